Source: an optimization exercise on an open RTL-to-GDS flow (aim: small area). Production flows keep margins and buffers that such runs may drop. Where RTL was checked, it was by simulation tests only, not by an equivalence proof against the original. The runs stand in the order in which they began. Some may have run side by side, so a run need not build on the results above it, and the first need not be the original design. Some runs may be left out. An edit can pass the tests and still lose a function that they never use. For runs 2 to 4, 7, 8 and 18, only the layout was checked, not whether the RTL still works. No driver is modelled on the clock port, so clocking that relies on it looks cheaper here than on a real chip.

[design/flow/design.v]
module counter
#(parameter xLen = 64)
(input  clk,
 input  start,
 input  reset,
 input  [xLen-1 : 0] init_val,
 input  init,
 input  return_current_count,
 output [xLen-1 : 0] current_count,
 output [xLen-1 : 0] debug_out,
 output count_valid,
 output count_valid_fsm
 );
reg [xLen-1 : 0] counter_reg;
reg [xLen-1 : 0] current_count_reg;
reg [xLen-1 : 0] init_val_reg;
reg return_current_count_reg;
reg init_reg;
reg start_reg;
reg count_valid_reg;
reg count_valid_fsm_reg;
reg[1:0] count_valid_timer;
reg[1:0] state, next_state;
parameter idle  = 2'b00;
parameter init_state  = 2'b01;
parameter count = 2'b10;
parameter current_count_state  = 2'b11;
reg cv_state, cv_next_state;
parameter c_not_valid = 1'b0;
parameter c_valid = 1'b1;
assign debug_out = counter_reg;
assign count_valid = count_valid_reg;
assign count_valid_fsm = count_valid_fsm_reg;
always @(posedge clk , posedge reset) begin
    if(reset) begin
        state <= idle;
        cv_state <= c_not_valid; 
    end
    else begin
        state <= next_state;
        cv_state <= cv_next_state;
    end
end
always @(*) begin
    next_state = state;
    case(state)
        idle                : if(start_reg) next_state = count;
                              else if(init_reg) next_state = init_state;
        count               : if(return_current_count_reg) next_state = current_count_state;
        current_count_state : next_state = count;
        init_state          : next_state = idle;
        default             : next_state = idle; 
    endcase
end
always @(*) begin
    cv_next_state = cv_state;
    case (cv_state)
        c_not_valid             : if (next_state == current_count_state) cv_next_state = c_valid; 
        c_valid                 : if (count_valid_timer == 3 )cv_next_state = c_not_valid;
        default                 : cv_next_state = c_not_valid;
    endcase 
end
always @(posedge clk) begin
    if(reset) begin
        counter_reg <= 0;
        current_count_reg <= 0;
        return_current_count_reg <= 0 ;
        init_reg <= 0;
        start_reg <=0;
        count_valid_fsm_reg <=0;
    end
    else if(state == idle) begin        
        if(init) begin 
            init_reg <= init;
            init_val_reg <= init_val;
        end
        else start_reg <= start;
    end
    else if (state == init_state) begin
        init_reg <= 0;
        counter_reg <= init_val_reg;
        current_count_reg <= init_val_reg;   
    end
    else if (state == current_count_state) begin
        current_count_reg <= counter_reg; 
        return_current_count_reg <=0;
        count_valid_fsm_reg <=1;
    end
    else if (state == count) begin
        start_reg <= 0;
        return_current_count_reg <= return_current_count;
        count_valid_fsm_reg <= 0;
        counter_reg <= counter_reg + 1;
    end
end
always @(posedge clk) begin
    if(reset) begin
        count_valid_reg <= 0;
        count_valid_timer <=0;
    end
    else if(cv_state == c_valid) begin
        count_valid_reg <= 1;
        count_valid_timer <= count_valid_timer + 1;
    end
    else if(cv_state == c_not_valid)begin
        count_valid_timer <= 0;
        count_valid_reg <= 0;
    end 
end
assign current_count = current_count_reg;
endmodule
[design/flow/run.sh]
#!/bin/bash
# synth_recipe.tcl (not shown) runs the flow's synth.tcl, then flattens the netlist and writes it again
# the make line also repeats each setting of config.mk as NAME=value (left out here)
make -C /OpenROAD-flow-scripts/flow DESIGN_CONFIG=/design/flow/config.mk WORK_HOME=/design/flow/orfs CLKGATE_MAP_FILE= SYNTH_SCRIPT=/design/flow/synth_recipe.tcl finish
[design/flow/config.mk]
export PLATFORM = sky130hd
export DESIGN_NAME = counter
export DESIGN_NICKNAME = counter
export VERILOG_FILES = /design/flow/design.v
export SDC_FILE = /design/flow/constraint.sdc
export NUM_CORES = 4
export LEC_CHECK = 0
export CAP_MARGIN = 20
export CORE_MARGIN = 2
export CORE_UTILIZATION = 40
export SLEW_MARGIN = 20
[design/flow/constraint.sdc]
create_clock -name core_clock -period 4.0 [get_ports {clk}]
set_input_delay 0.8000 -clock core_clock [delete_from_list [all_inputs] [get_ports {clk}]]
set_output_delay 0.8000 -clock core_clock [all_outputs]
set_load 0.01 [all_outputs]
==> out/metrics.yaml, run 1 <==
run_status: "timing/DRC/antenna clean"
cp_max_fanout: 8
regToRegStartpoint: "counter_reg[0]$_SDFFE_PP0P_"
dieHeight_um: 156.7
tns_ns: 0
cts_buffers: 23
area_growth_pct: 31.21
antenna_cells_inserted: 0
ys_seq_area_frac: 0.5037
nFillCells: 2105
regToRegSetupSlack_ns: 1.0
postCtsSetupRepairBufs: 0
worst_skew_late_latency_ns: 0.51
routed_wirelength_mm: 29.08
reg2reg_to: "counter_reg[54]$_SDFFE_PP0P_"
crit_path_cell_trace: "ha_1 -> and3_1 -> nand3_1 -> nor4_1 -> nand4b_1 -> or3_1 -> a31oi_1"
slew_headroom: 0.3082
number_of_cells_on_the_critical_path: 7
first_global_vias: 7760
cts.sinks: 202
htree_num_levels: 1
post_cts_resized: 0
ios: 199
finalWorstPathRequiredPeriod_ns: 3.001
cpLargestDelayFamily: "simple AND/OR/NAND/NOR gates"
finalMaxSlewViolations: 0
root_buffer: "sky130_fd_sc_hd__clkbuf_16"
critical_path.startpoint_type: "flip-flop"
floorplan.initialDensity: 0.4096
worstSetupEndpoint: "counter_reg[54]$_SDFFE_PP0P_"
worst_path_cell_with_the_longest_stage_delay: "sky130_fd_sc_hd__nor4_1"
drtPass1Iterations: 5
hold_violations: 0
fraction_of_layout_cells_with_a_size_suffix_above_1: 0.04839
drtIter0Drc: 753
finalClockSkew_ns: 0.008859
synth_area_per_cell_um2: 9.201
crit_path_max_incr_delay_ns: 0.88
ant_nets: 0
post_synth_num_cell_types: 56
worst_pin_slew_ns: 1.038
die_area_um2: 24560
syn-instance-count: 1014
drv_cap: 0
syn_area_um2: 9330
timing.critical_path.arrival_ns: 3.42
timing.hold.worst_path_depth: 1
synth_async_sr_flop_share: 0.01485
gr-usage-all-layers: 0.2320
r2r_cells: 7
synthesis.nets: 1089
clock.fmax_ghz: 0.3333
hold_class: "flip-flop to flip-flop"
drt_drc_violations_left: 0
tritoncts: "built"
worst-endpoint-required_ns: 4.42
vias: 8394
gp_routability_congestion: 0.8766
final-setup-viol-count: 0
path_clk_slew_ns: 0.06
global_route_wire_length_before_repair_mm: 45.41
port-buffer-count: 198
number_of_antenna_violations_at_the_first_check_in_global_routing: 0
yosysWarningCount: 1
finalCritPeriodShare: 0.7501
nNetsFinal: 1237
die_width_um: 156.7
route.detailed.wl_per_inst_um: 19.50
register_bit_total_from_synthesis: 202
fp-row-count: 55
number_of_enable_type_register_cells_in_the_synthesized_netlist: 64
cts_hold_bufs: 0
worstSetupEndpointType: "flip-flop"
largest_net_degree_at_the_start_of_global_routing: 135
crit_start: "counter_reg[0]$_SDFFE_PP0P_"
cp_num_buf_inv: 0
most-common-layout-cells: "197 x sky130_fd_sc_hd__clkdlybuf4s50_1, 135 x sky130_fd_sc_hd__dfxtp_1, 118 x sky130_fd_sc_hd__nor2_1"
rsz0062_at_grt: "false"
route.detailed.vias_per_inst: 5.630
cts_buffer_depth: 3
grt_overflow_total: 0
hpwl_mm: 19.62
worstSetupPathType: "flip-flop to flip-flop"
final_common_cell: "sky130_fd_sc_hd__clkdlybuf4s50_1"
postSynth.topFlopCell: "sky130_fd_sc_hd__dfxtp_1"
floorplan.core_area_um2: 22780
[synth_stat cells (all sizes together) (2+ instances only)]
| library cell | count | area (um^2) |
|---|---|---|
| a211oi | 61 | 457.9 |
| a21oi | 74 | 370.4 |
| a221oi | 2 | 17.52 |
| a22o | 2 | 17.52 |
| a22oi | 10 | 75.07 |
| a311oi | 18 | 157.7 |
| a31oi | 9 | 56.30 |
| a32o | 4 | 40.04 |
| a32oi | 4 | 35.03 |
| and2 | 5 | 31.28 |
| and3 | 32 | 200.2 |
| and4 | 5 | 43.79 |
| buf | 12 | 52.55 |
| clkbuf | 74 | 279.0 |
| dfrtp | 3 | 75.07 |
| dfxtp | 135 | 2703 |
| edfxtp | 64 | 1922 |
| ha | 6 | 75.07 |
| inv | 11 | 41.29 |
| mux2i | 53 | 530.5 |
| nand2 | 85 | 319.1 |
| nand2b | 5 | 38.78 |
| nand3 | 35 | 175.2 |
| nand4 | 26 | 162.7 |
| nor2 | 120 | 450.4 |
| nor2b | 19 | 118.9 |
| nor3 | 13 | 65.06 |
| nor3b | 4 | 30.03 |
| nor4 | 18 | 140.1 |
| o21ai | 51 | 255.2 |
| o22ai | 14 | 87.58 |
| o31a | 3 | 26.28 |
| o31ai | 8 | 60.06 |
| o41ai | 3 | 26.28 |
| or2 | 2 | 15.02 |
| or3 | 8 | 50.05 |
| or4 | 6 | 48.80 |
[per-stage QoR]
step | utilization | cell area (um^2) | setup slack (ns) | std cells | hold WS [ns]
2_1_floorplan | - | 9333 | 0.4848 | 1014 | 0.3984
3_3_place_gp | 0.5049 | 11500 | 1.064 | 1450 | 0.4112
3_5_place_dp | 0.5049 | 11500 | 1.011 | 1450 | 0.4303
4_1_cts | 0.5374 | 12240 | 1.005 | 1491 | 0.4421
5_1_grt | 0.5374 | 12240 | 0.7552 | 1491 | 0.4497
6_report | 0.5374 | 12240 | 0.9995 | 1491 | 0.4467
[cell families after synthesis]
| family | count (synthesis) | synth area share |
|---|---|---|
| adders and majority gates | 6 | 0.008046 |
| DFF | 202 | 0.5037 |
| muxes | 53 | 0.05686 |
| buffers and inverters | 98 | 0.04036 |
| and+or+nand+nor | 385 | 0.2044 |
| AOI/OAI and AO/OA | 270 | 0.1867 |
[per-layer routing]
metal | up-vias | track usage | share of wire
li1 | 4078 | - | -
met1 | 3980 | 0.3500 | 0.48
met2 | 287 | 0.3444 | 0.43
met3 | 49 | 0.03711 | 0.059
met4 | 0 | 0.05854 | 0.025
met5 | - | 0 | 0
[how the worst min path moves through the flow]
| stage | startpoint | to | slack [ns] |
|---|---|---|---|
| floorplan | count_valid_timer[0]$_SDFF_PP0_ | count_valid_timer[0]$_SDFF_PP0_ | 0.40 |
| global placement | count_valid_timer[0]$_SDFF_PP0_ | count_valid_timer[0]$_SDFF_PP0_ | 0.41 |
| detailed placement | count_valid_timer[0]$_SDFF_PP0_ | count_valid_timer[0]$_SDFF_PP0_ | 0.43 |
| CTS | count_valid_timer[0]$_SDFF_PP0_ | count_valid_timer[0]$_SDFF_PP0_ | 0.44 |
| global route | count_valid_timer[0]$_SDFF_PP0_ | count_valid_timer[0]$_SDFF_PP0_ | 0.45 |
| finish | count_valid_timer[0]$_SDFF_PP0_ | count_valid_timer[0]$_SDFF_PP0_ | 0.45 |
[layout make-up]
class                   count  area, um^2  area share
flip-flops and latches    202        4700      0.3839
multi-input cells         714        4290      0.3505
repair buffers            209        2074      0.1695
clock buffers              36       715.7     0.05846
well taps                 313       391.6     0.03199
inverters                  12       45.04    0.003679
clock inverters             5       25.02    0.002044
Power of run 1 is not shown: the default activity estimate is doubtful for this run.
==> run 2: changes to the inputs <==
==> design/flow/design.v (replaced) <==
module counter
#(parameter xLen = 64)
(input  clk,
 input  start,
 input  reset,
 input  [xLen-1 : 0] init_val,
 input  init,
 input  return_current_count,
 output [xLen-1 : 0] current_count,
 output [xLen-1 : 0] debug_out,
 output count_valid,
 output count_valid_fsm
 );
reg [xLen-1 : 0] cnt;
reg [xLen-1 : 0] hold;
reg return_current_count_reg;
reg init_reg;
reg start_reg;
reg count_valid_reg;
reg count_valid_fsm_reg;
reg [1:0] count_valid_timer;
reg [1:0] state, next_state;
localparam idle                = 2'b00;
localparam init_state          = 2'b01;
localparam count               = 2'b10;
localparam current_count_state = 2'b11;
reg cv_state, cv_next_state;
assign debug_out = cnt;
assign current_count = state[1] ? hold : cnt;
assign count_valid = count_valid_reg;
assign count_valid_fsm = count_valid_fsm_reg;
always @(posedge clk, posedge reset) begin
    if (reset) begin
        state <= idle;
        cv_state <= 1'b0;
    end else begin
        state <= next_state;
        cv_state <= cv_next_state;
    end
end
always @(*) begin
    next_state = state;
    case (state)
        idle                : if (start_reg) next_state = count;
                              else if (init_reg) next_state = init_state;
        count               : if (return_current_count_reg) next_state = current_count_state;
        current_count_state : next_state = count;
        init_state          : next_state = idle;
    endcase
end
always @(*) begin
    cv_next_state = cv_state;
    if (!cv_state) begin
        if (next_state == current_count_state) cv_next_state = 1'b1;
    end else begin
        if (count_valid_timer == 2'd3) cv_next_state = 1'b0;
    end
end
always @(posedge clk) begin
    if (reset) begin
        return_current_count_reg <= 0;
        init_reg <= 0;
        start_reg <= 0;
        count_valid_fsm_reg <= 0;
    end else begin
        case (state)
            idle: if (init) init_reg <= 1'b1; else start_reg <= start;
            init_state: init_reg <= 1'b0;
            current_count_state: begin
                return_current_count_reg <= 1'b0;
                count_valid_fsm_reg <= 1'b1;
            end
            count: begin
                start_reg <= 1'b0;
                return_current_count_reg <= return_current_count;
                count_valid_fsm_reg <= 1'b0;
            end
        endcase
    end
end
always @(posedge clk) begin
    if (reset)
        cnt <= 0;
    else if (state == init_state)
        cnt <= hold;
    else if (state == count)
        cnt <= cnt + 1'b1;
end
always @(posedge clk) begin
    if (state == current_count_state || (state == idle && start_reg))
        hold <= cnt;
    else if (state == idle && init)
        hold <= init_val;
end
always @(posedge clk) begin
    if (reset) begin
        count_valid_reg <= 0;
        count_valid_timer <= 0;
    end else if (cv_state) begin
        count_valid_reg <= 1;
        count_valid_timer <= count_valid_timer + 1'b1;
    end else begin
        count_valid_timer <= 0;
        count_valid_reg <= 0;
    end
end
endmodule
==> run 2 against run 1 <==
- die area down 9.6%
- synthesized cell count down 13%
- hold slack worse by 0.017 ns
- clock skew up 0.0011 ns
- global-route usage up 0.44 points
- core utilization about the same
- first-iteration DRC count down 18%
- critical path type is now flip-flop to output pin
- critical path depth down 4
- routed wire length down 9.9%
- setup slack worse by 0.33 ns
- via count down 8.6%
- flip-flop and latch count down 64
==> out/metrics.yaml, run 2 <==
fp-row-count: 53
tns_ns: 0
htree_num_levels: 4
finalWorstPathRequiredPeriod_ns: 3.329
nNetsFinal: 1105
die_width_um: 149.0
synthesis.nets: 955
crit_path_max_incr_delay_ns: 0.78
syn-instance-count: 879
postCtsSetupRepairBufs: 0
drv_cap: 0
route.detailed.wl_per_inst_um: 19.90
register_bit_total_from_synthesis: 138
finalCritPeriodShare: 0.8323
ys_seq_area_frac: 0.4065
port-buffer-count: 198
run_status: "timing/DRC/antenna clean"
path_clk_slew_ns: 0.06
global_route_wire_length_before_repair_mm: 41.26
regToRegStartpoint: "cnt[1]$_SDFFE_PP0P_"
worstSetupEndpointType: "output pin"
number_of_antenna_violations_at_the_first_check_in_global_routing: 0
ant_nets: 0
area_growth_pct: 32.99
layout.core_utilization: 0.5371
timing.critical_path.arrival_ns: 2.53
floorplan.initialDensity: 0.4039
worstSetupPathType: "flip-flop to output pin"
worst_skew_late_latency_ns: 0.43
root_buffer: "sky130_fd_sc_hd__clkbuf_16"
netlist_top_cells_count: "119 x sky130_fd_sc_hd__mux2_2, 71 x sky130_fd_sc_hd__dfxtp_1, 71 x sky130_fd_sc_hd__nand2_1"
crit_start: "state[1]$_DFF_PP0_"
most-common-layout-cells: "197 x sky130_fd_sc_hd__clkdlybuf4s50_1, 119 x sky130_fd_sc_hd__mux2_2, 71 x sky130_fd_sc_hd__dfxtp_1"
synthDominantAreaCellType: "sky130_fd_sc_hd__edfxtp_1"
vias: 7670
synth_area_per_cell_um2: 9.567
floorplan.core_area_um2: 20820
worst-endpoint-required_ns: 3.20
cpLargestDelayFamily: "buffers and inverters"
dieHeight_um: 149.0
postSynth.topFlopCell: "sky130_fd_sc_hd__dfxtp_1"
yosysWarningCount: 1
post_synth_num_cell_types: 62
drtPass1Iterations: 5
critical_path.startpoint_type: "flip-flop"
ios: 199
route.detailed.vias_per_inst: 5.824
worst_path_cell_with_the_longest_stage_delay: "sky130_fd_sc_hd__dfrtp_2"
cts_buffer_depth: 2
finalMaxSlewViolations: 0
antenna_cells_inserted: 0
synth_async_sr_flop_share: 0.02174
proportion_of_netlist_area_held_by_the_largest_area_contributor: 0.2285
first_global_vias: 7315
largest_net_degree_at_the_start_of_global_routing: 73
fraction_of_layout_cells_with_a_size_suffix_above_1: 0.1833
final-setup-viol-count: 0
gr-usage-all-layers: 0.2364
worst_pin_slew_ns: 0.8982
slew_headroom: 0.4012
cts_buffers: 17
finalClockSkew_ns: 0.009932
drtIter0Drc: 621
cts.sinks: 138
tritoncts: "built"
clock.fmax_ghz: 0.3004
drt_drc_violations_left: 0
rsz0062_at_grt: "false"
post_route_design_area_um2: 11180
post_cts_resized: 0
cp_max_fanout: 29
cp_num_buf_inv: 2
hold_class: "flip-flop to flip-flop"
hpwl_mm: 17.81
cts_hold_bufs: 0
final_common_cell: "sky130_fd_sc_hd__clkdlybuf4s50_1"
syn_area_um2: 8409
die_area_um2: 22200
cell_area_after_placement_um2: 10550
min-delay-start: "count_valid_timer[0]$_SDFF_PP0_"
hold_violations: 0
yosys.cell_count.top_type: "sky130_fd_sc_hd__mux2_2"
netlist_top_cells_area: "sky130_fd_sc_hd__edfxtp_1 23%, sky130_fd_sc_hd__dfxtp_1 17%, sky130_fd_sc_hd__mux2_2 16%, sky130_fd_sc_hd__nand2_1 3.2%, sky130_fd_sc_hd__o21ai_0 3.1%"
number_of_enable_type_register_cells_in_the_synthesized_netlist: 64
nFillCells: 1907
gp_routability_congestion: 0.8598
routed_wirelength_mm: 26.20
crit_path_cell_trace: "buf_4 -> mux2_2 -> clkdlybuf4s50_1"
grt_overflow_total: 0
[run 2: cell types whose count changed after synthesis, sizes merged, moves of 32 or more]
cell	change
a21oi	-32
mux2i	-43
dfxtp	-64
mux2	+119
nor2	-72
a211oi	-49
[run 2: kinds of logic (layout without fill, tap and decap cells)]
family,count (synthesis),after routing,synth area share
AND/OR/NAND/NOR,286,286,0.1931
AO/OA/AOI/OAI,221,221,0.1727
flip-flops,138,138,0.4065
multiplexers,129,129,0.1713
buffers and inverters,98,261,0.04598
adder cells (fa/ha/maj),7,7,0.01041
[run 2: metal layers]
layer	global-route usage	part of all wire	up-vias
met5	0	0	-
met4	0.08286	0.021	0
met3	0.04557	0.063	40
met2	0.3747	0.46	285
met1	0.3233	0.45	3663
li1	-	-	3682
[run 2: per-stage QoR]
step,cells,hold slack (ns),setup WS (ns)
2_1_floorplan,879,0.3984,0.4476
3_3_place_gp,1285,0.4085,1.152
3_5_place_dp,1285,0.4260,1.110
4_1_cts,1317,0.4366,0.6381
5_1_grt,1317,0.4602,0.5477
6_report,1317,0.4298,0.6710
[run 2: area by class of cell]
cell class	instances	area, um^2	area share
Multi-Input combinational cell	643	4633	0.4143
Sequential cell	138	3420	0.3058
Timing Repair Buffer	215	2105	0.1882
Clock buffer	24	524.3	0.04688
Tap cell	275	344.1	0.03077
Clock inverter	8	105.1	0.009398
Inverter	14	52.55	0.004699
[run 2: final timing paths]
| path | endpoint | slack, ns | cells after the start |
|---|---|---|---|
| max in group asynchronous | state[1]$_DFF_PP0_ | 3.14 | 2 |
| setup reg to reg | cnt[54]$_SDFFE_PP0P_ | 1.13 | 6 |
| hold reg to reg | count_valid_timer[0]$_SDFF_PP0_ | 0.43 | 1 |
| setup / recovery | current_count[47] | 0.67 | 3 |
| min in group asynchronous | state[0]$_DFF_PP0_ | 0.54 | 2 |
| hold / removal | count_valid_timer[0]$_SDFF_PP0_ | 0.43 | 1 |
Power of run 2 is not shown: the default activity estimate is doubtful for this run.
==> run 3: changes to the inputs <==
--- a/design/flow/design.v
+++ b/design/flow/design.v
@@ -13,5 +13,5 @@
  );
 reg [xLen-1 : 0] cnt;
-reg [xLen-1 : 0] hold;
+reg [xLen-1 : 0] held;
 reg return_current_count_reg;
 reg init_reg;
@@ -26,6 +26,7 @@
 localparam current_count_state = 2'b11;
 reg cv_state, cv_next_state;
-assign debug_out = cnt;
-assign current_count = state[1] ? hold : cnt;
+wire capture = (state == idle) && init && !start_reg;
+assign debug_out = state[1] ? cnt : held;
+assign current_count = held;
 assign count_valid = count_valid_reg;
 assign count_valid_fsm = count_valid_fsm_reg;
@@ -79,17 +80,15 @@
     end
 end
-always @(posedge clk) begin
+always @(posedge clk, posedge reset) begin
     if (reset)
         cnt <= 0;
-    else if (state == init_state)
-        cnt <= hold;
-    else if (state == count)
-        cnt <= cnt + 1'b1;
+    else if (capture)
+        cnt <= init_val;
+    else
+        cnt <= cnt + (state == count);
 end
 always @(posedge clk) begin
-    if (state == current_count_state || (state == idle && start_reg))
-        hold <= cnt;
-    else if (state == idle && init)
-        hold <= init_val;
+    if (state[0] || reset)
+        held <= cnt;
 end
 always @(posedge clk) begin
==> run 3 against run 2 <==
- die area decreased by 17%
- critical endpoint is now debug_out[60]
- setup slack got worse by 0.078 ns
- flip-flop and latch count stayed put
- final cell count fell by 19%
- critical path depth unchanged
==> out/metrics.yaml, run 3 <==
run_status: "timing/DRC/antenna clean"
gp_routability_congestion: 0.7679
most-common-layout-cells: "198 x sky130_fd_sc_hd__clkdlybuf4s50_1, 79 x sky130_fd_sc_hd__nand2_1, 66 x sky130_fd_sc_hd__dfrtp_1"
worst_skew_late_latency_ns: 0.42
first_global_vias: 5733
slew_headroom: 0.3778
htree_num_levels: 4
post_synth_num_cell_types: 49
floorplan.core_area_um2: 17180
global_route_wire_length_before_repair_mm: 30.71
finalWorstPathRequiredPeriod_ns: 3.407
clock.fmax_ghz: 0.2935
critical_path.startpoint_type: "flip-flop"
fin_ws_ns: 0.5925
dieHeight_um: 135.9
routed_wirelength_mm: 19.45
layout.core_utilization: 0.5698
postSynth.topFlopCell: "sky130_fd_sc_hd__dfrtp_1"
worstSetupPathType: "flip-flop to output pin"
worstSetupEndpointType: "output pin"
cp_max_fanout: 39
root_buffer: "sky130_fd_sc_hd__clkbuf_16"
grt_overflow_total: 0
netlist_top_cells_count: "80 x sky130_fd_sc_hd__nand2_1, 67 x sky130_fd_sc_hd__dfrtp_1, 65 x sky130_fd_sc_hd__mux2_2"
synth_area_per_cell_um2: 11.02
hold_violations: 0
tns_ns: 0
final-seq-area_um2: 3742
largest_net_degree_at_the_start_of_global_routing: 68
vias: 5761
number_of_enable_type_register_cells_in_the_synthesized_netlist: 64
worst-endpoint-required_ns: 3.20
preCtsSetupSlack_ns: 0.7487
syn-instance-count: 632
rsz0062_at_grt: "false"
synthDominantAreaCellType: "sky130_fd_sc_hd__edfxtp_1"
proportion_of_netlist_area_held_by_the_largest_area_contributor: 0.2760
drtIter0Drc: 413
number_of_antenna_violations_at_the_first_check_in_global_routing: 2
synth-xor-area-share: 0.05031
cts_hold_bufs: 0
share_of_synthesized_area_spent_on_multiplexers: 0.1209
crit_path_cell_trace: "buf_4 -> mux2_2 -> clkdlybuf4s50_1"
nFillCells: 1515
post_cts_resized: 0
floorplan.initialDensity: 0.4054
fraction_of_layout_cells_with_a_size_suffix_above_1: 0.1364
ys_seq_area_frac: 0.5369
synthesis.nets: 703
antenna_cells_inserted: 0
yosys.area_share.adder: 0.003594
ios: 199
die_area_um2: 18480
whs_ns: 0.4336
yosys.cell_count.top_type: "sky130_fd_sc_hd__nand2_1"
cts_buffer_depth: 2
worst_path_cell_with_the_longest_stage_delay: "sky130_fd_sc_hd__dfrtp_4"
synth-simple-area-share: 0.1960
gr-usage-all-layers: 0.2142
cts.sinks: 138
final_common_cell: "sky130_fd_sc_hd__clkdlybuf4s50_1"
route.detailed.wl_per_inst_um: 18.33
die_width_um: 135.9
drt_drc_violations_left: 0
timing.critical_path.arrival_ns: 2.61
crit_path_max_incr_delay_ns: 0.74
hpwl_mm: 13.66
drv_cap: 0
synth_top_family_by_area: "simple AND/OR/NAND/NOR gates"
fp-row-count: 48
netlist_top_cells_area: "sky130_fd_sc_hd__edfxtp_1 28%, sky130_fd_sc_hd__dfrtp_1 24%, sky130_fd_sc_hd__mux2_2 11%, sky130_fd_sc_hd__nand2_1 4.3%, sky130_fd_sc_hd__xnor2_1 3.6%"
cts_buffers: 17
synth_async_sr_flop_share: 0.4855
postCtsSetupRepairBufs: 0
drtPass1Iterations: 5
syn_area_um2: 6963
port-buffer-count: 198
register_bit_total_from_synthesis: 138
worst_pin_slew_ns: 0.9334
path_clk_slew_ns: 0.06
ant_nets: 0
finalMaxSlewViolations: 0
area_growth_pct: 40.56
route.detailed.vias_per_inst: 5.430
tritoncts: "built"
yosysWarningCount: 1
finalClockSkew_ns: 0.01074
final-setup-viol-count: 0
finalCritPeriodShare: 0.8519
multi_input_comb_area_um2: 3078
synth_compound_area_frac: 0.06918
hold_class: "flip-flop to flip-flop"
nNetsFinal: 894
[run 3: worst paths after layout]
kind | startpoint | to | depth (start not counted) | slack [ns]
min in group asynchronous | reset | cv_state$_DFF_PP0_ | 3 | 1.26
hold reg to reg | count_valid_timer[0]$_SDFF_PP0_ | count_valid_timer[0]$_SDFF_PP0_ | 1 | 0.43
hold / removal | count_valid_timer[0]$_SDFF_PP0_ | count_valid_timer[0]$_SDFF_PP0_ | 1 | 0.43
setup / recovery | state[1]$_DFF_PP0_ | debug_out[60] | 3 | 0.59
max in group asynchronous | reset | state[1]$_DFF_PP0_ | 3 | 2.04
setup reg to reg | state[1]$_DFF_PP0_ | cnt[49]$_DFF_PP0_ | 5 | 0.81
[run 3: logic make-up after synthesis]
kind of cell,count (synthesis)
fa+ha+maj,2
xor+xnor,40
simple gates,253
mux,76
compound gates,83
buf+inv,40
flops,138
[run 3: layout make-up]
type                    instances  area share
clock inverters                10     0.01432
clock buffers                  22     0.04948
well taps                     225     0.02877
multi-input cells             454      0.3145
inverters                       8    0.003452
flip-flops and latches        138      0.3824
repair buffers                204      0.2071
[run 3: worst max-delay path: cells and delay by family, from the launching register on]
kind                   cells  cell delay (ns)
flip-flops                 1             0.74
buffers and inverters      2             1.03
multiplexers               1             0.41
[run 3: routing by layer]
layer | vias to the layer above | GRT usage | wire length (um)
li1 | 2734 | - | -
met1 | 2805 | 0.2824 | 8539
met2 | 193 | 0.3502 | 9391
met3 | 25 | 0.05220 | 1214
met4 | 4 | 0.06597 | 279
met5 | - | 0 | 22
[run 3: through the flow]
stage / cells / area, um^2
finish: 1061 / 9787
global route: 1061 / 9787
CTS: 1061 / 9787
detailed placement: 1029 / 9163
global placement: 1029 / 9163
floorplan: 632 / 6967
Power of run 3 is not shown: the default activity estimate is doubtful for this run.
==> run 4: changes to the inputs <==
==> design/flow/flow/run.sh (new file) <==
#!/bin/bash
# Standard ORFS layout with the smallest buffer on the ports and no dummy
# clock loads from CTS.
cp standard.sh standard.sh.txt
export BUFFER_PORTS_ARGS="-buffer_cell sky130_fd_sc_hd__buf_1"
export CTS_ARGS="-sink_clustering_enable -repair_clock_nets -dont_use_dummy_load"
bash standard.sh > standard.log 2>&1
==> design/flow/standard.sh (new file) <==
#!/bin/bash
# synth_recipe.tcl (not shown) runs the flow's synth.tcl, then flattens the netlist and writes it again
# the make line also repeats each setting of config.mk as NAME=value (left out here)
make -C /OpenROAD-flow-scripts/flow DESIGN_CONFIG=/design/flow/config.mk WORK_HOME=/design/flow/orfs CLKGATE_MAP_FILE= SYNTH_SCRIPT=/design/flow/synth_recipe.tcl "${@:-finish}"
removed: design/flow/run.sh
==> run 4 against run 3 <==
- still clean
- clock-buffer cell count down 5
- die area unchanged
- synthesized cell count unchanged
- first-iteration DRC count down 30%
- sequential share of layout area increased by 6.6 points
- core utilization down 8.4 points
- setup slack gained 0.50 ns
- non-clock buffer count is the same
- critical path type unchanged
- largest cell class unchanged
==> out/metrics.yaml, run 4 <==
run_status: "timing/DRC/antenna clean"
port-buffer-count: 198
route.detailed.wl_per_inst_um: 17.21
hpwl_mm: 12.60
nNetsFinal: 894
fp-row-count: 48
drv_cap: 0
critical_path.startpoint_type: "flip-flop"
number_of_enable_type_register_cells_in_the_synthesized_netlist: 64
gp_routability_congestion: 0.7559
multi_input_comb_area_um2: 3078
ios: 199
drt_drc_violations_left: 0
post_synth_num_cell_types: 49
drtIter0Drc: 290
root_buffer: "sky130_fd_sc_hd__clkbuf_16"
clock.fmax_ghz: 0.3436
syn_area_um2: 6963
number_of_antenna_violations_at_the_first_check_in_global_routing: 0
floorplan.core_area_um2: 17180
antenna_cells_inserted: 0
finalWorstPathRequiredPeriod_ns: 2.911
layout.core_utilization: 0.4861
synthesis.nets: 703
worstSetupEndpointType: "output pin"
floorplan.initialDensity: 0.4054
cts_buffer_depth: 2
r2r_cells: 5
postCtsSetupRepairBufs: 0
synth_async_sr_flop_share: 0.4855
final-seq-area_um2: 3742
slew_headroom: 0.3863
finalClockSkew_ns: 0.02355
die_width_um: 135.9
worst-endpoint-required_ns: 3.20
worst_pin_slew_ns: 0.9205
timing.critical_path.arrival_ns: 2.11
tns_ns: 0
vias: 5595
rsz0062_at_grt: "false"
synthDominantAreaCellType: "sky130_fd_sc_hd__edfxtp_1"
area_growth_pct: 19.91
final_common_cell: "sky130_fd_sc_hd__buf_1"
yosysWarningCount: 1
yosys.cell_count.top_type: "sky130_fd_sc_hd__nand2_1"
netlist_top_cells_area: "sky130_fd_sc_hd__edfxtp_1 28%, sky130_fd_sc_hd__dfrtp_1 24%, sky130_fd_sc_hd__mux2_2 11%, sky130_fd_sc_hd__nand2_1 4.3%, sky130_fd_sc_hd__xnor2_1 3.6%"
route.detailed.vias_per_inst: 5.349
netlist_top_cells_count: "80 x sky130_fd_sc_hd__nand2_1, 67 x sky130_fd_sc_hd__dfrtp_1, 65 x sky130_fd_sc_hd__mux2_2"
worstSetupPathType: "flip-flop to output pin"
timing.hold.worst_path_depth: 1
nFillCells: 1668
ant_nets: 0
cts_buffers: 17
crit_path_cell_trace: "buf_4 -> mux2_2 -> buf_1"
drtPass1Iterations: 4
cp_max_fanout: 71
most-common-layout-cells: "198 x sky130_fd_sc_hd__buf_1, 79 x sky130_fd_sc_hd__nand2_1, 66 x sky130_fd_sc_hd__dfrtp_1"
cts_hold_bufs: 0
global_route_wire_length_before_repair_mm: 28.57
dieHeight_um: 135.9
tritoncts: "built"
proportion_of_netlist_area_held_by_the_largest_area_contributor: 0.2760
synth_area_per_cell_um2: 11.02
post_route_design_area_um2: 8349
first_global_vias: 5433
crit_path_max_incr_delay_ns: 0.71
path_clk_slew_ns: 0.05
worst_skew_late_latency_ns: 0.42
cts.sinks: 138
htree_num_levels: 4
largest_net_degree_at_the_start_of_global_routing: 80
ys_seq_area_frac: 0.5369
cell_area_after_placement_um2: 7924
fraction_of_layout_cells_with_a_size_suffix_above_1: 0.1218
register_bit_total_from_synthesis: 138
grt_overflow_total: 0
syn-instance-count: 632
die_area_um2: 18480
post_cts_resized: 0
gr-usage-all-layers: 0.1992
worst_path_cell_with_the_longest_stage_delay: "sky130_fd_sc_hd__buf_4"
final-setup-viol-count: 0
hold_violations: 0
finalCritPeriodShare: 0.7277
routed_wirelength_mm: 18.00
finalMaxSlewViolations: 0
hold_class: "flip-flop to flip-flop"
postSynth.topFlopCell: "sky130_fd_sc_hd__dfrtp_1"
run 4: cell counts after synthesis:
Identical to the previous run, type by type.
run 4: routing by layer:
layer	global-route usage	share of wire	vias to the layer above
met1	0.2666	0.47	2698
met5	0	0	-
met3	0.04512	0.054	19
met4	0.06366	0.013	0
met2	0.3221	0.47	151
li1	-	-	2727
run 4: per-stage QoR:
step	setup slack [ns]	hold WS [ns]	std cells
final	1.089	0.4229	1046
after global routing	0.9623	0.4607	1046
after CTS	1.055	0.4274	1046
after detailed placement	1.095	0.4187	1029
after global placement	1.135	0.4146	1029
after floorplan	0.07866	0.3984	632
run 4: logic make-up (layout without fill, tap and decap cells):
kind of cell               after synthesis  in the layout  share of synthesized area
and+or+nand+nor                        253            253                     0.1960
DFF                                    138            138                     0.5369
AOI/OAI and AO/OA                       83             83                    0.06918
muxes                                   76             76                     0.1209
xor gates and xnor gates                40             40                    0.05031
buffers and inverters                   40            229                    0.02300
adders and majority gates                2              2                   0.003593
run 4: layout make-up:
type / count / area share
inverter: 8 / 0.004046
sequential: 138 / 0.4482
clock buffer: 17 / 0.05095
tap: 225 / 0.03372
multi-input combinational: 454 / 0.3686
timing repair buffer: 204 / 0.09441
run 4: path summary, 6_finish.rpt:
check                                                startpoint                              end  slack [ns]
max in group asynchronous                                 reset               state[1]$_DFF_PP0_        2.47
worst min register to register  count_valid_timer[0]$_SDFF_PP0_  count_valid_timer[0]$_SDFF_PP0_        0.42
worst max-delay path                         state[1]$_DFF_PP0_                    debug_out[23]        1.09
worst min-delay path            count_valid_timer[0]$_SDFF_PP0_  count_valid_timer[0]$_SDFF_PP0_        0.42
min in group asynchronous                                 reset                 cnt[0]$_DFF_PP0_        0.86
worst max register to register                 cnt[3]$_DFF_PP0_                cnt[51]$_DFF_PP0_        1.14
run 4: critical path: cells and delay by family (launching register included):
family	cells	cell delay (ns)
flops	1	0.40
buf+inv	2	0.84
mux	1	0.43
Power of run 4 is not shown: the default activity estimate is doubtful for this run.
==> run 5: changes to the inputs <==
--- a/design/flow/design.v
+++ b/design/flow/design.v
@@ -26,4 +26,87 @@
 localparam current_count_state = 2'b11;
 reg cv_state, cv_next_state;
+wire [xLen-1:0] carry;
+wire cin = (state == count);
+wire gc0 = cin;
+wire ga0 = &cnt[7:0];
+wire gc1 = gc0 & ga0;
+assign carry[0] = gc0;
+assign carry[1] = carry[0] & cnt[0];
+assign carry[2] = carry[1] & cnt[1];
+assign carry[3] = carry[2] & cnt[2];
+assign carry[4] = carry[3] & cnt[3];
+assign carry[5] = carry[4] & cnt[4];
+assign carry[6] = carry[5] & cnt[5];
+assign carry[7] = carry[6] & cnt[6];
+wire ga1 = &cnt[15:8];
+wire gc2 = gc1 & ga1;
+assign carry[8] = gc1;
+assign carry[9] = carry[8] & cnt[8];
+assign carry[10] = carry[9] & cnt[9];
+assign carry[11] = carry[10] & cnt[10];
+assign carry[12] = carry[11] & cnt[11];
+assign carry[13] = carry[12] & cnt[12];
+assign carry[14] = carry[13] & cnt[13];
+assign carry[15] = carry[14] & cnt[14];
+wire ga2 = &cnt[23:16];
+wire gc3 = gc2 & ga2;
+assign carry[16] = gc2;
+assign carry[17] = carry[16] & cnt[16];
+assign carry[18] = carry[17] & cnt[17];
+assign carry[19] = carry[18] & cnt[18];
+assign carry[20] = carry[19] & cnt[19];
+assign carry[21] = carry[20] & cnt[20];
+assign carry[22] = carry[21] & cnt[21];
+assign carry[23] = carry[22] & cnt[22];
+wire ga3 = &cnt[31:24];
+wire gc4 = gc3 & ga3;
+assign carry[24] = gc3;
+assign carry[25] = carry[24] & cnt[24];
+assign carry[26] = carry[25] & cnt[25];
+assign carry[27] = carry[26] & cnt[26];
+assign carry[28] = carry[27] & cnt[27];
+assign carry[29] = carry[28] & cnt[28];
+assign carry[30] = carry[29] & cnt[29];
+assign carry[31] = carry[30] & cnt[30];
+wire ga4 = &cnt[39:32];
+wire gc5 = gc4 & ga4;
+assign carry[32] = gc4;
+assign carry[33] = carry[32] & cnt[32];
+assign carry[34] = carry[33] & cnt[33];
+assign carry[35] = carry[34] & cnt[34];
+assign carry[36] = carry[35] & cnt[35];
+assign carry[37] = carry[36] & cnt[36];
+assign carry[38] = carry[37] & cnt[37];
+assign carry[39] = carry[38] & cnt[38];
+wire ga5 = &cnt[47:40];
+wire gc6 = gc5 & ga5;
+assign carry[40] = gc5;
+assign carry[41] = carry[40] & cnt[40];
+assign carry[42] = carry[41] & cnt[41];
+assign carry[43] = carry[42] & cnt[42];
+assign carry[44] = carry[43] & cnt[43];
+assign carry[45] = carry[44] & cnt[44];
+assign carry[46] = carry[45] & cnt[45];
+assign carry[47] = carry[46] & cnt[46];
+wire ga6 = &cnt[55:48];
+wire gc7 = gc6 & ga6;
+assign carry[48] = gc6;
+assign carry[49] = carry[48] & cnt[48];
+assign carry[50] = carry[49] & cnt[49];
+assign carry[51] = carry[50] & cnt[50];
+assign carry[52] = carry[51] & cnt[51];
+assign carry[53] = carry[52] & cnt[52];
+assign carry[54] = carry[53] & cnt[53];
+assign carry[55] = carry[54] & cnt[54];
+wire ga7 = &cnt[63:56];
+wire gc8 = gc7 & ga7;
+assign carry[56] = gc7;
+assign carry[57] = carry[56] & cnt[56];
+assign carry[58] = carry[57] & cnt[57];
+assign carry[59] = carry[58] & cnt[58];
+assign carry[60] = carry[59] & cnt[59];
+assign carry[61] = carry[60] & cnt[60];
+assign carry[62] = carry[61] & cnt[61];
+assign carry[63] = carry[62] & cnt[62];
 wire capture = (state == idle) && init && !start_reg;
 assign debug_out = state[1] ? cnt : held;
@@ -86,5 +169,5 @@
         cnt <= init_val;
     else
-        cnt <= cnt + (state == count);
+        cnt <= cnt ^ carry;
 end
 always @(posedge clk) begin
==> design/flow/flow/run.sh (replaced) <==
#!/bin/bash
# Standard ORFS layout with the smallest buffer on the ports and a small
# clock tree (clkbuf_4 only, no dummy loads).
export BUFFER_PORTS_ARGS="-buffer_cell sky130_fd_sc_hd__buf_1"
export CTS_ARGS="-sink_clustering_enable -repair_clock_nets -dont_use_dummy_load -buf_list sky130_fd_sc_hd__clkbuf_4 -sink_clustering_size 30 -sink_clustering_max_diameter 60"
bash standard.sh > standard.log 2>&1
==> run 5 against run 4 <==
- routed wire length fell by 20%
- die area down 8.5%
- global-route usage is 2.7 points lower
- non-clock buffer count is 2 lower
- synthesized cell count decreased by 36%
- via count fell by 27%
- largest cell class unchanged
- highest routed layer unchanged
==> out/metrics.yaml, run 5 <==
post_route_design_area_um2: 7457
register_bit_total_from_synthesis: 138
syn-instance-count: 407
worst-endpoint-required_ns: 4.41
nFillCells: 1486
fin_ws_ns: 0.7843
syn_area_um2: 6355
synthesis.nets: 533
htree_num_levels: 4
critical_path.startpoint_type: "flip-flop"
rsz0062_at_grt: "false"
worst_pin_slew_ns: 0.9915
worst_path_cell_with_the_longest_stage_delay: "sky130_fd_sc_hd__or4_1"
ios: 199
nNetsFinal: 737
route.detailed.vias_per_inst: 4.938
port-buffer-count: 198
hold_violations: 0
tritoncts: "built"
post_cts_resized: 0
gp_routability_congestion: 0.7785
worstSetupPathType: "flip-flop to flip-flop"
yosys.cell_count.top_type: "sky130_fd_sc_hd__mux2_2"
cts_buffers: 17
gr-usage-all-layers: 0.1725
ant_nets: 0
timing.hold.worst_path_depth: 1
root_buffer: "sky130_fd_sc_hd__clkbuf_4"
cp_max_fanout: 8
hpwl_mm: 10.17
die_width_um: 130.0
netlist_top_cells_count: "120 x sky130_fd_sc_hd__mux2_2, 67 x sky130_fd_sc_hd__dfrtp_1, 64 x sky130_fd_sc_hd__edfxtp_1"
final_common_cell: "sky130_fd_sc_hd__buf_1"
layout.core_utilization: 0.4746
final-setup-viol-count: 0
finalMaxSlewViolations: 0
global_route_wire_length_before_repair_mm: 21.85
timing.critical_path.arrival_ns: 3.63
routed_wirelength_mm: 14.34
postSynth.topFlopCell: "sky130_fd_sc_hd__dfrtp_1"
largest_net_degree_at_the_start_of_global_routing: 75
crit_path_max_incr_delay_ns: 0.74
run_status: "timing/DRC/antenna clean"
die_area_um2: 16910
first_global_vias: 4199
synth_area_per_cell_um2: 15.61
postCtsSetupRepairBufs: 0
ys_seq_area_frac: 0.5883
path_clk_slew_ns: 0.09
preCtsSetupSlack_ns: 0.7309
cts_buffer_depth: 2
drt_drc_violations_left: 0
slew_headroom: 0.3390
number_of_antenna_violations_at_the_first_check_in_global_routing: 1
crit_path_cell_trace: "or4_1 -> nor4_1 -> ha_1 -> ha_1 -> ha_1 -> ha_1 -> ha_1 -> ha_1 -> ha_1 -> mux2_2"
proportion_of_netlist_area_held_by_the_largest_area_contributor: 0.3024
yosysWarningCount: 1
finalCritPeriodShare: 0.8039
post_synth_num_cell_types: 29
synthDominantAreaCellType: "sky130_fd_sc_hd__edfxtp_1"
cpLargestDelayFamily: "adder cells"
finalClockSkew_ns: 0.03212
hold_class: "flip-flop to flip-flop"
grt_overflow_total: 0
finalWorstPathRequiredPeriod_ns: 3.216
timing.critical_path.mode_cell: "sky130_fd_sc_hd__ha_1"
netlist_top_cells_area: "sky130_fd_sc_hd__edfxtp_1 30%, sky130_fd_sc_hd__dfrtp_1 26%, sky130_fd_sc_hd__mux2_2 21%, sky130_fd_sc_hd__ha_1 11%, sky130_fd_sc_hd__dfxtp_1 2.2%"
cell_area_after_placement_um2: 7325
floorplan.initialDensity: 0.4044
drtPass1Iterations: 4
synth_async_sr_flop_share: 0.4855
r2r_cells: 10
cp_num_buf_inv: 0
floorplan.core_area_um2: 15710
dieHeight_um: 130.0
worstSetupEndpointType: "flip-flop"
clock.fmax_ghz: 0.3110
number_of_enable_type_register_cells_in_the_synthesized_netlist: 64
drv_cap: 0
tns_ns: 0
most-common-layout-cells: "198 x sky130_fd_sc_hd__buf_1, 120 x sky130_fd_sc_hd__mux2_2, 66 x sky130_fd_sc_hd__dfrtp_1"
cts.sinks: 138
worst_skew_late_latency_ns: 0.54
number_of_cells_on_the_critical_path: 10
fraction_of_layout_cells_with_a_size_suffix_above_1: 0.2430
vias: 4084
area_growth_pct: 17.35
route.detailed.wl_per_inst_um: 17.34
drtIter0Drc: 143
fp-row-count: 46
cts_hold_bufs: 0
[run 5: changes by cell type after synthesis, moves of 21 or more]
cell and change:
sky130_fd_sc_hd__clkbuf_1 -21, sky130_fd_sc_hd__ha_1 +55, sky130_fd_sc_hd__mux2_2 +55, sky130_fd_sc_hd__nand2_1 -71, sky130_fd_sc_hd__nor2_1 -24, sky130_fd_sc_hd__o21ai_0 -38, sky130_fd_sc_hd__xnor2_1 -21
[run 5: area by class of cell]
cell class,count,area [um^2],share of cell area
Multi-Input combinational cell,248,2520,0.3379
Timing Repair Buffer,202,773.2,0.1037
Antenna cell,2,5.005,0.0006711
Clock buffer,17,127.6,0.01711
Sequential cell,138,3742,0.5018
Tap cell,216,270.3,0.03624
Inverter,4,18.77,0.002517
[run 5: per-layer routing]
metal | GRT usage | routed length [um] | vias up | part of all wire
met5 | 0 | 0 | - | 0
met4 | 0.07337 | 290 | 0 | 0.020
met3 | 0.06109 | 928 | 16 | 0.065
met2 | 0.2775 | 6947 | 122 | 0.48
met1 | 0.2114 | 6177 | 2000 | 0.43
li1 | - | - | 1946 | -
[run 5: cells by family after synthesis]
group / after synthesis / share of synthesized area
muxes: 122 / 0.2158
adders and majority gates: 57 / 0.1122
xor gates and xnor gates: 8 / 0.01103
AOI/OAI and AO/OA: 14 / 0.01319
buffers and inverters: 21 / 0.01733
DFF: 138 / 0.5883
and+or+nand+nor: 47 / 0.04213
[run 5: worst reg2reg max path: cells and delay by family (launching register included)]
kind / cells / cell delay (ns)
AND/OR/NAND/NOR: 2 / 1.15
flip-flops: 1 / 0.47
adder cells (fa/ha/maj): 7 / 1.22
multiplexers: 1 / 0.25
[run 5: final timing paths]
| check | startpoint | endpoint | slack (ns) |
|---|---|---|---|
| max | state[0]$_DFF_PP0_ | cnt[54]$_DFF_PP0_ | 0.78 |
| min | count_valid_timer[0]$_SDFF_PP0_ | count_valid_timer[0]$_SDFF_PP0_ | 0.43 |
| max reg2reg | state[0]$_DFF_PP0_ | cnt[54]$_DFF_PP0_ | 0.78 |
| min reg2reg | count_valid_timer[0]$_SDFF_PP0_ | count_valid_timer[0]$_SDFF_PP0_ | 0.43 |
| max in group asynchronous | reset | state[1]$_DFF_PP0_ | 2.62 |
| min in group asynchronous | reset | cnt[1]$_DFF_PP0_ | 0.72 |
[run 5: metrics by stage]
| stage | std cells | hold slack, ns |
|---|---|---|
| after CTS | 825 | 0.4268 |
| after floorplan | 407 | 0.3984 |
| final | 827 | 0.4321 |
| after detailed placement | 808 | 0.4199 |
| after global placement | 808 | 0.4101 |
| after global routing | 827 | 0.4257 |
Power of run 5 is not shown: the default activity estimate is doubtful for this run.
==> run 6: changes to the inputs <==
--- a/design/flow/config.mk
+++ b/design/flow/config.mk
@@ -8,4 +8,4 @@
 export CAP_MARGIN = 20
 export CORE_MARGIN = 2
-export CORE_UTILIZATION = 40
+export CORE_UTILIZATION = 70
 export SLEW_MARGIN = 20
==> run 6 against run 5 <==
- still clean on timing, DRC and antenna
- clock skew grew 0.0085 ns
- final area is 1.7% lower
- sequential share of layout area increased by 0.84 points
- clock-buffer cell count is the same
- hold slack improved by 0.025 ns
- critical path type unchanged
- critical endpoint is now cnt[62]$_DFF_PP0_
==> out/metrics.yaml, run 6 <==
route.detailed.vias_per_inst: 5.791
finalWorstPathRequiredPeriod_ns: 3.313
regToRegStartpoint: "state[0]$_DFF_PP0_"
synth_area_per_cell_um2: 15.61
synth_async_sr_flop_share: 0.4855
worst_skew_late_latency_ns: 0.51
timing.critical_path.mode_cell: "sky130_fd_sc_hd__ha_1"
floorplan.core_area_um2: 8763
hold_violations: 0
worstHoldEndpoint: "count_valid_timer[0]$_SDFF_PP0_"
route.met3.wl_um: 837
netlist_top_cells_count: "120 x sky130_fd_sc_hd__mux2_2, 67 x sky130_fd_sc_hd__dfrtp_1, 64 x sky130_fd_sc_hd__edfxtp_1"
post_cts_resized: 0
cts_buffer_depth: 2
proportion_of_netlist_area_held_by_the_largest_area_contributor: 0.3024
final_common_cell: "sky130_fd_sc_hd__buf_1"
netlist_top_cells_area: "sky130_fd_sc_hd__edfxtp_1 30%, sky130_fd_sc_hd__dfrtp_1 26%, sky130_fd_sc_hd__mux2_2 21%, sky130_fd_sc_hd__ha_1 11%, sky130_fd_sc_hd__dfxtp_1 2.2%"
floorplan.initialDensity: 0.7252
fp-row-count: 34
top_layer_used: "met4"
cts_buffers: 17
cts_hold_bufs: 0
cp_max_fanout: 8
route.detailed.wl_per_inst_um: 18.29
rsz0062_at_grt: "false"
run_status: "timing/DRC/antenna clean"
whs_ns: 0.4567
min-delay-start: "count_valid_timer[0]$_SDFF_PP0_"
preCtsSetupSlack_ns: 0.7122
die_area_um2: 9857
critical_path.startpoint_type: "flip-flop"
first_global_vias: 4082
ant_nets: 0
worst_path_cell_with_the_longest_stage_delay: "sky130_fd_sc_hd__or4_1"
drt_drc_violations_left: 0
routed_wirelength_mm: 13.13
route.met2.wl_mm: 6.424
ios: 199
met1Wirelength_mm: 5.692
timing.hold.worst_path_depth: 1
number_of_enable_type_register_cells_in_the_synthesized_netlist: 64
hpwl_mm: 9.503
htree_num_levels: 4
synthesis.nets: 533
gp_routability_congestion: 0.8017
timing.critical_path.arrival_ns: 3.69
nNetsFinal: 738
area_growth_pct: 15.34
largest_net_degree_at_the_start_of_global_routing: 75
finalMaxSlewViolations: 0
fraction_of_layout_cells_with_a_size_suffix_above_1: 0.2443
vias: 4158
worstSetupEndpointType: "flip-flop"
antenna_cells_inserted: 0
die_width_um: 99.28
drtIter0Drc: 138
worstSetupPathType: "flip-flop to flip-flop"
worst-endpoint-required_ns: 4.38
dieHeight_um: 99.28
postSynth.topFlopCell: "sky130_fd_sc_hd__dfrtp_1"
postCtsSetupRepairBufs: 0
ys_seq_area_frac: 0.5883
finalClockSkew_ns: 0.04061
cts.sinks: 138
synthDominantAreaCellType: "sky130_fd_sc_hd__edfxtp_1"
crit_path_max_incr_delay_ns: 0.72
worst_pin_slew_ns: 0.9561
nFillCells: 516
clock.fmax_ghz: 0.3019
number_of_antenna_violations_at_the_first_check_in_global_routing: 0
syn-instance-count: 407
fin_ws_ns: 0.6873
tritoncts: "built"
root_buffer: "sky130_fd_sc_hd__clkbuf_4"
yosys.cell_count.top_type: "sky130_fd_sc_hd__mux2_2"
r2r_cells: 10
crit_path_cell_trace: "or4_1 -> nor4_1 -> ha_1 -> ha_1 -> ha_1 -> ha_1 -> ha_1 -> ha_1 -> ha_1 -> mux2_2"
path_clk_slew_ns: 0.09
most-common-layout-cells: "198 x sky130_fd_sc_hd__buf_1, 120 x sky130_fd_sc_hd__mux2_2, 66 x sky130_fd_sc_hd__dfrtp_1"
regToRegSetupSlack_ns: 0.69
port-buffer-count: 198
yosysWarningCount: 1
syn_area_um2: 6355
drtPass1Iterations: 4
global_route_wire_length_before_repair_mm: 20.66
reg2reg_to: "cnt[62]$_DFF_PP0_"
final-setup-viol-count: 0
hold_class: "flip-flop to flip-flop"
drv_cap: 0
grt_overflow_total: 0
finalCritPeriodShare: 0.8282
register_bit_total_from_synthesis: 138
slew_headroom: 0.3626
post_synth_num_cell_types: 29
gr-usage-all-layers: 0.2715
tns_ns: 0
-- run 6: changes by cell type in the layout (fill, tap and decap cells not counted) --
| cell | before | now |
|---|---|---|
| sky130_fd_sc_hd__diode_2 | 2 | 0 |
| sky130_fd_sc_hd__buf_12 | 0 | 1 |
| sky130_fd_sc_hd__dfrtp_2 | 0 | 1 |
| sky130_fd_sc_hd__dfrtp_4 | 1 | 0 |
| sky130_fd_sc_hd__nand2_2 | 0 | 1 |
| sky130_fd_sc_hd__nand2_4 | 1 | 0 |
-- run 6: cells by family (layout without fill, tap and decap cells) --
kind of cell	after synthesis	in the layout	share of synthesized area
mux	122	122	0.2158
flops	138	138	0.5883
simple gates	47	47	0.04213
buf+inv	21	224	0.01733
xor+xnor	8	8	0.01103
fa+ha+maj	57	57	0.1122
compound gates	14	14	0.01319
-- run 6: routing by layer --
metal / GRT usage / vias up
met2: 0.4330 / 171
li1: - / 1935
met4: 0.07692 / 0
met3: 0.06887 / 17
met5: 0 / -
met1: 0.3771 / 2035
-- run 6: how the worst max path moves through the flow --
| stage | startpoint | end | slack (ns) |
|---|---|---|---|
| after global routing | state[0]$_DFF_PP0_ | cnt[62]$_DFF_PP0_ | 0.50 |
| after global placement | state[0]$_DFF_PP0_ | cnt[62]$_DFF_PP0_ | 0.79 |
| after detailed placement | state[0]$_DFF_PP0_ | cnt[62]$_DFF_PP0_ | 0.71 |
| after CTS | state[0]$_DFF_PP0_ | cnt[62]$_DFF_PP0_ | 0.68 |
| after floorplan | reset | held[0]$_DFFE_PP_ | 0.07 |
| final | state[0]$_DFF_PP0_ | cnt[62]$_DFF_PP0_ | 0.69 |
-- run 6: area by class of cell --
type                            count  area [um^2]  area share
Timing Repair Buffer              203        793.3      0.1082
Tap cell                          108        135.1     0.01844
Inverter                            4        18.77    0.002561
Clock buffer                       17        127.6     0.01741
Sequential cell                   138         3740      0.5102
Multi-Input combinational cell    248         2515      0.3431
-- run 6: worst max-delay path: cells and delay by family, from the launching register on --
family                   cells  cell delay [ns]
AND/OR/NAND/NOR              2             1.27
multiplexers                 1             0.27
adder cells (fa/ha/maj)      7             1.19
flip-flops                   1             0.47
-- run 6: metrics by stage --
| step | std cells | utilization | area [um^2] |
|---|---|---|---|
| 6_report | 718 | 0.8364 | 7330 |
| 5_1_grt | 718 | 0.8364 | 7330 |
| 4_1_cts | 718 | 0.8364 | 7330 |
| 3_5_place_dp | 701 | 0.8218 | 7202 |
| 3_3_place_gp | 701 | 0.8218 | 7202 |
| 2_1_floorplan | 407 | - | 6359 |
Power of run 6 is not shown: the default activity estimate is doubtful for this run.
==> run 7: changes to the inputs <==
--- a/design/flow/design.v
+++ b/design/flow/design.v
@@ -163,15 +163,10 @@
     end
 end
-always @(posedge clk, posedge reset) begin
-    if (reset)
-        cnt <= 0;
-    else if (capture)
-        cnt <= init_val;
-    else
-        cnt <= cnt ^ carry;
-end
+wire [xLen-1:0] cnt_next = reset ? {xLen{1'b0}} : capture ? init_val : cnt ^ carry;
+always @(posedge clk)
+    cnt <= cnt_next;
 always @(posedge clk) begin
     if (state[0] || reset)
-        held <= cnt;
+        held <= cnt_next;
 end
 always @(posedge clk) begin
--- a/design/flow/config.mk
+++ b/design/flow/config.mk
@@ -8,4 +8,4 @@
 export CAP_MARGIN = 20
 export CORE_MARGIN = 2
-export CORE_UTILIZATION = 70
+export CORE_UTILIZATION = 40
 export SLEW_MARGIN = 20
==> run 7 against run 6 <==
- still clean on timing, DRC and antenna
- critical path depth increased by 1
- flip-flop and latch count unchanged
- core utilization decreased by 36 points
- global-route usage decreased by 8.7 points
- via count increased by 13%
- final area decreased by 0.48%
- maximum frequency increased by 1.2%
- final cell count increased by 30%
- critical path type unchanged
==> out/metrics.yaml, run 7 <==
tns_ns: 0
worstHoldEndpoint: "count_valid_timer[0]$_SDFF_PP0_"
fraction_of_layout_cells_with_a_size_suffix_above_1: 0.1454
fin_ws_ns: 0.7271
rsz0062_at_grt: "false"
number_of_antenna_violations_at_the_first_check_in_global_routing: 0
floorplan.core_area_um2: 15260
cts.sinks: 138
die_area_um2: 16640
hold_class: "flip-flop to flip-flop"
finalMaxSlewViolations: 0
yosys.cell_count.top_type: "sky130_fd_sc_hd__nand2_1"
port-buffer-count: 198
slew_headroom: 0.3409
drv_cap: 0
route.detailed.wl_per_inst_um: 16.39
postCtsSetupRepairBufs: 0
multi_input_comb_area_um2: 2671
global_route_wire_length_before_repair_mm: 23.60
fp-row-count: 45
finalClockSkew_ns: 0.03190
tritoncts: "built"
critical_path.startpoint_type: "flip-flop"
dieHeight_um: 129.0
final-seq-area_um2: 3422
vias: 4693
timing.hold.worst_path_depth: 1
preCtsSetupSlack_ns: 0.7223
min-delay-start: "count_valid_timer[0]$_SDFF_PP0_"
cts_hold_bufs: 0
die_width_um: 129.0
worstSetupPathType: "flip-flop to flip-flop"
ios: 199
drt_drc_violations_left: 0
final_common_cell: "sky130_fd_sc_hd__buf_1"
reg2reg_to: "held[63]$_DFFE_PP_"
path_clk_slew_ns: 0.09
drtIter0Drc: 224
synthesis.nets: 659
cts_buffers: 17
finalWorstPathRequiredPeriod_ns: 3.273
area_growth_pct: 16.69
clock.fmax_ghz: 0.3055
ant_nets: 0
synth_area_per_cell_um2: 11.73
antenna_cells_inserted: 0
regToRegStartpoint: "state[0]$_DFF_PP0_"
r2r_cells: 11
number_of_enable_type_register_cells_in_the_synthesized_netlist: 64
synth_async_sr_flop_share: 0.02174
timing.critical_path.arrival_ns: 3.49
regToRegSetupSlack_ns: 0.73
postSynth.topFlopCell: "sky130_fd_sc_hd__dfxtp_1"
cts_buffer_depth: 2
numPlacedInstances: 916
route.detailed.vias_per_inst: 5.030
layout.core_utilization: 0.4781
post_cts_resized: 0
netlist_top_cells_area: "sky130_fd_sc_hd__edfxtp_1 31%, sky130_fd_sc_hd__dfxtp_1 23%, sky130_fd_sc_hd__mux2_2 12%, sky130_fd_sc_hd__ha_1 11%, sky130_fd_sc_hd__nand2_1 6.8%"
grt_overflow_total: 0
drtPass1Iterations: 4
run_status: "timing/DRC/antenna clean"
routed_wirelength_mm: 15.29
root_buffer: "sky130_fd_sc_hd__clkbuf_4"
worst-endpoint-required_ns: 4.22
worst_pin_slew_ns: 0.9886
nFillCells: 1493
ys_seq_area_frac: 0.5468
proportion_of_netlist_area_held_by_the_largest_area_contributor: 0.3074
largest_net_degree_at_the_start_of_global_routing: 75
stdcell_count: 933
hold_violations: 0
yosysWarningCount: 1
worstSetupEndpointType: "flip-flop"
first_global_vias: 4687
syn_area_um2: 6251
post_synth_num_cell_types: 33
final-setup-viol-count: 0
floorplan.initialDensity: 0.4097
hpwl_mm: 10.59
most-common-layout-cells: "197 x sky130_fd_sc_hd__buf_1, 112 x sky130_fd_sc_hd__nand2_1, 71 x sky130_fd_sc_hd__dfxtp_1"
htree_num_levels: 4
worst_skew_late_latency_ns: 0.52
cp_max_fanout: 9
synthDominantAreaCellType: "sky130_fd_sc_hd__edfxtp_1"
finalCritPeriodShare: 0.8182
nNetsFinal: 850
netlist_top_cells_count: "113 x sky130_fd_sc_hd__nand2_1, 71 x sky130_fd_sc_hd__dfxtp_1, 64 x sky130_fd_sc_hd__edfxtp_1, 64 x sky130_fd_sc_hd__mux2_2, 58 x sky130_fd_sc_hd__a21oi_1"
gp_routability_congestion: 0.8043
register_bit_total_from_synthesis: 138
syn-instance-count: 533
gr-usage-all-layers: 0.1845
[run 7: cell count changes in the layout (fill, tap and decap cells not counted), moves of 56 or more]
cell                      previous run  this run
sky130_fd_sc_hd__dfxtp_1             7        71
sky130_fd_sc_hd__mux2_2            120        64
sky130_fd_sc_hd__nand2_1             8       112
sky130_fd_sc_hd__a21oi_1             1        58
sky130_fd_sc_hd__dfrtp_1            66         2
[run 7: routing by layer]
layer  global-route usage  wire length [um]  vias up
li1                     -                 -     2286
met1               0.2286              6825     2215
met2               0.3072              7220      172
met3              0.04955              1003       20
met4              0.07481               244        0
met5                    0                 0        -
[run 7: how the worst max path moves through the flow]
stage / startpoint / endpoint / slack, ns / cells after the start
finish: state[0]$_DFF_PP0_ / held[63]$_DFFE_PP_ / 0.73 / 11
global route: state[0]$_DFF_PP0_ / held[63]$_DFFE_PP_ / 0.45 / 11
CTS: state[0]$_DFF_PP0_ / held[63]$_DFFE_PP_ / 0.69 / 11
detailed placement: state[0]$_DFF_PP0_ / held[63]$_DFFE_PP_ / 0.72 / 11
global placement: state[0]$_DFF_PP0_ / held[63]$_DFFE_PP_ / 0.73 / 11
floorplan: reset / held[0]$_DFFE_PP_ / 0.62 / 4
[run 7: cell type report]
cell class / instances / area share
inverter: 4 / 0.002058
clock buffer: 17 / 0.01750
sequential: 138 / 0.4691
tap: 211 / 0.03619
timing repair buffer: 203 / 0.1089
multi-input combinational: 360 / 0.3662
[run 7: cells by family after synthesis]
group           share of synthesized area
compound gates                    0.06745
xor+xnor                          0.01121
fa+ha+maj                          0.1141
buf+inv                           0.02782
flops                              0.5468
mux                                0.1185
simple gates                       0.1141
[run 7: stage by stage]
step	hold WS [ns]	instance area (um^2)
4_1_cts	0.4322	7295
2_1_floorplan	0.3984	6251
3_5_place_dp	0.4238	7167
5_1_grt	0.4394	7295
6_report	0.4397	7295
3_3_place_gp	0.4094	7167
[run 7: critical path: stages (launching register included)]
cell	delay (ns)
sky130_fd_sc_hd__dfrtp_1	0.48
sky130_fd_sc_hd__or4_1	0.77
sky130_fd_sc_hd__nor4_2	0.39
sky130_fd_sc_hd__ha_1	0.21
sky130_fd_sc_hd__ha_1	0.14
sky130_fd_sc_hd__ha_1	0.16
sky130_fd_sc_hd__ha_1	0.15
sky130_fd_sc_hd__ha_1	0.14
sky130_fd_sc_hd__ha_1	0.15
sky130_fd_sc_hd__ha_1	0.16
sky130_fd_sc_hd__xnor2_1	0.13
sky130_fd_sc_hd__a211oi_2	0.10
Power of run 7 is not shown: the default activity estimate is doubtful for this run.
==> run 8: changes to the inputs <==
==> design/flow/flow/run.sh (replaced) <==
#!/bin/bash
# Standard ORFS layout with the smallest buffer on the ports and a small
# clock tree (clkbuf_8 only, no dummy loads).
export BUFFER_PORTS_ARGS="-buffer_cell sky130_fd_sc_hd__buf_1"
export CTS_ARGS="-sink_clustering_enable -repair_clock_nets -dont_use_dummy_load -buf_list sky130_fd_sc_hd__clkbuf_8 -sink_clustering_size 40 -sink_clustering_max_diameter 100"
bash standard.sh > standard.log 2>&1
==> run 8 against run 7 <==
- still clean
- final area increased by 1.5%
- hold slack worse by 0.0047 ns
- flip-flop and latch count stayed put
- synthesized cell count is the same
- routed wire length increased by 0.73%
- clock-buffer cell count unchanged
- maximum frequency increased by 0.46%
- register-to-register slack barely moved
- highest routed layer unchanged
==> out/metrics.yaml, run 8 <==
run_status: "timing/DRC/antenna clean"
antenna_cells_inserted: 0
cp_max_fanout: 9
hold_class: "flip-flop to flip-flop"
syn-instance-count: 533
floorplan.core_area_um2: 15260
cts_buffers: 17
postSynth.topFlopCell: "sky130_fd_sc_hd__dfxtp_1"
crit_start: "state[0]$_DFF_PP0_"
area_growth_pct: 18.39
cts_hold_bufs: 0
cts_buffer_depth: 2
worstSetupPathType: "flip-flop to flip-flop"
finalMaxSlewViolations: 0
syn_area_um2: 6251
register_bit_total_from_synthesis: 138
most-common-layout-cells: "197 x sky130_fd_sc_hd__buf_1, 112 x sky130_fd_sc_hd__nand2_1, 71 x sky130_fd_sc_hd__dfxtp_1"
final_common_cell: "sky130_fd_sc_hd__buf_1"
synth-simple-area-share: 0.1141
timing.critical_path.arrival_ns: 3.39
clock.fmax_ghz: 0.3069
post_synth_num_cell_types: 33
gr-usage-met3: 0.05078
largest_net_degree_at_the_start_of_global_routing: 75
route.detailed.vias_per_inst: 5.040
regToRegStartpoint: "state[0]$_DFF_PP0_"
dieHeight_um: 129.0
cell_area_after_placement_um2: 7167
nFillCells: 1481
post_route_design_area_um2: 7401
root_buffer: "sky130_fd_sc_hd__clkbuf_8"
netlist_top_cells_count: "113 x sky130_fd_sc_hd__nand2_1, 71 x sky130_fd_sc_hd__dfxtp_1, 64 x sky130_fd_sc_hd__edfxtp_1, 64 x sky130_fd_sc_hd__mux2_2, 58 x sky130_fd_sc_hd__a21oi_1"
synth_top_family_by_area: "multiplexers"
route.detailed.wl_per_inst_um: 16.51
gr-usage-all-layers: 0.1855
die_area_um2: 16640
share_of_synthesized_area_spent_on_multiplexers: 0.1185
tns_ns: 0
ant_nets: 0
synth_area_per_cell_um2: 11.73
slew_headroom: 0.3435
finalWorstPathRequiredPeriod_ns: 3.258
ios: 199
timing.critical_path.mode_cell: "sky130_fd_sc_hd__ha_1"
hpwl_mm: 10.59
yosys.cell_count.top_type: "sky130_fd_sc_hd__nand2_1"
tritoncts: "built"
floorplan.initialDensity: 0.4097
crit_path_cell_trace: "or4_1 -> nor4_2 -> ha_1 -> ha_1 -> ha_1 -> ha_1 -> ha_1 -> ha_1 -> ha_1 -> xnor2_1 -> a211oi_2"
critical_path.startpoint_type: "flip-flop"
yosys.area_share.adder: 0.1141
grt_use_met2: 0.3100
number_of_enable_type_register_cells_in_the_synthesized_netlist: 64
number_of_antenna_violations_at_the_first_check_in_global_routing: 0
synth_compound_area_frac: 0.06745
worst-endpoint-required_ns: 4.13
port-buffer-count: 198
gp_routability_congestion: 0.8043
synth_async_sr_flop_share: 0.02174
drtIter0Drc: 232
worst_pin_slew_ns: 0.9848
min-delay-start: "count_valid_timer[0]$_SDFF_PP0_"
vias: 4702
first_global_vias: 4702
hold_violations: 0
path_clk_slew_ns: 0.06
nNetsFinal: 850
fp-row-count: 45
final-setup-viol-count: 0
die_width_um: 129.0
fraction_of_layout_cells_with_a_size_suffix_above_1: 0.1454
routed_wirelength_mm: 15.40
whs_ns: 0.4350
gr-max-usage-layer: "met2"
rsz0062_at_grt: "false"
grt_overflow_total: 0
drt_drc_violations_left: 0
global_route_wire_length_before_repair_mm: 23.63
netlist_top_cells_area: "sky130_fd_sc_hd__edfxtp_1 31%, sky130_fd_sc_hd__dfxtp_1 23%, sky130_fd_sc_hd__mux2_2 12%, sky130_fd_sc_hd__ha_1 11%, sky130_fd_sc_hd__nand2_1 6.8%"
synthDominantAreaCellType: "sky130_fd_sc_hd__edfxtp_1"
proportion_of_netlist_area_held_by_the_largest_area_contributor: 0.3074
drv_cap: 0
postCtsSetupRepairBufs: 0
synthesis.nets: 659
synth-xor-area-share: 0.01121
crit_path_max_incr_delay_ns: 0.77
drtPass1Iterations: 4
finalCritPeriodShare: 0.8145
ys_seq_area_frac: 0.5468
grt_use_met1: 0.2269
worst_path_cell_with_the_longest_stage_delay: "sky130_fd_sc_hd__or4_1"
htree_num_levels: 4
yosysWarningCount: 1
worst_skew_late_latency_ns: 0.44
cts.sinks: 138
finalClockSkew_ns: 0.02237
worstSetupEndpointType: "flip-flop"
post_cts_resized: 0
-- run 8: cell count changes in the layout (fill, tap and decap cells not counted) --
cell,previous run,this run
sky130_fd_sc_hd__clkbuf_8,0,17
sky130_fd_sc_hd__clkbuf_4,17,0
-- run 8: worst max-delay path: cells and delay by family (launching register included) --
| family | cells | cell delay, ns |
|---|---|---|
| adder cells (fa/ha/maj) | 7 | 1.11 |
| flip-flops | 1 | 0.46 |
| AND/OR/NAND/NOR | 2 | 1.16 |
| XOR/XNOR | 1 | 0.13 |
| AO/OA/AOI/OAI | 1 | 0.10 |
-- run 8: layer usage --
metal | share of wire | vias to the layer above | routed length (um)
li1 | - | 2284 | -
met1 | 0.45 | 2219 | 6913
met2 | 0.47 | 179 | 7212
met3 | 0.067 | 20 | 1031
met4 | 0.016 | 0 | 247
met5 | 0 | - | 0
-- run 8: kinds of logic after synthesis --
kind of cell | Yosys count
DFF | 138
xor gates and xnor gates | 8
AOI/OAI and AO/OA | 70
muxes | 66
and+or+nand+nor | 159
adders and majority gates | 57
buffers and inverters | 35
-- run 8: final cells by class --
type	count	area (um^2)	area share
sequential	138	3422	0.4624
clock buffer	17	234.0	0.03161
multi-input combinational	360	2671	0.3609
timing repair buffer	203	794.5	0.1074
inverter	4	15.01	0.002029
tap	211	264.0	0.03567
-- run 8: metrics by stage --
stage	cells	util	setup slack (ns)
finish	933	0.4850	0.7421
global route	933	0.4850	0.4540
CTS	933	0.4850	0.6972
detailed placement	916	0.4697	0.7223
global placement	916	0.4697	0.7316
floorplan	533	-	0.6234
-- run 8: path summary, 6_finish.rpt --
| kind | end | slack, ns | cells after the start |
|---|---|---|---|
| worst max-delay path | held[63]$_DFFE_PP_ | 0.74 | 11 |
| worst min-delay path | count_valid_timer[0]$_SDFF_PP0_ | 0.43 | 1 |
| worst max register to register | held[63]$_DFFE_PP_ | 0.74 | 11 |
| worst min register to register | count_valid_timer[0]$_SDFF_PP0_ | 0.43 | 1 |
| max in group asynchronous | state[1]$_DFF_PP0_ | 3.11 | 2 |
| min in group asynchronous | cv_state$_DFF_PP0_ | 0.68 | 2 |
Power of run 8 is not shown: the default activity estimate is doubtful for this run.
==> run 9: changes to the inputs <==
==> design/flow/design.v (replaced) <==
module counter
#(parameter xLen = 64)
(input  clk,
 input  start,
 input  reset,
 input  [xLen-1 : 0] init_val,
 input  init,
 input  return_current_count,
 output [xLen-1 : 0] current_count,
 output [xLen-1 : 0] debug_out,
 output count_valid,
 output count_valid_fsm
 );
reg [xLen-1 : 0] cnt;
reg [xLen-1 : 0] held;
reg return_current_count_reg;
reg init_reg;
reg start_reg;
reg count_valid_fsm_reg;
reg cv_on;
reg [1:0] cv_ph;
reg [1:0] state, next_state;
localparam idle                = 2'b00;
localparam init_state          = 2'b01;
localparam count               = 2'b10;
localparam current_count_state = 2'b11;
wire [xLen-1:0] carry;
wire cin = (state == count);
wire gc0 = cin;
wire ga0 = &cnt[3:0];
wire gc1 = gc0 & ga0;
assign carry[0] = gc0;
assign carry[1] = carry[0] & cnt[0];
assign carry[2] = carry[1] & cnt[1];
assign carry[3] = carry[2] & cnt[2];
wire ga1 = &cnt[11:4];
wire gc2 = gc1 & ga1;
assign carry[4] = gc1;
assign carry[5] = carry[4] & cnt[4];
assign carry[6] = carry[5] & cnt[5];
assign carry[7] = carry[6] & cnt[6];
assign carry[8] = carry[7] & cnt[7];
assign carry[9] = carry[8] & cnt[8];
assign carry[10] = carry[9] & cnt[9];
assign carry[11] = carry[10] & cnt[10];
wire ga2 = &cnt[19:12];
wire gc3 = gc2 & ga2;
assign carry[12] = gc2;
assign carry[13] = carry[12] & cnt[12];
assign carry[14] = carry[13] & cnt[13];
assign carry[15] = carry[14] & cnt[14];
assign carry[16] = carry[15] & cnt[15];
assign carry[17] = carry[16] & cnt[16];
assign carry[18] = carry[17] & cnt[17];
assign carry[19] = carry[18] & cnt[18];
wire ga3 = &cnt[27:20];
wire gc4 = gc3 & ga3;
assign carry[20] = gc3;
assign carry[21] = carry[20] & cnt[20];
assign carry[22] = carry[21] & cnt[21];
assign carry[23] = carry[22] & cnt[22];
assign carry[24] = carry[23] & cnt[23];
assign carry[25] = carry[24] & cnt[24];
assign carry[26] = carry[25] & cnt[25];
assign carry[27] = carry[26] & cnt[26];
wire ga4 = &cnt[35:28];
wire gc5 = gc4 & ga4;
assign carry[28] = gc4;
assign carry[29] = carry[28] & cnt[28];
assign carry[30] = carry[29] & cnt[29];
assign carry[31] = carry[30] & cnt[30];
assign carry[32] = carry[31] & cnt[31];
assign carry[33] = carry[32] & cnt[32];
assign carry[34] = carry[33] & cnt[33];
assign carry[35] = carry[34] & cnt[34];
wire ga5 = &cnt[43:36];
wire gc6 = gc5 & ga5;
assign carry[36] = gc5;
assign carry[37] = carry[36] & cnt[36];
assign carry[38] = carry[37] & cnt[37];
assign carry[39] = carry[38] & cnt[38];
assign carry[40] = carry[39] & cnt[39];
assign carry[41] = carry[40] & cnt[40];
assign carry[42] = carry[41] & cnt[41];
assign carry[43] = carry[42] & cnt[42];
wire ga6 = &cnt[51:44];
wire gc7 = gc6 & ga6;
assign carry[44] = gc6;
assign carry[45] = carry[44] & cnt[44];
assign carry[46] = carry[45] & cnt[45];
assign carry[47] = carry[46] & cnt[46];
assign carry[48] = carry[47] & cnt[47];
assign carry[49] = carry[48] & cnt[48];
assign carry[50] = carry[49] & cnt[49];
assign carry[51] = carry[50] & cnt[50];
wire ga7 = &cnt[63:52];
wire gc8 = gc7 & ga7;
assign carry[52] = gc7;
assign carry[53] = carry[52] & cnt[52];
assign carry[54] = carry[53] & cnt[53];
assign carry[55] = carry[54] & cnt[54];
assign carry[56] = carry[55] & cnt[55];
assign carry[57] = carry[56] & cnt[56];
assign carry[58] = carry[57] & cnt[57];
assign carry[59] = carry[58] & cnt[58];
assign carry[60] = carry[59] & cnt[59];
assign carry[61] = carry[60] & cnt[60];
assign carry[62] = carry[61] & cnt[61];
assign carry[63] = carry[62] & cnt[62];
wire capture = (state == idle) && init && !start_reg;
assign debug_out = state[1] ? cnt : held;
assign current_count = held;
assign count_valid = cv_on;
assign count_valid_fsm = count_valid_fsm_reg;
always @(*) begin
    next_state = state;
    case (state)
        idle                : if (start_reg) next_state = count;
                              else if (init_reg) next_state = init_state;
        count               : if (return_current_count_reg) next_state = current_count_state;
        current_count_state : next_state = count;
        init_state          : next_state = idle;
    endcase
end
wire cv_start = (state == count) && return_current_count_reg;
wire cv_free = cv_on ? (cv_ph == 2'b11) : (cv_ph == 2'b00);
always @(posedge clk, posedge reset) begin
    if (reset) state <= idle;
    else state <= next_state;
end
always @(posedge clk) begin
    if (reset) begin
        init_reg <= 1'b0;
        start_reg <= 1'b0;
        count_valid_fsm_reg <= 1'b0;
        cv_on <= 1'b0;
        cv_ph <= 2'b00;
    end else begin
        if (state == idle) begin
            if (init) init_reg <= 1'b1; else start_reg <= start;
        end
        if (state == init_state) init_reg <= 1'b0;
        count_valid_fsm_reg <= (state == current_count_state);
        if (cv_free) begin
            cv_on <= 1'b0;
            cv_ph <= {1'b0, cv_start};
        end else begin
            cv_on <= 1'b1;
            cv_ph <= cv_on ? cv_ph + 1'b1 : 2'b00;
        end
    end
end
always @(posedge clk)
    return_current_count_reg <= (state == count) && return_current_count;
wire [xLen-1:0] cnt_next = reset ? {xLen{1'b0}} : capture ? init_val : cnt ^ carry;
always @(posedge clk)
    cnt <= cnt_next;
always @(posedge clk) begin
    if (state[0] || reset)
        held <= cnt_next;
end
endmodule
==> design/flow/flow/run.sh (replaced) <==
#!/bin/bash
# Standard ORFS layout with the smallest buffer on the ports and a small
# clock tree (clkbuf_4 only, no dummy loads).
export BUFFER_PORTS_ARGS="-buffer_cell sky130_fd_sc_hd__buf_1"
export CTS_ARGS="-sink_clustering_enable -repair_clock_nets -dont_use_dummy_load -buf_list {sky130_fd_sc_hd__clkbuf_4 sky130_fd_sc_hd__clkbuf_8} -sink_clustering_buffer sky130_fd_sc_hd__clkbuf_8 -sink_clustering_size 35 -sink_clustering_max_diameter 80 -sink_clustering_levels 1"
bash standard.sh > standard.log 2>&1
==> run 9 against run 8 <==
- register-to-register slack got worse by 0.45 ns
- core utilization barely moved
- critical path depth rose by 5
- still clean
==> out/metrics.yaml, run 9 <==
run_status: "timing/DRC/antenna clean"
route.detailed.vias_per_inst: 5.128
ant_nets: 0
final_common_cell: "sky130_fd_sc_hd__buf_1"
proportion_of_netlist_area_held_by_the_largest_area_contributor: 0.3104
preCtsSetupSlack_ns: 0.2067
worst-endpoint-required_ns: 4.24
yosys.area_share.adder: 0.1172
routed_wirelength_mm: 15.32
slew_headroom: 0.3333
rsz0062_at_grt: "false"
synthDominantAreaCellType: "sky130_fd_sc_hd__edfxtp_1"
hold_class: "primary input to async pin"
crit_path_cell_trace: "nand4_1 -> or4_1 -> nor4_2 -> ha_1 -> ha_1 -> ha_1 -> ha_1 -> ha_1 -> ha_1 -> ha_1 -> ha_1 -> ha_1 -> ha_1 -> ha_1 -> xnor2_1 -> a211oi_1"
finalCritPeriodShare: 0.9281
syn_area_um2: 6192
postCtsSetupRepairBufs: 0
largest_net_degree_at_the_start_of_global_routing: 72
most-common-layout-cells: "197 x sky130_fd_sc_hd__buf_1, 112 x sky130_fd_sc_hd__nand2_1, 71 x sky130_fd_sc_hd__dfxtp_1"
ys_seq_area_frac: 0.5480
final-setup-viol-count: 0
fin_ws_ns: 0.2874
die_area_um2: 16490
post_synth_num_cell_types: 31
worst_path_cell_with_the_longest_stage_delay: "sky130_fd_sc_hd__or4_1"
netlist_top_cells_area: "sky130_fd_sc_hd__edfxtp_1 31%, sky130_fd_sc_hd__dfxtp_1 23%, sky130_fd_sc_hd__mux2_2 12%, sky130_fd_sc_hd__ha_1 12%, sky130_fd_sc_hd__nand2_1 6.8%"
synth_top_family_by_area: "multiplexers"
cp_num_buf_inv: 0
clock.fmax_ghz: 0.2694
root_buffer: "sky130_fd_sc_hd__clkbuf_8"
drt_drc_violations_left: 0
worstSetupPathType: "flip-flop to flip-flop"
ios: 199
yosysWarningCount: 1
number_of_antenna_violations_at_the_first_check_in_global_routing: 0
cts_buffers: 17
vias: 4682
postSynth.topFlopCell: "sky130_fd_sc_hd__dfxtp_1"
nFillCells: 1458
synth-xor-area-share: 0.01132
cts.sinks: 137
synth_area_per_cell_um2: 11.60
grt_overflow_total: 0
cts_buffer_depth: 2
hold_violations: 0
synth_async_sr_flop_share: 0.01460
route.detailed.wl_per_inst_um: 16.78
fraction_of_layout_cells_with_a_size_suffix_above_1: 0.1393
post_cts_resized: 0
path_clk_slew_ns: 0.07
finalClockSkew_ns: 0.01892
dieHeight_um: 128.4
critical_path.startpoint_type: "flip-flop"
floorplan.core_area_um2: 15150
timing.critical_path.arrival_ns: 3.96
antenna_cells_inserted: 0
drtPass1Iterations: 4
gr-usage-all-layers: 0.1884
share_of_synthesized_area_spent_on_multiplexers: 0.1198
finalWorstPathRequiredPeriod_ns: 3.713
die_width_um: 128.4
global_route_wire_length_before_repair_mm: 24.09
register_bit_total_from_synthesis: 137
hpwl_mm: 10.63
htree_num_levels: 4
first_global_vias: 4845
tns_ns: 0
gp_routability_congestion: 0.8072
worstSetupEndpointType: "flip-flop"
drv_cap: 0
cpLargestDelayFamily: "adder cells"
cts_hold_bufs: 0
syn-instance-count: 534
worst_skew_late_latency_ns: 0.44
area_growth_pct: 18.73
port-buffer-count: 198
synth-simple-area-share: 0.1146
nNetsFinal: 854
number_of_enable_type_register_cells_in_the_synthesized_netlist: 64
drtIter0Drc: 215
yosys.cell_count.top_type: "sky130_fd_sc_hd__nand2_1"
crit_path_max_incr_delay_ns: 0.64
worst_pin_slew_ns: 1.000
synthesis.nets: 661
timing.critical_path.mode_cell: "sky130_fd_sc_hd__ha_1"
finalMaxSlewViolations: 0
cp_max_fanout: 3
floorplan.initialDensity: 0.4088
tritoncts: "built"
fp-row-count: 45
layout.core_utilization: 0.4854
synth_compound_area_frac: 0.06163
netlist_top_cells_count: "113 x sky130_fd_sc_hd__nand2_1, 71 x sky130_fd_sc_hd__dfxtp_1, 65 x sky130_fd_sc_hd__mux2_2"
[run 9: cell type report]
cell class	count	area (um^2)	area share
timing repair buffer	205	822.0	0.1118
inverter	7	26.28	0.003574
clock buffer	17	234.0	0.03182
multi-input combinational	359	2638	0.3587
tap	188	235.2	0.03199
sequential	137	3397	0.4620
[run 9: worst paths after layout]
kind | from | endpoint | slack (ns) | cells after the start
worst max-delay path | cnt[21]$_DFF_P_ | held[63]$_DFFE_PP_ | 0.29 | 16
worst min-delay path | reset | state[0]$_DFFE_PP0P_ | 0.24 | 2
worst max register to register | cnt[21]$_DFF_P_ | held[63]$_DFFE_PP_ | 0.29 | 16
worst min register to register | return_current_count_reg$_DFF_P_ | cv_ph[0]$_SDFF_PP0_ | 0.50 | 2
max in group asynchronous | reset | state[1]$_DFFE_PP0P_ | 3.61 | 2
min in group core_clock | return_current_count_reg$_DFF_P_ | cv_ph[0]$_SDFF_PP0_ | 0.50 | 2
[run 9: per-stage QoR]
stage          hold slack (ns)  area [um^2]  std cells
3_3_place_gp            0.4793         7118        896
3_5_place_dp            0.4943         7118        896
4_1_cts                 0.1986         7352        913
2_1_floorplan           0.4696         6192        534
5_1_grt                 0.2059         7352        913
6_report                0.2400         7352        913
[run 9: kinds of logic after synthesis]
group,count (synthesis)
AO/OA/AOI/OAI,69
XOR/XNOR,8
adder cells (fa/ha/maj),58
buffers and inverters,38
flip-flops,137
multiplexers,66
AND/OR/NAND/NOR,158
[run 9: worst register-to-register path, stage by stage (launching register included)]
cell                       delay (ns)
sky130_fd_sc_hd__dfxtp_1         0.36
sky130_fd_sc_hd__nand4_1         0.16
sky130_fd_sc_hd__or4_1           0.64
sky130_fd_sc_hd__nor4_2          0.34
sky130_fd_sc_hd__ha_1            0.21
sky130_fd_sc_hd__ha_1            0.14
sky130_fd_sc_hd__ha_1            0.14
sky130_fd_sc_hd__ha_1            0.15
sky130_fd_sc_hd__ha_1            0.14
sky130_fd_sc_hd__ha_1            0.14
sky130_fd_sc_hd__ha_1            0.14
sky130_fd_sc_hd__ha_1            0.15
sky130_fd_sc_hd__ha_1            0.14
sky130_fd_sc_hd__ha_1            0.16
sky130_fd_sc_hd__ha_1            0.16
sky130_fd_sc_hd__xnor2_1         0.07
sky130_fd_sc_hd__a211oi_1        0.29
[run 9: routing by layer]
metal  vias to the layer above  wire (um)  track usage
met2                       156       6942       0.3013
met5                         -          0            0
met4                         0        218      0.06206
li1                       2280          -            -
met3                        17       1108      0.06944
met1                      2229       7054       0.2372
Power of run 9 is not shown: the default activity estimate is doubtful for this run.
==> run 10: changes to the inputs <==
==> design/flow/flow/run.sh (replaced) <==
#!/bin/bash
# Standard ORFS layout with the smallest buffer on the ports and a small
# clock tree (clkbuf_4 only, no dummy loads).
export BUFFER_PORTS_ARGS="-buffer_cell sky130_fd_sc_hd__buf_1"
export CTS_ARGS="-sink_clustering_enable -repair_clock_nets -dont_use_dummy_load -buf_list sky130_fd_sc_hd__clkbuf_4 -sink_clustering_size 30 -sink_clustering_max_diameter 60"
bash standard.sh > standard.log 2>&1
==> run 10 against run 9 <==
- clock-buffer cell count stayed put
- final area down 1.4%
- highest routed layer unchanged
- register-to-register slack got worse by 0.02 ns
- global-route usage is essentially flat
- first-iteration DRC count fell by 11%
- hold slack worse by 0.099 ns
- maximum frequency down 0.47%
- final cell count is the same
- critical path type unchanged
- synthesized cell count unchanged
- clock skew rose by 0.015 ns
- non-clock buffer count did not move
- sequential share of layout area up 0.68 points
==> out/metrics.yaml, run 10 <==
run_status: "timing/DRC/antenna clean"
route.detailed.wl_per_inst_um: 16.77
final_common_cell: "sky130_fd_sc_hd__buf_1"
register_bit_total_from_synthesis: 137
antenna_cells_inserted: 0
ios: 199
synth_area_per_cell_um2: 11.60
worst-endpoint-required_ns: 4.34
postSynth.topFlopCell: "sky130_fd_sc_hd__dfxtp_1"
finalMaxSlewViolations: 0
area_growth_pct: 17.01
cts_hold_bufs: 0
route.detailed.vias_per_inst: 5.140
number_of_antenna_violations_at_the_first_check_in_global_routing: 0
synthDominantAreaCellType: "sky130_fd_sc_hd__edfxtp_1"
postCtsSetupRepairBufs: 0
syn-instance-count: 534
fraction_of_layout_cells_with_a_size_suffix_above_1: 0.1393
number_of_enable_type_register_cells_in_the_synthesized_netlist: 64
rsz0062_at_grt: "false"
worst_pin_slew_ns: 0.9802
synth_async_sr_flop_share: 0.01460
tns_ns: 0
most-common-layout-cells: "197 x sky130_fd_sc_hd__buf_1, 112 x sky130_fd_sc_hd__nand2_1, 71 x sky130_fd_sc_hd__dfxtp_1"
path_clk_slew_ns: 0.11
finalClockSkew_ns: 0.03404
r2r_cells: 16
yosys.cell_count.top_type: "sky130_fd_sc_hd__nand2_1"
post_cts_resized: 0
tritoncts: "built"
die_width_um: 128.4
final-setup-viol-count: 0
vias: 4693
ant_nets: 0
netlist_top_cells_area: "sky130_fd_sc_hd__edfxtp_1 31%, sky130_fd_sc_hd__dfxtp_1 23%, sky130_fd_sc_hd__mux2_2 12%, sky130_fd_sc_hd__ha_1 12%, sky130_fd_sc_hd__nand2_1 6.8%"
synthesis.nets: 661
root_buffer: "sky130_fd_sc_hd__clkbuf_4"
yosysWarningCount: 1
critical_path.startpoint_type: "flip-flop"
cts_buffer_depth: 2
port-buffer-count: 198
worstSetupPathType: "flip-flop to flip-flop"
ys_seq_area_frac: 0.5480
syn_area_um2: 6192
drtIter0Drc: 192
grt_overflow_total: 0
proportion_of_netlist_area_held_by_the_largest_area_contributor: 0.3104
routed_wirelength_mm: 15.32
post_synth_num_cell_types: 31
drv_cap: 0
clock.fmax_ghz: 0.2681
first_global_vias: 4833
worstSetupEndpointType: "flip-flop"
hpwl_mm: 10.63
slew_headroom: 0.3465
htree_num_levels: 4
cp_max_fanout: 3
hold_class: "primary input to async pin"
finalCritPeriodShare: 0.9325
largest_net_degree_at_the_start_of_global_routing: 72
nNetsFinal: 854
drtPass1Iterations: 5
drt_drc_violations_left: 0
worst_skew_late_latency_ns: 0.53
netlist_top_cells_count: "113 x sky130_fd_sc_hd__nand2_1, 71 x sky130_fd_sc_hd__dfxtp_1, 65 x sky130_fd_sc_hd__mux2_2"
fp-row-count: 45
cts.sinks: 137
timing.critical_path.arrival_ns: 4.07
dieHeight_um: 128.4
floorplan.core_area_um2: 15150
gp_routability_congestion: 0.8072
finalWorstPathRequiredPeriod_ns: 3.730
global_route_wire_length_before_repair_mm: 24.10
gr-usage-all-layers: 0.1885
hold_violations: 0
floorplan.initialDensity: 0.4088
cts_buffers: 17
die_area_um2: 16490
[run 10: final timing paths]
| kind | from | endpoint | slack (ns) |
|---|---|---|---|
| min in group core_clock | init_val[18] | cnt[18]$_DFF_P_ | 0.49 |
| setup / recovery | cnt[21]$_DFF_P_ | held[63]$_DFFE_PP_ | 0.27 |
| setup reg to reg | cnt[21]$_DFF_P_ | held[63]$_DFFE_PP_ | 0.27 |
| hold / removal | reset | state[1]$_DFFE_PP0P_ | 0.14 |
| max in group asynchronous | reset | state[1]$_DFFE_PP0P_ | 3.71 |
| hold reg to reg | cv_on$_SDFF_PP0_ | cv_ph[1]$_SDFF_PP0_ | 0.51 |
[run 10: critical path, stage by stage, from the launching register on]
cell,delay (ns)
sky130_fd_sc_hd__dfxtp_1,0.38
sky130_fd_sc_hd__nand4_1,0.16
sky130_fd_sc_hd__or4_1,0.64
sky130_fd_sc_hd__nor4_2,0.34
sky130_fd_sc_hd__ha_1,0.21
sky130_fd_sc_hd__ha_1,0.14
sky130_fd_sc_hd__ha_1,0.14
sky130_fd_sc_hd__ha_1,0.15
sky130_fd_sc_hd__ha_1,0.14
sky130_fd_sc_hd__ha_1,0.14
sky130_fd_sc_hd__ha_1,0.14
sky130_fd_sc_hd__ha_1,0.15
sky130_fd_sc_hd__ha_1,0.14
sky130_fd_sc_hd__ha_1,0.16
sky130_fd_sc_hd__ha_1,0.16
sky130_fd_sc_hd__xnor2_1,0.07
sky130_fd_sc_hd__a211oi_1,0.29
[run 10: cell families (layout without fill, tap and decap cells)]
| logic type | Yosys count | in the layout | share of synthesized area |
|---|---|---|---|
| compound gates | 69 | 69 | 0.06163 |
| xor+xnor | 8 | 8 | 0.01132 |
| fa+ha+maj | 58 | 58 | 0.1172 |
| buf+inv | 38 | 229 | 0.02748 |
| flops | 137 | 137 | 0.5480 |
| mux | 66 | 66 | 0.1198 |
| simple gates | 158 | 158 | 0.1146 |
[run 10: cell type report]
cell class	instances	area [um^2]
Clock buffer	17	127.6
Fill cell	1476	7900
Inverter	7	26.28
Multi-Input combinational cell	359	2638
Sequential cell	137	3397
Tap cell	188	235.2
Timing Repair Buffer	205	822.0
[run 10: metrics by stage]
stage	instance area, um^2	setup slack (ns)	util	std cells	hold WS, ns
after floorplan	6192	0.5529	-	534	0.4696
after global placement	7118	0.3404	0.4700	896	0.4793
after detailed placement	7118	0.2067	0.4700	896	0.4943
after CTS	7246	0.1894	0.4784	913	0.07330
after global routing	7246	0.02935	0.4784	913	0.06943
final	7246	0.2698	0.4784	913	0.1409
[run 10: per-layer routing]
metal / vias to the layer above / share of wire / wire length [um] / track usage
met4: 0 / 0.014 / 212 / 0.06206
met1: 2237 / 0.46 / 7042 / 0.2384
met5: - / 0 / 0 / 0
li1: 2280 / - / - / -
met3: 15 / 0.071 / 1088 / 0.07069
met2: 161 / 0.46 / 6972 / 0.2994
Power of run 10 is not shown: the default activity estimate is doubtful for this run.
==> run 11: changes to the inputs <==
--- a/design/flow/config.mk
+++ b/design/flow/config.mk
@@ -6,6 +6,6 @@
 export NUM_CORES = 4
 export LEC_CHECK = 0
-export CAP_MARGIN = 20
+export CAP_MARGIN = 0
 export CORE_MARGIN = 2
 export CORE_UTILIZATION = 40
-export SLEW_MARGIN = 20
+export SLEW_MARGIN = 0
==> run 11 against run 10 <==
- still clean on timing, DRC and antenna
- flip-flop and latch count stayed put
- critical path depth stayed put
- area after synthesis stayed put
- final area stayed put
==> out/metrics.yaml, run 11 <==
cp_num_buf_inv: 0
synth_compound_area_frac: 0.06163
cts_buffers: 17
finalClockSkew_ns: 0.03404
nNetsFinal: 854
drt_drc_violations_left: 0
synthDominantAreaCellType: "sky130_fd_sc_hd__edfxtp_1"
antenna_cells_inserted: 0
synth_async_sr_flop_share: 0.01460
tns_ns: 0
postSynth.topFlopCell: "sky130_fd_sc_hd__dfxtp_1"
hold_class: "primary input to async pin"
rsz0062_at_grt: "false"
timing.critical_path.arrival_ns: 4.07
ant_nets: 0
area_growth_pct: 17.01
post_synth_num_cell_types: 31
ys_seq_area_frac: 0.5480
run_status: "timing/DRC/antenna clean"
number_of_antenna_violations_at_the_first_check_in_global_routing: 0
finalWorstPathRequiredPeriod_ns: 3.730
floorplan.core_area_um2: 15150
worst-endpoint-required_ns: 4.34
cts_buffer_depth: 2
route.detailed.vias_per_inst: 5.140
hold_violations: 0
worst_path_cell_with_the_longest_stage_delay: "sky130_fd_sc_hd__or4_1"
dieHeight_um: 128.4
route.met2.wl_mm: 6.972
synthesis.nets: 661
synth-xor-area-share: 0.01132
hpwl_mm: 10.63
tritoncts: "built"
global_route_wire_length_before_repair_mm: 24.10
gp_routability_congestion: 0.8072
met1Wirelength_mm: 7.042
postCtsSetupRepairBufs: 0
synth-simple-area-share: 0.1146
path_clk_slew_ns: 0.11
cts_hold_bufs: 0
cpLargestDelayFamily: "adder cells"
ios: 199
synth_top_family_by_area: "multiplexers"
drtPass1Iterations: 5
worst_skew_late_latency_ns: 0.53
number_of_enable_type_register_cells_in_the_synthesized_netlist: 64
routed_wirelength_mm: 15.32
netlist_top_cells_area: "sky130_fd_sc_hd__edfxtp_1 31%, sky130_fd_sc_hd__dfxtp_1 23%, sky130_fd_sc_hd__mux2_2 12%, sky130_fd_sc_hd__ha_1 12%, sky130_fd_sc_hd__nand2_1 6.8%"
vias: 4693
finalCritPeriodShare: 0.9325
fp-row-count: 45
die_area_um2: 16490
share_of_synthesized_area_spent_on_multiplexers: 0.1198
post_cts_resized: 0
syn_area_um2: 6192
netlist_top_cells_count: "113 x sky130_fd_sc_hd__nand2_1, 71 x sky130_fd_sc_hd__dfxtp_1, 65 x sky130_fd_sc_hd__mux2_2"
largest_net_degree_at_the_start_of_global_routing: 72
yosys.area_share.adder: 0.1172
syn-instance-count: 534
finalMaxSlewViolations: 0
cts.sinks: 137
crit_path_cell_trace: "nand4_1 -> or4_1 -> nor4_2 -> ha_1 -> ha_1 -> ha_1 -> ha_1 -> ha_1 -> ha_1 -> ha_1 -> ha_1 -> ha_1 -> ha_1 -> ha_1 -> xnor2_1 -> a211oi_1"
crit_path_max_incr_delay_ns: 0.64
drv_cap: 0
timing.critical_path.mode_cell: "sky130_fd_sc_hd__ha_1"
whs_ns: 0.1409
worst_pin_slew_ns: 0.9802
route.detailed.wl_per_inst_um: 16.77
slew_headroom: 0.3465
gr-usage-all-layers: 0.1885
cp_max_fanout: 3
register_bit_total_from_synthesis: 137
final_common_cell: "sky130_fd_sc_hd__buf_1"
worstSetupPathType: "flip-flop to flip-flop"
route.met3.wl_mm: 1.088
proportion_of_netlist_area_held_by_the_largest_area_contributor: 0.3104
grt_overflow_total: 0
yosysWarningCount: 1
port-buffer-count: 198
floorplan.initialDensity: 0.4088
yosys.cell_count.top_type: "sky130_fd_sc_hd__nand2_1"
worstSetupEndpointType: "flip-flop"
final-setup-viol-count: 0
clock.fmax_ghz: 0.2681
critical_path.startpoint_type: "flip-flop"
most-common-layout-cells: "197 x sky130_fd_sc_hd__buf_1, 112 x sky130_fd_sc_hd__nand2_1, 71 x sky130_fd_sc_hd__dfxtp_1"
first_global_vias: 4833
drtIter0Drc: 192
top_layer_used: "met4"
htree_num_levels: 4
root_buffer: "sky130_fd_sc_hd__clkbuf_4"
synth_area_per_cell_um2: 11.60
die_width_um: 128.4
fraction_of_layout_cells_with_a_size_suffix_above_1: 0.1393
-- run 11: cell counts in the layout (fill, tap and decap cells not counted) --
Identical to the previous run, type by type.
-- run 11: cell families after synthesis --
family | Yosys count
buf+inv | 38
simple gates | 158
fa+ha+maj | 58
xor+xnor | 8
mux | 66
flops | 137
compound gates | 69
-- run 11: worst register-to-register path, stage by stage (launching register included) --
cell and delay (ns):
sky130_fd_sc_hd__dfxtp_1 0.38, sky130_fd_sc_hd__nand4_1 0.16, sky130_fd_sc_hd__or4_1 0.64, sky130_fd_sc_hd__nor4_2 0.34, sky130_fd_sc_hd__ha_1 0.21, sky130_fd_sc_hd__ha_1 0.14, sky130_fd_sc_hd__ha_1 0.14, sky130_fd_sc_hd__ha_1 0.15
sky130_fd_sc_hd__ha_1 0.14, sky130_fd_sc_hd__ha_1 0.14, sky130_fd_sc_hd__ha_1 0.14, sky130_fd_sc_hd__ha_1 0.15, sky130_fd_sc_hd__ha_1 0.14, sky130_fd_sc_hd__ha_1 0.16, sky130_fd_sc_hd__ha_1 0.16, sky130_fd_sc_hd__xnor2_1 0.07
sky130_fd_sc_hd__a211oi_1 0.29
-- run 11: path summary, 6_finish.rpt --
check	from	to	slack, ns	cells past startpoint
setup reg to reg	cnt[21]$_DFF_P_	held[63]$_DFFE_PP_	0.27	16
hold / removal	reset	state[1]$_DFFE_PP0P_	0.14	2
hold reg to reg	cv_on$_SDFF_PP0_	cv_ph[1]$_SDFF_PP0_	0.51	1
min in group core_clock	init_val[18]	cnt[18]$_DFF_P_	0.49	3
max in group asynchronous	reset	state[1]$_DFFE_PP0P_	3.71	2
setup / recovery	cnt[21]$_DFF_P_	held[63]$_DFFE_PP_	0.27	16
-- run 11: area by class of cell --
cell class / instances / area [um^2]
fill: 1476 / 7900
tap: 188 / 235.2
sequential: 137 / 3397
inverter: 7 / 26.28
multi-input combinational: 359 / 2638
timing repair buffer: 205 / 822.0
clock buffer: 17 / 127.6
-- run 11: metal layers --
metal,global-route usage,up-vias
li1,-,2280
met2,0.2994,161
met5,0,-
met1,0.2384,2237
met3,0.07069,15
met4,0.06206,0
-- run 11: stage by stage --
stage	utilization	area, um^2	worst slack (ns)	std cells
2_1_floorplan	-	6192	0.5529	534
3_3_place_gp	0.4700	7118	0.3404	896
3_5_place_dp	0.4700	7118	0.2067	896
4_1_cts	0.4784	7246	0.1894	913
5_1_grt	0.4784	7246	0.02935	913
6_report	0.4784	7246	0.2698	913
Power of run 11 is not shown: the default activity estimate is doubtful for this run.
==> run 12: changes to the inputs <==
--- a/design/flow/design.v
+++ b/design/flow/design.v
@@ -28,5 +28,5 @@
 wire cin = (state == count);
 wire gc0 = cin;
-wire ga0 = &cnt[3:0];
+wire ga0 = &cnt[7:0];
 wire gc1 = gc0 & ga0;
 assign carry[0] = gc0;
@@ -34,71 +34,71 @@
 assign carry[2] = carry[1] & cnt[1];
 assign carry[3] = carry[2] & cnt[2];
-wire ga1 = &cnt[11:4];
-wire gc2 = gc1 & ga1;
-assign carry[4] = gc1;
+assign carry[4] = carry[3] & cnt[3];
 assign carry[5] = carry[4] & cnt[4];
 assign carry[6] = carry[5] & cnt[5];
 assign carry[7] = carry[6] & cnt[6];
-assign carry[8] = carry[7] & cnt[7];
+wire ga1 = &cnt[15:8];
+wire gc2 = gc1 & ga1;
+assign carry[8] = gc1;
 assign carry[9] = carry[8] & cnt[8];
 assign carry[10] = carry[9] & cnt[9];
 assign carry[11] = carry[10] & cnt[10];
-wire ga2 = &cnt[19:12];
-wire gc3 = gc2 & ga2;
-assign carry[12] = gc2;
+assign carry[12] = carry[11] & cnt[11];
 assign carry[13] = carry[12] & cnt[12];
 assign carry[14] = carry[13] & cnt[13];
 assign carry[15] = carry[14] & cnt[14];
-assign carry[16] = carry[15] & cnt[15];
+wire ga2 = &cnt[23:16];
+wire gc3 = gc2 & ga2;
+assign carry[16] = gc2;
 assign carry[17] = carry[16] & cnt[16];
 assign carry[18] = carry[17] & cnt[17];
 assign carry[19] = carry[18] & cnt[18];
-wire ga3 = &cnt[27:20];
-wire gc4 = gc3 & ga3;
-assign carry[20] = gc3;
+assign carry[20] = carry[19] & cnt[19];
 assign carry[21] = carry[20] & cnt[20];
 assign carry[22] = carry[21] & cnt[21];
 assign carry[23] = carry[22] & cnt[22];
-assign carry[24] = carry[23] & cnt[23];
+wire ga3 = &cnt[31:24];
+wire gc4 = gc3 & ga3;
+assign carry[24] = gc3;
 assign carry[25] = carry[24] & cnt[24];
 assign carry[26] = carry[25] & cnt[25];
 assign carry[27] = carry[26] & cnt[26];
-wire ga4 = &cnt[35:28];
-wire gc5 = gc4 & ga4;
-assign carry[28] = gc4;
+assign carry[28] = carry[27] & cnt[27];
 assign carry[29] = carry[28] & cnt[28];
 assign carry[30] = carry[29] & cnt[29];
 assign carry[31] = carry[30] & cnt[30];
-assign carry[32] = carry[31] & cnt[31];
+wire ga4 = &cnt[39:32];
+wire gc5 = gc4 & ga4;
+assign carry[32] = gc4;
 assign carry[33] = carry[32] & cnt[32];
 assign carry[34] = carry[33] & cnt[33];
 assign carry[35] = carry[34] & cnt[34];
-wire ga5 = &cnt[43:36];
-wire gc6 = gc5 & ga5;
-assign carry[36] = gc5;
+assign carry[36] = carry[35] & cnt[35];
 assign carry[37] = carry[36] & cnt[36];
 assign carry[38] = carry[37] & cnt[37];
 assign carry[39] = carry[38] & cnt[38];
-assign carry[40] = carry[39] & cnt[39];
+wire ga5 = &cnt[47:40];
+wire gc6 = gc5 & ga5;
+assign carry[40] = gc5;
 assign carry[41] = carry[40] & cnt[40];
 assign carry[42] = carry[41] & cnt[41];
 assign carry[43] = carry[42] & cnt[42];
-wire ga6 = &cnt[51:44];
-wire gc7 = gc6 & ga6;
-assign carry[44] = gc6;
+assign carry[44] = carry[43] & cnt[43];
 assign carry[45] = carry[44] & cnt[44];
 assign carry[46] = carry[45] & cnt[45];
 assign carry[47] = carry[46] & cnt[46];
-assign carry[48] = carry[47] & cnt[47];
+wire ga6 = &cnt[55:48];
+wire gc7 = gc6 & ga6;
+assign carry[48] = gc6;
 assign carry[49] = carry[48] & cnt[48];
 assign carry[50] = carry[49] & cnt[49];
 assign carry[51] = carry[50] & cnt[50];
-wire ga7 = &cnt[63:52];
-wire gc8 = gc7 & ga7;
-assign carry[52] = gc7;
+assign carry[52] = carry[51] & cnt[51];
 assign carry[53] = carry[52] & cnt[52];
 assign carry[54] = carry[53] & cnt[53];
 assign carry[55] = carry[54] & cnt[54];
-assign carry[56] = carry[55] & cnt[55];
+wire ga7 = &cnt[63:56];
+wire gc8 = gc7 & ga7;
+assign carry[56] = gc7;
 assign carry[57] = carry[56] & cnt[56];
 assign carry[58] = carry[57] & cnt[57];
@@ -109,5 +109,4 @@
 assign carry[63] = carry[62] & cnt[62];
 wire capture = (state == idle) && init && !start_reg;
-assign debug_out = state[1] ? cnt : held;
 assign current_count = held;
 assign count_valid = cv_on;
@@ -153,5 +152,12 @@
 always @(posedge clk)
     return_current_count_reg <= (state == count) && return_current_count;
-wire [xLen-1:0] cnt_next = reset ? {xLen{1'b0}} : capture ? init_val : cnt ^ carry;
+wire take_init = capture && !reset;
+wire take_sum = !capture && !reset;
+wire [xLen-1:0] cnt_next;
+genvar bi;
+generate for (bi = 0; bi < xLen; bi = bi + 1) begin : g_bit
+    and_or u_next (.a(init_val[bi]), .sa(take_init), .b(cnt[bi] ^ carry[bi]), .sb(take_sum), .y(cnt_next[bi]));
+    and_or u_out (.a(cnt[bi]), .sa(state[1]), .b(held[bi]), .sb(!state[1]), .y(debug_out[bi]));
+end endgenerate
 always @(posedge clk)
     cnt <= cnt_next;
@@ -161,2 +167,5 @@
 end
 endmodule
+module and_or(input a, input sa, input b, input sb, output y);
+    assign y = (a & sa) | (b & sb);
+endmodule
--- a/design/flow/config.mk
+++ b/design/flow/config.mk
@@ -6,6 +6,8 @@
 export NUM_CORES = 4
 export LEC_CHECK = 0
-export CAP_MARGIN = 0
+export CAP_MARGIN = 20
 export CORE_MARGIN = 2
 export CORE_UTILIZATION = 40
-export SLEW_MARGIN = 0
+export SLEW_MARGIN = 20
+export SYNTH_HIERARCHICAL = 1
+export SYNTH_MINIMUM_KEEP_SIZE = 0
==> run 12 against run 11 <==
- still clean
- first-iteration DRC count up 57%
- global-route usage up 0.66 points
- clock-buffer cell count unchanged
- clock skew down 0.0050 ns
- maximum frequency up 15%
- sequential share of layout area up 3.0 points
- routed wire length down 4.0%
- via count down 6.6%
- final cell count down 14%
- critical path depth down 5
- register-to-register slack better by 0.50 ns
- critical endpoint unchanged
- highest routed layer unchanged
==> out/metrics.yaml, run 12 <==
postSynth.topFlopCell: "sky130_fd_sc_hd__dfxtp_1"
postCtsSetupRepairBufs: 0
gr-usage-met3: 0.07528
grt_use_met2: 0.3011
final_common_cell: "sky130_fd_sc_hd__buf_1"
hold_class: "primary input to async pin"
floorplan.core_area_um2: 13830
die_width_um: 122.8
cts_hold_bufs: 0
cts_buffer_depth: 2
routed_wirelength_mm: 14.70
clock.fmax_ghz: 0.3092
grt_use_met1: 0.2493
drt_drc_violations_left: 0
crit_path_max_incr_delay_ns: 0.74
ys_seq_area_frac: 0.6011
yosysWarningCount: 7
fin_ws_ns: 0.7662
hold_violations: 0
nNetsFinal: 734
finalMaxSlewViolations: 0
htree_num_levels: 4
crit_path_cell_trace: "or4_1 -> nor4_1 -> ha_1 -> ha_1 -> ha_1 -> ha_1 -> ha_1 -> ha_1 -> ha_1 -> xor2_1 -> a22o_1"
port-buffer-count: 198
route.detailed.wl_per_inst_um: 18.71
syn-instance-count: 388
grt_overflow_total: 0
die_area_um2: 15080
synthesis.nets: 515
root_buffer: "sky130_fd_sc_hd__clkbuf_4"
finalClockSkew_ns: 0.02904
dieHeight_um: 122.8
tritoncts: "built"
synthDominantAreaCellType: "sky130_fd_sc_hd__edfxtp_1"
most-common-layout-cells: "198 x sky130_fd_sc_hd__buf_1, 128 x sky130_fd_sc_hd__a22o_1, 71 x sky130_fd_sc_hd__dfxtp_1"
worstSetupPathType: "flip-flop to flip-flop"
cpLargestDelayFamily: "simple AND/OR/NAND/NOR gates"
syn_area_um2: 5645
finalCritPeriodShare: 0.8084
run_status: "timing/DRC/antenna clean"
first_global_vias: 4353
post_cts_resized: 0
rsz0062_at_grt: "false"
cts_buffers: 17
register_bit_total_from_synthesis: 137
vias: 4381
gr-usage-all-layers: 0.1951
cp_num_buf_inv: 0
yosys.cell_count.top_type: "sky130_fd_sc_hd__a22o_1"
post_synth_num_cell_types: 28
proportion_of_netlist_area_held_by_the_largest_area_contributor: 0.3404
worstSetupEndpointType: "flip-flop"
route.detailed.vias_per_inst: 5.574
fp-row-count: 43
ios: 199
timing.critical_path.arrival_ns: 3.52
synth_area_per_cell_um2: 14.55
worst_skew_late_latency_ns: 0.53
worst-endpoint-required_ns: 4.28
path_clk_slew_ns: 0.09
worst_pin_slew_ns: 0.9544
cts.sinks: 137
synth_async_sr_flop_share: 0.01460
cp_max_fanout: 8
ant_nets: 0
timing.critical_path.mode_cell: "sky130_fd_sc_hd__ha_1"
final-setup-viol-count: 0
worst_path_cell_with_the_longest_stage_delay: "sky130_fd_sc_hd__or4_1"
netlist_top_cells_area: "sky130_fd_sc_hd__edfxtp_1 34%, sky130_fd_sc_hd__dfxtp_1 25%, sky130_fd_sc_hd__a22o_1 20%, sky130_fd_sc_hd__ha_1 13%, sky130_fd_sc_hd__nand4_1 1.6%"
drtIter0Drc: 302
preCtsSetupSlack_ns: 0.7384
gr-max-usage-layer: "met2"
netlist_top_cells_count: "128 x sky130_fd_sc_hd__a22o_1, 71 x sky130_fd_sc_hd__dfxtp_1, 64 x sky130_fd_sc_hd__edfxtp_1"
floorplan.initialDensity: 0.4083
fraction_of_layout_cells_with_a_size_suffix_above_1: 0.04793
finalWorstPathRequiredPeriod_ns: 3.234
largest_net_degree_at_the_start_of_global_routing: 71
drv_cap: 0
global_route_wire_length_before_repair_mm: 22.26
gp_routability_congestion: 0.7888
number_of_enable_type_register_cells_in_the_synthesized_netlist: 64
number_of_antenna_violations_at_the_first_check_in_global_routing: 1
hpwl_mm: 9.663
area_growth_pct: 20.61
drtPass1Iterations: 7
slew_headroom: 0.3631
tns_ns: 0
critical_path.startpoint_type: "flip-flop"
-- run 12: changes by cell type after synthesis, moves of 4 or more --
cell	before	now
sky130_fd_sc_hd__nand2_1	113	1
sky130_fd_sc_hd__clkbuf_1	16	1
sky130_fd_sc_hd__a211oi_1	7	0
sky130_fd_sc_hd__xnor2_1	8	0
sky130_fd_sc_hd__mux2_2	65	0
sky130_fd_sc_hd__a21oi_1	58	1
sky130_fd_sc_hd__xor2_1	0	8
sky130_fd_sc_hd__nor4_1	0	4
sky130_fd_sc_hd__buf_2	13	1
sky130_fd_sc_hd__a22o_1	0	128
sky130_fd_sc_hd__nor2_1	15	6
-- run 12: kinds of logic (layout without fill, tap and decap cells) --
| kind of cell | after synthesis | in the layout | share of synthesized area |
|---|---|---|---|
| flops | 137 | 137 | 0.6011 |
| compound gates | 132 | 132 | 0.2035 |
| fa+ha+maj | 58 | 58 | 0.1285 |
| simple gates | 42 | 42 | 0.04455 |
| buf+inv | 9 | 226 | 0.006203 |
| xor+xnor | 8 | 8 | 0.01241 |
| mux | 2 | 2 | 0.003768 |
| other cells | 0 | 1 | 0 |
-- run 12: final timing paths --
check	start	endpoint	slack, ns	cells after the start
setup / recovery	state[0]$_DFFE_PP0P_	held[63]$_DFFE_PP_	0.77	11
hold reg to reg	init_reg$_SDFFE_PP0P_	init_reg$_SDFFE_PP0P_	0.49	2
min in group core_clock	return_current_count	return_current_count_reg$_DFF_P_	0.48	2
hold / removal	reset	state[1]$_DFFE_PP0P_	0.36	2
setup reg to reg	state[0]$_DFFE_PP0P_	held[63]$_DFFE_PP_	0.77	11
max in group asynchronous	reset	state[1]$_DFFE_PP0P_	3.47	2
-- run 12: per-layer routing --
metal,share of wire,vias up,routed length [um]
li1,-,2053,-
met3,0.085,17,1246
met4,0.013,0,194
met1,0.45,2125,6567
met5,0,-,0
met2,0.46,186,6695
-- run 12: cell type report --
type | count | area (um^2)
multi-input cells | 242 | 2247
well taps | 180 | 225.2
diodes | 1 | 2.502
clock buffers | 17 | 127.6
repair buffers | 202 | 785.8
fillers | 1292 | 7018
flip-flops and latches | 137 | 3395
inverters | 7 | 26.28
-- run 12: per-module statistics from Yosys, one instance, submodules excluded --
module   cells inside  copies in the design  flops+latches
and_or              1                   128              0
counter           260                     1            137
-- run 12: worst reg2reg max path, stage by stage (launching register included) --
cell and delay [ns]:
sky130_fd_sc_hd__dfrtp_1 0.49, sky130_fd_sc_hd__or4_1 0.74, sky130_fd_sc_hd__nor4_1 0.41, sky130_fd_sc_hd__ha_1 0.22, sky130_fd_sc_hd__ha_1 0.14, sky130_fd_sc_hd__ha_1 0.15, sky130_fd_sc_hd__ha_1 0.14, sky130_fd_sc_hd__ha_1 0.14
sky130_fd_sc_hd__ha_1 0.14, sky130_fd_sc_hd__ha_1 0.15, sky130_fd_sc_hd__xor2_1 0.07, sky130_fd_sc_hd__a22o_1 0.21
-- run 12: through the flow --
step / cell area (um^2) / instances / util / hold WS (ns)
after floorplan: 5662 / 388 / - / 0.4420
after global placement: 6679 / 768 / 0.4830 / 0.4572
after detailed placement: 6679 / 768 / 0.4830 / 0.4709
after CTS: 6807 / 785 / 0.4923 / 0.3154
after global routing: 6809 / 786 / 0.4924 / 0.3404
final: 6809 / 786 / 0.4924 / 0.3627
Power of run 12 is not shown: the default activity estimate is doubtful for this run.
==> run 13: changes to the inputs <==
--- a/design/flow/design.v
+++ b/design/flow/design.v
@@ -155,15 +155,17 @@
 wire take_sum = !capture && !reset;
 wire [xLen-1:0] cnt_next;
+wire held_load = state[0] && !reset;
+wire held_keep = !state[0] && !reset;
+wire [xLen-1:0] held_next;
 genvar bi;
 generate for (bi = 0; bi < xLen; bi = bi + 1) begin : g_bit
     and_or u_next (.a(init_val[bi]), .sa(take_init), .b(cnt[bi] ^ carry[bi]), .sb(take_sum), .y(cnt_next[bi]));
+    and_or u_held (.a(cnt[bi]), .sa(held_load), .b(held[bi]), .sb(held_keep), .y(held_next[bi]));
     and_or u_out (.a(cnt[bi]), .sa(state[1]), .b(held[bi]), .sb(!state[1]), .y(debug_out[bi]));
 end endgenerate
 always @(posedge clk)
     cnt <= cnt_next;
-always @(posedge clk) begin
-    if (state[0] || reset)
-        held <= cnt_next;
-end
+always @(posedge clk)
+    held <= held_next;
 endmodule
 module and_or(input a, input sa, input b, input sb, output y);
==> run 13 against run 12 <==
- first-iteration DRC count grew 7.6%
- core utilization about the same
- clock skew rose by 0.012 ns
- register-to-register slack improved by 0.11 ns
- critical path depth increased by 1
- sequential share of layout area fell by 9.2 points
- largest cell class is now multi-input combinational cells
- via count is 12% higher
- final cell count grew 8.7%
- non-clock buffer count increased by 3
==> out/metrics.yaml, run 13 <==
worst_skew_late_latency_ns: 0.54
top_layer_used: "met4"
die_area_um2: 14920
dieHeight_um: 122.1
fin_ws_ns: 0.8721
drt_drc_violations_left: 0
worstSetupPathType: "flip-flop to flip-flop"
global_route_wire_length_before_repair_mm: 24.20
synthesis.nets: 581
hold_violations: 0
synthDominantAreaCellType: "sky130_fd_sc_hd__dfxtp_1"
regToRegSetupSlack_ns: 0.87
vias: 4886
cts_buffer_depth: 2
cts_hold_bufs: 0
most-common-layout-cells: "198 x sky130_fd_sc_hd__buf_1, 192 x sky130_fd_sc_hd__a22o_1, 135 x sky130_fd_sc_hd__dfxtp_1"
register_bit_total_from_synthesis: 137
whs_ns: 0.4235
drtPass1Iterations: 4
nNetsFinal: 802
postSynth.topFlopCell: "sky130_fd_sc_hd__dfxtp_1"
route.detailed.vias_per_inst: 5.721
finalMaxSlewViolations: 0
port-buffer-count: 198
tns_ns: 0
drv_cap: 0
final_common_cell: "sky130_fd_sc_hd__buf_1"
floorplan.core_area_um2: 13770
clock.fmax_ghz: 0.3197
ant_nets: 0
worst_pin_slew_ns: 0.9503
slew_headroom: 0.3650
numPlacedInstances: 836
proportion_of_netlist_area_held_by_the_largest_area_contributor: 0.4841
tritoncts: "built"
route.detailed.wl_per_inst_um: 18.75
root_buffer: "sky130_fd_sc_hd__clkbuf_4"
floorplan.initialDensity: 0.4053
drtIter0Drc: 325
run_status: "timing/DRC/antenna clean"
worstSetupEndpointType: "flip-flop"
route.met3.wl_mm: 1.059
finalWorstPathRequiredPeriod_ns: 3.128
post_synth_num_cell_types: 27
synth_async_sr_flop_share: 0.01460
number_of_antenna_violations_at_the_first_check_in_global_routing: 1
first_global_vias: 4558
yosysWarningCount: 7
met1Wirelength_mm: 7.153
timing.critical_path.arrival_ns: 3.55
cp_max_fanout: 5
hold_class: "primary input to async pin"
cts.sinks: 137
critical_path.startpoint_type: "flip-flop"
finalClockSkew_ns: 0.04128
number_of_enable_type_register_cells_in_the_synthesized_netlist: 0
path_clk_slew_ns: 0.11
syn_area_um2: 5583
synth_area_per_cell_um2: 12.30
netlist_top_cells_count: "192 x sky130_fd_sc_hd__a22o_1, 135 x sky130_fd_sc_hd__dfxtp_1, 58 x sky130_fd_sc_hd__ha_1"
hpwl_mm: 10.62
route.met2.wl_mm: 7.543
postCtsSetupRepairBufs: 0
preCtsSetupSlack_ns: 0.8325
post_cts_resized: 0
cts_buffers: 17
largest_net_degree_at_the_start_of_global_routing: 70
gp_routability_congestion: 0.8147
finalCritPeriodShare: 0.7820
fp-row-count: 43
grt_overflow_total: 0
final-setup-viol-count: 0
worst-endpoint-required_ns: 4.42
stdcell_count: 854
ios: 199
rsz0062_at_grt: "false"
netlist_top_cells_area: "sky130_fd_sc_hd__dfxtp_1 48%, sky130_fd_sc_hd__a22o_1 30%, sky130_fd_sc_hd__ha_1 13%, sky130_fd_sc_hd__nand4_1 1.6%, sky130_fd_sc_hd__xor2_1 1.3%"
die_width_um: 122.1
htree_num_levels: 4
gr-usage-all-layers: 0.2113
area_growth_pct: 21.43
routed_wirelength_mm: 16.01
fraction_of_layout_cells_with_a_size_suffix_above_1: 0.05052
syn-instance-count: 454
ys_seq_area_frac: 0.4931
yosys.cell_count.top_type: "sky130_fd_sc_hd__a22o_1"
==> run 13: layer usage <==
metal  vias up  track usage
li1       2313            -
met1      2381       0.2744
met2       172       0.3293
met3        20      0.05946
met4         0      0.08980
met5         -            0
==> run 13: logic make-up after synthesis <==
| group | share of synthesized area |
|---|---|
| compound gates | 0.3061 |
| xor+xnor | 0.01255 |
| buf+inv | 0.008069 |
| fa+ha+maj | 0.1300 |
| simple gates | 0.04639 |
| flops | 0.4931 |
| mux | 0.003810 |
==> run 13: through the flow <==
stage	util	cell area, um^2
floorplan	-	5599
global placement	0.4827	6649
detailed placement	0.4827	6649
CTS	0.4920	6777
global route	0.4922	6779
finish	0.4922	6779
==> run 13: worst max-delay path, cell delays in order (launching register included) <==
cell                      delay (ns)
sky130_fd_sc_hd__dfxtp_1        0.40
sky130_fd_sc_hd__nand4_1        0.16
sky130_fd_sc_hd__or4_1          0.66
sky130_fd_sc_hd__nor4_1         0.43
sky130_fd_sc_hd__ha_1           0.22
sky130_fd_sc_hd__ha_1           0.15
sky130_fd_sc_hd__ha_1           0.15
sky130_fd_sc_hd__ha_1           0.14
sky130_fd_sc_hd__ha_1           0.14
sky130_fd_sc_hd__ha_1           0.14
sky130_fd_sc_hd__ha_1           0.16
sky130_fd_sc_hd__xor2_1         0.07
sky130_fd_sc_hd__a22o_1         0.20
==> run 13: area by class of cell <==
| type | instances | area (um^2) |
|---|---|---|
| Clock buffer | 17 | 127.6 |
| Timing Repair Buffer | 205 | 820.8 |
| Antenna cell | 1 | 2.502 |
| Tap cell | 180 | 225.2 |
| Multi-Input combinational cell | 307 | 2823 |
| Sequential cell | 137 | 2754 |
| Inverter | 7 | 26.28 |
| Fill cell | 1350 | 6994 |
==> run 13: final timing paths <==
check | startpoint | end | depth (start not counted)
worst max-delay path | cnt[12]$_DFF_P_ | cnt[55]$_DFF_P_ | 12
worst min-delay path | reset | state[0]$_DFFE_PP0P_ | 2
worst max register to register | cnt[12]$_DFF_P_ | cnt[55]$_DFF_P_ | 12
worst min register to register | init_reg$_SDFFE_PP0P_ | init_reg$_SDFFE_PP0P_ | 2
max in group asynchronous | reset | state[1]$_DFFE_PP0P_ | 2
min in group core_clock | return_current_count | return_current_count_reg$_DFF_P_ | 2
==> run 13: modules after synthesis, one instance, submodules excluded <==
| module | copies in the design | cell area [um^2] |
|---|---|---|
| counter | 1 | 3901 |
| and_or | 192 | 8.758 |
Power of run 13 is not shown: the default activity estimate is doubtful for this run.
==> run 14: changes to the inputs <==
--- a/design/flow/config.mk
+++ b/design/flow/config.mk
@@ -8,5 +8,5 @@
 export CAP_MARGIN = 20
 export CORE_MARGIN = 2
-export CORE_UTILIZATION = 40
+export CORE_UTILIZATION = 30
 export SLEW_MARGIN = 20
 export SYNTH_HIERARCHICAL = 1
==> run 14 against run 13 <==
- still clean on timing, DRC and antenna
- setup slack worse by 0.035 ns
- global-route usage is 4.6 points lower
- clock-buffer cell count unchanged
- largest cell class unchanged
==> out/metrics.yaml, run 14 <==
worst_path_cell_with_the_longest_stage_delay: "sky130_fd_sc_hd__or4_1"
drv_cap: 0
floorplan.core_area_um2: 18090
hpwl_mm: 10.96
finalCritPeriodShare: 0.7907
postCtsSetupRepairBufs: 0
worst_skew_late_latency_ns: 0.55
synthesis.nets: 581
rsz0062_at_grt: "false"
crit_path_cell_trace: "nand4_1 -> or4_1 -> nor4_1 -> ha_1 -> ha_1 -> ha_1 -> ha_1 -> ha_1 -> ha_1 -> ha_1 -> a22o_1"
nNetsFinal: 802
yosysWarningCount: 7
numPlacedInstances: 885
tritoncts: "built"
hold_violations: 0
drtIter0Drc: 238
root_buffer: "sky130_fd_sc_hd__clkbuf_4"
syn_area_um2: 5583
number_of_enable_type_register_cells_in_the_synthesized_netlist: 0
synth_async_sr_flop_share: 0.01460
post_synth_num_cell_types: 27
finalMaxSlewViolations: 0
gr-usage-all-layers: 0.1653
drtPass1Iterations: 4
proportion_of_netlist_area_held_by_the_largest_area_contributor: 0.4841
netlist_top_cells_count: "192 x sky130_fd_sc_hd__a22o_1, 135 x sky130_fd_sc_hd__dfxtp_1, 58 x sky130_fd_sc_hd__ha_1"
die_area_um2: 19720
slew_headroom: 0.4135
fin_ws_ns: 0.8374
drt_drc_violations_left: 0
run_status: "timing/DRC/antenna clean"
critical_path.startpoint_type: "flip-flop"
htree_num_levels: 4
vias: 4810
route.detailed.wl_per_inst_um: 18.36
cpLargestDelayFamily: "simple AND/OR/NAND/NOR gates"
nFillCells: 1823
area_growth_pct: 22.75
cts.sinks: 137
gp_routability_congestion: 0.7523
hold_class: "primary input to async pin"
cts_buffer_depth: 2
postSynth.topFlopCell: "sky130_fd_sc_hd__dfxtp_1"
route.detailed.vias_per_inst: 5.327
global_route_wire_length_before_repair_mm: 25.63
worst_pin_slew_ns: 0.8776
worstSetupEndpointType: "flip-flop"
cts_hold_bufs: 0
routed_wirelength_mm: 16.58
fraction_of_layout_cells_with_a_size_suffix_above_1: 0.05052
path_clk_slew_ns: 0.12
post_cts_resized: 0
grt_overflow_total: 0
crit_path_max_incr_delay_ns: 0.65
finalClockSkew_ns: 0.03800
finalWorstPathRequiredPeriod_ns: 3.163
cp_num_buf_inv: 0
ys_seq_area_frac: 0.4931
synth_area_per_cell_um2: 12.30
fp-row-count: 49
worst-endpoint-required_ns: 4.44
floorplan.initialDensity: 0.3087
die_width_um: 140.4
register_bit_total_from_synthesis: 137
cts_buffers: 17
timing.critical_path.arrival_ns: 3.61
number_of_antenna_violations_at_the_first_check_in_global_routing: 2
final_common_cell: "sky130_fd_sc_hd__buf_1"
port-buffer-count: 198
netlist_top_cells_area: "sky130_fd_sc_hd__dfxtp_1 48%, sky130_fd_sc_hd__a22o_1 30%, sky130_fd_sc_hd__ha_1 13%, sky130_fd_sc_hd__nand4_1 1.6%, sky130_fd_sc_hd__xor2_1 1.3%"
clock.fmax_ghz: 0.3162
cp_max_fanout: 5
first_global_vias: 4700
dieHeight_um: 140.4
ios: 199
preCtsSetupSlack_ns: 0.7784
final-setup-viol-count: 0
layout.core_utilization: 0.3789
largest_net_degree_at_the_start_of_global_routing: 71
syn-instance-count: 454
synthDominantAreaCellType: "sky130_fd_sc_hd__dfxtp_1"
tns_ns: 0
stdcell_count: 903
worstSetupPathType: "flip-flop to flip-flop"
most-common-layout-cells: "198 x sky130_fd_sc_hd__buf_1, 192 x sky130_fd_sc_hd__a22o_1, 135 x sky130_fd_sc_hd__dfxtp_1"
ant_nets: 0
yosys.cell_count.top_type: "sky130_fd_sc_hd__a22o_1"
timing.critical_path.mode_cell: "sky130_fd_sc_hd__ha_1"
run 14: cell counts after synthesis:
Identical to the previous run, type by type.
run 14: per-module statistics from Yosys, one instance, submodules excluded:
module,cells inside,copies in the design,flip-flops and latches,area (um^2)
and_or,1,192,0,8.758
counter,262,1,137,3901
run 14: logic make-up after synthesis:
logic type,share of synthesized area
buffers and inverters,0.008069
multiplexers,0.003810
flip-flops,0.4931
AND/OR/NAND/NOR,0.04639
XOR/XNOR,0.01255
adder cells (fa/ha/maj),0.1300
AO/OA/AOI/OAI,0.3061
run 14: worst paths after layout:
| check | start | endpoint | slack, ns | depth (start not counted) |
|---|---|---|---|---|
| setup / recovery | cnt[14]$_DFF_P_ | cnt[62]$_DFF_P_ | 0.84 | 11 |
| hold / removal | reset | state[0]$_DFFE_PP0P_ | 0.42 | 2 |
| setup reg to reg | cnt[14]$_DFF_P_ | cnt[62]$_DFF_P_ | 0.84 | 11 |
| hold reg to reg | init_reg$_SDFFE_PP0P_ | init_reg$_SDFFE_PP0P_ | 0.48 | 2 |
| max in group asynchronous | reset | state[1]$_DFFE_PP0P_ | 3.43 | 2 |
| min in group core_clock | return_current_count | return_current_count_reg$_DFF_P_ | 0.45 | 2 |
run 14: cell type report:
cell class / instances / area [um^2] / share of cell area
Sequential cell: 137 / 2754 / 0.4019
Tap cell: 229 / 286.5 / 0.04181
Timing Repair Buffer: 205 / 833.3 / 0.1216
Inverter: 7 / 26.28 / 0.003834
Antenna cell: 1 / 2.502 / 0.0003652
Multi-Input combinational cell: 307 / 2823 / 0.4119
Clock buffer: 17 / 127.6 / 0.01862
run 14: per-stage QoR:
step / instance area (um^2) / hold WS, ns
final: 6853 / 0.4226
after global placement: 6723 / 0.4673
after detailed placement: 6723 / 0.4713
after floorplan: 5599 / 0.4420
after global routing: 6853 / 0.3737
after CTS: 6850 / 0.3840
run 14: routing by layer:
layer  vias up  share of wire  global-route usage  wire [um]
met4         2          0.014             0.04944        231
met1      2331           0.46              0.2135       7689
met3        19          0.063             0.05846       1038
met2       146           0.46              0.2603       7604
li1       2312              -                   -          -
met5         -        0.00078                   0         13
Power of run 14 is not shown: the default activity estimate is doubtful for this run.
==> run 15: changes to the inputs <==
==> design/flow/flow/run.sh (replaced) <==
#!/bin/bash
# Standard ORFS layout with the smallest buffer on the ports, a small clock
# tree (clkbuf_4, no dummy loads), and the slowest leaf clock buffers
# upsized after CTS.
export BUFFER_PORTS_ARGS="-buffer_cell sky130_fd_sc_hd__buf_1"
export CTS_ARGS="-sink_clustering_enable -repair_clock_nets -dont_use_dummy_load -buf_list sky130_fd_sc_hd__clkbuf_4 -sink_clustering_size 30 -sink_clustering_max_diameter 60"
export POST_CTS_TCL="$PWD/flow/post_cts.tcl"
export CLK_SLEW_SWAP=0.074
bash standard.sh > standard.log 2>&1
==> design/flow/flow/post_cts.tcl (new file) <==
set_propagated_clock [all_clocks]
estimate_parasitics -placement
set swapped 0
foreach inst [get_cells clkbuf_*] {
  if {[get_property $inst ref_name] ne "sky130_fd_sc_hd__clkbuf_4"} { continue }
  set out [get_pins -of_objects $inst -filter "direction==output"]
  set worst 0.0
  foreach pin [get_pins -of_objects [get_nets -of_objects $out] -filter "direction==input"] {
    if {![sta::is_clock_pin $pin] && [string first "CLK" [get_full_name $pin]] < 0} { continue }
    foreach a {max min} { foreach e {rise fall} {
      set s [get_property $pin slew_${a}_$e]
      if {[string is double -strict $s] && $s > $worst} { set worst $s }
    } }
  }
  puts "post_cts: [get_full_name $inst] worst clock-pin slew $worst"
  if {$worst > $::env(CLK_SLEW_SWAP)} {
    replace_cell $inst sky130_fd_sc_hd__clkbuf_8
    incr swapped
  }
}
puts "post_cts: swapped $swapped leaf clock buffers"
if {$swapped} {
  detailed_placement
  check_placement -verbose
}
--- a/design/flow/config.mk
+++ b/design/flow/config.mk
@@ -8,5 +8,5 @@
 export CAP_MARGIN = 20
 export CORE_MARGIN = 2
-export CORE_UTILIZATION = 30
+export CORE_UTILIZATION = 40
 export SLEW_MARGIN = 20
 export SYNTH_HIERARCHICAL = 1
==> run 15 against run 14 <==
- area after synthesis stayed put
- synthesized cell count is the same
- the flow now stops in 4_1_cts
==> out/metrics.yaml, run 15 <==
number_of_enable_type_register_cells_in_the_synthesized_netlist: 0
die_width_um: 122.1
syn-instance-count: 454
fp-row-count: 43
floorplan.initialDensity: 0.4053
error_message: "Error: cts.tcl, 90 invalid command name \"sta::is_clock_pin\""
postSynth.topFlopCell: "sky130_fd_sc_hd__dfxtp_1"
yosysWarningCount: 7
run_status: "did not finish"
share_of_synthesized_area_spent_on_multiplexers: 0.003810
proportion_of_netlist_area_held_by_the_largest_area_contributor: 0.4841
synth_async_sr_flop_share: 0.01460
synth_area_per_cell_um2: 12.30
cts.sinks: 137
syn_area_um2: 5583
numPlacedInstances: 836
netlist_top_cells_area: "sky130_fd_sc_hd__dfxtp_1 48%, sky130_fd_sc_hd__a22o_1 30%, sky130_fd_sc_hd__ha_1 13%, sky130_fd_sc_hd__nand4_1 1.6%, sky130_fd_sc_hd__xor2_1 1.3%"
hpwl_mm: 10.62
synth-xor-area-share: 0.01255
yosys.cell_count.top_type: "sky130_fd_sc_hd__a22o_1"
synth-simple-area-share: 0.04639
ys_seq_area_frac: 0.4931
synthesis.nets: 581
yosys.area_share.adder: 0.1300
netlist_top_cells_count: "192 x sky130_fd_sc_hd__a22o_1, 135 x sky130_fd_sc_hd__dfxtp_1, 58 x sky130_fd_sc_hd__ha_1"
register_bit_total_from_synthesis: 137
post_synth_num_cell_types: 27
synthDominantAreaCellType: "sky130_fd_sc_hd__dfxtp_1"
gp_routability_congestion: 0.8147
dieHeight_um: 122.1
synth_top_family_by_area: "compound AO/OA/AOI/OAI gates"
ios: 199
port-buffer-count: 198
haltStage: "4_1_cts"
synth_compound_area_frac: 0.3061
-- run 15: cell families after synthesis --
logic type,count (synthesis)
compound gates,196
mux,2
fa+ha+maj,58
flops,137
xor+xnor,8
simple gates,43
buf+inv,10
-- run 15: how the worst max path moves through the flow --
stage | startpoint | endpoint | slack (ns) | depth (start not counted)
3_3_place_gp | cnt[12]$_DFF_P_ | cnt[62]$_DFF_P_ | 0.92 | 11
2_1_floorplan | state[1]$_DFFE_PP0P_ | cnt[54]$_DFF_P_ | 0.20 | 12
3_5_place_dp | cnt[12]$_DFF_P_ | cnt[55]$_DFF_P_ | 0.83 | 12
-- run 15: per-stage QoR --
step	worst slack (ns)	hold slack, ns	util	area, um^2
global placement	0.9217	0.4632	0.4827	6649
floorplan	0.1993	0.4420	-	5599
detailed placement	0.8325	0.4594	0.4827	6649
-- run 15: modules after synthesis (local to each module, per instance) --
module | cells inside | copies in the design | area, um^2
counter | 262 | 1 | 3901
and_or | 1 | 192 | 8.758
==> run 16: changes to the inputs <==
--- a/design/flow/flow/run.sh
+++ b/design/flow/flow/run.sh
@@ -6,4 +6,4 @@
 export CTS_ARGS="-sink_clustering_enable -repair_clock_nets -dont_use_dummy_load -buf_list sky130_fd_sc_hd__clkbuf_4 -sink_clustering_size 30 -sink_clustering_max_diameter 60"
 export POST_CTS_TCL="$PWD/flow/post_cts.tcl"
-export CLK_SLEW_SWAP=0.074
+export CLK_SLEW_SWAP=0.108
 bash standard.sh > standard.log 2>&1
--- a/design/flow/flow/post_cts.tcl
+++ b/design/flow/flow/post_cts.tcl
@@ -7,5 +7,5 @@
   set worst 0.0
   foreach pin [get_pins -of_objects [get_nets -of_objects $out] -filter "direction==input"] {
-    if {![sta::is_clock_pin $pin] && [string first "CLK" [get_full_name $pin]] < 0} { continue }
+    if {[get_property $pin lib_pin_name] ne "CLK"} { continue }
     foreach a {max min} { foreach e {rise fall} {
       set s [get_property $pin slew_${a}_$e]
==> run 16 against run 15 <==
- now clean on timing, DRC and antenna
- area after synthesis unchanged
- synthesized cell count unchanged
==> out/metrics.yaml, run 16 <==
regToRegSetupSlack_ns: 0.87
fin_ws_ns: 0.8735
netlist_top_cells_area: "sky130_fd_sc_hd__dfxtp_1 48%, sky130_fd_sc_hd__a22o_1 30%, sky130_fd_sc_hd__ha_1 13%, sky130_fd_sc_hd__nand4_1 1.6%, sky130_fd_sc_hd__xor2_1 1.3%"
finalClockSkew_ns: 0.03587
largest_net_degree_at_the_start_of_global_routing: 70
hold_violations: 0
first_global_vias: 4558
floorplan.initialDensity: 0.4053
crit_path_cell_trace: "nand4_1 -> or4_1 -> nor4_1 -> ha_1 -> ha_1 -> ha_1 -> ha_1 -> ha_1 -> ha_1 -> ha_1 -> a22o_1"
run_status: "timing/DRC/antenna clean"
finalWorstPathRequiredPeriod_ns: 3.126
worst_skew_late_latency_ns: 0.54
route.detailed.wl_per_inst_um: 18.82
most-common-layout-cells: "198 x sky130_fd_sc_hd__buf_1, 192 x sky130_fd_sc_hd__a22o_1, 135 x sky130_fd_sc_hd__dfxtp_1"
register_bit_total_from_synthesis: 137
ys_seq_area_frac: 0.4931
slew_headroom: 0.3613
tns_ns: 0
clock.fmax_ghz: 0.3198
netlist_top_cells_count: "192 x sky130_fd_sc_hd__a22o_1, 135 x sky130_fd_sc_hd__dfxtp_1, 58 x sky130_fd_sc_hd__ha_1"
proportion_of_netlist_area_held_by_the_largest_area_contributor: 0.4841
yosys.cell_count.top_type: "sky130_fd_sc_hd__a22o_1"
die_area_um2: 14920
port-buffer-count: 198
finalCritPeriodShare: 0.7816
syn-instance-count: 454
synthesis.nets: 581
drt_drc_violations_left: 0
syn_area_um2: 5583
worstSetupPathType: "flip-flop to flip-flop"
number_of_enable_type_register_cells_in_the_synthesized_netlist: 0
number_of_antenna_violations_at_the_first_check_in_global_routing: 1
nNetsFinal: 802
routed_wirelength_mm: 16.08
gp_routability_congestion: 0.8147
hpwl_mm: 10.62
drv_cap: 0
crit_path_max_incr_delay_ns: 0.66
yosysWarningCount: 7
rsz0062_at_grt: "false"
timing.critical_path.arrival_ns: 3.54
gr-usage-all-layers: 0.2113
finalMaxSlewViolations: 0
tritoncts: "built"
critical_path.startpoint_type: "flip-flop"
post_synth_num_cell_types: 27
worst-endpoint-required_ns: 4.42
drtIter0Drc: 325
postSynth.topFlopCell: "sky130_fd_sc_hd__dfxtp_1"
worstSetupEndpointType: "flip-flop"
synth_async_sr_flop_share: 0.01460
area_growth_pct: 21.65
path_clk_slew_ns: 0.11
ant_nets: 0
fraction_of_layout_cells_with_a_size_suffix_above_1: 0.05052
nFillCells: 1348
grt_overflow_total: 0
timing.critical_path.mode_cell: "sky130_fd_sc_hd__ha_1"
dieHeight_um: 122.1
global_route_wire_length_before_repair_mm: 24.21
hold_class: "primary input to async pin"
cp_max_fanout: 5
drtPass1Iterations: 6
worst_path_cell_with_the_longest_stage_delay: "sky130_fd_sc_hd__or4_1"
preCtsSetupSlack_ns: 0.8325
synthDominantAreaCellType: "sky130_fd_sc_hd__dfxtp_1"
cts.sinks: 137
floorplan.core_area_um2: 13770
final-setup-viol-count: 0
die_width_um: 122.1
synth_area_per_cell_um2: 12.30
fp-row-count: 43
vias: 4882
ios: 199
route.detailed.vias_per_inst: 5.717
cp_num_buf_inv: 0
final_common_cell: "sky130_fd_sc_hd__buf_1"
cpLargestDelayFamily: "simple AND/OR/NAND/NOR gates"
worst_pin_slew_ns: 0.9558
run 16: area by class of cell:
type | instances | area, um^2 | area share
Antenna cell | 1 | 2.502 | 0.0003685
Clock buffer | 17 | 140.1 | 0.02063
Sequential cell | 137 | 2754 | 0.4055
Tap cell | 180 | 225.2 | 0.03316
Inverter | 7 | 26.28 | 0.003869
Multi-Input combinational cell | 307 | 2823 | 0.4156
Timing Repair Buffer | 205 | 820.8 | 0.1209
run 16: routing by layer:
layer	vias up	track usage	routed length, um
met5	-	0	0
met4	0	0.08980	252
met3	20	0.05946	996
met2	157	0.3300	7572
met1	2394	0.2739	7254
li1	2311	-	-
run 16: cell families after synthesis:
| kind of cell | synth area share |
|---|---|
| AO/OA/AOI/OAI | 0.3061 |
| XOR/XNOR | 0.01255 |
| adder cells (fa/ha/maj) | 0.1300 |
| buffers and inverters | 0.008069 |
| flip-flops | 0.4931 |
| multiplexers | 0.003810 |
| AND/OR/NAND/NOR | 0.04639 |
run 16: worst reg2reg max path, cell delays in order (launching register included):
cell	delay (ns)
sky130_fd_sc_hd__dfxtp_1	0.40
sky130_fd_sc_hd__nand4_1	0.16
sky130_fd_sc_hd__or4_1	0.66
sky130_fd_sc_hd__nor4_1	0.43
sky130_fd_sc_hd__ha_1	0.22
sky130_fd_sc_hd__ha_1	0.15
sky130_fd_sc_hd__ha_1	0.15
sky130_fd_sc_hd__ha_1	0.14
sky130_fd_sc_hd__ha_1	0.14
sky130_fd_sc_hd__ha_1	0.14
sky130_fd_sc_hd__ha_1	0.22
sky130_fd_sc_hd__a22o_1	0.19
run 16: modules after synthesis (local to each module, per instance):
module   flip-flops and latches  times used  cell area, um^2
counter                     137           1             3901
and_or                        0         192            8.758
run 16: final timing paths:
check	startpoint	endpoint	cells after the start
worst max-delay path	cnt[12]$_DFF_P_	cnt[54]$_DFF_P_	11
worst min-delay path	reset	state[0]$_DFFE_PP0P_	2
worst max register to register	cnt[12]$_DFF_P_	cnt[54]$_DFF_P_	11
worst min register to register	cv_on$_SDFF_PP0_	cv_ph[1]$_SDFF_PP0_	1
max in group asynchronous	reset	state[1]$_DFFE_PP0P_	2
min in group core_clock	return_current_count	return_current_count_reg$_DFF_P_	2
run 16: through the flow:
step | instance area [um^2] | util | std cells | hold slack [ns]
after floorplan | 5599 | - | 454 | 0.4420
after global placement | 6649 | 0.4827 | 836 | 0.4632
after detailed placement | 6649 | 0.4827 | 836 | 0.4594
after global routing | 6792 | 0.4931 | 854 | 0.3797
final | 6792 | 0.4931 | 854 | 0.4122
Power of run 16 is not shown: the default activity estimate is doubtful for this run.
==> run 17: changes to the inputs <==
==> design/flow/design.v (replaced) <==
module counter
#(parameter xLen = 64)
(input  clk,
 input  start,
 input  reset,
 input  [xLen-1 : 0] init_val,
 input  init,
 input  return_current_count,
 output [xLen-1 : 0] current_count,
 output [xLen-1 : 0] debug_out,
 output count_valid,
 output count_valid_fsm
 );
reg [xLen-1 : 0] cnt;
reg [xLen-1 : 0] held;
reg return_current_count_reg;
reg init_reg;
reg start_reg;
reg count_valid_fsm_reg;
reg cv_on;
reg [1:0] cv_ph;
reg [1:0] state, next_state;
localparam idle                = 2'b00;
localparam init_state          = 2'b01;
localparam count               = 2'b10;
localparam current_count_state = 2'b11;
localparam GROUP = 8;
wire [xLen-1:0] carry;
wire [xLen/GROUP:0] gc;
assign gc[0] = (state == count);
genvar gi, gj;
generate for (gi = 0; gi < xLen/GROUP; gi = gi + 1) begin : g_grp
    assign gc[gi+1] = gc[gi] & (&cnt[gi*GROUP +: GROUP]);
    assign carry[gi*GROUP] = gc[gi];
    for (gj = 1; gj < GROUP; gj = gj + 1) begin : g_rip
        assign carry[gi*GROUP+gj] = carry[gi*GROUP+gj-1] & cnt[gi*GROUP+gj-1];
    end
end endgenerate
wire capture = (state == idle) && init && !start_reg;
assign current_count = held;
assign count_valid = cv_on;
assign count_valid_fsm = count_valid_fsm_reg;
always @(*) begin
    next_state = state;
    case (state)
        idle                : if (start_reg) next_state = count;
                              else if (init_reg) next_state = init_state;
        count               : if (return_current_count_reg) next_state = current_count_state;
        current_count_state : next_state = count;
        init_state          : next_state = idle;
    endcase
end
wire cv_start = (state == count) && return_current_count_reg;
wire cv_free = cv_on ? (cv_ph == 2'b11) : (cv_ph == 2'b00);
always @(posedge clk, posedge reset) begin
    if (reset) state <= idle;
    else state <= next_state;
end
always @(posedge clk) begin
    if (reset) begin
        init_reg <= 1'b0;
        start_reg <= 1'b0;
        count_valid_fsm_reg <= 1'b0;
        cv_on <= 1'b0;
        cv_ph <= 2'b00;
    end else begin
        if (state == idle) begin
            if (init) init_reg <= 1'b1; else start_reg <= start;
        end
        if (state == init_state) init_reg <= 1'b0;
        count_valid_fsm_reg <= (state == current_count_state);
        if (cv_free) begin
            cv_on <= 1'b0;
            cv_ph <= {1'b0, cv_start};
        end else begin
            cv_on <= 1'b1;
            cv_ph <= cv_on ? cv_ph + 1'b1 : 2'b00;
        end
    end
end
always @(posedge clk)
    return_current_count_reg <= (state == count) && return_current_count;
wire take_init = capture && !reset;
wire take_sum = !capture && !reset;
wire [xLen-1:0] cnt_next;
wire held_load = state[0] && !reset;
wire held_keep = !state[0] && !reset;
wire [xLen-1:0] held_next;
genvar bi;
generate for (bi = 0; bi < xLen; bi = bi + 1) begin : g_bit
    and_or u_next (.a(init_val[bi]), .sa(take_init), .b(cnt[bi] ^ carry[bi]), .sb(take_sum), .y(cnt_next[bi]));
    and_or u_held (.a(cnt[bi]), .sa(held_load), .b(held[bi]), .sb(held_keep), .y(held_next[bi]));
    and_or u_out (.a(cnt[bi]), .sa(state[1]), .b(held[bi]), .sb(!state[1]), .y(debug_out[bi]));
end endgenerate
always @(posedge clk)
    cnt <= cnt_next;
always @(posedge clk)
    held <= held_next;
endmodule
module and_or(input a, input sa, input b, input sb, output y);
    assign y = (a & sa) | (b & sb);
endmodule
==> run 17 against run 16 <==
- still clean on timing, DRC and antenna
- flip-flop and latch count unchanged
- clock-buffer cell count stayed put
- final area unchanged
- non-clock buffer count did not move
- first-iteration DRC count unchanged
- via count is the same
- largest cell class unchanged
==> out/metrics.yaml, run 17 <==
run_status: "timing/DRC/antenna clean"
ant_nets: 0
nNetsFinal: 802
grt_overflow_total: 0
hpwl_mm: 10.62
finalCritPeriodShare: 0.7816
yosys.cell_count.top_type: "sky130_fd_sc_hd__a22o_1"
nFillCells: 1348
r2r_cells: 11
regToRegStartpoint: "cnt[12]$_DFF_P_"
rsz0062_at_grt: "false"
cp_max_fanout: 5
netlist_top_cells_count: "192 x sky130_fd_sc_hd__a22o_1, 135 x sky130_fd_sc_hd__dfxtp_1, 58 x sky130_fd_sc_hd__ha_1"
syn_area_um2: 5583
critical_path.startpoint_type: "flip-flop"
synthesis.nets: 581
largest_net_degree_at_the_start_of_global_routing: 70
routed_wirelength_mm: 16.08
area_growth_pct: 21.65
route.detailed.vias_per_inst: 5.717
drtIter0Drc: 325
syn-instance-count: 454
synthDominantAreaCellType: "sky130_fd_sc_hd__dfxtp_1"
synth_async_sr_flop_share: 0.01460
number_of_enable_type_register_cells_in_the_synthesized_netlist: 0
ys_seq_area_frac: 0.4931
fp-row-count: 43
multi_input_comb_area_um2: 2823
die_area_um2: 14920
worstSetupPathType: "flip-flop to flip-flop"
first_global_vias: 4558
register_bit_total_from_synthesis: 137
finalClockSkew_ns: 0.03587
route.detailed.wl_per_inst_um: 18.82
floorplan.core_area_um2: 13770
cts.sinks: 137
gp_routability_congestion: 0.8147
gr-usage-all-layers: 0.2113
fin_ws_ns: 0.8735
netlist_top_cells_area: "sky130_fd_sc_hd__dfxtp_1 48%, sky130_fd_sc_hd__a22o_1 30%, sky130_fd_sc_hd__ha_1 13%, sky130_fd_sc_hd__nand4_1 1.6%, sky130_fd_sc_hd__xor2_1 1.3%"
worst_skew_late_latency_ns: 0.54
layout.core_utilization: 0.4931
timing.critical_path.arrival_ns: 3.54
fraction_of_layout_cells_with_a_size_suffix_above_1: 0.05052
clock.fmax_ghz: 0.3198
floorplan.initialDensity: 0.4053
top_layer_used: "met4"
finalWorstPathRequiredPeriod_ns: 3.126
route.met3.wl_um: 996
drv_cap: 0
yosysWarningCount: 7
postSynth.topFlopCell: "sky130_fd_sc_hd__dfxtp_1"
hold_class: "primary input to async pin"
most-common-layout-cells: "198 x sky130_fd_sc_hd__buf_1, 192 x sky130_fd_sc_hd__a22o_1, 135 x sky130_fd_sc_hd__dfxtp_1"
slew_headroom: 0.3613
vias: 4882
dieHeight_um: 122.1
worst_pin_slew_ns: 0.9558
met1Wirelength_mm: 7.254
final-setup-viol-count: 0
final-seq-area_um2: 2754
number_of_antenna_violations_at_the_first_check_in_global_routing: 1
hold_violations: 0
global_route_wire_length_before_repair_mm: 24.21
finalMaxSlewViolations: 0
drtPass1Iterations: 6
synth_area_per_cell_um2: 12.30
crit_start: "cnt[12]$_DFF_P_"
preCtsSetupSlack_ns: 0.8325
drt_drc_violations_left: 0
tritoncts: "built"
port-buffer-count: 198
route.met2.wl_mm: 7.572
tns_ns: 0
path_clk_slew_ns: 0.11
die_width_um: 122.1
worst-endpoint-required_ns: 4.42
post_synth_num_cell_types: 27
worstSetupEndpointType: "flip-flop"
proportion_of_netlist_area_held_by_the_largest_area_contributor: 0.4841
final_common_cell: "sky130_fd_sc_hd__buf_1"
ios: 199
[run 17: per-stage QoR]
stage / cell area (um^2) / hold slack [ns] / std cells
finish: 6792 / 0.4122 / 854
global route: 6792 / 0.3797 / 854
detailed placement: 6649 / 0.4594 / 836
global placement: 6649 / 0.4632 / 836
floorplan: 5599 / 0.4420 / 454
[run 17: worst paths after layout]
check                                              endpoint  slack, ns
setup / recovery                            cnt[54]$_DFF_P_       0.87
hold / removal                         state[0]$_DFFE_PP0P_       0.41
setup reg to reg                            cnt[54]$_DFF_P_       0.87
hold reg to reg                         cv_ph[1]$_SDFF_PP0_       0.47
max in group asynchronous              state[1]$_DFFE_PP0P_       3.44
min in group core_clock    return_current_count_reg$_DFF_P_       0.45
[run 17: metal layers]
metal / vias up / track usage
met5: - / 0
met4: 0 / 0.08980
met3: 20 / 0.05946
met2: 157 / 0.3300
met1: 2394 / 0.2739
li1: 2311 / -
[run 17: cell type report]
cell class | count | area share
Sequential cell | 137 | 0.4055
Timing Repair Buffer | 205 | 0.1209
Multi-Input combinational cell | 307 | 0.4156
Clock buffer | 17 | 0.02063
Antenna cell | 1 | 0.0003685
Tap cell | 180 | 0.03316
Inverter | 7 | 0.003869
[run 17: cell families (layout without fill, tap and decap cells)]
family                     after synthesis  count (layout)  synth area share
adders and majority gates               58              58            0.1300
xor gates and xnor gates                 8               8           0.01255
AOI/OAI and AO/OA                      196             196            0.3061
muxes                                    2               2          0.003810
buffers and inverters                   10             229          0.008069
DFF                                    137             137            0.4931
other                                    0               1                 0
and+or+nand+nor                         43              43           0.04639
[run 17: worst max-delay path, stage by stage (launching register included)]
cell	delay, ns
sky130_fd_sc_hd__dfxtp_1	0.40
sky130_fd_sc_hd__nand4_1	0.16
sky130_fd_sc_hd__or4_1	0.66
sky130_fd_sc_hd__nor4_1	0.43
sky130_fd_sc_hd__ha_1	0.22
sky130_fd_sc_hd__ha_1	0.15
sky130_fd_sc_hd__ha_1	0.15
sky130_fd_sc_hd__ha_1	0.14
sky130_fd_sc_hd__ha_1	0.14
sky130_fd_sc_hd__ha_1	0.14
sky130_fd_sc_hd__ha_1	0.22
sky130_fd_sc_hd__a22o_1	0.19
[run 17: modules after synthesis (local to each module, per instance)]
module   flops+latches  copies in the design  cells
and_or               0                   192      1
counter            137                     1    262
Power of run 17 is not shown: the default activity estimate is doubtful for this run.
==> run 18: changes to the inputs <==
--- a/design/flow/design.v
+++ b/design/flow/design.v
@@ -25,5 +25,5 @@
 localparam count               = 2'b10;
 localparam current_count_state = 2'b11;
-localparam GROUP = 8;
+localparam GROUP = 16;
 wire [xLen-1:0] carry;
 wire [xLen/GROUP:0] gc;
==> run 18 against run 17 <==
- critical path type unchanged
- final area rose by 7.5%
- setup slack got worse by 0.74 ns
- register-to-register slack got worse by 0.74 ns
==> out/metrics.yaml, run 18 <==
die_area_um2: 14810
hpwl_mm: 10.53
cell_area_after_placement_um2: 6935
crit_path_cell_trace: "nand4_1 -> or4_4 -> nor4_4 -> ha_2 -> ha_4 -> ha_4 -> ha_4 -> ha_4 -> ha_4 -> ha_2 -> ha_2 -> ha_1 -> ha_2 -> ha_2 -> ha_4 -> ha_4 -> ha_4 -> ha_2 -> a22o_1"
finalMaxSlewViolations: 0
r2r_cells: 19
path_clk_slew_ns: 0.09
worst_pin_slew_ns: 0.7655
synth_async_sr_flop_share: 0.01460
numPlacedInstances: 864
ys_seq_area_frac: 0.4966
register_bit_total_from_synthesis: 137
global_route_wire_length_before_repair_mm: 23.76
cpLargestDelayFamily: "adder cells"
regToRegStartpoint: "cnt[47]$_DFF_P_"
post_route_design_area_um2: 7302
ant_nets: 0
regToRegSetupSlack_ns: 0.14
fraction_of_layout_cells_with_a_size_suffix_above_1: 0.1700
hold_class: "primary input to async pin"
worstSetupPathType: "flip-flop to flip-flop"
timing.critical_path.arrival_ns: 4.27
floorplan.initialDensity: 0.4040
drv_cap: 0
worstSetupEndpointType: "flip-flop"
cts.sinks: 137
number_of_antenna_violations_at_the_first_check_in_global_routing: 1
fp-row-count: 43
netlist_top_cells_area: "sky130_fd_sc_hd__dfxtp_1 49%, sky130_fd_sc_hd__a22o_1 30%, sky130_fd_sc_hd__ha_1 14%, sky130_fd_sc_hd__nand4_1 1.2%, sky130_fd_sc_hd__dfrtp_1 0.90%"
synthDominantAreaCellType: "sky130_fd_sc_hd__dfxtp_1"
worst-endpoint-required_ns: 4.41
synth_area_per_cell_um2: 12.46
reg2reg_to: "cnt[62]$_DFF_P_"
timing.critical_path.mode_cell: "sky130_fd_sc_hd__ha_4"
drtPass1Iterations: 4
first_global_vias: 4625
postSynth.topFlopCell: "sky130_fd_sc_hd__dfxtp_1"
most-common-layout-cells: "198 x sky130_fd_sc_hd__buf_1, 192 x sky130_fd_sc_hd__a22o_1, 121 x sky130_fd_sc_hd__dfxtp_1"
yosysWarningCount: 7
drt_drc_violations_left: 0
cp_max_fanout: 2
drtIter0Drc: 307
dieHeight_um: 121.7
tritoncts: "built"
die_width_um: 121.7
route.detailed.vias_per_inst: 5.519
route.detailed.wl_per_inst_um: 17.07
yosys.cell_count.top_type: "sky130_fd_sc_hd__a22o_1"
hold_violations: 0
crit_path_max_incr_delay_ns: 0.58
finalWorstPathRequiredPeriod_ns: 3.865
cp_num_buf_inv: 0
stdcell_count: 887
grt_overflow_total: 0
vias: 4895
syn-instance-count: 445
finalClockSkew_ns: 0.03329
port-buffer-count: 198
floorplan.core_area_um2: 13720
largest_net_degree_at_the_start_of_global_routing: 71
gr-usage-all-layers: 0.2050
gp_routability_congestion: 0.7578
whs_ns: 0.4198
critical_path.startpoint_type: "flip-flop"
run_status: "timing/DRC/antenna clean"
final_common_cell: "sky130_fd_sc_hd__buf_1"
syn_area_um2: 5543
clock.fmax_ghz: 0.2587
routed_wirelength_mm: 15.14
nNetsFinal: 839
ios: 199
worst_skew_late_latency_ns: 0.54
finalCritPeriodShare: 0.9662
proportion_of_netlist_area_held_by_the_largest_area_contributor: 0.4876
area_growth_pct: 31.74
netlist_top_cells_count: "192 x sky130_fd_sc_hd__a22o_1, 135 x sky130_fd_sc_hd__dfxtp_1, 62 x sky130_fd_sc_hd__ha_1"
final-setup-viol-count: 0
slew_headroom: 0.4897
number_of_enable_type_register_cells_in_the_synthesized_netlist: 0
synthesis.nets: 576
worst_path_cell_with_the_longest_stage_delay: "sky130_fd_sc_hd__or4_4"
post_synth_num_cell_types: 28
[run 18: cell count changes in the layout (fill, tap and decap cells not counted), moves of 8 or more]
cell / delta
sky130_fd_sc_hd__ha_2: +19
sky130_fd_sc_hd__buf_4: +41
sky130_fd_sc_hd__dfxtp_2: +11
sky130_fd_sc_hd__dfxtp_1: -14
sky130_fd_sc_hd__ha_1: -23
sky130_fd_sc_hd__ha_4: +8
[run 18: modules after synthesis, one instance, submodules excluded]
module / times used / cells / area [um^2]
and_or: 192 / 1 / 8.758
counter: 1 / 253 / 3861
[run 18: cell families (layout without fill, tap and decap cells)]
logic type | Yosys count | in the layout | share of synthesized area
compound gates | 196 | 196 | 0.3084
flops | 137 | 137 | 0.4966
fa+ha+maj | 62 | 62 | 0.1400
simple gates | 36 | 36 | 0.03951
buf+inv | 8 | 269 | 0.005418
xor+xnor | 4 | 4 | 0.006320
mux | 2 | 2 | 0.003837
other cells | 0 | 1 | 0
[run 18: area by class of cell]
cell class              instances  area [um^2]
fillers                      1296         6417
multi-input cells             300         2983
flip-flops and latches        137         2781
repair buffers                246         1129
well taps                     180        225.2
clock buffers                  17        158.9
inverters                       6        22.52
diodes                          1        2.502
[run 18: worst max path at each step]
stage / slack [ns] / depth (start not counted) / from / end
5_1_grt: -0.007 / 19 / cnt[34]$_DFF_P_ / cnt[62]$_DFF_P_
6_report: 0.14 / 19 / cnt[47]$_DFF_P_ / cnt[62]$_DFF_P_
3_3_place_gp: 0.13 / 19 / cnt[28]$_DFF_P_ / cnt[62]$_DFF_P_
3_5_place_dp: 0.05 / 19 / cnt[26]$_DFF_P_ / cnt[62]$_DFF_P_
2_1_floorplan: 0.004 / 20 / state[1]$_DFFE_PP0P_ / cnt[63]$_DFF_P_
[run 18: per-layer routing]
layer,global-route usage,up-vias,wire (um)
li1,-,2364,-
met1,0.2726,2329,7079
met2,0.3160,181,6757
met3,0.05805,21,996
met4,0.07902,0,308
met5,0,-,0
[run 18: through the flow]
step	setup WS [ns]	TNS [ns]	util
2_1_floorplan	0.004099	0	-
3_3_place_gp	0.1310	0	0.5055
3_5_place_dp	0.04838	0	0.5055
5_1_grt	-0.006706	-0.006706	0.5322
6_report	0.1351	0	0.5322
Power of run 18 is not shown: the default activity estimate is doubtful for this run.
==> run 19: changes to the inputs <==
--- a/design/flow/design.v
+++ b/design/flow/design.v
@@ -25,5 +25,5 @@
 localparam count               = 2'b10;
 localparam current_count_state = 2'b11;
-localparam GROUP = 16;
+localparam GROUP = 8;
 wire [xLen-1:0] carry;
 wire [xLen/GROUP:0] gc;
@@ -53,5 +53,5 @@
 wire cv_start = (state == count) && return_current_count_reg;
 wire cv_free = cv_on ? (cv_ph == 2'b11) : (cv_ph == 2'b00);
-always @(posedge clk, posedge reset) begin
+always @(posedge clk) begin
     if (reset) state <= idle;
     else state <= next_state;
==> run 19 against run 18 <==
- synthesized cell count is 2.0% higher
- maximum frequency is 28% higher
- flip-flop and latch count stayed put
- global-route usage is 0.78 points higher
- largest cell class unchanged
==> out/metrics.yaml, run 19 <==
run_status: "timing/DRC/antenna clean"
synth_async_sr_flop_share: 0
number_of_enable_type_register_cells_in_the_synthesized_netlist: 0
yosysWarningCount: 7
reg2reg_to: "cnt[54]$_DFF_P_"
yosys.cell_count.top_type: "sky130_fd_sc_hd__a22o_1"
number_of_antenna_violations_at_the_first_check_in_global_routing: 0
gp_routability_congestion: 0.7911
ys_seq_area_frac: 0.4923
grt_overflow_total: 0
fraction_of_layout_cells_with_a_size_suffix_above_1: 0.04911
drv_cap: 0
r2r_cells: 11
hold_violations: 0
floorplan.core_area_um2: 13720
register_bit_total_from_synthesis: 137
slew_headroom: 0.4401
postSynth.topFlopCell: "sky130_fd_sc_hd__dfxtp_1"
critical_path.startpoint_type: "flip-flop"
nFillCells: 1324
finalWorstPathRequiredPeriod_ns: 3.029
vias: 4864
drtPass1Iterations: 5
global_route_wire_length_before_repair_mm: 24.46
worst_skew_late_latency_ns: 0.55
ios: 199
cp_max_fanout: 5
finalMaxSlewViolations: 0
netlist_top_cells_area: "sky130_fd_sc_hd__dfxtp_1 49%, sky130_fd_sc_hd__a22o_1 30%, sky130_fd_sc_hd__ha_1 13%, sky130_fd_sc_hd__nand4_1 1.6%, sky130_fd_sc_hd__xor2_1 1.3%"
route.detailed.vias_per_inst: 5.709
worstSetupEndpointType: "flip-flop"
worstSetupEndpoint: "cnt[54]$_DFF_P_"
netlist_top_cells_count: "192 x sky130_fd_sc_hd__a22o_1, 137 x sky130_fd_sc_hd__dfxtp_1, 58 x sky130_fd_sc_hd__ha_1"
syn_area_um2: 5572
largest_net_degree_at_the_start_of_global_routing: 71
tns_ns: 0
die_area_um2: 14890
die_width_um: 122.0
synth_area_per_cell_um2: 12.27
final-setup-viol-count: 0
antenna_cells_inserted: 0
drtIter0Drc: 392
hold_class: "primary input to flip-flop"
port-buffer-count: 198
post_synth_num_cell_types: 25
path_clk_slew_ns: 0.09
regToRegStartpoint: "cnt[10]$_DFF_P_"
regToRegSetupSlack_ns: 0.97
tritoncts: "built"
nNetsFinal: 801
area_growth_pct: 21.74
rsz0062_at_grt: "false"
routed_wirelength_mm: 15.85
worst-endpoint-required_ns: 4.43
final_common_cell: "sky130_fd_sc_hd__buf_1"
floorplan.initialDensity: 0.4061
fp-row-count: 43
finalClockSkew_ns: 0.03131
proportion_of_netlist_area_held_by_the_largest_area_contributor: 0.4923
hpwl_mm: 10.40
clock.fmax_ghz: 0.3301
route.detailed.wl_per_inst_um: 18.61
synthDominantAreaCellType: "sky130_fd_sc_hd__dfxtp_1"
synthesis.nets: 581
dieHeight_um: 122.0
ant_nets: 0
finalCritPeriodShare: 0.7573
syn-instance-count: 454
gr-usage-all-layers: 0.2128
worst_pin_slew_ns: 0.8378
timing.critical_path.arrival_ns: 3.46
first_global_vias: 4644
worstSetupPathType: "flip-flop to flip-flop"
crit_start: "cnt[10]$_DFF_P_"
cts.sinks: 137
drt_drc_violations_left: 0
most-common-layout-cells: "198 x sky130_fd_sc_hd__buf_1, 192 x sky130_fd_sc_hd__a22o_1, 136 x sky130_fd_sc_hd__dfxtp_1"
## run 19: cell count changes in the layout (fill, tap and decap cells not counted), moves of 8 or more
cell                      previous run  this run
sky130_fd_sc_hd__buf_4              46         3
sky130_fd_sc_hd__ha_1               35        58
sky130_fd_sc_hd__ha_2               19         0
sky130_fd_sc_hd__dfxtp_1           121       136
sky130_fd_sc_hd__dfxtp_2            11         1
sky130_fd_sc_hd__ha_4                8         0
## run 19: routing by layer
layer  global-route usage  part of all wire  vias to the layer above  routed length [um]
met5                    0                 0                        -                   0
li1                     -                 -                     2320                   -
met1               0.2690              0.44                     2353                7037
met3              0.04775             0.057                       25                 908
met2               0.3499              0.48                      166                7586
met4              0.08908             0.020                        0                 318
## run 19: critical path, cell delays in order, from the launching register on
cell	delay (ns)
sky130_fd_sc_hd__dfxtp_1	0.41
sky130_fd_sc_hd__nand4_1	0.13
sky130_fd_sc_hd__or4_1	0.69
sky130_fd_sc_hd__nor4_1	0.36
sky130_fd_sc_hd__ha_1	0.21
sky130_fd_sc_hd__ha_1	0.15
sky130_fd_sc_hd__ha_1	0.15
sky130_fd_sc_hd__ha_1	0.14
sky130_fd_sc_hd__ha_1	0.14
sky130_fd_sc_hd__ha_1	0.14
sky130_fd_sc_hd__ha_1	0.22
sky130_fd_sc_hd__a22o_1	0.19
## run 19: layout make-up
class                      count  area, um^2  area share
clock buffer                  17       140.1     0.02066
inverter                       6       22.52    0.003320
multi-input combinational    308        2825      0.4165
sequential                   137        2744      0.4045
tap                          180       225.2     0.03320
timing repair buffer         204       825.8      0.1217
## run 19: cells by family (layout without fill, tap and decap cells)
family	after synthesis	count (layout)	share of synthesized area
AND/OR/NAND/NOR	44	44	0.04739
multiplexers	2	2	0.003818
flip-flops	137	137	0.4923
adder cells (fa/ha/maj)	58	58	0.1302
buffers and inverters	9	227	0.007411
XOR/XNOR	8	8	0.01258
AO/OA/AOI/OAI	196	196	0.3063
## run 19: worst min-delay path by stage
stage	to	from	cells past startpoint	slack [ns]
floorplan	init_reg$_SDFFE_PP0P_	init_reg$_SDFFE_PP0P_	2	0.44
detailed placement	init_reg$_SDFFE_PP0P_	init_reg$_SDFFE_PP0P_	2	0.47
global route	cnt[32]$_DFF_P_	init_val[32]	2	0.43
global placement	init_reg$_SDFFE_PP0P_	init_reg$_SDFFE_PP0P_	2	0.45
finish	return_current_count_reg$_DFF_P_	return_current_count	2	0.45
## run 19: modules after synthesis (local to each module, per instance)
module | cell area, um^2 | cells | flip-flops and latches | copies in the design
and_or | 8.758 | 1 | 0 | 192
counter | 3890 | 262 | 137 | 1
## run 19: stage by stage
stage          worst slack, ns  instances  hold slack (ns)  instance area (um^2)  utilization
5_1_grt                 0.7067        852           0.4344                  6783       0.4944
3_3_place_gp             1.061        835           0.4549                  6643       0.4842
6_report                0.9709        852           0.4512                  6783       0.4944
3_5_place_dp            0.9476        835           0.4720                  6643       0.4842
2_1_floorplan           0.1464        454           0.4420                  5579            -
Power of run 19 is not shown: the default activity estimate is doubtful for this run.

==> port drivers added, routing unchanged <==
No port has a modelled driver above. Below, the same layouts with a new extraction and two added sets of constraints.
Step 1: set_driving_cell puts a clkbuf_16 on clk and a buf_2 on each other input, an assumption about the parent block.
Step 2 also shifts input and output timing later by t, the mid clock arrival at the registers, as if the neighbouring blocks saw the same clock.
Slacks: no drivers / after step 1 / after step 2; pairs: no drivers / after step 1.
run	t (ns)	slack for setup (ns)	clock arrival spread, ns	worst slew at a driven data input, ns	pins driven straight from the clock port
run 1	0.551	0.999 / 0.999 / 0.999	0.010 / 0.010	0.06	1
run 2	0.476	0.671 / 0.624 / 1.100	0.010 / 0.010	0.05	1
run 3	0.458	0.593 / 0.551 / 0.719	0.011 / 0.011	0.06	1
run 4	0.454	1.089 / 1.047 / 1.122	0.024 / 0.024	0.06	1
run 5	0.557	0.784 / 0.784 / 0.784	0.032 / 0.032	0.06	1
run 6	0.526	0.687 / 0.687 / 0.687	0.041 / 0.041	0.06	1
run 7	0.542	0.727 / 0.727 / 0.727	0.032 / 0.032	0.06	1
run 8	0.461	0.742 / 0.742 / 0.742	0.023 / 0.023	0.05	1
run 9	0.465	0.287 / 0.287 / 0.287	0.019 / 0.019	0.05	1
run 10	0.549	0.270 / 0.270 / 0.270	0.034 / 0.034	0.05	1
run 11	0.549	0.270 / 0.270 / 0.270	0.034 / 0.034	0.05	1
run 12	0.552	0.766 / 0.766 / 0.766	0.029 / 0.029	0.05	1
run 13	0.555	0.872 / 0.872 / 0.872	0.042 / 0.042	0.06	1
run 14	0.567	0.837 / 0.837 / 0.837	0.038 / 0.039	0.06	1
run 16	0.558	0.874 / 0.873 / 0.873	0.036 / 0.036	0.06	1
run 17	0.558	0.874 / 0.873 / 0.873	0.036 / 0.036	0.06	1
run 18	0.560	0.135 / 0.135 / 0.135	0.034 / 0.034	0.06	1
run 19	0.570	0.971 / 0.971 / 0.971	0.032 / 0.031	0.06	1
After both steps every run listed still meets setup and hold.
